Background: an optimization exercise with open tools, aiming at small area. Do not read the settings as production practice.
Only simulation tests tie the RTL to the original design; equivalence was not proved.
Order is by start time. A run may have started before the one above it ended, and the first run may already hold edits.
The series may have gaps, and a smaller design here may also do less where the tests do not look.
Power and IR drop assume default switching activity.

## design/flow/config.mk

```make
export PLATFORM = sky130hd
export DESIGN_NAME = fc_top
export DESIGN_NICKNAME = fc_top
export VERILOG_FILES = /design/flow/design.v
export SDC_FILE = /design/flow/constraint.sdc
export NUM_CORES = 4
export LEC_CHECK = 0
export CAP_MARGIN = 20
export CORE_MARGIN = 2
export CORE_UTILIZATION = 40
export PLACE_DENSITY = 0.6
export SLEW_MARGIN = 20
```

## design/flow/constraint.sdc

```tcl
create_clock -name core_clock -period 8.0 [get_ports {clk}]
set_input_delay 1.6000 -clock core_clock [delete_from_list [all_inputs] [get_ports {clk}]]
set_output_delay 1.6000 -clock core_clock [all_outputs]
set_load 0.01 [all_outputs]
```

## design/flow/design.v

```verilog
module pe_fc(
		input clk,
		input rst_n,
		input signed [7:0] data_i,
		input signed [7:0] weight_i,
		input signed [15:0] bias_i,
		input en,
		input bias_en,
		input flush,
		output reg signed [31:0] data_o
);
reg signed [15:0] mul;
reg signed [15:0] add;    
always @(posedge clk or negedge rst_n) begin
	if (!rst_n)
		mul <= 0;
	else 
		mul <= data_i * weight_i;
end
always @(*) begin
	if (en)
		add = mul;
	else if (bias_en)
		add = bias_i;
	else
		add = 0;
end
always @(posedge clk or negedge rst_n) begin
	if (!rst_n)
		data_o <= 0;
	else if (flush)
		data_o <= mul;
	else 
		data_o <= data_o + add;
end
endmodule
module fc_top(
	input wire clk,
	input wire rst_n,
	input wire valid_i,
	input wire [9*8-1:0] data_in,
	input wire [9*8-1:0] weight1,
	input wire [9*8-1:0] weight2,
	input wire [31:0] bias,
	output reg valid_o,
	output reg [7:0] data1_o,
	output reg [7:0] data2_o
);
parameter M0 = 4'd11;  
parameter n = 15;  
reg [9*8-1:0] weight1_inst;
reg [9*8-1:0] weight2_inst;
reg [32-1:0]  bias_inst;
wire signed [7:0] input_div [8:0];
wire signed [7:0] weight1_div [8:0];
wire signed [7:0] weight2_div [8:0];
wire signed [15:0] bias1;
wire signed [15:0] bias2;
reg       fc_en;
reg [3:0] cnt;
reg [5:0] num_cnt;
reg pe_en;
reg bias_en;
reg flush;
reg signed [7:0] pe_data;
reg signed [7:0] pe_weight1;
reg signed [7:0] pe_weight2;
wire signed [31:0] data_o_1,data_o_2;
reg signed [35:0] data_big_1, data_big_2;
genvar input_allo;
generate for (input_allo=0; input_allo<9; input_allo=input_allo+1)
	begin: INPUT_ALLOCATION
		assign input_div[input_allo] = data_in[(input_allo+1)*8 -1-:8];	
	end
endgenerate
genvar weight_allo;
generate for (weight_allo=0; weight_allo<9; weight_allo=weight_allo+1)
	begin: WEIGHT_ALLOCATION
		assign weight1_div[weight_allo] = weight1_inst[(weight_allo+1)*8 -1-:8];	
		assign weight2_div[weight_allo] = weight2_inst[(weight_allo+1)*8 -1-:8];	
	end
endgenerate
assign bias1 = bias_inst[15:0];
assign bias2 = bias_inst[31:16];
always @(posedge clk or negedge rst_n) begin
	if (!rst_n)
		weight1_inst <= 0;
	else if (valid_i)
		weight1_inst <= weight1;
end
always @(posedge clk or negedge rst_n) begin
	if (!rst_n)
		weight2_inst <= 0;
	else if (valid_i)
		weight2_inst <= weight2;
end
always @(posedge clk or negedge rst_n) begin
	if (!rst_n)
		bias_inst <= 0;
	else if (valid_i)
		bias_inst <= bias;
end
always @(posedge clk or negedge rst_n) begin
	if (!rst_n)
		fc_en <= 1'b0;
	else if (valid_i)
		fc_en <= 1'b1;
	else if (cnt == 4'd11)
		fc_en <= 1'b0;
end
always @(posedge clk or negedge rst_n) begin
	if (!rst_n)
		cnt <= 0;
	else if (cnt == 4'd12)
		cnt <= 0;
	else if (valid_i | fc_en)
		cnt <= cnt + 1'b1;
end
always @(posedge clk or negedge rst_n) begin
	if (!rst_n)
		num_cnt <= 0;
	else if (num_cnt == 6'd32 && valid_i)
		num_cnt <= 6'd1;
	else if (valid_i)
		num_cnt <= num_cnt + 1'b1;
end
always @(posedge clk or negedge rst_n) begin
	if (!rst_n)
		pe_en <= 1'b0;
	else if ((cnt>= 5'd1) && (cnt<= 5'd9))
		pe_en <= 1'b1;
	else 
		pe_en <= 1'b0;
end
always @(posedge clk or negedge rst_n) begin
	if (!rst_n)
		bias_en <= 1'b0;
	else if ((cnt== 5'd10) && (num_cnt == 6'd1))
		bias_en <= 1'b1;
	else 
		bias_en <= 1'b0;
end
always @(posedge clk or negedge rst_n) begin
	if (!rst_n)
		flush <= 1'b0;
	else if ((cnt== 5'd1) && (num_cnt == 6'd1))
		flush <= 1'b1;
	else 
		flush <= 1'b0;
end
always @(*) begin
	if ((cnt>= 5'd1) && (cnt<= 5'd9))
		pe_data = input_div[cnt-1];
	else
		pe_data = 0;
end
always @(*) begin
	if ((cnt>= 5'd1) && (cnt<= 5'd9))
		pe_weight1 = weight1_div[cnt-1];
	else
		pe_weight1 = 0;
end
always @(*) begin
	if ((cnt>= 5'd1) && (cnt<= 5'd9))
		pe_weight2 = weight2_div[cnt-1];
	else
		pe_weight2 = 0;
end
pe_fc u_pe_fc1(
	.clk(clk),
	.rst_n(rst_n),
	.data_i(pe_data),
	.weight_i(pe_weight1),
	.bias_i(bias1),
	.en(pe_en),
	.bias_en(bias_en),
	.flush(flush),
	.data_o(data_o_1)
);
pe_fc u_pe_fc2(
	.clk(clk),
	.rst_n(rst_n),
	.data_i(pe_data),
	.weight_i(pe_weight2),
	.bias_i(bias2),
	.en(pe_en),
	.bias_en(bias_en),
	.flush(flush),
	.data_o(data_o_2)
);
always @(posedge clk or negedge rst_n) begin
	if (!rst_n)
		data_big_1 <= 0;
	else
		data_big_1 <= data_o_1 * $signed({1'b0, M0});
end
always @(posedge clk or negedge rst_n) begin
	if (!rst_n)
		data_big_2 <= 0;
	else
		data_big_2 <= data_o_2 * $signed({1'b0, M0});
end
always@(posedge clk or negedge rst_n) begin  
	if(!rst_n)
		data1_o <= 0;
	else if((cnt== 5'd12) && (num_cnt == 6'd32)) begin
		if (data_big_1[35])
			data1_o <= (&data_big_1[35:22])?data_big_1[22:15]:8'h80;
		else 
			data1_o <= data_big_1[35:22]?8'h7f:data_big_1[22:15];
	end
end
always@(posedge clk or negedge rst_n) begin  
	if(!rst_n)
		data2_o <= 0;
	else if((cnt== 5'd12) && (num_cnt == 6'd32)) begin
		if (data_big_2[35])
			data2_o <= (&data_big_2[35:22])?data_big_2[22:15]:8'h80;
		else 
			data2_o <= data_big_2[35:22]?8'h7f:data_big_2[22:15];
	end
end
always@(posedge clk or negedge rst_n) begin
	if(!rst_n)
		valid_o <= 1'b0;
	else if (valid_o)
		valid_o <= 1'b0;
	else if ((cnt== 5'd12) && (num_cnt == 6'd32))
		valid_o <= 1'b1;
end
endmodule 
```

## design/flow/run.sh

```bash
#!/bin/bash
# synth_recipe.tcl (not shown) runs the flow's synth.tcl, then flattens the netlist and writes it again
# the make line also repeats each setting of config.mk as NAME=value (left out here)
make -C /OpenROAD-flow-scripts/flow DESIGN_CONFIG=/design/flow/config.mk WORK_HOME=/design/flow/orfs CLKGATE_MAP_FILE= SYNTH_SCRIPT=/design/flow/synth_recipe.tcl finish
```

==> summary.md, run 1 <==
| Metric | Value |
|---|---|
| Skew final | `about 0.044 ns` |
| Die height | `around 270 µm` |
| I/O Buffers | `roughly 270` |
| Max-slew violation count | `0` |
| EDFF count, synth | `0` |
| Synth area leaders | `dfrtp_1 (31%), fa_1 (12%), ha_1 (11%), mux2_2 (7.5%), inv_1 (6.5%)` |
| Post-synth ARST share | `1.00` |
| Syn-to-layout area delta | `18.4%` |
| Fin crit share | `0.924` |
| Slowest stage cell, crit path | `and2_1` |
| Seq/Total Area, Yosys | `0.307` |
| Vias | `~22000` |
| Core ar. | `between 0.06 and 0.07 mm²` |
| H-tree levels | `2` |
| Slew HR | `0.298` |
| Slew @ Worst Pin | `1.05 ns` |
| Dpl ws | `slightly below 0.4 ns` |
| Share of layout cells above drive strength 1 | `0.105` |
| Filler cells | `~6400` |
| Yosys warning count | `2` |
| Setup TNS | `0 ns` |
| Hpwl dp | `slightly below 60 mm` |
| FP Rows | `slightly below 100` |
| Io pins | `~270` |
| CTS clock-pin slew for the worst setup and hold paths | `0.06 ns` |
| Cells after Synth | `between 2000 and 3000` |
| Avg WL per Cell | `18.1 µm` |
| Crit path max fanout | `14` |
| Placement-stage cell area | `~0.032 mm²` |
| Status | `finished clean` |
| Nets@finish | `3841` |
| Yosys top cell by area | `dfrtp_1` |
| Post-synth top flop | `dfrtp_1` |
| Worst Setup End Kind | `flop` |
| Number of global-route vias before repair | `about 23000` |
| Post-Syn Area per Cell | `slightly below 10 µm²` |
| CTS Hold Bufs | `0` |
| Drt via density | `between 5 and 6` |
| Max Freq | `approximately 0.14 GHz` |
| Inserted Clock Buffers | `43` |
| Clock buffer depth | `3` |
| Distinct cells, synth | `77` |
| First-pass GRT wire length | `around 120 mm` |
| Top Family by Delay on Critical Path | `adder cells` |
| Synth Register Bits | `~350` |
| Crit path buffers/inverters | `5` |
| Min Clock Period, post-route | `roughly 7.4 ns` |
| Setup bufs post-CTS | `0` |
| Die area | `0.0724 mm²` |
| Number of diodes | `0` |
| Detailed-route DRC error count | `0` |
| Grt total ovfl | `0` |
| Fin area | `0.0333 mm²` |
| Synthesized area | `between 0.02 and 0.03 mm²` |
| DRT antenna net count | `0` |
| Clock Latency Late Sink | `around 0.61 ns` |
| CTS tree | `built` |
| Post-cts sizing count | `0` |
| Initial antenna violation count | `3` |
| Pin count of the biggest net entering global routing | `between 100 and 150` |
| Final Wtd Congestion | `around 0.9` |
| Net Count, Synth | `3600` |
| # Max-Cap Violations | `0` |
| Total GRT Usage | `0.208` |
| Worst Hold Class | `flop to flop` |
| Starting Density | `0.403` |
| CP Data Arrival Time | `7.85 ns` |
| DR iter-0 viols | `~1300` |
| Root buffer selected by CTS | `clkbuf_16` |
| Fin. Hold Viols | `0` |
| # setup viols final | `0` |
| Clk sinks | `345` |
| CP Class | `flop to flop` |
| Drt pass-1 iters | `8` |
| CP required | `between 8 and 9 ns` |
| Area share of the largest cell type after synthesis | `0.307` |
| CP Launch Type | `flop` |
| Slowest stage delay, CP | `about 0.7 ns` |
| Total wire length | `about 75 mm` |
| Final setup margin | `roughly 0.61 ns` |
| RSZ-0062 raised after global routing | `false` |
| Die W | `between 200 and 300 µm` |
-- worst register-to-register path: stages (launching register included) --
cell      delay [ns]
dfrtp_1         0.52
inv_1           0.18
ha_1            0.33
o41ai_2         0.53
and2_1          0.70
buf_4           0.28
a22o_1          0.12
a221oi_1        0.04
and3_1          0.28
nand2b_2        0.36
nand2_1         0.15
fa_1            0.44
fa_1            0.50
inv_1           0.05
fa_1            0.48
inv_1           0.06
fa_1            0.48
inv_1           0.04
ha_1            0.31
o21ai_0         0.12
a21boi_0        0.24
o21ai_0         0.14
a21boi_0        0.27
o21ai_0         0.14
nor2b_1         0.17
o311ai_0        0.31
-- path summary, 6_finish.rpt --
kind | start | endpoint | slack [ns] | depth (start not counted)
max | cnt[0]$_DFFE_PN0P_ | u_pe_fc1.mul[14]$_DFF_PN0_ | 0.61 | 25
min | valid_o$_DFF_PN0_ | valid_o$_DFF_PN0_ | 0.42 | 1
max reg2reg | cnt[0]$_DFFE_PN0P_ | u_pe_fc1.mul[14]$_DFF_PN0_ | 0.61 | 25
min reg2reg | valid_o$_DFF_PN0_ | valid_o$_DFF_PN0_ | 0.42 | 1
max in group asynchronous | rst_n | weight2_inst[3]$_DFFE_PN0P_ | 5.74 | 2
min in group asynchronous | rst_n | u_pe_fc1.mul[11]$_DFF_PN0_ | 0.96 | 1
-- through the flow --
stage / cells / hold slack (ns) / utilization
global route: 4135 / 0.464 / 0.477
floorplan: 2922 / 0.450 / -
global placement: 4058 / 0.412 / 0.456
detailed placement: 4058 / 0.422 / 0.456
finish: 4135 / 0.422 / 0.477
CTS: 4135 / 0.430 / 0.477
-- metal layers --
layer | GRT usage | wire length (µm)
met1 | 0.260 | 32100
met4 | 0.0578 | 1920
met3 | 0.0403 | 4240
met2 | 0.364 | 36600
met5 | 0 | 23
-- placed cells by master (no fill, tap or decap), types with 35 or more instances in the layout --
cell,n
buf_4,42
xor2_1,37
nand3_1,51
nand4_1,35
xnor2_1,95
a22o_1,49
clkbuf_16,43
a21o_1,61
inv_1,487
o21ai_0,152
clkdlybuf4s50_1,265
nand2_1,150
mux2_2,187
dfrtp_1,344
ha_1,258
fa_1,169
a21oi_1,126
nor3_1,36
a22oi_1,40
nor2_1,143
-- registers in the layout, summed over array words and instances (netlist names) --
| signal | cells |
|---|---|
| weight2_inst | 72 |
| u_pe_fc1.mul | 16 |
| cnt | 4 |
| bias_inst | 32 |
| pe_en | 1 |
| data_big_2 | 21 |
| bias_en | 1 |
| u_pe_fc2.mul | 16 |
| u_pe_fc2.data_o | 32 |
| u_pe_fc1.data_o | 32 |
| data_big_1 | 21 |
| valid_o | 1 |
| data2_o | 8 |
| num_cnt | 6 |
| weight1_inst | 72 |
| flush | 1 |
| data1_o | 8 |
| fc_en | 1 |
-- final cells by class --
type	count	area, µm²	area share
clock inverters	20	282	0.00846
multi-input cells	1976	17200	0.515
well taps	940	1180	0.0353
clock buffers	57	1190	0.0357
inverters	487	1830	0.0549
flip-flops and latches	345	8630	0.259
repair buffers	310	3020	0.0906
-- cell families (layout without fill, tap and decap cells) --
family,after synthesis,after routing,synth area share
fa+ha+maj,427,427,0.235
flops,345,345,0.307
simple gates,589,589,0.104
compound gates,637,637,0.153
xor+xnor,133,133,0.0419
buf+inv,601,874,0.0831
mux,190,190,0.0760
-- cell usage after synthesis, types with 11 or more instances --
master / n
or2_2: 13
a221oi_1: 15
nor4_1: 12
a222oi_1: 24
a21o_1: 61
dfrtp_1: 345
a211oi_1: 16
ha_1: 258
nand3_1: 51
nand2b_1: 20
and2_1: 12
o21a_1: 13
or3_1: 22
a31oi_1: 21
xor2_1: 37
nand4_1: 35
a22oi_1: 40
nor2b_1: 25
o31ai_1: 11
o21ai_0: 153
mux2_2: 187
clkbuf_1: 74
fa_1: 169
nand2_1: 150
xnor2_1: 95
inv_1: 487
nor2_1: 143
a21oi_1: 126
and3_1: 31
o21bai_1: 20
buf_2: 25
a22o_1: 49
nor3_1: 36
Power of run 1 is left out: the tool's default activity adds up to more than one toggle a clock period on the data nets, which glitch-free logic cannot reach.
==> run 2: changes to the inputs <==
==> design/flow/design.v (replaced) <==
module pe_fc(
	input [7:0] x,
	input [7:0] w,
	input act,
	input load,
	input [15:0] bias,
	input [23:0] acc,
	input [2:0] cb,
	output [23:0] acc_n,
	output [2:0] cb_n
);
wire [23:0] kb = {4'b0111, 3'b000, ~bias[15], bias};
wire [23:0] base = load ? kb : acc;
wire [2:0] cbg = cb & {3{~load}};
wire p_0_0 = x[0] & w[0];
wire p_0_1 = x[1] & w[0];
wire p_0_2 = x[2] & w[0];
wire p_0_3 = x[3] & w[0];
wire p_0_4 = x[4] & w[0];
wire p_0_5 = x[5] & w[0];
wire p_0_6 = x[6] & w[0];
wire p_1_0 = x[0] & w[1];
wire p_1_1 = x[1] & w[1];
wire p_1_2 = x[2] & w[1];
wire p_1_3 = x[3] & w[1];
wire p_1_4 = x[4] & w[1];
wire p_1_5 = x[5] & w[1];
wire p_1_6 = x[6] & w[1];
wire p_2_0 = x[0] & w[2];
wire p_2_1 = x[1] & w[2];
wire p_2_2 = x[2] & w[2];
wire p_2_3 = x[3] & w[2];
wire p_2_4 = x[4] & w[2];
wire p_2_5 = x[5] & w[2];
wire p_2_6 = x[6] & w[2];
wire p_3_0 = x[0] & w[3];
wire p_3_1 = x[1] & w[3];
wire p_3_2 = x[2] & w[3];
wire p_3_3 = x[3] & w[3];
wire p_3_4 = x[4] & w[3];
wire p_3_5 = x[5] & w[3];
wire p_3_6 = x[6] & w[3];
wire p_4_0 = x[0] & w[4];
wire p_4_1 = x[1] & w[4];
wire p_4_2 = x[2] & w[4];
wire p_4_3 = x[3] & w[4];
wire p_4_4 = x[4] & w[4];
wire p_4_5 = x[5] & w[4];
wire p_4_6 = x[6] & w[4];
wire p_5_0 = x[0] & w[5];
wire p_5_1 = x[1] & w[5];
wire p_5_2 = x[2] & w[5];
wire p_5_3 = x[3] & w[5];
wire p_5_4 = x[4] & w[5];
wire p_5_5 = x[5] & w[5];
wire p_5_6 = x[6] & w[5];
wire p_6_0 = x[0] & w[6];
wire p_6_1 = x[1] & w[6];
wire p_6_2 = x[2] & w[6];
wire p_6_3 = x[3] & w[6];
wire p_6_4 = x[4] & w[6];
wire p_6_5 = x[5] & w[6];
wire p_6_6 = x[6] & w[6];
wire p_7_7 = x[7] & w[7];
wire g_0 = act & ~(x[0] & w[7]);
wire g_1 = act & ~(x[1] & w[7]);
wire g_2 = act & ~(x[2] & w[7]);
wire g_3 = act & ~(x[3] & w[7]);
wire g_4 = act & ~(x[4] & w[7]);
wire g_5 = act & ~(x[5] & w[7]);
wire g_6 = act & ~(x[6] & w[7]);
wire h_0 = act & ~(x[7] & w[0]);
wire h_1 = act & ~(x[7] & w[1]);
wire h_2 = act & ~(x[7] & w[2]);
wire h_3 = act & ~(x[7] & w[3]);
wire h_4 = act & ~(x[7] & w[4]);
wire h_5 = act & ~(x[7] & w[5]);
wire h_6 = act & ~(x[7] & w[6]);
wire n1, n2;
ha u2 (.a(base[5]), .b(p_0_5), .s(n1), .co(n2));
wire n3, n4;
fa u4 (.a(base[6]), .b(p_0_6), .c(p_1_5), .s(n3), .co(n4));
wire n5, n6;
ha u6 (.a(p_2_4), .b(p_3_3), .s(n5), .co(n6));
wire n7, n8;
fa u8 (.a(base[7]), .b(p_1_6), .c(p_2_5), .s(n7), .co(n8));
wire n9, n10;
fa u10 (.a(p_3_4), .b(p_4_3), .c(p_5_2), .s(n9), .co(n10));
wire n11, n12;
ha u12 (.a(p_6_1), .b(g_0), .s(n11), .co(n12));
wire n13, n14;
fa u14 (.a(base[8]), .b(p_2_6), .c(p_3_5), .s(n13), .co(n14));
wire n15, n16;
fa u16 (.a(p_4_4), .b(p_5_3), .c(p_6_2), .s(n15), .co(n16));
wire n17, n18;
ha u18 (.a(g_1), .b(h_1), .s(n17), .co(n18));
wire n19, n20;
fa u20 (.a(base[9]), .b(p_3_6), .c(p_4_5), .s(n19), .co(n20));
wire n21, n22;
fa u22 (.a(p_5_4), .b(p_6_3), .c(g_2), .s(n21), .co(n22));
wire n23, n24;
fa u24 (.a(base[10]), .b(p_4_6), .c(p_5_5), .s(n23), .co(n24));
wire n25, n26;
ha u26 (.a(base[3]), .b(p_0_3), .s(n25), .co(n26));
wire n27, n28;
fa u28 (.a(base[4]), .b(p_0_4), .c(p_1_3), .s(n27), .co(n28));
wire n29, n30;
ha u30 (.a(p_2_2), .b(p_3_1), .s(n29), .co(n30));
wire n31, n32;
fa u32 (.a(p_1_4), .b(p_2_3), .c(p_3_2), .s(n31), .co(n32));
wire n33, n34;
fa u34 (.a(p_4_1), .b(p_5_0), .c(n1), .s(n33), .co(n34));
wire n35, n36;
fa u36 (.a(p_4_2), .b(p_5_1), .c(p_6_0), .s(n35), .co(n36));
wire n37, n38;
fa u38 (.a(n2), .b(n5), .c(n3), .s(n37), .co(n38));
wire n39, n40;
fa u40 (.a(h_0), .b(n6), .c(n11), .s(n39), .co(n40));
wire n41, n42;
fa u42 (.a(n4), .b(n7), .c(n9), .s(n41), .co(n42));
wire n43, n44;
fa u44 (.a(n12), .b(n17), .c(n8), .s(n43), .co(n44));
wire n45, n46;
fa u46 (.a(n10), .b(n13), .c(n15), .s(n45), .co(n46));
wire n47, n48;
fa u48 (.a(h_2), .b(n18), .c(n14), .s(n47), .co(n48));
wire n49, n50;
fa u50 (.a(n16), .b(n19), .c(n21), .s(n49), .co(n50));
wire n51, n52;
fa u52 (.a(p_6_4), .b(g_3), .c(h_3), .s(n51), .co(n52));
wire n53, n54;
fa u54 (.a(n20), .b(n22), .c(n23), .s(n53), .co(n54));
wire n55, n56;
fa u56 (.a(base[11]), .b(p_5_6), .c(p_6_5), .s(n55), .co(n56));
wire n57, n58;
fa u58 (.a(g_4), .b(h_4), .c(n24), .s(n57), .co(n58));
wire n59, n60;
fa u60 (.a(base[12]), .b(p_6_6), .c(g_5), .s(n59), .co(n60));
wire n61, n62;
ha u62 (.a(load), .b(base[13]), .s(n61), .co(n62));
wire n63, n64;
ha u64 (.a(base[2]), .b(p_0_2), .s(n63), .co(n64));
wire n65, n66;
fa u66 (.a(p_1_2), .b(p_2_1), .c(p_3_0), .s(n65), .co(n66));
wire n67, n68;
fa u68 (.a(p_4_0), .b(n26), .c(n29), .s(n67), .co(n68));
wire n69, n70;
fa u70 (.a(n30), .b(n28), .c(n31), .s(n69), .co(n70));
wire n71, n72;
fa u72 (.a(n32), .b(n35), .c(n34), .s(n71), .co(n72));
wire n73, n74;
fa u74 (.a(n36), .b(n39), .c(n38), .s(n73), .co(n74));
wire n75, n76;
fa u76 (.a(n40), .b(n42), .c(n43), .s(n75), .co(n76));
wire n77, n78;
fa u78 (.a(n44), .b(n46), .c(n47), .s(n77), .co(n78));
wire n79, n80;
fa u80 (.a(n51), .b(n48), .c(n50), .s(n79), .co(n80));
wire n81, n82;
fa u82 (.a(n52), .b(n55), .c(n54), .s(n81), .co(n82));
wire n83, n84;
fa u84 (.a(h_5), .b(n56), .c(n59), .s(n83), .co(n84));
wire n85, n86;
fa u86 (.a(n61), .b(g_6), .c(h_6), .s(n85), .co(n86));
wire n87, n88;
ha u88 (.a(base[14]), .b(n62), .s(n87), .co(n88));
wire n89, n90;
ha u90 (.a(base[1]), .b(p_0_1), .s(n89), .co(n90));
wire n91, n92;
fa u92 (.a(p_1_1), .b(p_2_0), .c(n63), .s(n91), .co(n92));
wire n93, n94;
fa u94 (.a(n64), .b(n25), .c(n65), .s(n93), .co(n94));
wire n95, n96;
fa u96 (.a(n66), .b(n27), .c(n67), .s(n95), .co(n96));
wire n97, n98;
fa u98 (.a(n68), .b(n33), .c(n69), .s(n97), .co(n98));
wire n99, n100;
fa u100 (.a(n70), .b(n37), .c(n71), .s(n99), .co(n100));
wire n101, n102;
fa u102 (.a(n41), .b(n72), .c(n73), .s(n101), .co(n102));
wire n103, n104;
fa u104 (.a(n45), .b(n74), .c(n75), .s(n103), .co(n104));
wire n105, n106;
fa u106 (.a(n49), .b(n76), .c(n77), .s(n105), .co(n106));
wire n107, n108;
fa u108 (.a(n53), .b(n78), .c(n79), .s(n107), .co(n108));
wire n109, n110;
fa u110 (.a(n57), .b(n80), .c(n81), .s(n109), .co(n110));
wire n111, n112;
fa u112 (.a(n58), .b(n83), .c(n82), .s(n111), .co(n112));
wire n113, n114;
fa u114 (.a(n60), .b(n85), .c(n84), .s(n113), .co(n114));
wire n115, n116;
fa u116 (.a(p_7_7), .b(n87), .c(n86), .s(n115), .co(n116));
wire n117, n118;
ha u118 (.a(base[15]), .b(n88), .s(n117), .co(n118));
wire n119, n120;
ha u120 (.a(base[0]), .b(p_0_0), .s(n119), .co(n120));
wire n121, n122;
fa u122 (.a(n89), .b(p_1_0), .c(n120), .s(n121), .co(n122));
wire n123, n124;
fa u124 (.a(n90), .b(n91), .c(n122), .s(n123), .co(n124));
wire n125, n126;
fa u126 (.a(n92), .b(n93), .c(n124), .s(n125), .co(n126));
wire n127, n128;
fa u128 (.a(n94), .b(n95), .c(n126), .s(n127), .co(n128));
wire n129, n130;
fa u130 (.a(n96), .b(n97), .c(n128), .s(n129), .co(n130));
wire n131, n132;
fa u132 (.a(n98), .b(n99), .c(cbg[0]), .s(n131), .co(n132));
wire n133, n134;
fa u134 (.a(n100), .b(n101), .c(n132), .s(n133), .co(n134));
wire n135, n136;
fa u136 (.a(n102), .b(n103), .c(n134), .s(n135), .co(n136));
wire n137, n138;
fa u138 (.a(n104), .b(n105), .c(n136), .s(n137), .co(n138));
wire n139, n140;
fa u140 (.a(n106), .b(n107), .c(n138), .s(n139), .co(n140));
wire n141, n142;
fa u142 (.a(n108), .b(n109), .c(n140), .s(n141), .co(n142));
wire n143, n144;
fa u144 (.a(n110), .b(n111), .c(cbg[1]), .s(n143), .co(n144));
wire n145, n146;
fa u146 (.a(n112), .b(n113), .c(n144), .s(n145), .co(n146));
wire n147, n148;
fa u148 (.a(n114), .b(n115), .c(n146), .s(n147), .co(n148));
wire n149, n150;
fa u150 (.a(n116), .b(n117), .c(n148), .s(n149), .co(n150));
wire n151, n152;
fa u152 (.a(n118), .b(base[16]), .c(n150), .s(n151), .co(n152));
wire n153, n154;
ha u154 (.a(base[17]), .b(n152), .s(n153), .co(n154));
wire n155, n156;
ha u156 (.a(base[18]), .b(cbg[2]), .s(n155), .co(n156));
wire n157, n158;
ha u158 (.a(base[19]), .b(n156), .s(n157), .co(n158));
wire n159, n160;
ha u160 (.a(base[20]), .b(n158), .s(n159), .co(n160));
wire n161, n162;
ha u162 (.a(base[21]), .b(n160), .s(n161), .co(n162));
wire n163, n164;
ha u164 (.a(base[22]), .b(n162), .s(n163), .co(n164));
wire n165 = base[23] ^ n164;
assign acc_n = {n165, n163, n161, n159, n157, n155, n153, n151, n149, n147, n145, n143, n141, n139, n137, n135, n133, n131, n129, n127, n125, n123, n121, n119};
assign cb_n = {n154, n142, n130};
endmodule
module rescale(
	input [23:0] s,
	input [1:0] r,
	output [1:0] r_n,
	output [7:0] q
);
wire n1, n2;
ha u2 (.a(s[3]), .b(s[2]), .s(n1), .co(n2));
wire n3, n4;
fa u4 (.a(s[4]), .b(s[3]), .c(s[1]), .s(n3), .co(n4));
wire n5, n6;
fa u6 (.a(s[5]), .b(s[4]), .c(s[2]), .s(n5), .co(n6));
wire n7, n8;
fa u8 (.a(s[6]), .b(s[5]), .c(s[3]), .s(n7), .co(n8));
wire n9, n10;
fa u10 (.a(s[7]), .b(s[6]), .c(s[4]), .s(n9), .co(n10));
wire n11, n12;
fa u12 (.a(s[8]), .b(s[7]), .c(s[5]), .s(n11), .co(n12));
wire n13, n14;
fa u14 (.a(s[9]), .b(s[8]), .c(s[6]), .s(n13), .co(n14));
wire n15, n16;
fa u16 (.a(s[10]), .b(s[9]), .c(s[7]), .s(n15), .co(n16));
wire n17, n18;
fa u18 (.a(s[11]), .b(s[10]), .c(s[8]), .s(n17), .co(n18));
wire n19, n20;
fa u20 (.a(s[12]), .b(s[11]), .c(s[9]), .s(n19), .co(n20));
wire n21, n22;
fa u22 (.a(s[13]), .b(s[12]), .c(s[10]), .s(n21), .co(n22));
wire n23, n24;
fa u24 (.a(s[14]), .b(s[13]), .c(s[11]), .s(n23), .co(n24));
wire n25, n26;
fa u26 (.a(s[15]), .b(s[14]), .c(s[12]), .s(n25), .co(n26));
wire n27, n28;
fa u28 (.a(s[16]), .b(s[15]), .c(s[13]), .s(n27), .co(n28));
wire n29, n30;
fa u30 (.a(s[17]), .b(s[16]), .c(s[14]), .s(n29), .co(n30));
wire n31, n32;
fa u32 (.a(s[18]), .b(s[17]), .c(s[15]), .s(n31), .co(n32));
wire n33, n34;
fa u34 (.a(s[19]), .b(s[18]), .c(s[16]), .s(n33), .co(n34));
wire n35, n36;
fa u36 (.a(s[20]), .b(s[19]), .c(s[17]), .s(n35), .co(n36));
wire n37, n38;
fa u38 (.a(s[21]), .b(s[20]), .c(s[18]), .s(n37), .co(n38));
wire n39, n40;
fa u40 (.a(s[22]), .b(s[21]), .c(s[19]), .s(n39), .co(n40));
wire n41, n42;
fa u42 (.a(s[23]), .b(s[22]), .c(s[20]), .s(n41), .co(n42));
wire n43 = s[1] & s[0];
wire n44;
mj u44 (.a(s[2]), .b(s[1]), .c(n43), .y(n44));
wire n45;
mj u45 (.a(n1), .b(s[0]), .c(n44), .y(n45));
wire n46;
mj u46 (.a(n2), .b(n3), .c(n45), .y(n46));
wire n47;
mj u47 (.a(n4), .b(n5), .c(n46), .y(n47));
wire n48;
mj u48 (.a(n6), .b(n7), .c(n47), .y(n48));
wire n49;
mj u49 (.a(n8), .b(n9), .c(n48), .y(n49));
wire n50;
mj u50 (.a(n10), .b(n11), .c(n49), .y(n50));
wire n51;
mj u51 (.a(n12), .b(n13), .c(n50), .y(n51));
wire n52;
mj u52 (.a(n14), .b(n15), .c(n51), .y(n52));
wire n53;
mj u53 (.a(n16), .b(n17), .c(n52), .y(n53));
wire n54;
mj u54 (.a(n18), .b(n19), .c(n53), .y(n54));
wire n55;
mj u55 (.a(n20), .b(n21), .c(n54), .y(n55));
wire n56;
mj u56 (.a(n22), .b(n23), .c(n55), .y(n56));
wire n57, n58;
fa u58 (.a(n24), .b(n25), .c(r[0]), .s(n57), .co(n58));
wire n59, n60;
fa u60 (.a(n26), .b(n27), .c(n58), .s(n59), .co(n60));
wire n61, n62;
fa u62 (.a(n28), .b(n29), .c(n60), .s(n61), .co(n62));
wire n63, n64;
fa u64 (.a(n30), .b(n31), .c(n62), .s(n63), .co(n64));
wire n65, n66;
fa u66 (.a(n32), .b(n33), .c(n64), .s(n65), .co(n66));
wire n67, n68;
fa u68 (.a(n34), .b(n35), .c(r[1]), .s(n67), .co(n68));
wire n69, n70;
fa u70 (.a(n36), .b(n37), .c(n68), .s(n69), .co(n70));
wire n71, n72;
fa u72 (.a(n38), .b(n39), .c(n70), .s(n71), .co(n72));
wire n73, n74;
fa u74 (.a(n40), .b(n41), .c(n72), .s(n73), .co(n74));
wire n75, n76;
fa u76 (.a(n42), .b(s[21]), .c(n74), .s(n75), .co(n76));
wire n77, n78;
fa u78 (.a(s[22]), .b(s[23]), .c(n76), .s(n77), .co(n78));
wire [27:15] t = {s[23], n78, n77, n75, n73, n71, n69, n67, n65, n63, n61, n59, n57};
assign r_n = {n66, n56};
wire in_range = (&t[27:22]) | ~(|t[27:22]);
assign q = in_range ? t[22:15] : (t[27] ? 8'h80 : 8'h7f);
endmodule
module fa(input a, input b, input c, output s, output co);
assign s = a ^ b ^ c;
assign co = (a & b) | (a & c) | (b & c);
endmodule
module ha(input a, input b, output s, output co);
assign s = a ^ b;
assign co = a & b;
endmodule
module mj(input a, input b, input c, output y);
assign y = (a & b) | (a & c) | (b & c);
endmodule
module fc_top(
	input wire clk,
	input wire rst_n,
	input wire valid_i,
	input wire [9*8-1:0] data_in,
	input wire [9*8-1:0] weight1,
	input wire [9*8-1:0] weight2,
	input wire [31:0] bias,
	output wire valid_o,
	output wire [7:0] data1_o,
	output wire [7:0] data2_o
);
reg [3:0] cnt;
reg [4:0] num_cnt;
always @(posedge clk or negedge rst_n) begin
	if (!rst_n)
		cnt <= 4'd0;
	else if (valid_i)
		cnt <= 4'd1;
	else if (cnt == 4'd13)
		cnt <= 4'd0;
	else if (cnt != 4'd0)
		cnt <= cnt + 4'd1;
end
always @(posedge clk or negedge rst_n) begin
	if (!rst_n)
		num_cnt <= 5'd0;
	else if (valid_i)
		num_cnt <= num_cnt + 5'd1;
end
assign valid_o = (cnt == 4'd13) && (num_cnt == 5'd0);
reg [63:0] w1_sr, w2_sr;
always @(posedge clk) begin
	if (valid_i) begin
		w1_sr <= weight1[71:8];
		w2_sr <= weight2[71:8];
	end else begin
		w1_sr <= {weight1[71:64], w1_sr[63:8]};
		w2_sr <= {weight2[71:64], w2_sr[63:8]};
	end
end
wire act = valid_i | ((cnt != 4'd0) && (cnt <= 4'd8));
reg [7:0] pe_data;
integer k;
always @(*) begin
	pe_data = valid_i ? data_in[7:0] : 8'd0;
	for (k = 1; k < 9; k = k + 1)
		if (cnt == k)
			pe_data = data_in[8*k +: 8];
end
wire [7:0] pe_w1 = valid_i ? weight1[7:0] : w1_sr[7:0];
wire [7:0] pe_w2 = valid_i ? weight2[7:0] : w2_sr[7:0];
wire load = (num_cnt == 5'd0) && ((cnt == 4'd0) || (cnt == 4'd13));
reg [23:0] acc1, acc2;
reg [2:0] cb1, cb2;
wire [23:0] acc1_n, acc2_n;
wire [2:0] cb1_n, cb2_n;
pe_fc u_pe_fc1(
	.x(pe_data), .w(pe_w1), .act(act), .load(load), .bias(bias[15:0]),
	.acc(acc1), .cb(cb1), .acc_n(acc1_n), .cb_n(cb1_n)
);
pe_fc u_pe_fc2(
	.x(pe_data), .w(pe_w2), .act(act), .load(load), .bias(bias[31:16]),
	.acc(acc2), .cb(cb2), .acc_n(acc2_n), .cb_n(cb2_n)
);
always @(posedge clk) begin
	acc1 <= acc1_n;
	acc2 <= acc2_n;
	cb1 <= cb1_n;
	cb2 <= cb2_n;
end
reg [1:0] rc1, rc2;
wire [1:0] rc1_n, rc2_n;
rescale u_rescale1(.s(acc1), .r(rc1), .r_n(rc1_n), .q(data1_o));
rescale u_rescale2(.s(acc2), .r(rc2), .r_n(rc2_n), .q(data2_o));
always @(posedge clk) begin
	rc1 <= rc1_n;
	rc2 <= rc2_n;
end
endmodule
--- a/design/flow/config.mk
+++ b/design/flow/config.mk
@@ -11,2 +11,4 @@
 export PLACE_DENSITY = 0.6
 export SLEW_MARGIN = 20
+export SYNTH_HIERARCHICAL = 1
+export SYNTH_MINIMUM_KEEP_SIZE = 0
==> run 2 against run 1 <==
Effect of this change: setup slack gained 0.46 ns; clock-buffer cell count shrank 39; sequential share of layout area shrank 2.3 points; critical endpoint is now acc2[17]$_DFF_P_; largest cell class unchanged.
==> summary.md, run 2 <==
| Metric | Value |
|---|---|
| Io pins | `268 (unchanged)` |
| EDFF count, synth | `0 (unchanged)` |
| Skew final | `0.0142 ns (was 0.0438 ns)` |
| # setup viols final | `0 (unchanged)` |
| Slew @ Worst Pin | `0.794 ns (was 1.05 ns)` |
| Pin count of the biggest net entering global routing | `136 (was 149)` |
| CP most frequent cell | `fa_1` |
| Area share of the largest cell type after synthesis | `0.284 (was 0.307)` |
| Synth area leaders | `fa_1 (28%), dfxtp_1 (28%), mux2_2 (12%), and2_1 (4.8%), ha_1 (3.7%) (was dfrtp_1 (31%), fa_1 (12%), ha_1 (11%), mux2_2 (7.5%), inv_1 (6.5%))` |
| Die height | `187 µm (was 269 µm)` |
| Final Hold Slack | `0.455 ns (was 0.422 ns)` |
| Distinct cells, synth | `54 (was 77)` |
| Fin. Hold Viols | `0 (unchanged)` |
| Clock Latency Late Sink | `0.45 ns (was 0.61 ns)` |
| Initial antenna violation count | `2 (was 3)` |
| Drt pass-1 iters | `5 (was 8)` |
| Fin crit share | `0.867 (was 0.924)` |
| # Max-Cap Violations | `0 (unchanged)` |
| Leakage power | `between 6 and 7 nW` |
| Worst Setup End Kind | `flop (unchanged)` |
| Yosys warning count | `7 (was 2)` |
| Inserted Clock Buffers | `17 (was 43)` |
| Starting Density | `0.409 (was 0.403)` |
| Clk sinks | `195 (was 345)` |
| Slowest stage cell, crit path | `a221o_1 (was and2_1)` |
| Syn-to-layout area delta | `24.8% (was 18.4%)` |
| Setup TNS | `0 ns (unchanged)` |
| Top Family by Delay on Critical Path | `adder cells (unchanged)` |
| Top-count cell post-synth | `fa_1 (was inv_1)` |
| Min Clock Period, post-route | `6.93 ns (was 7.39 ns)` |
| Yosys top cell by area | `fa_1 (was dfrtp_1)` |
| Max IR drop VDD | `approximately 0.23 mV` |
| CTS clock-pin slew for the worst setup and hold paths | `0.08 ns (was 0.06 ns)` |
| Clock buffer depth | `2 (was 3)` |
| Synthesized area | `0.0134 mm² (was 0.0281 mm²)` |
| CP Launch Type | `input pin (was flop)` |
| Top flop regs | `w1_sr x64, w2_sr x64 (was weight1_inst x72, weight2_inst x72)` |
| CTS tree | `built (unchanged)` |
| Share of layout cells above drive strength 1 | `0.198 (was 0.105)` |
| Detailed-route DRC error count | `0 (unchanged)` |
| Nets@finish | `1748 (was 3841)` |
| Drt via density | `4.87 (was 5.28)` |
| Post-synth ARST share | `0.0462 (was 1.00)` |
| H-tree levels | `4 (was 2)` |
| Post-Syn Area per Cell | `12.6 µm² (was 9.62 µm²)` |
| Core ar. | `0.0327 mm² (was 0.0698 mm²)` |
| Max Freq | `0.144 GHz (was 0.135 GHz)` |
| Seq/Total Area, Yosys | `0.295 (was 0.307)` |
| Number of global-route vias before repair | `9268 (was 22997)` |
| Commonest non-fill, non-tap cell in the layout | `clkdlybuf4s50_1 (was inv_1)` |
| Filler cells | `2985 (was 6448)` |
| Setup bufs post-CTS | `0 (unchanged)` |
| Slew HR | `0.470 (was 0.298)` |
| Cells after Synth | `1065 (was 2922)` |
| CP Class | `input pin to flop (was flop to flop)` |
| Placement-stage cell area | `0.0161 mm² (was 0.0318 mm²)` |
| Total GRT Usage | `0.181 (was 0.208)` |
| Max-slew violation count | `0 (unchanged)` |
| DR iter-0 viols | `253 (was 1316)` |
| Net Count, Synth | `1546 (was 3600)` |
| Synth Register Bits | `195 (was 345)` |
| Synth top cells by count | `fa_1 (190), dfxtp_1 (186), mux2_2 (140), and2_1 (103), buf_4 (61) (was inv_1 (487), dfrtp_1 (345), ha_1 (258), mux2_2 (187), fa_1 (169))` |
| Crit path max fanout | `16 (was 14)` |
| Post-cts sizing count | `0 (unchanged)` |
| Avg WL per Cell | `17.5 µm (was 18.1 µm)` |
| Hpwl dp | `23.8 mm (was 59.0 mm)` |
| CP Data Arrival Time | `7.26 ns (was 7.85 ns)` |
| Slowest stage delay, CP | `0.52 ns (was 0.70 ns)` |
| CP Cell Sequence | `clkdlybuf4s50_1 -> mux2i_1 -> a22o_1 -> a31oi_1 -> a221o_1 -> and2_1 -> fa_1 -> fa_1 -> fa_1 -> fa_1 -> fa_1 -> fa_1 -> fa_1 -> fa_1 -> fa_1 -> ha_1` |
| I/O Buffers | `267 (unchanged)` |
| Grt total ovfl | `0 (unchanged)` |
| Status | `finished clean (unchanged)` |
| Vias | `8384 (was 21825)` |
| Pwr per Cell Area | `about 420 mW/mm²` |
| Die W | `187 µm (was 269 µm)` |
| Fin area | `0.0167 mm² (was 0.0333 mm²)` |
| Total wire length | `30.2 mm (was 74.9 mm)` |
| Crit path buffers/inverters | `1 (was 5)` |
| First-pass GRT wire length | `49.7 mm (was 122 mm)` |
| FP Rows | `66 (was 97)` |
| Highest-count cells in the layout ignoring fill and taps | `clkdlybuf4s50_1 (266), fa_1 (190), dfxtp_1 (186) (was inv_1 (487), dfrtp_1 (344), clkdlybuf4s50_1 (265))` |
| Worst Hold Class | `flop to flop (unchanged)` |
| Final Wtd Congestion | `0.828 (was 0.918)` |
| RSZ-0062 raised after global routing | `false (unchanged)` |
| DRT antenna net count | `0 (unchanged)` |
| Number of diodes | `0 (unchanged)` |
| CTS Hold Bufs | `0 (unchanged)` |
| Die area | `0.0349 mm² (was 0.0724 mm²)` |
| Post-synth top flop | `dfxtp_1 (was dfrtp_1)` |
| Root buffer selected by CTS | `clkbuf_16 (unchanged)` |
| CP required | `8.33 ns (was 8.46 ns)` |
## run 2: cell types whose count changed after synthesis, sizes merged, moves of 132 or more
cell | before | now
inv | 487 | 6
dfrtp | 345 | 9
ha | 258 | 40
o21ai | 161 | 18
nor2 | 143 | 11
dfxtp | 0 | 186
## run 2: path summary, 6_finish.rpt
check / startpoint / to / slack (ns) / cells after the start
min reg2reg: w1_sr[44]$_DFF_P_ / w1_sr[36]$_DFF_P_ / 0.45 / 1
min: w1_sr[44]$_DFF_P_ / w1_sr[36]$_DFF_P_ / 0.45 / 1
max in group asynchronous: rst_n / cnt[1]$_DFFE_PN0P_ / 6.21 / 1
max: data_in[19] / acc2[17]$_DFF_P_ / 1.07 / 16
min in group asynchronous: rst_n / num_cnt[0]$_DFFE_PN0P_ / 1.47 / 1
max reg2reg: cnt[2]$_DFFE_PN0P_ / acc2[17]$_DFF_P_ / 1.30 / 16
## run 2: power by group
group	internal, W	switching [W]	leakage, nW
Combinational	0.00240	0.00210	4.70
Clock	0.000487	0.000423	0.306
Sequential	0.00130	0.000270	1.68
## run 2: cell type report
cell class / instances / area, µm² / area share
inverters: 6 / 22.5 / 0.00135
flip-flops and latches: 195 / 3950 / 0.237
clock buffers: 18 / 439 / 0.0263
well taps: 442 / 553 / 0.0332
clock inverters: 14 / 188 / 0.0113
repair buffers: 285 / 2830 / 0.170
multi-input cells: 762 / 8690 / 0.521
## run 2: modules after synthesis (local to each module, per instance)
module,cells inside,cell area (µm²),copies in the design,flops+latches
fa,1,20.0,190,0
fc_top,525,6600,1,195
rescale,19,136,2,0
mj,1,11.3,26,0
ha,1,12.5,38,0
pe_fc,124,963,2,0
## run 2: worst register-to-register path, stage by stage, from the launching register on
cell and delay, ns:
dfrtp_1 0.70, nor2b_1 0.72, o221ai_1 0.25, nand2b_1 0.12
a31oi_1 0.04, a221o_1 0.52, and2_1 0.27, fa_1 0.42
fa_1 0.42, fa_1 0.45, fa_1 0.40, fa_1 0.44
fa_1 0.39, fa_1 0.39, fa_1 0.40, fa_1 0.38
ha_1 0.28
## run 2: cell families (layout without fill, tap and decap cells)
group | count (synthesis) | after routing | share of synthesized area
buffers and inverters | 108 | 323 | 0.0555
xor gates and xnor gates | 7 | 7 | 0.00459
DFF | 195 | 195 | 0.295
AOI/OAI and AO/OA | 115 | 115 | 0.0619
adders and majority gates | 256 | 256 | 0.344
and+or+nand+nor | 219 | 219 | 0.0948
muxes | 165 | 165 | 0.144
## run 2: through the flow
stage / setup WS (ns) / utilization / instances / power [W]
6_report: 1.07 / 0.510 / 1722 / 0.00698
5_1_grt: 0.763 / 0.510 / 1722 / 0.00789
4_1_cts: 1.07 / 0.510 / 1722 / 0.00718
3_5_place_dp: 0.581 / 0.491 / 1690 / 0.00623
3_3_place_gp: 0.336 / 0.491 / 1690 / 0.00608
2_1_floorplan: 0.983 / - / 1065 / 0.00649
## run 2: layer usage
layer / part of all wire / GRT usage
met5: 0 / 0
met4: 0.018 / 0.0565
met3: 0.079 / 0.0625
met2: 0.49 / 0.309
met1: 0.41 / 0.215
==> run 3: changes to the inputs <==
==> design/flow/flow/run.sh (new file) <==
#!/bin/bash
# The standard layout (standard.sh), with the port buffers made of the
# smallest plain buffer cell instead of ORFS's default choice.
set -euo pipefail
export BUFFER_PORTS_ARGS="-buffer_cell sky130_fd_sc_hd__buf_1"
bash standard.sh > standard.log 2>&1
==> design/flow/standard.sh (new file) <==
#!/bin/bash
# synth_recipe.tcl (not shown) runs the flow's synth.tcl, then flattens the netlist and writes it again
# the make line also repeats each setting of config.mk as NAME=value (left out here)
make -C /OpenROAD-flow-scripts/flow DESIGN_CONFIG=/design/flow/config.mk WORK_HOME=/design/flow/orfs CLKGATE_MAP_FILE= SYNTH_SCRIPT=/design/flow/synth_recipe.tcl "${@:-finish}"
removed: design/flow/run.sh
==> run 3 against run 2 <==
Effect of this change: worst hold slack gained 0.0014 ns; first-iteration DRC count grew 67%; register-to-register slack lost 0.09 ns; highest routed layer unchanged.
==> summary.md, run 3 <==
| Metric | Value |
|---|---|
| Hpwl dp | `23.4 mm (was 23.8 mm)` |
| Worst Hold Launch | `w2_sr[52]$_DFF_P_ (was w1_sr[44]$_DFF_P_)` |
| Slew @ Worst Pin | `0.925 ns (was 0.794 ns)` |
| Die W | `187 µm (unchanged)` |
| Metal2 WL | `14.9 mm (about the same)` |
| Nets@finish | `1746 (was 1748)` |
| Initial antenna violation count | `1 (was 2)` |
| RSZ-0062 raised after global routing | `false (unchanged)` |
| Starting Density | `0.409 (unchanged)` |
| Number of diodes | `0 (unchanged)` |
| Inserted Clock Buffers | `17 (unchanged)` |
| Synthesized area | `0.0134 mm² (unchanged)` |
| Dpl ws | `0.425 ns (was 0.581 ns)` |
| First-pass GRT wire length | `48.9 mm (was 49.7 mm)` |
| Final setup margin | `1.14 ns (was 1.07 ns)` |
| Hold depth | `1 (unchanged)` |
| Crit path max fanout | `139 (was 16)` |
| CP Cell Sequence | `clkbuf_4 -> buf_12 -> mux2_2 -> and2_1 -> fa_1 -> fa_1 -> fa_1 -> fa_1 -> fa_1 -> fa_1 -> fa_1 -> fa_1 -> fa_1 -> ha_1 (was clkdlybuf4s50_1 -> mux2i_1 -> a22o_1 -> a31oi_1 -> a221o_1 -> and2_1 -> fa_1 -> fa_1 -> fa_1 -> fa_1 -> fa_1 -> fa_1 -> fa_1 -> fa_1 -> fa_1 -> ha_1)` |
| Drt via density | `4.89 (was 4.87)` |
| EDFF count, synth | `0 (unchanged)` |
| CTS clock-pin slew for the worst setup and hold paths | `0.08 ns (about the same)` |
| Pwr per Cell Area | `456 mW/mm² (was 418 mW/mm²)` |
| Cells after Synth | `1065 (unchanged)` |
| # setup viols final | `0 (unchanged)` |
| Worst Setup End Kind | `flop (unchanged)` |
| Post-synth top flop | `dfxtp_1 (unchanged)` |
| Worst reg2reg setup slack | `1.21 ns (was 1.30 ns)` |
| Commonest non-fill, non-tap cell in the layout | `buf_1 (was clkdlybuf4s50_1)` |
| Avg WL per Cell | `17.3 µm (was 17.5 µm)` |
| Top flop regs | `w1_sr x64, w2_sr x64 (unchanged)` |
| Slowest stage delay, CP | `0.51 ns (was 0.52 ns)` |
| Drt pass-1 iters | `5 (unchanged)` |
| Worst r2r src | `cnt[3]$_DFFE_PN0P_ (was cnt[2]$_DFFE_PN0P_)` |
| Total wire length | `29.7 mm (was 30.2 mm)` |
| Slew HR | `0.379 (was 0.470)` |
| Root buffer selected by CTS | `clkbuf_16 (unchanged)` |
| Reg2Reg Capture Point | `acc2[17]$_DFF_P_ (unchanged)` |
| Net Count, Synth | `1546 (unchanged)` |
| Slowest stage cell, crit path | `mux2_2 (was a221o_1)` |
| Fin crit share | `0.858 (was 0.867)` |
| CP Class | `input pin to flop (unchanged)` |
| Hold Path Sink | `w2_sr[44]$_DFF_P_ (was w1_sr[36]$_DFF_P_)` |
| DR iter-0 viols | `422 (was 253)` |
| Clock Latency Late Sink | `0.44 ns (was 0.45 ns)` |
| Io pins | `268 (unchanged)` |
| DRT antenna net count | `0 (unchanged)` |
| Setup bufs post-CTS | `0 (unchanged)` |
| Final Wtd Congestion | `0.848 (was 0.828)` |
| Max Freq | `0.146 GHz (was 0.144 GHz)` |
| Highest-count cells in the layout ignoring fill and taps | `buf_1 (266), fa_1 (190), dfxtp_1 (186) (was clkdlybuf4s50_1 (266), fa_1 (190), dfxtp_1 (186))` |
| Leakage power | `5.96 nW (was 6.68 nW)` |
| Post-cts sizing count | `0 (unchanged)` |
| Vias | `8411 (was 8384)` |
| Synth Register Bits | `195 (unchanged)` |
| CP required | `8.33 ns (about the same)` |
| Clk sinks | `195 (unchanged)` |
| Detailed-route DRC error count | `0 (unchanged)` |
| Setup TNS | `0 ns (unchanged)` |
| Core ar. | `0.0327 mm² (unchanged)` |
| Distinct cells, synth | `54 (unchanged)` |
| Grt total ovfl | `0 (unchanged)` |
| Fin. Hold Viols | `0 (unchanged)` |
| Post-Syn Area per Cell | `12.6 µm² (unchanged)` |
| Yosys warning count | `7 (unchanged)` |
| H-tree levels | `4 (unchanged)` |
| Yosys top cell by area | `fa_1 (unchanged)` |
| Clock buffer depth | `2 (unchanged)` |
| M1 wire length | `12.2 mm (was 12.3 mm)` |
| Skew final | `0.0161 ns (was 0.0142 ns)` |
| Area of the multi-input gates | `0.00870 mm² (was 0.00869 mm²)` |
| Reg2Reg Depth | `16 (unchanged)` |
| CP Data Arrival Time | `7.19 ns (was 7.26 ns)` |
| CTS Hold Bufs | `0 (unchanged)` |
| Seq/Total Area, Yosys | `0.295 (unchanged)` |
| Pin count of the biggest net entering global routing | `140 (was 136)` |
| Worst Hold Class | `flop to flop (unchanged)` |
| Max-slew violation count | `0 (unchanged)` |
| Syn-to-layout area delta | `12.4% (was 24.8%)` |
| Status | `finished clean (unchanged)` |
| Min Clock Period, post-route | `6.86 ns (was 6.93 ns)` |
| CP most frequent cell | `fa_1 (unchanged)` |
| # Max-Cap Violations | `0 (unchanged)` |
| CTS tree | `built (unchanged)` |
| Max IR drop VDD | `0.233 mV (was 0.228 mV)` |
| Top Layer Used | `met4 (unchanged)` |
| Share of layout cells above drive strength 1 | `0.197 (was 0.198)` |
| Synth top cells by count | `fa_1 (190), dfxtp_1 (186), mux2_2 (140), and2_1 (103), buf_4 (61) (unchanged)` |
| Filler cells | `3130 (was 2985)` |
| Top-count cell post-synth | `fa_1 (unchanged)` |
| Number of global-route vias before repair | `9209 (was 9268)` |
| I/O Buffers | `267 (unchanged)` |
| Synth area leaders | `fa_1 (28%), dfxtp_1 (28%), mux2_2 (12%), and2_1 (4.8%), ha_1 (3.7%) (unchanged)` |
| WL met3 | `2.22 mm (was 2.40 mm)` |
| Area share of the largest cell type after synthesis | `0.284 (unchanged)` |
| Die height | `187 µm (unchanged)` |
| FP Rows | `66 (unchanged)` |
| Post-synth ARST share | `0.0462 (unchanged)` |
| CP Launch Type | `input pin (unchanged)` |
| Die area | `0.0349 mm² (unchanged)` |
| Reg area | `0.00395 mm² (unchanged)` |
| Total GRT Usage | `0.178 (was 0.181)` |
run 3: how the worst max path moves through the flow:
stage	startpoint	end	slack [ns]	cells past startpoint
floorplan	valid_i	acc1[17]$_DFF_P_	0.98	17
global placement	valid_i	acc2[17]$_DFF_P_	0.64	16
detailed placement	valid_i	acc1[17]$_DFF_P_	0.43	16
CTS	cnt[3]$_DFFE_PN0P_	acc1[17]$_DFF_P_	0.84	16
global route	cnt[3]$_DFFE_PN0P_	acc2[17]$_DFF_P_	0.89	16
finish	valid_i	acc2[17]$_DFF_P_	1.14	14
run 3: critical path: cells and delay by family:
kind	cells	cell delay, ns
adder cells (fa/ha/maj)	10	4.01
AND/OR/NAND/NOR	1	0.21
multiplexers	1	0.51
buffers and inverters	2	0.64
run 3: through the flow:
| stage | util | power (W) | hold WS, ns | cell area (µm²) | std cells |
|---|---|---|---|---|---|
| finish | 0.459 | 0.00686 | 0.456 | 15000 | 1720 |
| global route | 0.459 | 0.00780 | 0.468 | 15000 | 1720 |
| CTS | 0.459 | 0.00706 | 0.461 | 15000 | 1720 |
| detailed placement | 0.439 | 0.00606 | 0.441 | 14400 | 1688 |
| global placement | 0.439 | 0.00590 | 0.437 | 14400 | 1688 |
| floorplan | - | 0.00649 | 0.434 | 13400 | 1065 |
run 3: logic make-up after synthesis:
kind of cell             synth area share
AND/OR/NAND/NOR                    0.0948
adder cells (fa/ha/maj)             0.344
multiplexers                        0.144
XOR/XNOR                          0.00459
AO/OA/AOI/OAI                      0.0619
buffers and inverters              0.0555
flip-flops                          0.295
run 3: Yosys stat by module, one instance, submodules excluded:
module | flip-flops and latches | copies in the design | cells
fa | 0 | 190 | 1
fc_top | 195 | 1 | 525
mj | 0 | 26 | 1
ha | 0 | 38 | 1
rescale | 0 | 2 | 19
pe_fc | 0 | 2 | 124
run 3: area by class of cell:
| cell class | count | share of cell area |
|---|---|---|
| clock buffer | 17 | 0.0283 |
| clock inverter | 15 | 0.0157 |
| inverter | 6 | 0.00150 |
| multi-input combinational | 762 | 0.579 |
| sequential | 195 | 0.263 |
| tap | 442 | 0.0368 |
| timing repair buffer | 283 | 0.0758 |
run 3: metal layers:
| metal | up-vias | global-route usage |
|---|---|---|
| li1 | 3948 | - |
| met1 | 4164 | 0.218 |
| met2 | 268 | 0.308 |
| met3 | 31 | 0.0540 |
| met4 | 0 | 0.0433 |
| met5 | - | 0 |
run 3: where the power goes:
part	switching, W	total (W)	leakage, nW	internal (W)
Sequential	0.000268	0.00157	1.68	0.00130
Combinational	0.00212	0.00433	3.96	0.00221
Clock	0.000461	0.000959	0.321	0.000498
==> run 4: changes to the inputs <==
--- a/design/flow/design.v
+++ b/design/flow/design.v
@@ -1,5 +1,5 @@
 module pe_fc(
-	input [7:0] x,
-	input [7:0] w,
+	input [7:0] xn,
+	input [7:0] wn,
 	input act,
 	input load,
@@ -13,68 +13,68 @@
 wire [23:0] base = load ? kb : acc;
 wire [2:0] cbg = cb & {3{~load}};
-wire p_0_0 = x[0] & w[0];
-wire p_0_1 = x[1] & w[0];
-wire p_0_2 = x[2] & w[0];
-wire p_0_3 = x[3] & w[0];
-wire p_0_4 = x[4] & w[0];
-wire p_0_5 = x[5] & w[0];
-wire p_0_6 = x[6] & w[0];
-wire p_1_0 = x[0] & w[1];
-wire p_1_1 = x[1] & w[1];
-wire p_1_2 = x[2] & w[1];
-wire p_1_3 = x[3] & w[1];
-wire p_1_4 = x[4] & w[1];
-wire p_1_5 = x[5] & w[1];
-wire p_1_6 = x[6] & w[1];
-wire p_2_0 = x[0] & w[2];
-wire p_2_1 = x[1] & w[2];
-wire p_2_2 = x[2] & w[2];
-wire p_2_3 = x[3] & w[2];
-wire p_2_4 = x[4] & w[2];
-wire p_2_5 = x[5] & w[2];
-wire p_2_6 = x[6] & w[2];
-wire p_3_0 = x[0] & w[3];
-wire p_3_1 = x[1] & w[3];
-wire p_3_2 = x[2] & w[3];
-wire p_3_3 = x[3] & w[3];
-wire p_3_4 = x[4] & w[3];
-wire p_3_5 = x[5] & w[3];
-wire p_3_6 = x[6] & w[3];
-wire p_4_0 = x[0] & w[4];
-wire p_4_1 = x[1] & w[4];
-wire p_4_2 = x[2] & w[4];
-wire p_4_3 = x[3] & w[4];
-wire p_4_4 = x[4] & w[4];
-wire p_4_5 = x[5] & w[4];
-wire p_4_6 = x[6] & w[4];
-wire p_5_0 = x[0] & w[5];
-wire p_5_1 = x[1] & w[5];
-wire p_5_2 = x[2] & w[5];
-wire p_5_3 = x[3] & w[5];
-wire p_5_4 = x[4] & w[5];
-wire p_5_5 = x[5] & w[5];
-wire p_5_6 = x[6] & w[5];
-wire p_6_0 = x[0] & w[6];
-wire p_6_1 = x[1] & w[6];
-wire p_6_2 = x[2] & w[6];
-wire p_6_3 = x[3] & w[6];
-wire p_6_4 = x[4] & w[6];
-wire p_6_5 = x[5] & w[6];
-wire p_6_6 = x[6] & w[6];
-wire p_7_7 = x[7] & w[7];
-wire g_0 = act & ~(x[0] & w[7]);
-wire g_1 = act & ~(x[1] & w[7]);
-wire g_2 = act & ~(x[2] & w[7]);
-wire g_3 = act & ~(x[3] & w[7]);
-wire g_4 = act & ~(x[4] & w[7]);
-wire g_5 = act & ~(x[5] & w[7]);
-wire g_6 = act & ~(x[6] & w[7]);
-wire h_0 = act & ~(x[7] & w[0]);
-wire h_1 = act & ~(x[7] & w[1]);
-wire h_2 = act & ~(x[7] & w[2]);
-wire h_3 = act & ~(x[7] & w[3]);
-wire h_4 = act & ~(x[7] & w[4]);
-wire h_5 = act & ~(x[7] & w[5]);
-wire h_6 = act & ~(x[7] & w[6]);
+wire p_0_0 = ~(xn[0] | wn[0]);
+wire p_0_1 = ~(xn[1] | wn[0]);
+wire p_0_2 = ~(xn[2] | wn[0]);
+wire p_0_3 = ~(xn[3] | wn[0]);
+wire p_0_4 = ~(xn[4] | wn[0]);
+wire p_0_5 = ~(xn[5] | wn[0]);
+wire p_0_6 = ~(xn[6] | wn[0]);
+wire p_1_0 = ~(xn[0] | wn[1]);
+wire p_1_1 = ~(xn[1] | wn[1]);
+wire p_1_2 = ~(xn[2] | wn[1]);
+wire p_1_3 = ~(xn[3] | wn[1]);
+wire p_1_4 = ~(xn[4] | wn[1]);
+wire p_1_5 = ~(xn[5] | wn[1]);
+wire p_1_6 = ~(xn[6] | wn[1]);
+wire p_2_0 = ~(xn[0] | wn[2]);
+wire p_2_1 = ~(xn[1] | wn[2]);
+wire p_2_2 = ~(xn[2] | wn[2]);
+wire p_2_3 = ~(xn[3] | wn[2]);
+wire p_2_4 = ~(xn[4] | wn[2]);
+wire p_2_5 = ~(xn[5] | wn[2]);
+wire p_2_6 = ~(xn[6] | wn[2]);
+wire p_3_0 = ~(xn[0] | wn[3]);
+wire p_3_1 = ~(xn[1] | wn[3]);
+wire p_3_2 = ~(xn[2] | wn[3]);
+wire p_3_3 = ~(xn[3] | wn[3]);
+wire p_3_4 = ~(xn[4] | wn[3]);
+wire p_3_5 = ~(xn[5] | wn[3]);
+wire p_3_6 = ~(xn[6] | wn[3]);
+wire p_4_0 = ~(xn[0] | wn[4]);
+wire p_4_1 = ~(xn[1] | wn[4]);
+wire p_4_2 = ~(xn[2] | wn[4]);
+wire p_4_3 = ~(xn[3] | wn[4]);
+wire p_4_4 = ~(xn[4] | wn[4]);
+wire p_4_5 = ~(xn[5] | wn[4]);
+wire p_4_6 = ~(xn[6] | wn[4]);
+wire p_5_0 = ~(xn[0] | wn[5]);
+wire p_5_1 = ~(xn[1] | wn[5]);
+wire p_5_2 = ~(xn[2] | wn[5]);
+wire p_5_3 = ~(xn[3] | wn[5]);
+wire p_5_4 = ~(xn[4] | wn[5]);
+wire p_5_5 = ~(xn[5] | wn[5]);
+wire p_5_6 = ~(xn[6] | wn[5]);
+wire p_6_0 = ~(xn[0] | wn[6]);
+wire p_6_1 = ~(xn[1] | wn[6]);
+wire p_6_2 = ~(xn[2] | wn[6]);
+wire p_6_3 = ~(xn[3] | wn[6]);
+wire p_6_4 = ~(xn[4] | wn[6]);
+wire p_6_5 = ~(xn[5] | wn[6]);
+wire p_6_6 = ~(xn[6] | wn[6]);
+wire p_7_7 = ~(xn[7] | wn[7]);
+wire g_0 = act & (xn[0] | wn[7]);
+wire g_1 = act & (xn[1] | wn[7]);
+wire g_2 = act & (xn[2] | wn[7]);
+wire g_3 = act & (xn[3] | wn[7]);
+wire g_4 = act & (xn[4] | wn[7]);
+wire g_5 = act & (xn[5] | wn[7]);
+wire g_6 = act & (xn[6] | wn[7]);
+wire h_0 = act & (xn[7] | wn[0]);
+wire h_1 = act & (xn[7] | wn[1]);
+wire h_2 = act & (xn[7] | wn[2]);
+wire h_3 = act & (xn[7] | wn[3]);
+wire h_4 = act & (xn[7] | wn[4]);
+wire h_5 = act & (xn[7] | wn[5]);
+wire h_6 = act & (xn[7] | wn[6]);
 wire n1, n2;
 ha u2 (.a(base[5]), .b(p_0_5), .s(n1), .co(n2));
@@ -347,4 +347,13 @@
 assign q = in_range ? t[22:15] : (t[27] ? 8'h80 : 8'h7f);
 endmodule
+module xmux(input [8:0] sel, input [71:0] d, output [7:0] xn);
+genvar j;
+generate for (j = 0; j < 8; j = j + 1) begin: BIT
+	wire a = ~((sel[0] & d[j]) | (sel[1] & d[8 + j]) | (sel[2] & d[16 + j]));
+	wire b = ~((sel[3] & d[24 + j]) | (sel[4] & d[32 + j]) | (sel[5] & d[40 + j]));
+	wire c = ~((sel[6] & d[48 + j]) | (sel[7] & d[56 + j]) | (sel[8] & d[64 + j]));
+	assign xn[j] = a & b & c;
+end endgenerate
+endmodule
 module fa(input a, input b, input c, output s, output co);
 assign s = a ^ b ^ c;
@@ -400,14 +409,14 @@
 end
 wire act = valid_i | ((cnt != 4'd0) && (cnt <= 4'd8));
-reg [7:0] pe_data;
-integer k;
-always @(*) begin
-	pe_data = valid_i ? data_in[7:0] : 8'd0;
-	for (k = 1; k < 9; k = k + 1)
-		if (cnt == k)
-			pe_data = data_in[8*k +: 8];
-end
-wire [7:0] pe_w1 = valid_i ? weight1[7:0] : w1_sr[7:0];
-wire [7:0] pe_w2 = valid_i ? weight2[7:0] : w2_sr[7:0];
+wire [8:0] dsel;
+assign dsel[0] = valid_i;
+genvar gk;
+generate for (gk = 1; gk < 9; gk = gk + 1) begin: DSEL
+	assign dsel[gk] = (cnt == gk);
+end endgenerate
+wire [7:0] pe_xn;
+xmux u_xmux(.sel(dsel), .d(data_in), .xn(pe_xn));
+wire [7:0] pe_wn1 = ~(valid_i ? weight1[7:0] : w1_sr[7:0]);
+wire [7:0] pe_wn2 = ~(valid_i ? weight2[7:0] : w2_sr[7:0]);
 wire load = (num_cnt == 5'd0) && ((cnt == 4'd0) || (cnt == 4'd13));
 reg [23:0] acc1, acc2;
@@ -416,9 +425,9 @@
 wire [2:0] cb1_n, cb2_n;
 pe_fc u_pe_fc1(
-	.x(pe_data), .w(pe_w1), .act(act), .load(load), .bias(bias[15:0]),
+	.xn(pe_xn), .wn(pe_wn1), .act(act), .load(load), .bias(bias[15:0]),
 	.acc(acc1), .cb(cb1), .acc_n(acc1_n), .cb_n(cb1_n)
 );
 pe_fc u_pe_fc2(
-	.x(pe_data), .w(pe_w2), .act(act), .load(load), .bias(bias[31:16]),
+	.xn(pe_xn), .wn(pe_wn2), .act(act), .load(load), .bias(bias[31:16]),
 	.acc(acc2), .cb(cb2), .acc_n(acc2_n), .cb_n(cb2_n)
 );
==> design/flow/flow/run.sh (replaced) <==
#!/bin/bash
# The standard layout (standard.sh) with two changes: the port buffers are the
# smallest plain buffer cell instead of ORFS's default choice, and clock tree
# synthesis uses clkbuf_8 buffers and no dummy loads.
set -euo pipefail
export BUFFER_PORTS_ARGS="-buffer_cell sky130_fd_sc_hd__buf_1"
export CTS_ARGS="-sink_clustering_enable -repair_clock_nets -dont_use_dummy_load -buf_list sky130_fd_sc_hd__clkbuf_8"
bash standard.sh > standard.log 2>&1
==> run 4 against run 3 <==
Effect of this change: wire length fell by 2.8%; sequential power hardly changed; still clean on timing, DRC and antenna; largest cell class unchanged; first-iteration DRC count rose by 1.4%; combinational power fell by 5.1%; global-route usage up 0.21 points; critical path type unchanged.
==> summary.md, run 4 <==
| Metric | Value |
|---|---|
| Syn-to-layout area delta | `8.50% (was 12.4%)` |
| Worst Hold Launch | `w2_sr[43]$_DFF_P_ (was w2_sr[52]$_DFF_P_)` |
| Highest-count cells in the layout ignoring fill and taps | `buf_1 (266), fa_1 (190), dfxtp_1 (186) (unchanged)` |
| Hold Path Sink | `w2_sr[35]$_DFF_P_ (was w2_sr[44]$_DFF_P_)` |
| CP required | `8.33 ns (about the same)` |
| Fin crit share | `0.853 (was 0.858)` |
| H-tree levels | `4 (unchanged)` |
| Cells after Synth | `1007 (was 1065)` |
| DR iter-0 viols | `428 (was 422)` |
| Switching pwr | `0.00258 W (was 0.00285 W)` |
| Yosys warning count | `7 (unchanged)` |
| First-pass GRT wire length | `46.1 mm (was 48.9 mm)` |
| Flop pwr share | `0.253 (was 0.229)` |
| Die area | `0.0336 mm² (was 0.0349 mm²)` |
| CP Class | `input pin to flop (unchanged)` |
| Reg2Reg Depth | `17 (was 16)` |
| Total GRT Usage | `0.180 (was 0.178)` |
| Synthesized area | `0.0128 mm² (was 0.0134 mm²)` |
| Min Clock Period, post-route | `6.83 ns (was 6.86 ns)` |
| Max-slew violation count | `0 (unchanged)` |
| Fin util | `0.442 (was 0.459)` |
| Comb pwr share | `0.668 (was 0.631)` |
| Filler cells | `3016 (was 3130)` |
| Drt via density | `4.97 (was 4.89)` |
| Die W | `183 µm (was 187 µm)` |
| Post-synth top flop | `dfxtp_1 (unchanged)` |
| Tot Pwr | `0.00616 W (was 0.00686 W)` |
| CTS tree | `built (unchanged)` |
| Distinct cells, synth | `41 (was 54)` |
| Final Wtd Congestion | `0.858 (was 0.848)` |
| Clock power share | `0.080 (was 0.140)` |
| Slowest stage delay, CP | `0.64 ns (was 0.51 ns)` |
| Hold depth | `1 (unchanged)` |
| Leakage power | `5.54 nW (was 5.96 nW)` |
| Max Freq | `0.146 GHz (about the same)` |
| Placement-stage cell area | `0.0137 mm² (was 0.0144 mm²)` |
| CP Cell Sequence | `buf_1 -> a222oi_1 -> nand3_1 -> a221oi_2 -> buf_4 -> nor2_1 -> ha_1 -> fa_1 -> fa_1 -> fa_1 -> fa_1 -> fa_1 -> fa_1 -> fa_1 -> fa_1 -> fa_1 (was clkbuf_4 -> buf_12 -> mux2_2 -> and2_1 -> fa_1 -> fa_1 -> fa_1 -> fa_1 -> fa_1 -> fa_1 -> fa_1 -> fa_1 -> fa_1 -> ha_1)` |
| Area share of the largest cell type after synthesis | `0.296 (was 0.284)` |
| Clock buffer depth | `2 (unchanged)` |
| Clk sinks | `195 (unchanged)` |
| Switching Fraction | `0.418 (was 0.416)` |
| EDFF count, synth | `0 (unchanged)` |
| Worst Setup End Kind | `flop (unchanged)` |
| Worst reg2reg setup slack | `1.38 ns (was 1.21 ns)` |
| CTS clock-pin slew for the worst setup and hold paths | `0.11 ns (was 0.08 ns)` |
| CP Data Arrival Time | `7.15 ns (was 7.19 ns)` |
| Worst r2r src | `cnt[1]$_DFFE_PN0P_ (was cnt[3]$_DFFE_PN0P_)` |
| Synth top cells by count | `fa_1 (190), dfxtp_1 (186), mux2_2 (124), nor2_1 (110), buf_4 (61) (was fa_1 (190), dfxtp_1 (186), mux2_2 (140), and2_1 (103), buf_4 (61))` |
| Setup TNS | `0 ns (unchanged)` |
| Avg WL per Cell | `18.1 µm (was 17.3 µm)` |
| Vias | `7925 (was 8411)` |
| Root buffer selected by CTS | `clkbuf_8 (was clkbuf_16)` |
| Hpwl dp | `23.7 mm (was 23.4 mm)` |
| Slew @ Worst Pin | `0.969 ns (was 0.925 ns)` |
| Post-cts sizing count | `0 (unchanged)` |
| Synth Register Bits | `195 (unchanged)` |
| Pin count of the biggest net entering global routing | `74 (was 140)` |
| Setup bufs post-CTS | `0 (unchanged)` |
| Net Count, Synth | `1488 (was 1546)` |
| Seq/Total Area, Yosys | `0.307 (was 0.295)` |
| Slew HR | `0.335 (was 0.379)` |
| Commonest non-fill, non-tap cell in the layout | `buf_1 (unchanged)` |
| Fin area | `0.0139 mm² (was 0.0150 mm²)` |
| Post-synth ARST share | `0.0462 (unchanged)` |
| Core ar. | `0.0316 mm² (was 0.0327 mm²)` |
| Io pins | `268 (unchanged)` |
| Number of global-route vias before repair | `8819 (was 9209)` |
| Detailed-route DRC error count | `0 (unchanged)` |
| CP Launch Type | `input pin (unchanged)` |
| RSZ-0062 raised after global routing | `false (unchanged)` |
| Internal | `0.00359 W (was 0.00401 W)` |
| Nets@finish | `1673 (was 1746)` |
| Yosys top cell by area | `fa_1 (unchanged)` |
| Skew final | `0.0472 ns (was 0.0161 ns)` |
| CTS Hold Bufs | `0 (unchanged)` |
| I/O Buffers | `267 (unchanged)` |
| Synth area leaders | `fa_1 (30%), dfxtp_1 (29%), mux2_2 (11%), ha_1 (3.9%), buf_4 (3.6%) (was fa_1 (28%), dfxtp_1 (28%), mux2_2 (12%), and2_1 (4.8%), ha_1 (3.7%))` |
| Total wire length | `28.9 mm (was 29.7 mm)` |
| Post-Syn Area per Cell | `12.8 µm² (was 12.6 µm²)` |
| Pwr per Cell Area | `442 mW/mm² (was 456 mW/mm²)` |
| Inserted Clock Buffers | `17 (unchanged)` |
| Crit path max fanout | `16 (was 139)` |
| FP Rows | `65 (was 66)` |
| Drt pass-1 iters | `5 (unchanged)` |
| Worst Hold Class | `flop to flop (unchanged)` |
| Top-count cell post-synth | `fa_1 (unchanged)` |
| # Max-Cap Violations | `0 (unchanged)` |
| Top flop regs | `w1_sr x64, w2_sr x64 (unchanged)` |
| Die height | `183 µm (was 187 µm)` |
| Fin. Hold Viols | `0 (unchanged)` |
| Reg2Reg Capture Point | `acc1[11]$_DFF_P_ (was acc2[17]$_DFF_P_)` |
| Slowest stage cell, crit path | `a222oi_1 (was mux2_2)` |
| Starting Density | `0.407 (was 0.409)` |
| DRT antenna net count | `0 (unchanged)` |
| Initial antenna violation count | `3 (was 1)` |
| Status | `finished clean (unchanged)` |
| # setup viols final | `0 (unchanged)` |
| Clock Latency Late Sink | `0.48 ns (was 0.44 ns)` |
| Max IR drop VDD | `0.230 mV (was 0.233 mV)` |
| Grt total ovfl | `0 (unchanged)` |
| Share of layout cells above drive strength 1 | `0.192 (was 0.197)` |
| CP most frequent cell | `fa_1 (unchanged)` |
## run 4: cell count changes after synthesis, moves of 16 or more
cell      previous run  this run
a22oi_1              0        16
nand2_1             42         7
o21a_1               0        28
a21boi_0            28         0
clkbuf_1             5        37
mux2_2             140       124
and2_1             103         3
nor2_1              11       110
## run 4: power by group through the flow
stage          Sequential, W  Combinational [W]  Clock [W]
2_1_floorplan        0.00153            0.00478          0
3_3_place_gp         0.00158            0.00407          0
3_5_place_dp         0.00159            0.00420          0
4_1_cts              0.00157            0.00421   0.000523
5_1_grt              0.00161            0.00491   0.000555
6_report             0.00156            0.00411   0.000492
## run 4: worst max-delay path by stage
stage | startpoint | end | slack, ns | cells past startpoint
3_3_place_gp | valid_i | acc1[17]$_DFF_P_ | 0.85 | 14
5_1_grt | valid_i | acc1[11]$_DFF_P_ | 0.98 | 13
3_5_place_dp | valid_i | acc1[11]$_DFF_P_ | 0.74 | 15
4_1_cts | data_in[45] | acc1[11]$_DFF_P_ | 1.26 | 16
6_report | data_in[45] | acc1[11]$_DFF_P_ | 1.17 | 16
2_1_floorplan | data_in[45] | acc1[11]$_DFF_P_ | 1.29 | 16
## run 4: cell type report
cell class	count	area, µm²	area share
inverter	4	15.0	0.00108
sequential	195	3950	0.283
clock buffer	17	234	0.0168
multi-input combinational	679	8020	0.575
antenna	1	2.50	0.000180
timing repair buffer	295	1220	0.0873
tap	402	503	0.0361
## run 4: worst max-delay path: cells and delay by family
family | cells | cell delay, ns
adders and majority gates | 10 | 4.11
AOI/OAI and AO/OA | 2 | 0.85
and+or+nand+nor | 2 | 0.25
buffers and inverters | 2 | 0.34
## run 4: per-stage QoR
step,instances,hold WS (ns),setup WS [ns]
after global placement,1575,0.437,0.848
after global routing,1593,0.442,0.978
after floorplan,1007,0.434,1.29
after CTS,1592,0.427,1.26
final,1593,0.431,1.17
after detailed placement,1575,0.440,0.743
## run 4: cells by family after synthesis
family	share of synthesized area
buffers and inverters	0.0697
flip-flops	0.307
AND/OR/NAND/NOR	0.0588
multiplexers	0.146
AO/OA/AOI/OAI	0.0552
XOR/XNOR	0.00477
adder cells (fa/ha/maj)	0.358
## run 4: per-module statistics from Yosys, one instance, submodules excluded
module,cell area [µm²],cells inside,flops+latches,times used
pe_fc,900,140,0,2
fa,20.0,1,0,190
ha,12.5,1,0,38
rescale,136,19,0,2
mj,11.3,1,0,26
fc_top,5790,386,195,1
xmux,408,49,0,1
## run 4: metal layers
layer,wire [µm],global-route usage,part of all wire,vias to the layer above
met5,27,0,0.00094,-
met4,762,0.0646,0.026,4
met3,2230,0.0506,0.077,40
met2,14600,0.319,0.50,291
met1,11300,0.209,0.39,3914
li1,-,-,-,3676
==> run 5: changes to the inputs <==
--- a/design/flow/design.v
+++ b/design/flow/design.v
@@ -246,102 +246,113 @@
 endmodule
 module rescale(
-	input [23:0] s,
-	input [1:0] r,
-	output [1:0] r_n,
+	input [11:0] sa,
+	input [17:8] sb,
+	input [23:14] sc,
+	input r_a,
+	input r_b,
+	input [17:15] tb,
+	output r_a_n,
+	output r_b_n,
+	output [17:15] tb_n,
 	output [7:0] q
 );
 wire n1, n2;
-ha u2 (.a(s[3]), .b(s[2]), .s(n1), .co(n2));
+fa u2 (.a(sa[3]), .b(sa[2]), .c(sa[0]), .s(n1), .co(n2));
 wire n3, n4;
-fa u4 (.a(s[4]), .b(s[3]), .c(s[1]), .s(n3), .co(n4));
+fa u4 (.a(sa[4]), .b(sa[3]), .c(sa[1]), .s(n3), .co(n4));
 wire n5, n6;
-fa u6 (.a(s[5]), .b(s[4]), .c(s[2]), .s(n5), .co(n6));
+fa u6 (.a(sa[5]), .b(sa[4]), .c(sa[2]), .s(n5), .co(n6));
 wire n7, n8;
-fa u8 (.a(s[6]), .b(s[5]), .c(s[3]), .s(n7), .co(n8));
+fa u8 (.a(sa[6]), .b(sa[5]), .c(sa[3]), .s(n7), .co(n8));
 wire n9, n10;
-fa u10 (.a(s[7]), .b(s[6]), .c(s[4]), .s(n9), .co(n10));
+fa u10 (.a(sa[7]), .b(sa[6]), .c(sa[4]), .s(n9), .co(n10));
 wire n11, n12;
-fa u12 (.a(s[8]), .b(s[7]), .c(s[5]), .s(n11), .co(n12));
+fa u12 (.a(sa[8]), .b(sa[7]), .c(sa[5]), .s(n11), .co(n12));
 wire n13, n14;
-fa u14 (.a(s[9]), .b(s[8]), .c(s[6]), .s(n13), .co(n14));
+fa u14 (.a(sa[9]), .b(sa[8]), .c(sa[6]), .s(n13), .co(n14));
 wire n15, n16;
-fa u16 (.a(s[10]), .b(s[9]), .c(s[7]), .s(n15), .co(n16));
+fa u16 (.a(sa[10]), .b(sa[9]), .c(sa[7]), .s(n15), .co(n16));
 wire n17, n18;
-fa u18 (.a(s[11]), .b(s[10]), .c(s[8]), .s(n17), .co(n18));
-wire n19, n20;
-fa u20 (.a(s[12]), .b(s[11]), .c(s[9]), .s(n19), .co(n20));
-wire n21, n22;
-fa u22 (.a(s[13]), .b(s[12]), .c(s[10]), .s(n21), .co(n22));
-wire n23, n24;
-fa u24 (.a(s[14]), .b(s[13]), .c(s[11]), .s(n23), .co(n24));
-wire n25, n26;
-fa u26 (.a(s[15]), .b(s[14]), .c(s[12]), .s(n25), .co(n26));
-wire n27, n28;
-fa u28 (.a(s[16]), .b(s[15]), .c(s[13]), .s(n27), .co(n28));
-wire n29, n30;
-fa u30 (.a(s[17]), .b(s[16]), .c(s[14]), .s(n29), .co(n30));
-wire n31, n32;
-fa u32 (.a(s[18]), .b(s[17]), .c(s[15]), .s(n31), .co(n32));
-wire n33, n34;
-fa u34 (.a(s[19]), .b(s[18]), .c(s[16]), .s(n33), .co(n34));
-wire n35, n36;
-fa u36 (.a(s[20]), .b(s[19]), .c(s[17]), .s(n35), .co(n36));
-wire n37, n38;
-fa u38 (.a(s[21]), .b(s[20]), .c(s[18]), .s(n37), .co(n38));
-wire n39, n40;
-fa u40 (.a(s[22]), .b(s[21]), .c(s[19]), .s(n39), .co(n40));
-wire n41, n42;
-fa u42 (.a(s[23]), .b(s[22]), .c(s[20]), .s(n41), .co(n42));
-wire n43 = s[1] & s[0];
+fa u18 (.a(sa[11]), .b(sa[10]), .c(sa[8]), .s(n17), .co(n18));
+wire n19 = sa[1] & sa[0];
+wire n20;
+mj u20 (.a(sa[2]), .b(sa[1]), .c(n19), .y(n20));
+wire n21 = n1 & n20;
+wire n22;
+mj u22 (.a(n2), .b(n3), .c(n21), .y(n22));
+wire n23;
+mj u23 (.a(n4), .b(n5), .c(n22), .y(n23));
+wire n24;
+mj u24 (.a(n6), .b(n7), .c(n23), .y(n24));
+wire n25;
+mj u25 (.a(n8), .b(n9), .c(n24), .y(n25));
+wire n26;
+mj u26 (.a(n10), .b(n11), .c(n25), .y(n26));
+wire n27;
+mj u27 (.a(n12), .b(n13), .c(n26), .y(n27));
+wire n28;
+mj u28 (.a(n14), .b(n15), .c(n27), .y(n28));
+wire n29;
+mj u29 (.a(n16), .b(n17), .c(n28), .y(n29));
+wire n30, n31;
+fa u31 (.a(sb[12]), .b(sb[11]), .c(sb[9]), .s(n30), .co(n31));
+wire n32, n33;
+fa u33 (.a(sb[13]), .b(sb[12]), .c(sb[10]), .s(n32), .co(n33));
+wire n34, n35;
+fa u35 (.a(sb[14]), .b(sb[13]), .c(sb[11]), .s(n34), .co(n35));
+wire n36, n37;
+fa u37 (.a(sb[15]), .b(sb[14]), .c(sb[12]), .s(n36), .co(n37));
+wire n38, n39;
+fa u39 (.a(sb[16]), .b(sb[15]), .c(sb[13]), .s(n38), .co(n39));
+wire n40, n41;
+fa u41 (.a(sb[17]), .b(sb[16]), .c(sb[14]), .s(n40), .co(n41));
+wire n42;
+mj u42 (.a(sb[11]), .b(sb[10]), .c(sb[8]), .y(n42));
+wire n43;
+mj u43 (.a(n30), .b(n42), .c(r_a), .y(n43));
 wire n44;
-mj u44 (.a(s[2]), .b(s[1]), .c(n43), .y(n44));
+mj u44 (.a(n31), .b(n32), .c(n43), .y(n44));
 wire n45;
-mj u45 (.a(n1), .b(s[0]), .c(n44), .y(n45));
-wire n46;
-mj u46 (.a(n2), .b(n3), .c(n45), .y(n46));
-wire n47;
-mj u47 (.a(n4), .b(n5), .c(n46), .y(n47));
-wire n48;
-mj u48 (.a(n6), .b(n7), .c(n47), .y(n48));
-wire n49;
-mj u49 (.a(n8), .b(n9), .c(n48), .y(n49));
-wire n50;
-mj u50 (.a(n10), .b(n11), .c(n49), .y(n50));
-wire n51;
-mj u51 (.a(n12), .b(n13), .c(n50), .y(n51));
-wire n52;
-mj u52 (.a(n14), .b(n15), .c(n51), .y(n52));
-wire n53;
-mj u53 (.a(n16), .b(n17), .c(n52), .y(n53));
-wire n54;
-mj u54 (.a(n18), .b(n19), .c(n53), .y(n54));
-wire n55;
-mj u55 (.a(n20), .b(n21), .c(n54), .y(n55));
-wire n56;
-mj u56 (.a(n22), .b(n23), .c(n55), .y(n56));
-wire n57, n58;
-fa u58 (.a(n24), .b(n25), .c(r[0]), .s(n57), .co(n58));
-wire n59, n60;
-fa u60 (.a(n26), .b(n27), .c(n58), .s(n59), .co(n60));
-wire n61, n62;
-fa u62 (.a(n28), .b(n29), .c(n60), .s(n61), .co(n62));
-wire n63, n64;
-fa u64 (.a(n30), .b(n31), .c(n62), .s(n63), .co(n64));
+mj u45 (.a(n33), .b(n34), .c(n44), .y(n45));
+wire n46, n47;
+fa u47 (.a(n35), .b(n36), .c(n45), .s(n46), .co(n47));
+wire n48, n49;
+fa u49 (.a(n37), .b(n38), .c(n47), .s(n48), .co(n49));
+wire n50, n51;
+fa u51 (.a(n39), .b(n40), .c(n49), .s(n50), .co(n51));
+wire n52, n53;
+fa u53 (.a(sc[18]), .b(sc[17]), .c(sc[15]), .s(n52), .co(n53));
+wire n54, n55;
+fa u55 (.a(sc[19]), .b(sc[18]), .c(sc[16]), .s(n54), .co(n55));
+wire n56, n57;
+fa u57 (.a(sc[20]), .b(sc[19]), .c(sc[17]), .s(n56), .co(n57));
+wire n58, n59;
+fa u59 (.a(sc[21]), .b(sc[20]), .c(sc[18]), .s(n58), .co(n59));
+wire n60, n61;
+fa u61 (.a(sc[22]), .b(sc[21]), .c(sc[19]), .s(n60), .co(n61));
+wire n62, n63;
+fa u63 (.a(sc[23]), .b(sc[22]), .c(sc[20]), .s(n62), .co(n63));
+wire n64;
+mj u64 (.a(sc[17]), .b(sc[16]), .c(sc[14]), .y(n64));
 wire n65, n66;
-fa u66 (.a(n32), .b(n33), .c(n64), .s(n65), .co(n66));
+fa u66 (.a(n52), .b(n64), .c(r_b), .s(n65), .co(n66));
 wire n67, n68;
-fa u68 (.a(n34), .b(n35), .c(r[1]), .s(n67), .co(n68));
+fa u68 (.a(n53), .b(n54), .c(n66), .s(n67), .co(n68));
 wire n69, n70;
-fa u70 (.a(n36), .b(n37), .c(n68), .s(n69), .co(n70));
+fa u70 (.a(n55), .b(n56), .c(n68), .s(n69), .co(n70));
 wire n71, n72;
-fa u72 (.a(n38), .b(n39), .c(n70), .s(n71), .co(n72));
+fa u72 (.a(n57), .b(n58), .c(n70), .s(n71), .co(n72));
 wire n73, n74;
-fa u74 (.a(n40), .b(n41), .c(n72), .s(n73), .co(n74));
+fa u74 (.a(n59), .b(n60), .c(n72), .s(n73), .co(n74));
 wire n75, n76;
-fa u76 (.a(n42), .b(s[21]), .c(n74), .s(n75), .co(n76));
+fa u76 (.a(n61), .b(n62), .c(n74), .s(n75), .co(n76));
 wire n77, n78;
-fa u78 (.a(s[22]), .b(s[23]), .c(n76), .s(n77), .co(n78));
-wire [27:15] t = {s[23], n78, n77, n75, n73, n71, n69, n67, n65, n63, n61, n59, n57};
-assign r_n = {n66, n56};
+fa u78 (.a(sc[21]), .b(n63), .c(n76), .s(n77), .co(n78));
+wire n79, n80;
+fa u80 (.a(sc[22]), .b(sc[23]), .c(n78), .s(n79), .co(n80));
+assign r_a_n = n29;
+assign r_b_n = n51;
+assign tb_n = {n50, n48, n46};
+wire [27:15] t = {sc[23], n80, n79, n77, n75, n73, n71, n69, n67, n65, tb};
 wire in_range = (&t[27:22]) | ~(|t[27:22]);
 assign q = in_range ? t[22:15] : (t[27] ? 8'h80 : 8'h7f);
@@ -438,11 +449,24 @@
 	cb2 <= cb2_n;
 end
-reg [1:0] rc1, rc2;
-wire [1:0] rc1_n, rc2_n;
-rescale u_rescale1(.s(acc1), .r(rc1), .r_n(rc1_n), .q(data1_o));
-rescale u_rescale2(.s(acc2), .r(rc2), .r_n(rc2_n), .q(data2_o));
+wire [11:0] rs_a = (cnt == 4'd10) ? acc1[11:0] : acc2[11:0];
+wire [17:8] rs_b = (cnt == 4'd11) ? acc1[17:8] : acc2[17:8];
+wire [23:14] rs_c = (cnt == 4'd12) ? acc1[23:14] : acc2[23:14];
+reg rs_ra, rs_rb;
+reg [17:15] rs_tb;
+reg [7:0] q1;
+wire rs_ra_n, rs_rb_n;
+wire [17:15] rs_tb_n;
+wire [7:0] rs_q;
+rescale u_rescale(
+	.sa(rs_a), .sb(rs_b), .sc(rs_c), .r_a(rs_ra), .r_b(rs_rb), .tb(rs_tb),
+	.r_a_n(rs_ra_n), .r_b_n(rs_rb_n), .tb_n(rs_tb_n), .q(rs_q)
+);
 always @(posedge clk) begin
-	rc1 <= rc1_n;
-	rc2 <= rc2_n;
+	rs_ra <= rs_ra_n;
+	rs_rb <= rs_rb_n;
+	rs_tb <= rs_tb_n;
+	q1 <= rs_q;
 end
+assign data1_o = q1;
+assign data2_o = rs_q;
 endmodule
==> run 5 against run 4 <==
Effect of this change: worst hold slack worse by 0.026 ns; wire length is 1.8% higher; area after synthesis is 2.4% lower; combinational power is 6.6% lower.
==> summary.md, run 5 <==
| Metric | Value |
|---|---|
| Status | `finished clean (unchanged)` |
| Top flop regs | `w1_sr x64, w2_sr x64 (unchanged)` |
| DRT antenna net count | `0 (unchanged)` |
| Internal | `0.00367 W (was 0.00359 W)` |
| Fin crit share | `0.978 (was 0.853)` |
| Post-synth top flop | `dfxtp_1 (unchanged)` |
| Post-synthesis mux area share | `0.181 (was 0.146)` |
| CTS tree | `built (unchanged)` |
| Comb pwr share | `0.627 (was 0.668)` |
| Die area | `0.0328 mm² (was 0.0336 mm²)` |
| Root buffer selected by CTS | `clkbuf_8 (unchanged)` |
| Post-Syn Area per Cell | `12.6 µm² (was 12.8 µm²)` |
| Max Freq | `0.128 GHz (was 0.146 GHz)` |
| H-tree levels | `2 (was 4)` |
| Initial antenna violation count | `0 (was 3)` |
| Commonest non-fill, non-tap cell in the layout | `buf_1 (unchanged)` |
| Reg2Reg Depth | `18 (was 17)` |
| Core ar. | `0.0307 mm² (was 0.0316 mm²)` |
| CTS Hold Bufs | `0 (unchanged)` |
| DR iter-0 viols | `316 (was 428)` |
| First-pass GRT wire length | `47.0 mm (was 46.1 mm)` |
| Top-count cell post-synth | `dfxtp_1 (was fa_1)` |
| Distinct cells, synth | `45 (was 41)` |
| # Max-Cap Violations | `0 (unchanged)` |
| Highest-count cells in the layout ignoring fill and taps | `buf_1 (261), dfxtp_1 (195), fa_1 (156) (was buf_1 (266), fa_1 (190), dfxtp_1 (186))` |
| Final Hold Slack | `0.405 ns (was 0.431 ns)` |
| Avg WL per Cell | `18.3 µm (was 18.1 µm)` |
| Post-synth ARST share | `0.0441 (was 0.0462)` |
| Final Wtd Congestion | `0.797 (was 0.858)` |
| Clock power share | `0.129 (was 0.080)` |
| Slowest stage cell, crit path | `fa_1 (was a222oi_1)` |
| Top Family by Delay on Critical Path | `adder cells (unchanged)` |
| Max IR drop VDD | `0.209 mV (was 0.230 mV)` |
| Synth Area in Compound Gates | `0.0506 (was 0.0552)` |
| Starting Density | `0.408 (was 0.407)` |
| Inserted Clock Buffers | `37 (was 17)` |
| Yosys top cell by area | `dfxtp_1 (was fa_1)` |
| Hold depth | `1 (unchanged)` |
| Switching pwr | `0.00245 W (was 0.00258 W)` |
| CP Launch Type | `flop (was input pin)` |
| Reg2Reg Capture Point | `acc2[17]$_DFF_P_ (was acc1[11]$_DFF_P_)` |
| Synth Register Bits | `204 (was 195)` |
| Number of diodes | `0 (was 1)` |
| Slew @ Worst Pin | `1.06 ns (was 0.969 ns)` |
| Seq/Total Area, Yosys | `0.329 (was 0.307)` |
| Min Clock Period, post-route | `7.82 ns (was 6.83 ns)` |
| Cells after Synth | `995 (was 1007)` |
| Post-synthesis adder-cell area fraction | `0.306 (was 0.358)` |
| # setup viols final | `0 (unchanged)` |
| Hpwl dp | `22.9 mm (was 23.7 mm)` |
| Total wire length | `29.4 mm (was 28.9 mm)` |
| Drt via density | `4.94 (was 4.97)` |
| Fin. Hold Viols | `0 (unchanged)` |
| Clk sinks | `204 (was 195)` |
| Largest family of logic cells by synthesized area | `adder cells (unchanged)` |
| Slowest stage delay, CP | `0.62 ns (was 0.64 ns)` |
| Die height | `181 µm (was 183 µm)` |
| CTS clock-pin slew for the worst setup and hold paths | `0.05 ns (was 0.11 ns)` |
| Crit path buffers/inverters | `2 (unchanged)` |
| Net Count, Synth | `1444 (was 1488)` |
| Critical Path Source | `cnt[0]$_DFFE_PN0P_ (was data_in[45])` |
| Detailed-route DRC error count | `0 (unchanged)` |
| Flop pwr share | `0.243 (was 0.253)` |
| Worst reg2reg setup slack | `1.49 ns (was 1.38 ns)` |
| Die W | `181 µm (was 183 µm)` |
| Setup TNS | `0 ns (unchanged)` |
| Number of global-route vias before repair | `8772 (was 8819)` |
| Post-synthesis xor/xnor area fraction | `0.00489 (was 0.00477)` |
| Post-synthesis simple-gate area fraction | `0.0620 (was 0.0588)` |
| Grt total ovfl | `0 (unchanged)` |
| Vias | `7922 (was 7925)` |
| Hold Path Sink | `w2_sr[11]$_DFF_P_ (was w2_sr[35]$_DFF_P_)` |
| Pwr per Cell Area | `434 mW/mm² (was 442 mW/mm²)` |
| I/O Buffers | `267 (unchanged)` |
| Clock Latency Late Sink | `0.54 ns (was 0.48 ns)` |
| Final setup margin | `0.178 ns (was 1.17 ns)` |
| Nets@finish | `1659 (was 1673)` |
| Switching Fraction | `0.400 (was 0.418)` |
| Clock buffer depth | `3 (was 2)` |
| CP Data Arrival Time | `6.22 ns (was 7.15 ns)` |
| Worst Hold Launch | `w2_sr[19]$_DFF_P_ (was w2_sr[43]$_DFF_P_)` |
| Pin count of the biggest net entering global routing | `68 (was 74)` |
| CP Cell Sequence | `nand2b_2 -> nor2_4 -> buf_4 -> mux2_2 -> fa_1 -> fa_2 -> fa_1 -> fa_2 -> fa_1 -> fa_1 -> fa_2 -> fa_2 -> fa_1 -> nor2_4 -> a2bb2o_4 -> a21o_1 -> clkbuf_2 (was buf_1 -> a222oi_1 -> nand3_1 -> a221oi_2 -> buf_4 -> nor2_1 -> ha_1 -> fa_1 -> fa_1 -> fa_1 -> fa_1 -> fa_1 -> fa_1 -> fa_1 -> fa_1 -> fa_1)` |
| Worst Setup End Kind | `output port (was flop)` |
| Share of layout cells above drive strength 1 | `0.231 (was 0.192)` |
| Crit path max fanout | `7 (was 16)` |
| Worst r2r src | `cnt[2]$_DFFE_PN0P_ (was cnt[1]$_DFFE_PN0P_)` |
| Io pins | `268 (unchanged)` |
| CP required | `6.40 ns (was 8.33 ns)` |
| Filler cells | `2912 (was 3016)` |
| Slew HR | `0.292 (was 0.335)` |
| Synth area leaders | `dfxtp_1 (31%), fa_1 (26%), mux2_2 (11%), ha_1 (3.8%), mux2_4 (3.6%) (was fa_1 (30%), dfxtp_1 (29%), mux2_2 (11%), ha_1 (3.9%), buf_4 (3.6%))` |
| EDFF count, synth | `0 (unchanged)` |
| # placed instances | `1563 (was 1575)` |
| CP Class | `flop to output port (was input pin to flop)` |
| Placement-stage cell area | `0.0135 mm² (was 0.0137 mm²)` |
| Area share of the largest cell type after synthesis | `0.311 (was 0.296)` |
| Fin area | `0.0141 mm² (was 0.0139 mm²)` |
| Synth top cells by count | `dfxtp_1 (195), fa_1 (160), mux2_2 (128), nor2_1 (106), buf_4 (59) (was fa_1 (190), dfxtp_1 (186), mux2_2 (124), nor2_1 (110), buf_4 (61))` |
| Drt pass-1 iters | `7 (was 5)` |
| Skew final | `0.0647 ns (was 0.0472 ns)` |
| Dpl ws | `0.337 ns (was 0.743 ns)` |
| Max-slew violation count | `0 (unchanged)` |
| Worst Hold Class | `flop to flop (unchanged)` |
| Leakage power | `5.70 nW (was 5.54 nW)` |
| Yosys warning count | `7 (unchanged)` |
| CP most frequent cell | `fa_1 (unchanged)` |
| FP Rows | `64 (was 65)` |
| Total GRT Usage | `0.184 (was 0.180)` |
| Syn-to-layout area delta | `12.6% (was 8.50%)` |
| Final instance count without filler cells | `1604 (was 1593)` |
| Synthesized area | `0.0125 mm² (was 0.0128 mm²)` |
## run 5: cell count changes in the layout (fill, tap and decap cells not counted), sizes merged, moves of 7 or more
| cell | delta |
|---|---|
| dfxtp | +9 |
| nor3 | +7 |
| fa | -30 |
| clkbuf | +25 |
| mux2 | +32 |
| a21o | -7 |
| maj3 | -12 |
## run 5: power groups by stage
stage	registers [W]	clock network [W]	logic [W]
finish	0.00149	0.000791	0.00384
global route	0.00152	0.000870	0.00450
CTS	0.00149	0.000831	0.00378
detailed placement	0.00151	0	0.00375
global placement	0.00151	0	0.00362
floorplan	0.00147	0	0.00431
## run 5: worst max-delay path by stage
stage	end	slack, ns	depth (start not counted)
2_1_floorplan	data2_o[0]	0.78	16
3_3_place_gp	data2_o[1]	0.49	16
3_5_place_dp	data2_o[6]	0.34	16
4_1_cts	data2_o[6]	0.01	16
5_1_grt	data2_o[5]	-0.01	17
6_report	data2_o[6]	0.18	17
## run 5: worst register-to-register path: stages, from the launching register on
cell and delay, ns:
dfrtp_1 0.38, buf_4 0.18, nand2b_1 0.17, nor3_1 0.78
a222oi_1 0.19, nand3_1 0.16, a221oi_2 0.05, buf_4 0.25
nor2_1 0.19, fa_1 0.47, fa_1 0.42, fa_1 0.45
fa_1 0.45, fa_1 0.44, fa_1 0.38, fa_1 0.39
fa_1 0.40, fa_1 0.39, ha_1 0.28
## run 5: kinds of logic after synthesis
group / after synthesis
AND/OR/NAND/NOR: 170
XOR/XNOR: 7
adder cells (fa/ha/maj): 212
buffers and inverters: 133
multiplexers: 194
flip-flops: 204
AO/OA/AOI/OAI: 75
## run 5: Yosys stat by module (local to each module, per instance)
| module | cells inside | cell area (µm²) |
|---|---|---|
| fc_top | 435 | 6370 |
| pe_fc | 140 | 900 |
| xmux | 49 | 408 |
| rescale | 21 | 150 |
| fa | 1 | 20.0 |
| ha | 1 | 12.5 |
| mj | 1 | 11.3 |
## run 5: per-stage QoR
stage / total power [W] / util
after floorplan: 0.00578 / -
after global placement: 0.00514 / 0.439
after detailed placement: 0.00526 / 0.439
after CTS: 0.00610 / 0.456
after global routing: 0.00688 / 0.459
final: 0.00612 / 0.459
## run 5: area by class of cell
type                            count  area [µm²]  area share
Sequential cell                   204        4130       0.293
Tap cell                          396         495      0.0351
Multi-Input combinational cell    658        7660       0.543
Inverter                            4        15.0     0.00106
Clock buffer                       37         509      0.0361
Timing Repair Buffer              305        1300      0.0920
## run 5: layer usage
layer	global-route usage	wire length, µm
met4	0.0514	682
met3	0.0536	2380
met1	0.228	12000
met5	0	0
met2	0.312	14300
## run 5: repair_timing
item	4_1_cts	5_1_grt
pin swaps	1	5
setup endpoints to repair	7	7
setup buffers	3	1
gates resized for setup	1	20
hold endpoints to repair	0	0
==> run 6: changes to the inputs <==
--- a/design/flow/design.v
+++ b/design/flow/design.v
@@ -4,4 +4,5 @@
 	input act,
 	input load,
+	input loadn,
 	input [15:0] bias,
 	input [23:0] acc,
@@ -10,7 +11,14 @@
 	output [2:0] cb_n
 );
-wire [23:0] kb = {4'b0111, 3'b000, ~bias[15], bias};
-wire [23:0] base = load ? kb : acc;
-wire [2:0] cbg = cb & {3{~load}};
+wire [23:0] base;
+genvar gb;
+generate for (gb = 0; gb < 16; gb = gb + 1) begin: BASE
+	ao u_ao(.a(bias[gb]), .sa(load), .b(acc[gb]), .sb(loadn), .y(base[gb]));
+end endgenerate
+assign base[16] = (load & ~bias[15]) | (loadn & acc[16]);
+assign base[19:17] = acc[19:17] & {3{loadn}};
+assign base[22:20] = acc[22:20] | {3{load}};
+assign base[23] = acc[23] & loadn;
+wire [2:0] cbg = cb & {3{loadn}};
 wire p_0_0 = ~(xn[0] | wn[0]);
 wire p_0_1 = ~(xn[1] | wn[0]);
@@ -358,13 +366,26 @@
 assign q = in_range ? t[22:15] : (t[27] ? 8'h80 : 8'h7f);
 endmodule
+module ao(input a, input sa, input b, input sb, output y);
+assign y = (a & sa) | (b & sb);
+endmodule
+module aoi(input a, input sa, input b, input sb, output y);
+assign y = ~((a | sb) & (b | sa));
+endmodule
 module xmux(input [8:0] sel, input [71:0] d, output [7:0] xn);
 genvar j;
 generate for (j = 0; j < 8; j = j + 1) begin: BIT
-	wire a = ~((sel[0] & d[j]) | (sel[1] & d[8 + j]) | (sel[2] & d[16 + j]));
-	wire b = ~((sel[3] & d[24 + j]) | (sel[4] & d[32 + j]) | (sel[5] & d[40 + j]));
-	wire c = ~((sel[6] & d[48 + j]) | (sel[7] & d[56 + j]) | (sel[8] & d[64 + j]));
-	assign xn[j] = a & b & c;
+	wire a, b, c;
+	aoi222 u_a(.a1(sel[0]), .b1(d[j]), .a2(sel[1]), .b2(d[8 + j]), .a3(sel[2]), .b3(d[16 + j]), .y(a));
+	aoi222 u_b(.a1(sel[3]), .b1(d[24 + j]), .a2(sel[4]), .b2(d[32 + j]), .a3(sel[5]), .b3(d[40 + j]), .y(b));
+	aoi222 u_c(.a1(sel[6]), .b1(d[48 + j]), .a2(sel[7]), .b2(d[56 + j]), .a3(sel[8]), .b3(d[64 + j]), .y(c));
+	and3m u_and(.a(a), .b(b), .c(c), .y(xn[j]));
 end endgenerate
 endmodule
+module aoi222(input a1, input b1, input a2, input b2, input a3, input b3, output y);
+assign y = ~((a1 & b1) | (a2 & b2) | (a3 & b3));
+endmodule
+module and3m(input a, input b, input c, output y);
+assign y = a & b & c;
+endmodule
 module fa(input a, input b, input c, output s, output co);
 assign s = a ^ b ^ c;
@@ -409,13 +430,17 @@
 end
 assign valid_o = (cnt == 4'd13) && (num_cnt == 5'd0);
+wire valid_n = ~valid_i;
 reg [63:0] w1_sr, w2_sr;
+wire [63:0] w1_sr_n, w2_sr_n;
+genvar gw;
+generate for (gw = 0; gw < 56; gw = gw + 1) begin: WSR
+	ao u_ao1(.a(weight1[gw + 8]), .sa(valid_i), .b(w1_sr[gw + 8]), .sb(valid_n), .y(w1_sr_n[gw]));
+	ao u_ao2(.a(weight2[gw + 8]), .sa(valid_i), .b(w2_sr[gw + 8]), .sb(valid_n), .y(w2_sr_n[gw]));
+end endgenerate
+assign w1_sr_n[63:56] = weight1[71:64];
+assign w2_sr_n[63:56] = weight2[71:64];
 always @(posedge clk) begin
-	if (valid_i) begin
-		w1_sr <= weight1[71:8];
-		w2_sr <= weight2[71:8];
-	end else begin
-		w1_sr <= {weight1[71:64], w1_sr[63:8]};
-		w2_sr <= {weight2[71:64], w2_sr[63:8]};
-	end
+	w1_sr <= w1_sr_n;
+	w2_sr <= w2_sr_n;
 end
 wire act = valid_i | ((cnt != 4'd0) && (cnt <= 4'd8));
@@ -428,7 +453,11 @@
 wire [7:0] pe_xn;
 xmux u_xmux(.sel(dsel), .d(data_in), .xn(pe_xn));
-wire [7:0] pe_wn1 = ~(valid_i ? weight1[7:0] : w1_sr[7:0]);
-wire [7:0] pe_wn2 = ~(valid_i ? weight2[7:0] : w2_sr[7:0]);
+wire [7:0] pe_wn1, pe_wn2;
+generate for (gw = 0; gw < 8; gw = gw + 1) begin: WOP
+	aoi u_aoi1(.a(weight1[gw]), .sa(valid_i), .b(w1_sr[gw]), .sb(valid_n), .y(pe_wn1[gw]));
+	aoi u_aoi2(.a(weight2[gw]), .sa(valid_i), .b(w2_sr[gw]), .sb(valid_n), .y(pe_wn2[gw]));
+end endgenerate
 wire load = (num_cnt == 5'd0) && ((cnt == 4'd0) || (cnt == 4'd13));
+wire load_n = ~load;
 reg [23:0] acc1, acc2;
 reg [2:0] cb1, cb2;
@@ -436,9 +465,9 @@
 wire [2:0] cb1_n, cb2_n;
 pe_fc u_pe_fc1(
-	.xn(pe_xn), .wn(pe_wn1), .act(act), .load(load), .bias(bias[15:0]),
+	.xn(pe_xn), .wn(pe_wn1), .act(act), .load(load), .loadn(load_n), .bias(bias[15:0]),
 	.acc(acc1), .cb(cb1), .acc_n(acc1_n), .cb_n(cb1_n)
 );
 pe_fc u_pe_fc2(
-	.xn(pe_xn), .wn(pe_wn2), .act(act), .load(load), .bias(bias[31:16]),
+	.xn(pe_xn), .wn(pe_wn2), .act(act), .load(load), .loadn(load_n), .bias(bias[31:16]),
 	.acc(acc2), .cb(cb2), .acc_n(acc2_n), .cb_n(cb2_n)
 );
@@ -449,7 +478,19 @@
 	cb2 <= cb2_n;
 end
-wire [11:0] rs_a = (cnt == 4'd10) ? acc1[11:0] : acc2[11:0];
-wire [17:8] rs_b = (cnt == 4'd11) ? acc1[17:8] : acc2[17:8];
-wire [23:14] rs_c = (cnt == 4'd12) ? acc1[23:14] : acc2[23:14];
+wire s10 = (cnt == 4'd10), s11 = (cnt == 4'd11), s12 = (cnt == 4'd12);
+wire s10_n = ~s10, s11_n = ~s11, s12_n = ~s12;
+wire [11:0] rs_a;
+wire [17:8] rs_b;
+wire [23:14] rs_c;
+genvar gr;
+generate for (gr = 0; gr < 12; gr = gr + 1) begin: RSA
+	ao u_ao(.a(acc1[gr]), .sa(s10), .b(acc2[gr]), .sb(s10_n), .y(rs_a[gr]));
+end endgenerate
+generate for (gr = 8; gr < 18; gr = gr + 1) begin: RSB
+	ao u_ao(.a(acc1[gr]), .sa(s11), .b(acc2[gr]), .sb(s11_n), .y(rs_b[gr]));
+end endgenerate
+generate for (gr = 14; gr < 24; gr = gr + 1) begin: RSC
+	ao u_ao(.a(acc1[gr]), .sa(s12), .b(acc2[gr]), .sb(s12_n), .y(rs_c[gr]));
+end endgenerate
 reg rs_ra, rs_rb;
 reg [17:15] rs_tb;
==> run 6 against run 5 <==
Effect of this change: fmax rose by 0.82%; synthesized cell count is 3.2% lower; core utilization increased by 1.2 points; largest power group unchanged; via count increased by 7.2%; design area down 3.9%; global-route usage is 2.4 points higher; still clean on timing, DRC and antenna; power is 0.92% lower; sequential power is essentially flat; die area fell by 6.3%; wire length up 8.6%; largest cell class unchanged; clock power about the same; critical endpoint is now data2_o[5]; critical path type unchanged; worst hold slack lost 0.0047 ns.
==> summary.md, run 6 <==
| Metric | Value |
|---|---|
| Status | `finished clean (unchanged)` |
| Busiest grt layer | `met2 (unchanged)` |
| # Max-Cap Violations | `0 (unchanged)` |
| Share of layout cells above drive strength 1 | `0.112 (was 0.231)` |
| CP Class | `flop to output port (unchanged)` |
| Min Clock Period, post-route | `7.76 ns (was 7.82 ns)` |
| Slowest stage delay, CP | `0.58 ns (was 0.62 ns)` |
| RSZ-0062 raised after global routing | `false` |
| Worst Hold Launch | `w1_sr[8]$_DFF_P_ (was w2_sr[19]$_DFF_P_)` |
| Hpwl dp | `24.7 mm (was 22.9 mm)` |
| Pwr per Cell Area | `447 mW/mm² (was 434 mW/mm²)` |
| Root buffer selected by CTS | `clkbuf_8 (unchanged)` |
| EDFF count, synth | `0 (unchanged)` |
| Worst r2r src | `cnt[2]$_DFFE_PN0P_ (unchanged)` |
| Fin crit share | `0.970 (was 0.978)` |
| Starting Density | `0.407 (was 0.408)` |
| Drt pass-1 iters | `5 (was 7)` |
| Max Freq | `0.129 GHz (was 0.128 GHz)` |
| Post-synth top flop | `dfxtp_1 (unchanged)` |
| Number of global-route vias before repair | `9274 (was 8772)` |
| Post-Syn Area per Cell | `12.2 µm² (was 12.6 µm²)` |
| CP Cell Sequence | `nand2b_4 -> or2_4 -> a22o_4 -> fa_1 -> fa_1 -> fa_2 -> fa_1 -> fa_1 -> fa_1 -> fa_1 -> fa_1 -> fa_2 -> nor2_4 -> a2bb2o_4 -> a21o_1 -> clkbuf_2 (was nand2b_2 -> nor2_4 -> buf_4 -> mux2_2 -> fa_1 -> fa_2 -> fa_1 -> fa_2 -> fa_1 -> fa_1 -> fa_2 -> fa_2 -> fa_1 -> nor2_4 -> a2bb2o_4 -> a21o_1 -> clkbuf_2)` |
| Die height | `175 µm (was 181 µm)` |
| CTS Hold Bufs | `0 (unchanged)` |
| Leakage power | `5.68 nW (was 5.70 nW)` |
| Avg WL per Cell | `19.9 µm (was 18.3 µm)` |
| Pin count of the biggest net entering global routing | `53 (was 68)` |
| Total wire length | `31.9 mm (was 29.4 mm)` |
| FP Rows | `62 (was 64)` |
| Fin util | `0.471 (was 0.459)` |
| Drt via density | `5.28 (was 4.94)` |
| CTS clock-pin slew for the worst setup and hold paths | `0.05 ns (about the same)` |
| DR iter-0 viols | `463 (was 316)` |
| # setup viols final | `0 (unchanged)` |
| Synth area leaders | `dfxtp_1 (33%), fa_1 (27%), a22o_1 (13%), ha_1 (4.1%), buf_4 (3.6%) (was dfxtp_1 (31%), fa_1 (26%), mux2_2 (11%), ha_1 (3.8%), mux2_4 (3.6%))` |
| CP required | `6.40 ns (about the same)` |
| CP most frequent cell | `fa_1 (unchanged)` |
| CP Launch Type | `flop (unchanged)` |
| Crit path buffers/inverters | `1 (was 2)` |
| Worst Setup End Kind | `output port (unchanged)` |
| Inserted Clock Buffers | `37 (unchanged)` |
| Top Family by Delay on Critical Path | `adder cells (unchanged)` |
| Slew @ Worst Pin | `1.01 ns (was 1.06 ns)` |
| Dpl ws | `0.256 ns (was 0.337 ns)` |
| Clock buffer depth | `3 (unchanged)` |
| Net Count, Synth | `1412 (was 1444)` |
| Synth top cells by count | `dfxtp_1 (195), a22o_1 (176), fa_1 (160), nor2_1 (109), buf_4 (57) (was dfxtp_1 (195), fa_1 (160), mux2_2 (128), nor2_1 (106), buf_4 (59))` |
| Cells after Synth | `963 (was 995)` |
| First-pass GRT wire length | `49.3 mm (was 47.0 mm)` |
| DRT antenna net count | `0 (unchanged)` |
| Skew final | `0.0670 ns (was 0.0647 ns)` |
| Die area | `0.0307 mm² (was 0.0328 mm²)` |
| Slowest stage cell, crit path | `fa_2 (was fa_1)` |
| Tot Pwr | `0.00606 W (was 0.00612 W)` |
| Core ar. | `0.0288 mm² (was 0.0307 mm²)` |
| Critical Path Source | `cnt[1]$_DFFE_PN0P_ (was cnt[0]$_DFFE_PN0P_)` |
| CP Data Arrival Time | `6.16 ns (was 6.22 ns)` |
| Seq/Total Area, Yosys | `0.352 (was 0.329)` |
| Total GRT Usage | `0.207 (was 0.184)` |
| Setup TNS | `0 ns (unchanged)` |
| Final Wtd Congestion | `0.883 (was 0.797)` |
| Yosys top cell by area | `dfxtp_1 (unchanged)` |
| Grt total ovfl | `0 (unchanged)` |
| Fin. Hold Viols | `0 (unchanged)` |
| Io pins | `268 (unchanged)` |
| Nets@finish | `1673 (was 1659)` |
| Area share of the largest cell type after synthesis | `0.333 (was 0.311)` |
| Met1 Use GR | `0.252 (was 0.228)` |
| H-tree levels | `2 (unchanged)` |
| Clock Latency Late Sink | `0.54 ns (about the same)` |
| Initial antenna violation count | `5 (was 0)` |
| Post-synth ARST share | `0.0441 (unchanged)` |
| Synth Register Bits | `204 (unchanged)` |
| Distinct cells, synth | `40 (was 45)` |
| Max-slew violation count | `0 (unchanged)` |
| Met3 usage | `0.0711 (was 0.0536)` |
| Final setup margin | `0.242 ns (was 0.178 ns)` |
| Syn-to-layout area delta | `15.6% (was 12.6%)` |
| CTS tree | `built (unchanged)` |
| Vias | `8496 (was 7922)` |
| Slew HR | `0.323 (was 0.292)` |
| Die W | `175 µm (was 181 µm)` |
| Clk sinks | `204 (unchanged)` |
| Commonest non-fill, non-tap cell in the layout | `buf_1 (unchanged)` |
| Worst Hold Class | `flop to flop (unchanged)` |
| GR Util met2 | `0.347 (was 0.312)` |
| Yosys warning count | `7 (unchanged)` |
| Max IR drop VDD | `0.194 mV (was 0.209 mV)` |
| Crit path max fanout | `7 (unchanged)` |
| Synthesized area | `0.0117 mm² (was 0.0125 mm²)` |
| Top flop regs | `w1_sr x64, w2_sr x64 (unchanged)` |
| Detailed-route DRC error count | `0 (unchanged)` |
| Worst reg2reg setup slack | `1.33 ns (was 1.49 ns)` |
| I/O Buffers | `267 (unchanged)` |
| Highest-count cells in the layout ignoring fill and taps | `buf_1 (263), dfxtp_1 (195), a22o_1 (174) (was buf_1 (261), dfxtp_1 (195), fa_1 (156))` |
| Top-count cell post-synth | `dfxtp_1 (unchanged)` |
## run 6: cell types whose count changed after synthesis, moves of 12 or more
cell      previous run  this run
a222oi_1             8        24
a22o_1               0       176
a22oi_1             16         0
and2_1               2        14
buf_2               21        36
clkbuf_1            40         0
mux2_1              18         0
mux2_2             128         0
mux2_4              30         0
mux2i_1             18         0
nor2b_1             12         0
o22ai_1              0        16
## run 6: cell type report
class,instances,area (µm²)
diodes,2,5.00
flip-flops and latches,204,4130
clock buffers,37,509
inverters,8,36.3
multi-input cells,654,6990
repair buffers,319,1400
fillers,2697,15200
well taps,384,480
## run 6: modules after synthesis (local to each module, per instance), a selection
module	cell area, µm²	times used	cells
pe_fc	668	2	122
ha	12.5	36	1
rescale	150	1	21
and3m	6.26	8	1
aoi	6.26	16	1
fa	20.0	160	1
fc_top	4490	1	264
aoi222	10.0	24	1
mj	11.3	14	1
ao	8.76	176	1
## run 6: worst paths after layout
| path | to | cells past startpoint |
|---|---|---|
| min | w1_sr[0]$_DFF_P_ | 1 |
| min in group asynchronous | num_cnt[1]$_DFFE_PN0P_ | 1 |
| max | data2_o[5] | 16 |
| min reg2reg | w1_sr[0]$_DFF_P_ | 1 |
| max reg2reg | acc2[17]$_DFF_P_ | 16 |
| max in group asynchronous | cnt[3]$_DFFE_PN0P_ | 1 |
## run 6: what timing repair did
item / 4_1_cts / 5_1_grt
pin swaps: 0 / 4
gates resized for setup: 4 / 16
setup endpoints to repair: 7 / 7
gates cloned: 0 / 1
setup buffers: 0 / 3
## run 6: per-stage QoR
stage                     hold slack, ns  area (µm²)  cells
final                              0.400       13600   1608
after CTS                          0.403       13500   1602
after global routing               0.421       13600   1607
after detailed placement           0.423       12900   1565
after floorplan                    0.420       11700    963
after global placement             0.422       12900   1565
## run 6: routing by layer
| layer | wire length [µm] | vias up |
|---|---|---|
| li1 | - | 3925 |
| met1 | 13100 | 4183 |
| met2 | 15200 | 318 |
| met3 | 2790 | 62 |
| met4 | 756 | 8 |
| met5 | 55 | - |
## run 6: worst register-to-register path: cells and delay by family (launching register included)
kind	cells	cell delay, ns
AO/OA/AOI/OAI	1	0.28
buffers and inverters	1	0.19
adder cells (fa/ha/maj)	10	4.09
AND/OR/NAND/NOR	4	1.63
flip-flops	1	0.38
## run 6: kinds of logic after synthesis
logic type               share of synthesized area
flip-flops                                   0.352
XOR/XNOR                                   0.00523
buffers and inverters                       0.0591
adder cells (fa/ha/maj)                      0.327
AND/OR/NAND/NOR                             0.0666
AO/OA/AOI/OAI                                0.190
## run 6: power by group
| part | switching, W | internal, W |
|---|---|---|
| registers | 0.000134 | 0.00136 |
| logic | 0.00194 | 0.00183 |
| clock network | 0.000386 | 0.000407 |
==> run 7: changes to the inputs <==
--- a/design/flow/design.v
+++ b/design/flow/design.v
@@ -369,4 +369,7 @@
 assign y = (a & sa) | (b & sb);
 endmodule
+module xo(input a, input b, output y);
+assign y = a ^ b;
+endmodule
 module aoi(input a, input sa, input b, input sb, output y);
 assign y = ~((a | sb) & (b | sa));
@@ -435,6 +438,6 @@
 genvar gw;
 generate for (gw = 0; gw < 56; gw = gw + 1) begin: WSR
-	ao u_ao1(.a(weight1[gw + 8]), .sa(valid_i), .b(w1_sr[gw + 8]), .sb(valid_n), .y(w1_sr_n[gw]));
-	ao u_ao2(.a(weight2[gw + 8]), .sa(valid_i), .b(w2_sr[gw + 8]), .sb(valid_n), .y(w2_sr_n[gw]));
+	aoi u_aoi1(.a(weight1[gw + 8]), .sa(valid_i), .b(w1_sr[gw + 8]), .sb(valid_n), .y(w1_sr_n[gw]));
+	aoi u_aoi2(.a(weight2[gw + 8]), .sa(valid_i), .b(w2_sr[gw + 8]), .sb(valid_n), .y(w2_sr_n[gw]));
 end endgenerate
 assign w1_sr_n[63:56] = weight1[71:64];
@@ -453,8 +456,12 @@
 wire [7:0] pe_xn;
 xmux u_xmux(.sel(dsel), .d(data_in), .xn(pe_xn));
+wire winv = (cnt == 4'd1) || (cnt == 4'd3) || (cnt == 4'd5) || (cnt == 4'd7) || (cnt == 4'd8);
 wire [7:0] pe_wn1, pe_wn2;
 generate for (gw = 0; gw < 8; gw = gw + 1) begin: WOP
-	aoi u_aoi1(.a(weight1[gw]), .sa(valid_i), .b(w1_sr[gw]), .sb(valid_n), .y(pe_wn1[gw]));
-	aoi u_aoi2(.a(weight2[gw]), .sa(valid_i), .b(w2_sr[gw]), .sb(valid_n), .y(pe_wn2[gw]));
+	wire m1, m2;
+	aoi u_aoi1(.a(weight1[gw]), .sa(valid_i), .b(w1_sr[gw]), .sb(valid_n), .y(m1));
+	aoi u_aoi2(.a(weight2[gw]), .sa(valid_i), .b(w2_sr[gw]), .sb(valid_n), .y(m2));
+	xo u_xo1(.a(m1), .b(winv), .y(pe_wn1[gw]));
+	xo u_xo2(.a(m2), .b(winv), .y(pe_wn2[gw]));
 end endgenerate
 wire load = (num_cnt == 5'd0) && ((cnt == 4'd0) || (cnt == 4'd13));
@@ -478,5 +485,10 @@
 	cb2 <= cb2_n;
 end
-wire s10 = (cnt == 4'd10), s11 = (cnt == 4'd11), s12 = (cnt == 4'd12);
+reg s10, s11, s12;
+always @(posedge clk) begin
+	s10 <= (cnt == 4'd9);
+	s11 <= (cnt == 4'd10);
+	s12 <= (cnt == 4'd11);
+end
 wire s10_n = ~s10, s11_n = ~s11, s12_n = ~s12;
 wire [11:0] rs_a;
==> design/flow/flow/run.sh (replaced) <==
#!/bin/bash
# The standard layout (standard.sh) with two changes: the port buffers are the
# smallest plain buffer cell instead of ORFS's default choice, and clock tree
# synthesis uses clkbuf_8 buffers, clusters of up to 12 sinks and no dummy loads.
set -euo pipefail
export BUFFER_PORTS_ARGS="-buffer_cell sky130_fd_sc_hd__buf_1"
export CTS_ARGS="-sink_clustering_enable -sink_clustering_size 12 -sink_clustering_max_diameter 150 -repair_clock_nets -dont_use_dummy_load -buf_list sky130_fd_sc_hd__clkbuf_8"
bash standard.sh > standard.log 2>&1
==> run 7 against run 6 <==
Effect of this change: global-route usage about the same; clock-buffer cell count down 16; wire length is essentially flat; critical path type unchanged; clock skew shrank 0.030 ns; area after synthesis fell by 0.93%; fmax is 1.6% higher; design area decreased by 3.5%; largest power group unchanged; synthesized cell count grew 2.0%; core utilization down 1.4 points.
==> summary.md, run 7 <==
| Metric | Value |
|---|---|
| Fin crit share | `0.954 (was 0.970)` |
| H-tree levels | `1 (was 2)` |
| Clk sinks | `207 (was 204)` |
| Share of layout cells above drive strength 1 | `0.0750 (was 0.112)` |
| Number of global-route vias before repair | `8989 (was 9274)` |
| CP required | `6.40 ns (about the same)` |
| Crit path max fanout | `11 (was 7)` |
| CP Launch Type | `flop (unchanged)` |
| Switching Fraction | `0.420 (was 0.405)` |
| Met1 Use GR | `0.261 (was 0.252)` |
| Fin util | `0.457 (was 0.471)` |
| Final Wtd Congestion | `0.869 (was 0.883)` |
| Distinct cells, synth | `35 (was 40)` |
| Setup TNS | `0 ns (unchanged)` |
| Synthesized area | `0.0116 mm² (was 0.0117 mm²)` |
| CTS Hold Bufs | `0 (unchanged)` |
| # setup viols final | `0 (unchanged)` |
| Min Clock Period, post-route | `7.64 ns (was 7.76 ns)` |
| GR Util met2 | `0.351 (was 0.347)` |
| Final instance count without filler cells | `1603 (was 1608)` |
| Worst Setup End Kind | `output port (unchanged)` |
| CTS tree | `built (unchanged)` |
| Top flop regs | `w1_sr x64, w2_sr x64 (unchanged)` |
| Leakage power | `5.27 nW (was 5.68 nW)` |
| Slew HR | `0.414 (was 0.323)` |
| CTS clock-pin slew for the worst setup and hold paths | `0.08 ns (was 0.05 ns)` |
| # placed instances | `1576 (was 1565)` |
| Pin count of the biggest net entering global routing | `51 (was 53)` |
| Clock Latency Late Sink | `0.53 ns (was 0.54 ns)` |
| Busiest grt layer | `met2 (unchanged)` |
| Max-slew violation count | `0 (unchanged)` |
| Die area | `0.0304 mm² (was 0.0307 mm²)` |
| Post-Syn Area per Cell | `11.8 µm² (was 12.2 µm²)` |
| Synth top cells by count | `dfxtp_1 (198), fa_1 (160), o22ai_1 (128), nor2_1 (110), a22o_1 (64) (was dfxtp_1 (195), a22o_1 (176), fa_1 (160), nor2_1 (109), buf_4 (57))` |
| EDFF count, synth | `0 (unchanged)` |
| # Max-Cap Violations | `0 (unchanged)` |
| Vias | `8466 (was 8496)` |
| Met3 usage | `0.0468 (was 0.0711)` |
| FP Rows | `62 (unchanged)` |
| Post-synth ARST share | `0.0435 (was 0.0441)` |
| Syn-to-layout area delta | `12.7% (was 15.6%)` |
| Nets@finish | `1664 (was 1673)` |
| Io pins | `268 (unchanged)` |
| Drt pass-1 iters | `5 (unchanged)` |
| Net Count, Synth | `1431 (was 1412)` |
| Fin. Hold Viols | `0 (unchanged)` |
| Core ar. | `0.0286 mm² (was 0.0288 mm²)` |
| Skew final | `0.0374 ns (was 0.0670 ns)` |
| Grt total ovfl | `0 (unchanged)` |
| Inserted Clock Buffers | `21 (was 37)` |
| Cells after Synth | `982 (was 963)` |
| Synth area leaders | `dfxtp_1 (34%), fa_1 (28%), o22ai_1 (6.9%), a22o_1 (4.8%), ha_1 (4.1%) (was dfxtp_1 (33%), fa_1 (27%), a22o_1 (13%), ha_1 (4.1%), buf_4 (3.6%))` |
| Yosys warning count | `7 (unchanged)` |
| Area share of the largest cell type after synthesis | `0.341 (was 0.333)` |
| CP Class | `flop to output port (unchanged)` |
| Worst Hold Class | `flop to flop (unchanged)` |
| Status | `finished clean (unchanged)` |
| Total wire length | `31.9 mm (about the same)` |
| Root buffer selected by CTS | `clkbuf_8 (unchanged)` |
| Comb pwr share | `0.657 (was 0.622)` |
| RSZ-0062 raised after global routing | `false (unchanged)` |
| DR iter-0 viols | `574 (was 463)` |
| Avg WL per Cell | `19.9 µm (about the same)` |
| Synth Register Bits | `207 (was 204)` |
| First-pass GRT wire length | `49.0 mm (was 49.3 mm)` |
| Slew @ Worst Pin | `0.875 ns (was 1.01 ns)` |
| Yosys top cell by area | `dfxtp_1 (unchanged)` |
| Flop pwr share | `0.249 (was 0.247)` |
| Pwr per Cell Area | `471 mW/mm² (was 447 mW/mm²)` |
| Clock buffer depth | `3 (unchanged)` |
| Highest-count cells in the layout ignoring fill and taps | `buf_1 (266), dfxtp_1 (197), fa_1 (160) (was buf_1 (263), dfxtp_1 (195), a22o_1 (174))` |
| Switching pwr | `0.00258 W (was 0.00246 W)` |
| Total GRT Usage | `0.207 (about the same)` |
| Starting Density | `0.406 (was 0.407)` |
| Die height | `174 µm (was 175 µm)` |
| Max IR drop VDD | `0.218 mV (was 0.194 mV)` |
| Commonest non-fill, non-tap cell in the layout | `buf_1 (unchanged)` |
| Top-count cell post-synth | `dfxtp_1 (unchanged)` |
| Die W | `174 µm (was 175 µm)` |
| Detailed-route DRC error count | `0 (unchanged)` |
| Hpwl dp | `25.3 mm (was 24.7 mm)` |
| CP Data Arrival Time | `6.04 ns (was 6.16 ns)` |
| Tot Pwr | `0.00616 W (was 0.00606 W)` |
| I/O Buffers | `267 (unchanged)` |
| Max Freq | `0.131 GHz (was 0.129 GHz)` |
| Internal | `0.00357 W (was 0.00360 W)` |
| Initial antenna violation count | `6 (was 5)` |
| Post-synth top flop | `dfxtp_1 (unchanged)` |
| Clock power share | `0.094 (was 0.131)` |
| Drt via density | `5.28 (about the same)` |
| Seq/Total Area, Yosys | `0.361 (was 0.352)` |
| DRT antenna net count | `0 (unchanged)` |
==> run 7: changes by cell type after synthesis, sizes merged, moves of 2 or more <==
cell,previous run,this run
clkbuf,0,4
a22o,176,64
o22ai,16,128
buf,97,92
xor2,2,17
nor3,5,7
dfxtp,195,198
or2,9,7
==> run 7: kinds of logic after synthesis <==
family / after synthesis / share of synthesized area
DFF: 207 / 0.361
AOI/OAI and AO/OA: 263 / 0.167
and+or+nand+nor: 171 / 0.0661
buffers and inverters: 106 / 0.0586
adders and majority gates: 212 / 0.330
xor gates and xnor gates: 23 / 0.0173
==> run 7: repair_timing <==
action,CTS,global route
buffers inserted,0,0
endpoints found under the setup margin,0,7
gates resized for setup,0,2
==> run 7: layer usage <==
layer	part of all wire	wire length, µm	up-vias
met5	0.00081	26	-
met4	0.030	965	4
met3	0.073	2330	61
met2	0.49	15600	324
met1	0.41	13000	4125
li1	-	-	3952
==> run 7: cell type report <==
class	instances	area [µm²]
Multi-Input combinational cell	669	6770
Timing Repair Buffer	307	1310
Inverter	9	37.5
Tap cell	384	480
Clock buffer	21	289
Sequential cell	207	4190
Fill cell	2721	15500
Antenna cell	6	15.0
==> run 7: metrics by stage <==
| step | worst slack, ns | area [µm²] | hold WS, ns |
|---|---|---|---|
| global placement | 0.556 | 12800 | 0.390 |
| floorplan | 0.0104 | 11600 | 0.388 |
| finish | 0.364 | 13100 | 0.378 |
| detailed placement | 0.501 | 12800 | 0.394 |
| global route | 0.0359 | 13100 | 0.387 |
| CTS | 0.0511 | 13100 | 0.378 |
==> run 7: worst paths after layout <==
path / cells past startpoint / end / start / slack (ns)
hold reg to reg: 1 / w1_sr[38]$_DFF_P_ / w1_sr[46]$_DFF_P_ / 0.38
setup reg to reg: 15 / acc2[17]$_DFF_P_ / cnt[1]$_DFFE_PN0P_ / 1.36
hold / removal: 1 / w1_sr[38]$_DFF_P_ / w1_sr[46]$_DFF_P_ / 0.38
setup / recovery: 15 / data2_o[5] / s12$_DFF_P_ / 0.36
max in group asynchronous: 1 / cnt[0]$_DFFE_PN0P_ / rst_n / 6.67
min in group asynchronous: 1 / cnt[1]$_DFFE_PN0P_ / rst_n / 0.99
==> run 7: worst max-delay path, cell delays in order (launching register included) <==
cell	delay [ns]
dfxtp_2	0.45
inv_1	0.20
a22o_1	0.31
fa_1	0.52
fa_1	0.44
fa_1	0.39
fa_1	0.39
fa_1	0.39
fa_1	0.39
fa_1	0.39
fa_1	0.41
fa_1	0.47
nor2_1	0.19
a2bb2o_2	0.26
a21o_1	0.15
buf_1	0.16
==> run 7: power groups by stage <==
stage / Sequential (W) / Combinational, W / Clock, W
floorplan: 0.00151 / 0.00478 / 0
global placement: 0.00155 / 0.00393 / 0
detailed placement: 0.00155 / 0.00409 / 0
CTS: 0.00153 / 0.00410 / 0.000607
global route: 0.00155 / 0.00471 / 0.000637
finish: 0.00153 / 0.00404 / 0.000581
==> run 7: per-module statistics from Yosys, one instance, submodules excluded, excerpt <==
module / times used / cell area (µm²) / cells / flip-flops and latches
aoi: 128 / 6.26 / 1 / 0
mj: 14 / 11.3 / 1 / 0
and3m: 8 / 6.26 / 1 / 0
rescale: 1 / 150 / 21 / 0
aoi222: 24 / 10.0 / 1 / 0
pe_fc: 2 / 668 / 122 / 0
fc_top: 1 / 4530 / 267 / 207
ao: 64 / 8.76 / 1 / 0
fa: 160 / 20.0 / 1 / 0
ha: 36 / 12.5 / 1 / 0
xo: 16 / 8.76 / 1 / 0
==> run 8: changes to the inputs <==
--- a/design/flow/design.v
+++ b/design/flow/design.v
@@ -283,8 +283,8 @@
 wire n17, n18;
 fa u18 (.a(sa[11]), .b(sa[10]), .c(sa[8]), .s(n17), .co(n18));
-wire n19 = sa[1] & sa[0];
+wire n19 = sa[1] | sa[0];
 wire n20;
 mj u20 (.a(sa[2]), .b(sa[1]), .c(n19), .y(n20));
-wire n21 = n1 & n20;
+wire n21 = n1 | n20;
 wire n22;
 mj u22 (.a(n2), .b(n3), .c(n21), .y(n22));
@@ -362,7 +362,7 @@
 assign r_b_n = n51;
 assign tb_n = {n50, n48, n46};
-wire [27:15] t = {sc[23], n80, n79, n77, n75, n73, n71, n69, n67, n65, tb};
-wire in_range = (&t[27:22]) | ~(|t[27:22]);
-assign q = in_range ? t[22:15] : (t[27] ? 8'h80 : 8'h7f);
+wire [27:15] tn = {sc[23], n80, n79, n77, n75, n73, n71, n69, n67, n65, tb};
+wire in_range = (&tn[27:22]) | ~(|tn[27:22]);
+assign q = in_range ? ~tn[22:15] : (tn[27] ? 8'h7f : 8'h80);
 endmodule
 module ao(input a, input sa, input b, input sb, output y);
@@ -497,11 +497,11 @@
 genvar gr;
 generate for (gr = 0; gr < 12; gr = gr + 1) begin: RSA
-	ao u_ao(.a(acc1[gr]), .sa(s10), .b(acc2[gr]), .sb(s10_n), .y(rs_a[gr]));
+	aoi u_aoi(.a(acc1[gr]), .sa(s10), .b(acc2[gr]), .sb(s10_n), .y(rs_a[gr]));
 end endgenerate
 generate for (gr = 8; gr < 18; gr = gr + 1) begin: RSB
-	ao u_ao(.a(acc1[gr]), .sa(s11), .b(acc2[gr]), .sb(s11_n), .y(rs_b[gr]));
+	aoi u_aoi(.a(acc1[gr]), .sa(s11), .b(acc2[gr]), .sb(s11_n), .y(rs_b[gr]));
 end endgenerate
 generate for (gr = 14; gr < 24; gr = gr + 1) begin: RSC
-	ao u_ao(.a(acc1[gr]), .sa(s12), .b(acc2[gr]), .sb(s12_n), .y(rs_c[gr]));
+	aoi u_aoi(.a(acc1[gr]), .sa(s12), .b(acc2[gr]), .sb(s12_n), .y(rs_c[gr]));
 end endgenerate
 reg rs_ra, rs_rb;
==> design/flow/flow/run.sh (replaced) <==
#!/bin/bash
# The standard layout (standard.sh) with two changes: the port buffers are the
# smallest plain buffer cell instead of ORFS's default choice, and clock tree
# synthesis uses clkbuf_8 buffers, clusters of up to 14 sinks and no dummy loads.
set -euo pipefail
export BUFFER_PORTS_ARGS="-buffer_cell sky130_fd_sc_hd__buf_1"
export CTS_ARGS="-sink_clustering_enable -sink_clustering_size 14 -sink_clustering_max_diameter 150 -repair_clock_nets -dont_use_dummy_load -buf_list sky130_fd_sc_hd__clkbuf_8"
bash standard.sh > standard.log 2>&1
--- a/design/flow/config.mk
+++ b/design/flow/config.mk
@@ -8,6 +8,6 @@
 export CAP_MARGIN = 20
 export CORE_MARGIN = 2
-export CORE_UTILIZATION = 40
-export PLACE_DENSITY = 0.6
+export CORE_UTILIZATION = 60
+export PLACE_DENSITY = 0.75
 export SLEW_MARGIN = 20
 export SYNTH_HIERARCHICAL = 1
==> run 8 against run 7 <==
Effect of this change: fmax increased by 0.45%; core utilization increased by 22 points; non-clock buffer count decreased by 7; worst hold slack improved by 0.012 ns; critical path depth unchanged; still clean on timing, DRC and antenna; power decreased by 2.6%; synthesized cell count decreased by 0.20%; combinational power decreased by 2%.
==> summary.md, run 8 <==
| Metric | Value |
|---|---|
| Post-synth top flop | `dfxtp_1 (unchanged)` |
| RSZ-0062 raised after global routing | `false (unchanged)` |
| Max-slew violation count | `0 (unchanged)` |
| Grt total ovfl | `0 (unchanged)` |
| Slowest stage cell, crit path | `fa_1 (unchanged)` |
| Setup TNS | `0 ns (unchanged)` |
| Starting Density | `0.613 (was 0.406)` |
| CP most frequent cell | `fa_1 (unchanged)` |
| Total GRT Usage | `0.288 (was 0.207)` |
| Hpwl dp | `22.5 mm (was 25.3 mm)` |
| Pwr per Cell Area | `471 mW/mm² (about the same)` |
| Nets@finish | `1654 (was 1664)` |
| Worst reg2reg setup slack | `1.43 ns (was 1.36 ns)` |
| Area of the multi-input gates | `0.00670 mm² (was 0.00677 mm²)` |
| EDFF count, synth | `0 (unchanged)` |
| Leakage power | `5.05 nW (was 5.27 nW)` |
| Clock Latency Late Sink | `0.54 ns (was 0.53 ns)` |
| Drt pass-1 iters | `6 (was 5)` |
| Switching pwr | `0.00253 W (was 0.00258 W)` |
| Fin. Hold Viols | `0 (unchanged)` |
| CP Cell Sequence | `inv_1 -> o22ai_2 -> fa_1 -> fa_1 -> fa_1 -> fa_1 -> fa_1 -> fa_1 -> fa_1 -> fa_1 -> fa_1 -> nor2_1 -> a21oi_2 -> o21ai_1 -> buf_1 (was inv_1 -> a22o_1 -> fa_1 -> fa_1 -> fa_1 -> fa_1 -> fa_1 -> fa_1 -> fa_1 -> fa_1 -> fa_1 -> nor2_1 -> a2bb2o_2 -> a21o_1 -> buf_1)` |
| Status | `finished clean (unchanged)` |
| Synth area leaders | `dfxtp_1 (34%), fa_1 (28%), o22ai_1 (8.7%), ha_1 (4.1%), buf_4 (3.7%) (was dfxtp_1 (34%), fa_1 (28%), o22ai_1 (6.9%), a22o_1 (4.8%), ha_1 (4.1%))` |
| Yosys warning count | `7 (unchanged)` |
| Reg2Reg Capture Point | `acc1[17]$_DFF_P_ (was acc2[17]$_DFF_P_)` |
| Synth Register Bits | `207 (unchanged)` |
| Flop pwr share | `0.254 (was 0.249)` |
| Fin util | `0.678 (was 0.457)` |
| Clock buffer depth | `3 (unchanged)` |
| Top-count cell post-synth | `dfxtp_1 (unchanged)` |
| Hold depth | `1 (unchanged)` |
| Number of global-route vias before repair | `8826 (was 8989)` |
| Pin count of the biggest net entering global routing | `55 (was 51)` |
| Die area | `0.0203 mm² (was 0.0304 mm²)` |
| Final Wtd Congestion | `0.876 (was 0.869)` |
| Worst r2r src | `cnt[1]$_DFFE_PN0P_ (unchanged)` |
| Worst Hold Launch | `w2_sr[42]$_DFF_P_ (was w1_sr[46]$_DFF_P_)` |
| Internal | `0.00347 W (was 0.00357 W)` |
| Post-synth ARST share | `0.0435 (unchanged)` |
| CTS clock-pin slew for the worst setup and hold paths | `0.10 ns (was 0.08 ns)` |
| Commonest non-fill, non-tap cell in the layout | `buf_1 (unchanged)` |
| Final setup margin | `0.399 ns (was 0.364 ns)` |
| DRT antenna net count | `0 (unchanged)` |
| Tot Pwr | `0.00600 W (was 0.00616 W)` |
| Fin crit share | `0.950 (was 0.954)` |
| CP Class | `flop to output port (unchanged)` |
| Inserted Clock Buffers | `18 (was 21)` |
| Reg2Reg Depth | `15 (unchanged)` |
| Worst Hold Class | `flop to flop (unchanged)` |
| Seq/Total Area, Yosys | `0.364 (was 0.361)` |
| Max Freq | `0.132 GHz (was 0.131 GHz)` |
| Min Clock Period, post-route | `7.60 ns (was 7.64 ns)` |
| Cells after Synth | `980 (was 982)` |
| Slowest stage delay, CP | `0.48 ns (was 0.52 ns)` |
| Highest-count cells in the layout ignoring fill and taps | `buf_1 (266), dfxtp_1 (197), fa_1 (160) (unchanged)` |
| Slew @ Worst Pin | `0.816 ns (was 0.875 ns)` |
| Syn-to-layout area delta | `10.6% (was 12.7%)` |
| Yosys top cell by area | `dfxtp_1 (unchanged)` |
| CP Launch Type | `flop (unchanged)` |
| Crit path max fanout | `11 (unchanged)` |
| Share of layout cells above drive strength 1 | `0.0715 (was 0.0750)` |
| Comb pwr share | `0.657 (about the same)` |
| Worst Setup End Kind | `output port (unchanged)` |
| Clock power share | `0.088 (was 0.094)` |
| Io pins | `268 (unchanged)` |
| CP required | `6.40 ns (about the same)` |
| Synthesized area | `0.0115 mm² (was 0.0116 mm²)` |
| CP Data Arrival Time | `6.00 ns (was 6.04 ns)` |
| CTS tree | `built (unchanged)` |
| Die W | `143 µm (was 174 µm)` |
| DR iter-0 viols | `568 (was 574)` |
| Slew HR | `0.456 (was 0.414)` |
| Hold Path Sink | `w2_sr[34]$_DFF_P_ (was w1_sr[38]$_DFF_P_)` |
| Vias | `8526 (was 8466)` |
| Avg WL per Cell | `20.1 µm (was 19.9 µm)` |
| Reg area | `0.00419 mm² (unchanged)` |
| Filler cells | `1454 (was 2721)` |
| Clk sinks | `207 (unchanged)` |
| FP Rows | `50 (was 62)` |
| Top Family by Delay on Critical Path | `adder cells (unchanged)` |
| Drt via density | `5.92 (was 5.28)` |
| Distinct cells, synth | `38 (was 35)` |
| H-tree levels | `1 (unchanged)` |
| Fin area | `0.0127 mm² (was 0.0131 mm²)` |
| Die height | `143 µm (was 174 µm)` |
| Dpl ws | `0.357 ns (was 0.501 ns)` |
| First-pass GRT wire length | `45.3 mm (was 49.0 mm)` |
| Setup bufs post-CTS | `0 (unchanged)` |
| # setup viols final | `0 (unchanged)` |
| Post-Syn Area per Cell | `11.7 µm² (was 11.8 µm²)` |
| Detailed-route DRC error count | `0 (unchanged)` |
| I/O Buffers | `267 (unchanged)` |
| Root buffer selected by CTS | `clkbuf_8 (unchanged)` |
| Top flop regs | `w1_sr x64, w2_sr x64 (unchanged)` |
| Placement-stage cell area | `0.0125 mm² (was 0.0128 mm²)` |
| Switching Fraction | `0.422 (was 0.420)` |
| Net Count, Synth | `1429 (was 1431)` |
| Core ar. | `0.0188 mm² (was 0.0286 mm²)` |
| Synth top cells by count | `dfxtp_1 (198), fa_1 (160), o22ai_1 (160), nor2_1 (110), buf_4 (57) (was dfxtp_1 (198), fa_1 (160), o22ai_1 (128), nor2_1 (110), a22o_1 (64))` |
| Area share of the largest cell type after synthesis | `0.344 (was 0.341)` |
| Initial antenna violation count | `1 (was 6)` |
| Total wire length | `28.9 mm (was 31.9 mm)` |
| # Max-Cap Violations | `0 (unchanged)` |
| Crit path buffers/inverters | `2 (unchanged)` |
| Skew final | `0.0489 ns (was 0.0374 ns)` |
| Max IR drop VDD | `0.270 mV (was 0.218 mV)` |
run 8: cell count changes in the layout (fill, tap and decap cells not counted), moves of 3 or more:
| cell | delta |
|---|---|
| buf_4 | -7 |
| o21ai_1 | +7 |
| a21o_1 | -7 |
| a22o_1 | -32 |
| diode_2 | -3 |
| o22ai_1 | +30 |
| clkbuf_8 | -3 |
run 8: what timing repair did:
| item | 4_1_cts | 5_1_grt |
|---|---|---|
| resized for setup | 0 | 3 |
| setup endpoints to repair | 0 | 7 |
| hold buffers | 0 | 0 |
run 8: logic make-up after synthesis:
| family | after synthesis | share of synthesized area |
|---|---|---|
| and+or+nand+nor | 170 | 0.0670 |
| AOI/OAI and AO/OA | 263 | 0.161 |
| xor gates and xnor gates | 23 | 0.0175 |
| DFF | 207 | 0.364 |
| buffers and inverters | 105 | 0.0576 |
| adders and majority gates | 212 | 0.333 |
run 8: layer usage:
layer  up-vias  track usage  share of wire
met2       366        0.480           0.50
met3        56       0.0572          0.076
met1      4188        0.385           0.40
met4         0       0.0886          0.026
li1       3916            -              -
met5         -            0              0
run 8: through the flow:
| stage | cells | hold WS [ns] |
|---|---|---|
| 3_3_place_gp | 1419 | 0.390 |
| 5_1_grt | 1438 | 0.392 |
| 2_1_floorplan | 980 | 0.388 |
| 3_5_place_dp | 1419 | 0.394 |
| 6_report | 1440 | 0.390 |
| 4_1_cts | 1437 | 0.392 |
run 8: modules after synthesis, one instance, submodules excluded, a selection:
| module | cells | area [µm²] | flops+latches |
|---|---|---|---|
| pe_fc | 122 | 668 | 0 |
| rescale | 19 | 126 | 0 |
| mj | 1 | 11.3 | 0 |
| aoi | 1 | 6.26 | 0 |
| ao | 1 | 8.76 | 0 |
| fc_top | 267 | 4530 | 207 |
| and3m | 1 | 6.26 | 0 |
| aoi222 | 1 | 10.0 | 0 |
| xo | 1 | 8.76 | 0 |
| ha | 1 | 12.5 | 0 |
| fa | 1 | 20.0 | 0 |
run 8: final cells by class:
| type | count | share of cell area |
|---|---|---|
| tap | 234 | 0.0230 |
| antenna | 3 | 0.000590 |
| timing repair buffer | 300 | 0.0985 |
| clock buffer | 18 | 0.0195 |
| inverter | 10 | 0.00324 |
| sequential | 207 | 0.329 |
| multi-input combinational | 668 | 0.526 |
run 8: worst max-delay path by stage:
stage	to	slack, ns	startpoint	depth (start not counted)
global placement	acc2[17]$_DFF_P_	0.48	valid_i	15
CTS	data2_o[2]	0.09	s12$_DFF_P_	15
floorplan	acc1[17]$_DFF_P_	0.01	valid_i	16
finish	data2_o[2]	0.40	s12$_DFF_P_	15
global route	data2_o[5]	0.008	s12$_DFF_P_	15
detailed placement	acc2[17]$_DFF_P_	0.36	valid_i	15
run 8: power by group through the flow:
| stage | Combinational, W | Sequential (W) | Clock [W] |
|---|---|---|---|
| after floorplan | 0.00472 | 0.00150 | 0 |
| after global placement | 0.00379 | 0.00154 | 0 |
| after detailed placement | 0.00401 | 0.00154 | 0 |
| after CTS | 0.00401 | 0.00152 | 0.000541 |
| after global routing | 0.00463 | 0.00155 | 0.000582 |
| final | 0.00394 | 0.00153 | 0.000529 |
run 8: worst register-to-register path: cells and delay by family (launching register included):
family | cells | cell delay (ns)
AOI/OAI and AO/OA | 1 | 0.20
adders and majority gates | 10 | 4.01
DFF | 1 | 0.51
and+or+nand+nor | 4 | 1.73
==> run 9: changes to the inputs <==
--- a/design/flow/design.v
+++ b/design/flow/design.v
@@ -146,110 +146,105 @@
 fa u60 (.a(base[12]), .b(p_6_6), .c(g_5), .s(n59), .co(n60));
 wire n61, n62;
-ha u62 (.a(load), .b(base[13]), .s(n61), .co(n62));
+ha u62 (.a(base[2]), .b(p_0_2), .s(n61), .co(n62));
 wire n63, n64;
-ha u64 (.a(base[2]), .b(p_0_2), .s(n63), .co(n64));
+fa u64 (.a(p_1_2), .b(p_2_1), .c(p_3_0), .s(n63), .co(n64));
 wire n65, n66;
-fa u66 (.a(p_1_2), .b(p_2_1), .c(p_3_0), .s(n65), .co(n66));
+fa u66 (.a(p_4_0), .b(n26), .c(n29), .s(n65), .co(n66));
 wire n67, n68;
-fa u68 (.a(p_4_0), .b(n26), .c(n29), .s(n67), .co(n68));
+fa u68 (.a(n30), .b(n28), .c(n31), .s(n67), .co(n68));
 wire n69, n70;
-fa u70 (.a(n30), .b(n28), .c(n31), .s(n69), .co(n70));
+fa u70 (.a(n32), .b(n35), .c(n34), .s(n69), .co(n70));
 wire n71, n72;
-fa u72 (.a(n32), .b(n35), .c(n34), .s(n71), .co(n72));
+fa u72 (.a(n36), .b(n39), .c(n38), .s(n71), .co(n72));
 wire n73, n74;
-fa u74 (.a(n36), .b(n39), .c(n38), .s(n73), .co(n74));
+fa u74 (.a(n40), .b(n42), .c(n43), .s(n73), .co(n74));
 wire n75, n76;
-fa u76 (.a(n40), .b(n42), .c(n43), .s(n75), .co(n76));
+fa u76 (.a(n44), .b(n46), .c(n47), .s(n75), .co(n76));
 wire n77, n78;
-fa u78 (.a(n44), .b(n46), .c(n47), .s(n77), .co(n78));
+fa u78 (.a(n51), .b(n48), .c(n50), .s(n77), .co(n78));
 wire n79, n80;
-fa u80 (.a(n51), .b(n48), .c(n50), .s(n79), .co(n80));
+fa u80 (.a(n52), .b(n55), .c(n54), .s(n79), .co(n80));
 wire n81, n82;
-fa u82 (.a(n52), .b(n55), .c(n54), .s(n81), .co(n82));
+fa u82 (.a(h_5), .b(n56), .c(n59), .s(n81), .co(n82));
 wire n83, n84;
-fa u84 (.a(h_5), .b(n56), .c(n59), .s(n83), .co(n84));
+fa u84 (.a(base[13]), .b(g_6), .c(h_6), .s(n83), .co(n84));
 wire n85, n86;
-fa u86 (.a(n61), .b(g_6), .c(h_6), .s(n85), .co(n86));
+ha u86 (.a(base[1]), .b(p_0_1), .s(n85), .co(n86));
 wire n87, n88;
-ha u88 (.a(base[14]), .b(n62), .s(n87), .co(n88));
+fa u88 (.a(p_1_1), .b(p_2_0), .c(n61), .s(n87), .co(n88));
 wire n89, n90;
-ha u90 (.a(base[1]), .b(p_0_1), .s(n89), .co(n90));
+fa u90 (.a(n62), .b(n25), .c(n63), .s(n89), .co(n90));
 wire n91, n92;
-fa u92 (.a(p_1_1), .b(p_2_0), .c(n63), .s(n91), .co(n92));
+fa u92 (.a(n64), .b(n27), .c(n65), .s(n91), .co(n92));
 wire n93, n94;
-fa u94 (.a(n64), .b(n25), .c(n65), .s(n93), .co(n94));
+fa u94 (.a(n66), .b(n33), .c(n67), .s(n93), .co(n94));
 wire n95, n96;
-fa u96 (.a(n66), .b(n27), .c(n67), .s(n95), .co(n96));
+fa u96 (.a(n68), .b(n37), .c(n69), .s(n95), .co(n96));
 wire n97, n98;
-fa u98 (.a(n68), .b(n33), .c(n69), .s(n97), .co(n98));
+fa u98 (.a(n41), .b(n70), .c(n71), .s(n97), .co(n98));
 wire n99, n100;
-fa u100 (.a(n70), .b(n37), .c(n71), .s(n99), .co(n100));
+fa u100 (.a(n45), .b(n72), .c(n73), .s(n99), .co(n100));
 wire n101, n102;
-fa u102 (.a(n41), .b(n72), .c(n73), .s(n101), .co(n102));
+fa u102 (.a(n49), .b(n74), .c(n75), .s(n101), .co(n102));
 wire n103, n104;
-fa u104 (.a(n45), .b(n74), .c(n75), .s(n103), .co(n104));
+fa u104 (.a(n53), .b(n76), .c(n77), .s(n103), .co(n104));
 wire n105, n106;
-fa u106 (.a(n49), .b(n76), .c(n77), .s(n105), .co(n106));
+fa u106 (.a(n57), .b(n78), .c(n79), .s(n105), .co(n106));
 wire n107, n108;
-fa u108 (.a(n53), .b(n78), .c(n79), .s(n107), .co(n108));
+fa u108 (.a(n58), .b(n81), .c(n80), .s(n107), .co(n108));
 wire n109, n110;
-fa u110 (.a(n57), .b(n80), .c(n81), .s(n109), .co(n110));
+fa u110 (.a(n60), .b(n83), .c(n82), .s(n109), .co(n110));
 wire n111, n112;
-fa u112 (.a(n58), .b(n83), .c(n82), .s(n111), .co(n112));
+fa u112 (.a(base[14]), .b(p_7_7), .c(n84), .s(n111), .co(n112));
 wire n113, n114;
-fa u114 (.a(n60), .b(n85), .c(n84), .s(n113), .co(n114));
+ha u114 (.a(base[0]), .b(p_0_0), .s(n113), .co(n114));
 wire n115, n116;
-fa u116 (.a(p_7_7), .b(n87), .c(n86), .s(n115), .co(n116));
+fa u116 (.a(n85), .b(p_1_0), .c(n114), .s(n115), .co(n116));
 wire n117, n118;
-ha u118 (.a(base[15]), .b(n88), .s(n117), .co(n118));
+fa u118 (.a(n86), .b(n87), .c(n116), .s(n117), .co(n118));
 wire n119, n120;
-ha u120 (.a(base[0]), .b(p_0_0), .s(n119), .co(n120));
+fa u120 (.a(n88), .b(n89), .c(n118), .s(n119), .co(n120));
 wire n121, n122;
-fa u122 (.a(n89), .b(p_1_0), .c(n120), .s(n121), .co(n122));
+fa u122 (.a(n90), .b(n91), .c(n120), .s(n121), .co(n122));
 wire n123, n124;
-fa u124 (.a(n90), .b(n91), .c(n122), .s(n123), .co(n124));
+fa u124 (.a(n92), .b(n93), .c(n122), .s(n123), .co(n124));
 wire n125, n126;
-fa u126 (.a(n92), .b(n93), .c(n124), .s(n125), .co(n126));
+fa u126 (.a(n94), .b(n95), .c(n124), .s(n125), .co(n126));
 wire n127, n128;
-fa u128 (.a(n94), .b(n95), .c(n126), .s(n127), .co(n128));
+fa u128 (.a(n96), .b(n97), .c(cbg[0]), .s(n127), .co(n128));
 wire n129, n130;
-fa u130 (.a(n96), .b(n97), .c(n128), .s(n129), .co(n130));
+fa u130 (.a(n98), .b(n99), .c(n128), .s(n129), .co(n130));
 wire n131, n132;
-fa u132 (.a(n98), .b(n99), .c(cbg[0]), .s(n131), .co(n132));
+fa u132 (.a(n100), .b(n101), .c(n130), .s(n131), .co(n132));
 wire n133, n134;
-fa u134 (.a(n100), .b(n101), .c(n132), .s(n133), .co(n134));
+fa u134 (.a(n102), .b(n103), .c(n132), .s(n133), .co(n134));
 wire n135, n136;
-fa u136 (.a(n102), .b(n103), .c(n134), .s(n135), .co(n136));
+fa u136 (.a(n104), .b(n105), .c(n134), .s(n135), .co(n136));
 wire n137, n138;
-fa u138 (.a(n104), .b(n105), .c(n136), .s(n137), .co(n138));
-wire n139, n140;
-fa u140 (.a(n106), .b(n107), .c(n138), .s(n139), .co(n140));
-wire n141, n142;
-fa u142 (.a(n108), .b(n109), .c(n140), .s(n141), .co(n142));
-wire n143, n144;
-fa u144 (.a(n110), .b(n111), .c(cbg[1]), .s(n143), .co(n144));
-wire n145, n146;
-fa u146 (.a(n112), .b(n113), .c(n144), .s(n145), .co(n146));
-wire n147, n148;
-fa u148 (.a(n114), .b(n115), .c(n146), .s(n147), .co(n148));
-wire n149, n150;
-fa u150 (.a(n116), .b(n117), .c(n148), .s(n149), .co(n150));
-wire n151, n152;
-fa u152 (.a(n118), .b(base[16]), .c(n150), .s(n151), .co(n152));
-wire n153, n154;
-ha u154 (.a(base[17]), .b(n152), .s(n153), .co(n154));
-wire n155, n156;
-ha u156 (.a(base[18]), .b(cbg[2]), .s(n155), .co(n156));
-wire n157, n158;
-ha u158 (.a(base[19]), .b(n156), .s(n157), .co(n158));
-wire n159, n160;
-ha u160 (.a(base[20]), .b(n158), .s(n159), .co(n160));
-wire n161, n162;
-ha u162 (.a(base[21]), .b(n160), .s(n161), .co(n162));
-wire n163, n164;
-ha u164 (.a(base[22]), .b(n162), .s(n163), .co(n164));
-wire n165 = base[23] ^ n164;
-assign acc_n = {n165, n163, n161, n159, n157, n155, n153, n151, n149, n147, n145, n143, n141, n139, n137, n135, n133, n131, n129, n127, n125, n123, n121, n119};
-assign cb_n = {n154, n142, n130};
+fa u138 (.a(n106), .b(n107), .c(n136), .s(n137), .co(n138));
+wire n139 = cbg[1] | load;
+wire n140, n141;
+fa u141 (.a(n108), .b(n109), .c(n139), .s(n140), .co(n141));
+wire n142, n143;
+fa u143 (.a(n110), .b(n111), .c(n141), .s(n142), .co(n143));
+wire n144, n145;
+fa u145 (.a(n112), .b(base[15]), .c(n143), .s(n144), .co(n145));
+wire n146, n147;
+ha u147 (.a(base[16]), .b(n145), .s(n146), .co(n147));
+wire n148, n149;
+ha u149 (.a(base[17]), .b(n147), .s(n148), .co(n149));
+wire n150, n151;
+ha u151 (.a(base[18]), .b(cbg[2]), .s(n150), .co(n151));
+wire n152, n153;
+ha u153 (.a(base[19]), .b(n151), .s(n152), .co(n153));
+wire n154, n155;
+ha u155 (.a(base[20]), .b(n153), .s(n154), .co(n155));
+wire n156, n157;
+ha u157 (.a(base[21]), .b(n155), .s(n156), .co(n157));
+wire n158, n159;
+ha u159 (.a(base[22]), .b(n157), .s(n158), .co(n159));
+wire n160 = base[23] ^ n159;
+assign acc_n = {n160, n158, n156, n154, n152, n150, n148, n146, n144, n142, n140, n137, n135, n133, n131, n129, n127, n125, n123, n121, n119, n117, n115, n113};
+assign cb_n = {n149, n138, n126};
 endmodule
 module rescale(
--- a/design/flow/config.mk
+++ b/design/flow/config.mk
@@ -8,6 +8,6 @@
 export CAP_MARGIN = 20
 export CORE_MARGIN = 2
-export CORE_UTILIZATION = 60
-export PLACE_DENSITY = 0.75
+export CORE_UTILIZATION = 70
+export PLACE_DENSITY = 0.85
 export SLEW_MARGIN = 20
 export SYNTH_HIERARCHICAL = 1
==> run 9 against run 8 <==
Effect of this change: design area decreased by 1.2%; clock power decreased by 1%; power increased by 2.5%; die area decreased by 15%; critical endpoint is now data2_o[1]; highest routed layer is now met5.
==> summary.md, run 9 <==
| Metric | Value |
|---|---|
| Status | `finished clean (unchanged)` |
| Comb pwr share | `0.666 (was 0.657)` |
| Final instance count without filler cells | `1413 (was 1440)` |
| Min Clock Period, post-route | `7.68 ns (was 7.60 ns)` |
| CP most frequent cell | `fa_1 (unchanged)` |
| Net Count, Synth | `1419 (was 1429)` |
| Starting Density | `0.717 (was 0.613)` |
| Detailed-route DRC error count | `0 (unchanged)` |
| Internal | `0.00354 W (was 0.00347 W)` |
| Area share of the largest cell type after synthesis | `0.347 (was 0.344)` |
| Core ar. | `0.0159 mm² (was 0.0188 mm²)` |
| Flop pwr share | `0.249 (was 0.254)` |
| DRT antenna net count | `0 (unchanged)` |
| Die area | `0.0174 mm² (was 0.0203 mm²)` |
| # placed instances | `1390 (was 1419)` |
| Crit path buffers/inverters | `2 (unchanged)` |
| Root buffer selected by CTS | `clkbuf_8 (unchanged)` |
| Setup bufs post-CTS | `0 (unchanged)` |
| Fin. Hold Viols | `0 (unchanged)` |
| Max IR drop VDD | `0.306 mV (was 0.270 mV)` |
| Hpwl dp | `23.3 mm (was 22.5 mm)` |
| Syn-to-layout area delta | `10.2% (was 10.6%)` |
| Switching Fraction | `0.425 (was 0.422)` |
| Worst Hold Launch | `w2_sr[39]$_DFF_P_ (was w2_sr[42]$_DFF_P_)` |
| CP Launch Type | `flop (unchanged)` |
| Reg2Reg Capture Point | `acc2[12]$_DFF_P_ (was acc1[17]$_DFF_P_)` |
| Post-synth top flop | `dfxtp_1 (unchanged)` |
| # setup viols final | `0 (unchanged)` |
| Yosys top cell by area | `dfxtp_1 (unchanged)` |
| Seq/Total Area, Yosys | `0.367 (was 0.364)` |
| Io pins | `268 (unchanged)` |
| Hold Path Sink | `w2_sr[31]$_DFF_P_ (was w2_sr[34]$_DFF_P_)` |
| Slowest stage delay, CP | `0.52 ns (was 0.48 ns)` |
| Placement-stage cell area | `0.0123 mm² (was 0.0125 mm²)` |
| CTS clock-pin slew for the worst setup and hold paths | `0.09 ns (was 0.10 ns)` |
| H-tree levels | `1 (unchanged)` |
| Distinct cells, synth | `38 (unchanged)` |
| First-pass GRT wire length | `46.1 mm (was 45.3 mm)` |
| Inserted Clock Buffers | `18 (unchanged)` |
| CP Class | `flop to output port (unchanged)` |
| Die height | `132 µm (was 143 µm)` |
| Synthesized area | `0.0114 mm² (was 0.0115 mm²)` |
| Skew final | `0.0435 ns (was 0.0489 ns)` |
| Clock power share | `0.085 (was 0.088)` |
| Commonest non-fill, non-tap cell in the layout | `buf_1 (unchanged)` |
| Worst reg2reg setup slack | `1.38 ns (was 1.43 ns)` |
| FP Rows | `46 (was 50)` |
| Total wire length | `29.7 mm (was 28.9 mm)` |
| Setup TNS | `0 ns (unchanged)` |
| Vias | `8764 (was 8526)` |
| Clock buffer depth | `3 (unchanged)` |
| Leakage power | `4.96 nW (was 5.05 nW)` |
| Initial antenna violation count | `7 (was 1)` |
| Final Wtd Congestion | `0.904 (was 0.876)` |
| EDFF count, synth | `0 (unchanged)` |
| Synth Register Bits | `207 (unchanged)` |
| Fin crit share | `0.961 (was 0.950)` |
| Clk sinks | `207 (unchanged)` |
| Reg2Reg Depth | `16 (was 15)` |
| Number of global-route vias before repair | `9258 (was 8826)` |
| Highest-count cells in the layout ignoring fill and taps | `buf_1 (266), dfxtp_1 (197), o22ai_1 (156) (was buf_1 (266), dfxtp_1 (197), fa_1 (160))` |
| I/O Buffers | `267 (unchanged)` |
| RSZ-0062 raised after global routing | `false (unchanged)` |
| Drt pass-1 iters | `6 (unchanged)` |
| Slowest stage cell, crit path | `fa_1 (unchanged)` |
| Total GRT Usage | `0.341 (was 0.288)` |
| Filler cells | `1052 (was 1454)` |
| Top-count cell post-synth | `dfxtp_1 (unchanged)` |
| Fin util | `0.789 (was 0.678)` |
| Max Freq | `0.130 GHz (was 0.132 GHz)` |
| Die W | `132 µm (was 143 µm)` |
| CTS Hold Bufs | `0 (unchanged)` |
| Fin area | `0.0126 mm² (was 0.0127 mm²)` |
| Tot Pwr | `0.00615 W (was 0.00600 W)` |
| CP required | `6.40 ns (about the same)` |
| Worst Hold Class | `flop to flop (unchanged)` |
| Drt via density | `6.20 (was 5.92)` |
| Slew HR | `0.425 (was 0.456)` |
| Grt total ovfl | `0 (unchanged)` |
| CP Data Arrival Time | `6.08 ns (was 6.00 ns)` |
| Slew @ Worst Pin | `0.860 ns (was 0.816 ns)` |
| Crit path max fanout | `11 (unchanged)` |
| # Max-Cap Violations | `0 (unchanged)` |
| Pin count of the biggest net entering global routing | `70 (was 55)` |
| Nets@finish | `1637 (was 1654)` |
| Worst Setup End Kind | `output port (unchanged)` |
| Worst r2r src | `cnt[1]$_DFFE_PN0P_ (unchanged)` |
| Avg WL per Cell | `21.0 µm (was 20.1 µm)` |
| Synth area leaders | `dfxtp_1 (35%), fa_1 (28%), o22ai_1 (8.8%), buf_4 (3.7%), ha_1 (3.7%) (was dfxtp_1 (34%), fa_1 (28%), o22ai_1 (8.7%), ha_1 (4.1%), buf_4 (3.7%))` |
| Max-slew violation count | `0 (unchanged)` |
| Pwr per Cell Area | `489 mW/mm² (was 471 mW/mm²)` |
| Cells after Synth | `976 (was 980)` |
| CTS tree | `built (unchanged)` |
| CP Cell Sequence | `inv_1 -> o22ai_2 -> fa_1 -> fa_1 -> fa_1 -> fa_1 -> fa_1 -> fa_1 -> fa_1 -> fa_1 -> fa_1 -> nor2_1 -> a21oi_2 -> o21ai_1 -> buf_1 (unchanged)` |
| Post-Syn Area per Cell | `11.7 µm² (about the same)` |
| Hold depth | `1 (unchanged)` |
| Yosys warning count | `7 (unchanged)` |
| Share of layout cells above drive strength 1 | `0.0721 (was 0.0715)` |
| Critical Path Source | `s12$_DFF_P_ (unchanged)` |
| Post-synth ARST share | `0.0435 (unchanged)` |
| Top flop regs | `w1_sr x64, w2_sr x64 (unchanged)` |
| Synth top cells by count | `dfxtp_1 (198), o22ai_1 (160), fa_1 (158), nor2_1 (110), buf_4 (57) (was dfxtp_1 (198), fa_1 (160), o22ai_1 (160), nor2_1 (110), buf_4 (57))` |
| Top Family by Delay on Critical Path | `adder cells (unchanged)` |
| Switching pwr | `0.00261 W (was 0.00253 W)` |
| DR iter-0 viols | `664 (was 568)` |
| Clock Latency Late Sink | `0.52 ns (was 0.54 ns)` |
[run 9: area by class of cell]
cell class	instances	area [µm²]	share of cell area
Antenna cell	5	12.5	0.000994
Tap cell	216	270	0.0215
Multi-Input combinational cell	664	6620	0.526
Clock buffer	18	248	0.0197
Timing Repair Buffer	293	1200	0.0954
Inverter	10	41.3	0.00328
Sequential cell	207	4190	0.333
[run 9: worst reg2reg max path, cell delays in order, from the launching register on]
cell	delay, ns
dfrtp_1	0.49
nand2b_1	0.23
nor3_1	0.14
buf_4	0.20
a21o_1	0.62
xor2_1	0.55
o21a_1	0.22
ha_1	0.24
fa_1	0.50
fa_1	0.45
fa_1	0.54
fa_2	0.39
fa_1	0.38
fa_1	0.39
fa_2	0.35
fa_2	0.35
fa_1	0.43
[run 9: worst max-delay path by stage]
stage / endpoint / slack (ns) / cells after the start
CTS: data2_o[1] / 0.07 / 15
finish: data2_o[1] / 0.32 / 15
floorplan: acc1[12]$_DFF_P_ / 0.0009 / 17
global placement: acc2[12]$_DFF_P_ / 0.70 / 15
detailed placement: acc2[12]$_DFF_P_ / 0.53 / 15
global route: data2_o[5] / 0.03 / 15
[run 9: power by group through the flow]
stage / Clock [W] / Sequential, W / Combinational (W)
2_1_floorplan: 0 / 0.00150 / 0.00474
3_3_place_gp: 0 / 0.00154 / 0.00379
3_5_place_dp: 0 / 0.00155 / 0.00408
4_1_cts: 0.000532 / 0.00153 / 0.00409
5_1_grt: 0.000569 / 0.00155 / 0.00466
6_report: 0.000522 / 0.00153 / 0.00409
[run 9: per-layer routing]
layer  global-route usage  routed length [µm]  vias to the layer above
met5                    0                  47                        -
met4                0.170                1450                        6
met3               0.0584                2290                      100
met2                0.593               15300                      484
met1                0.413               10700                     4286
li1                     -                   -                     3888
[run 9: cell families after synthesis]
group,synth area share
adders and majority gates,0.328
DFF,0.367
buffers and inverters,0.0580
xor gates and xnor gates,0.0176
and+or+nand+nor,0.0677
AOI/OAI and AO/OA,0.162
[run 9: repair_timing]
action / 4_1_cts / 5_1_grt
gates resized for setup: 0 / 3
endpoints found under the setup margin: 0 / 7
hold endpoints to repair: 0 / 0
[run 9: per-stage QoR]
step / hold WS, ns / setup WS [ns]
finish: 0.390 / 0.316
global route: 0.398 / 0.0339
CTS: 0.389 / 0.0692
detailed placement: 0.394 / 0.530
global placement: 0.390 / 0.703
floorplan: 0.388 / 0.000886
[run 9: modules after synthesis, one instance, submodules excluded, excerpt]
| module | copies in the design | area [µm²] | flip-flops and latches |
|---|---|---|---|
| aoi222 | 24 | 10.0 | 0 |
| fc_top | 1 | 4530 | 207 |
| fa | 158 | 20.0 | 0 |
| aoi | 160 | 6.26 | 0 |
| xo | 16 | 8.76 | 0 |
| mj | 14 | 11.3 | 0 |
| rescale | 1 | 126 | 0 |
==> run 10: changes to the inputs <==
--- a/design/flow/design.v
+++ b/design/flow/design.v
@@ -474,10 +474,4 @@
 	.acc(acc2), .cb(cb2), .acc_n(acc2_n), .cb_n(cb2_n)
 );
-always @(posedge clk) begin
-	acc1 <= acc1_n;
-	acc2 <= acc2_n;
-	cb1 <= cb1_n;
-	cb2 <= cb2_n;
-end
 reg s10, s11, s12;
 always @(posedge clk) begin
@@ -502,5 +496,4 @@
 reg rs_ra, rs_rb;
 reg [17:15] rs_tb;
-reg [7:0] q1;
 wire rs_ra_n, rs_rb_n;
 wire [17:15] rs_tb_n;
@@ -514,7 +507,19 @@
 	rs_rb <= rs_rb_n;
 	rs_tb <= rs_tb_n;
-	q1 <= rs_q;
 end
-assign data1_o = q1;
+wire keep_q1 = s12 && (num_cnt == 5'd0);
+wire keep_q1_n = ~keep_q1;
+wire [23:0] acc1_d;
+assign acc1_d[15:0] = acc1_n[15:0];
+generate for (gw = 0; gw < 8; gw = gw + 1) begin: Q1
+	ao u_ao(.a(rs_q[gw]), .sa(keep_q1), .b(acc1_n[16 + gw]), .sb(keep_q1_n), .y(acc1_d[16 + gw]));
+end endgenerate
+always @(posedge clk) begin
+	acc1 <= acc1_d;
+	acc2 <= acc2_n;
+	cb1 <= cb1_n;
+	cb2 <= cb2_n;
+end
+assign data1_o = acc1[23:16];
 assign data2_o = rs_q;
 endmodule
--- a/design/flow/config.mk
+++ b/design/flow/config.mk
@@ -8,6 +8,6 @@
 export CAP_MARGIN = 20
 export CORE_MARGIN = 2
-export CORE_UTILIZATION = 70
-export PLACE_DENSITY = 0.85
+export CORE_UTILIZATION = 40
+export PLACE_DENSITY = 0.6
 export SLEW_MARGIN = 20
 export SYNTH_HIERARCHICAL = 1
==> run 10 against run 9 <==
Effect of this change: still clean; core utilization fell by 33 points; worst hold slack lost 0.017 ns; sequential share of layout area fell by 1.6 points; register-to-register slack improved by 0.13 ns; clock-buffer cell count decreased by 1; clock power decreased by 6.3%; clock skew shrank 0.011 ns; critical endpoint is now data2_o[0].
==> summary.md, run 10 <==
| Metric | Value |
|---|---|
| Status | `finished clean (unchanged)` |
| CP Class | `flop to output port (unchanged)` |
| FP Rows | `61 (was 46)` |
| Avg WL per Cell | `19.9 µm (was 21.0 µm)` |
| Nets@finish | `1645 (was 1637)` |
| EDFF count, synth | `0 (unchanged)` |
| Synthesized area | `0.0114 mm² (about the same)` |
| Die area | `0.0299 mm² (was 0.0174 mm²)` |
| Setup TNS | `0 ns (unchanged)` |
| Max-slew violation count | `0 (unchanged)` |
| CP required | `6.40 ns (about the same)` |
| Hpwl dp | `25.6 mm (was 23.3 mm)` |
| Final Hold Slack | `0.374 ns (was 0.390 ns)` |
| Fin crit share | `0.952 (was 0.961)` |
| Final Wtd Congestion | `0.873 (was 0.904)` |
| Number of global-route vias before repair | `9075 (was 9258)` |
| RSZ-0062 raised after global routing | `false (unchanged)` |
| CP Data Arrival Time | `6.02 ns (was 6.08 ns)` |
| Min Clock Period, post-route | `7.62 ns (was 7.68 ns)` |
| Syn-to-layout area delta | `11.6% (was 10.2%)` |
| Fin. Hold Viols | `0 (unchanged)` |
| Seq/Total Area, Yosys | `0.353 (was 0.367)` |
| Area share of the largest cell type after synthesis | `0.334 (was 0.347)` |
| Leakage power | `4.98 nW (was 4.96 nW)` |
| Slew @ Worst Pin | `0.801 ns (was 0.860 ns)` |
| Area of the multi-input gates | `0.00669 mm² (was 0.00662 mm²)` |
| Die W | `173 µm (was 132 µm)` |
| First-pass GRT wire length | `48.7 mm (was 46.1 mm)` |
| Fin area | `0.0127 mm² (was 0.0126 mm²)` |
| Top-count cell post-synth | `dfxtp_1 (unchanged)` |
| CTS Hold Bufs | `0 (unchanged)` |
| Core ar. | `0.0279 mm² (was 0.0159 mm²)` |
| # Max-Cap Violations | `0 (unchanged)` |
| Share of layout cells above drive strength 1 | `0.0758 (was 0.0721)` |
| Placement-stage cell area | `0.0125 mm² (was 0.0123 mm²)` |
| CTS tree | `built (unchanged)` |
| Max Freq | `0.131 GHz (was 0.130 GHz)` |
| Vias | `8485 (was 8764)` |
| Distinct cells, synth | `38 (unchanged)` |
| Worst Setup End Kind | `output port (unchanged)` |
| Io pins | `268 (unchanged)` |
| Drt pass-1 iters | `8 (was 6)` |
| # setup viols final | `0 (unchanged)` |
| Initial antenna violation count | `3 (was 7)` |
| Detailed-route DRC error count | `0 (unchanged)` |
| DRT antenna net count | `0 (unchanged)` |
| Worst r2r src | `cnt[1]$_DFFE_PN0P_ (unchanged)` |
| Fin util | `0.456 (was 0.789)` |
| Cells after Synth | `986 (was 976)` |
| Slew HR | `0.466 (was 0.425)` |
| Reg area | `0.00403 mm² (was 0.00419 mm²)` |
| Starting Density | `0.408 (was 0.717)` |
| Worst Hold Class | `flop to flop (unchanged)` |
| Post-synth top flop | `dfxtp_1 (unchanged)` |
| Drt via density | `5.37 (was 6.20)` |
| Yosys warning count | `7 (unchanged)` |
| Clk sinks | `199 (was 207)` |
| Critical Path Source | `s12$_DFF_P_ (unchanged)` |
| Clock Latency Late Sink | `0.48 ns (was 0.52 ns)` |
| H-tree levels | `4 (was 1)` |
| Net Count, Synth | `1429 (was 1419)` |
| Clock buffer depth | `2 (was 3)` |
| Synth top cells by count | `dfxtp_1 (190), o22ai_1 (160), fa_1 (158), nor2_1 (110), buf_4 (65) (was dfxtp_1 (198), o22ai_1 (160), fa_1 (158), nor2_1 (110), buf_4 (57))` |
| Crit path max fanout | `11 (unchanged)` |
| Grt total ovfl | `0 (unchanged)` |
| I/O Buffers | `267 (unchanged)` |
| Synth Register Bits | `199 (was 207)` |
| Skew final | `0.0324 ns (was 0.0435 ns)` |
| Inserted Clock Buffers | `17 (was 18)` |
| Total GRT Usage | `0.212 (was 0.341)` |
| Post-cts sizing count | `0 (unchanged)` |
| Commonest non-fill, non-tap cell in the layout | `buf_1 (unchanged)` |
| Worst Hold Launch | `w1_sr[29]$_DFF_P_ (was w2_sr[39]$_DFF_P_)` |
| Die height | `173 µm (was 132 µm)` |
| Final instance count without filler cells | `1579 (was 1413)` |
| DR iter-0 viols | `637 (was 664)` |
| Pin count of the biggest net entering global routing | `64 (was 70)` |
| Highest-count cells in the layout ignoring fill and taps | `buf_1 (266), dfxtp_1 (189), o22ai_1 (157) (was buf_1 (266), dfxtp_1 (197), o22ai_1 (156))` |
| Pwr per Cell Area | `483 mW/mm² (was 489 mW/mm²)` |
| CP Launch Type | `flop (unchanged)` |
| Max IR drop VDD | `0.204 mV (was 0.306 mV)` |
| CTS clock-pin slew for the worst setup and hold paths | `0.11 ns (was 0.09 ns)` |
| Post-Syn Area per Cell | `11.6 µm² (was 11.7 µm²)` |
| Yosys top cell by area | `dfxtp_1 (unchanged)` |
| Root buffer selected by CTS | `clkbuf_8 (unchanged)` |
| # placed instances | `1561 (was 1390)` |
| Setup bufs post-CTS | `0 (unchanged)` |
| Filler cells | `2715 (was 1052)` |
| Total wire length | `31.4 mm (was 29.7 mm)` |
| Top flop regs | `w1_sr x64, w2_sr x64 (unchanged)` |
| Synth area leaders | `dfxtp_1 (33%), fa_1 (28%), o22ai_1 (8.8%), buf_4 (4.3%), ha_1 (3.7%) (was dfxtp_1 (35%), fa_1 (28%), o22ai_1 (8.8%), buf_4 (3.7%), ha_1 (3.7%))` |
| Post-synth ARST share | `0.0452 (was 0.0435)` |
## run 10: worst paths after layout
| kind | end | slack (ns) | cells after the start |
|---|---|---|---|
| max | data2_o[0] | 0.38 | 15 |
| min | w1_sr[21]$_DFF_P_ | 0.37 | 1 |
| min in group asynchronous | num_cnt[3]$_DFFE_PN0P_ | 1.10 | 1 |
| max reg2reg | acc2[12]$_DFF_P_ | 1.51 | 15 |
| min reg2reg | w1_sr[21]$_DFF_P_ | 0.37 | 1 |
| max in group asynchronous | cnt[0]$_DFFE_PN0P_ | 6.54 | 1 |
## run 10: critical path, stage by stage, from the launching register on
cell     delay, ns
dfxtp_2       0.46
inv_1         0.23
o22ai_1       0.40
fa_1          0.51
fa_1          0.44
fa_1          0.38
fa_1          0.40
fa_1          0.41
fa_1          0.39
fa_1          0.39
fa_1          0.40
fa_1          0.46
nor2_1        0.14
a21oi_2       0.12
o21ai_1       0.26
buf_1         0.18
## run 10: stage by stage
| stage | setup WS (ns) | power [W] |
|---|---|---|
| 6_report | 0.383 | 0.00614 |
| 5_1_grt | 0.104 | 0.00688 |
| 4_1_cts | 0.00533 | 0.00624 |
| 3_5_place_dp | 0.510 | 0.00576 |
| 3_3_place_gp | 0.646 | 0.00558 |
| 2_1_floorplan | 0.000886 | 0.00627 |
## run 10: per-layer routing
metal  wire (µm)  vias up  global-route usage
met5          25        -                   0
met2       15600      358               0.358
li1            -     3907                   -
met3        2250       55              0.0486
met4         897        4              0.0759
met1       12700     4161               0.265
## run 10: where the power goes
part	internal (W)	switching, W	leakage, nW
Combinational	0.00198	0.00219	3.14
Clock	0.000189	0.000300	0.122
Sequential	0.00134	0.000146	1.71
## run 10: logic make-up after synthesis
| group | share of synthesized area |
|---|---|
| compound gates | 0.168 |
| fa+ha+maj | 0.329 |
| flops | 0.353 |
| simple gates | 0.0684 |
| buf+inv | 0.0637 |
| xor+xnor | 0.0177 |
## run 10: area by class of cell
type	count	share of cell area
Inverter	11	0.00354
Tap cell	378	0.0372
Sequential cell	199	0.317
Timing Repair Buffer	300	0.0985
Clock buffer	17	0.0184
Multi-Input combinational cell	673	0.526
Antenna cell	1	0.000197
## run 10: Yosys stat by module, one instance, submodules excluded, a selection
module,area (µm²),times used,flip-flops and latches,cells inside
fc_top,4440,1,199,269
fa,20.0,158,0,1
rescale,126,1,0,19
pe_fc,669,2,0,123
aoi,6.26,160,0,1
xo,8.76,16,0,1
ao,8.76,40,0,1
mj,11.3,14,0,1

-- re-timing with driven ports --
The results above use ideal ports. As a check the final layouts listed here were re-extracted and re-timed, cells and wires unchanged.
Step 1 assumes that a clkbuf_16 drives the clock port and a buf_2 every other input.
Step 2 also shifts input and output timing later by t, the mid clock arrival at the registers, as if the neighbouring blocks saw the same clock.
Slacks: no drivers / after step 1 / after step 2; pairs: no drivers / after step 1.
| run | t, ns | slack for setup (ns) | worst slew at a driven data input, ns |
|---|---|---|---|
| run 1 | 0.648 | 0.610 / 0.610 / 0.455 | 0.09 |
| run 2 | 0.487 | 1.067 / 1.094 / 0.607 | 0.07 |
| run 3 | 0.485 | 1.140 / 1.166 / 0.681 | 0.08 |
| run 4 | 0.498 | 1.174 / 1.198 / 0.700 | 0.09 |
| run 5 | 0.553 | 0.178 / 0.132 / 0.659 | 0.08 |
| run 6 | 0.553 | 0.242 / 0.194 / 0.524 | 0.12 |
| run 7 | 0.564 | 0.364 / 0.318 / 0.481 | 0.12 |
| run 8 | 0.554 | 0.399 / 0.356 / 0.277 | 0.08 |
| run 9 | 0.533 | 0.316 / 0.276 / 0.510 | 0.11 |
| run 10 | 0.502 | 0.383 / 0.337 / 0.598 | 0.08 |
After both steps setup and hold are still met in every run listed. The setup slack of run 4, which loses most, moves by +0.024 ns with the drivers and by -0.474 ns with both steps.
